What follows belongs to an exercise in optimizing a design on an open flow for small area; a production flow would make more cautious choices. Where RTL was checked, it was by simulation tests only, not by an equivalence proof against the original. The runs stand in the order in which they began. Some may have run side by side, so a run need not build on the results above it, and the first need not be the original design. The series may have gaps, and a smaller design here may also do less where the tests do not look. Only the layout flow was run in runs 4, 5 and 10 to 12; the RTL was not checked for function there. The clock port is modelled as an ideal driver; clocking choices that lean on that would not hold on a real chip. Power is estimated from default activity; no workload was simulated.

===== flow/config.mk =====
export PLATFORM = sky130hd
export DESIGN_NAME = uart_axis_bridge
export DESIGN_NICKNAME = uart_axis_bridge
export VERILOG_FILES = /design/flow/design.v
export SDC_FILE = /design/flow/constraint.sdc
export NUM_CORES = 4
export LEC_CHECK = 0
export CAP_MARGIN = 20
export CORE_MARGIN = 2
export CORE_UTILIZATION = 40
export SLEW_MARGIN = 20

===== flow/constraint.sdc =====
create_clock -name core_clock -period 10.0 [get_ports {clk}]
set_input_delay 2.0000 -clock core_clock [delete_from_list [all_inputs] [get_ports {clk}]]
set_output_delay 2.0000 -clock core_clock [all_outputs]
set_load 0.01 [all_outputs]

===== flow/design.v =====
module speed_config(
	input clk,
	input rst_n,
	input bps_start,
	output clk_bps
    );
reg [12:0] cnt;	 
reg clk_bps_r;	 
always @(posedge clk or negedge rst_n) begin
	if(!rst_n)begin
		cnt <= 13'd0; 
	end
	else if((cnt == (10_000_000/10/1152)) || !bps_start) begin
		cnt <= 13'd0; 
	end
	else begin
		cnt <= cnt + 1'b1;
	end
end
always @(posedge clk or negedge rst_n) begin
	if(!rst_n) begin
		clk_bps_r <= 1'b0;
	end
	else if(cnt == ((10_000_000/10/1152)/2)) begin
		clk_bps_r <= 1'b1; 
	end
	else begin
		clk_bps_r <= 1'b0;
	end
end
assign clk_bps = clk_bps_r;
endmodule
module uart_rx(
	input clk,
	input rst_n,
	input uart_rx,
	input clk_bps,
	output bps_start, 
	output [7:0] rx_data, 
	output rx_int 
    );
reg uart_rx0,uart_rx1,uart_rx2,uart_rx3; 
wire neg_uart_rx;  
always @(posedge clk or negedge rst_n) begin
	if(!rst_n) begin
		uart_rx0 <= 1'b0;
		uart_rx1 <= 1'b0;
		uart_rx2 <= 1'b0;
		uart_rx3 <= 1'b0;
	end
	else begin
		uart_rx0 <= uart_rx;
		uart_rx1 <= uart_rx0;
		uart_rx2 <= uart_rx1;
		uart_rx3 <= uart_rx2;
	end
end
assign neg_uart_rx = uart_rx3 & uart_rx2 & ~uart_rx1 & ~uart_rx0;
reg bps_start_r;
reg [3:0] num; 
reg rx_int_r; 
assign rx_int = rx_int_r;
always @(posedge clk or negedge rst_n) begin
	if(!rst_n) begin
		bps_start_r <= 1'b0;
		rx_int_r <= 1'b0;
	end
	else if(neg_uart_rx) begin
		bps_start_r <= 1'b1;
		rx_int_r <= 1'b1;
	end
	else if(num == 4'd9) begin
		bps_start_r <= 1'b0;
		rx_int_r <= 1'b0;
	end
end
assign bps_start = bps_start_r;
reg [7:0] rx_data_r;
reg [7:0] rx_temp_data;
always @(posedge clk or negedge rst_n) begin
	if(!rst_n) begin
		rx_temp_data <= 8'd0;
		num <= 4'd0;
		rx_data_r <= 8'd0;
	end
	else if(rx_int) begin 
		if(clk_bps) begin 
			num <= num + 1'b1;
			case(num)
				4'd1: rx_temp_data[0] <= uart_rx;
				4'd2: rx_temp_data[1] <= uart_rx;
				4'd3: rx_temp_data[2] <= uart_rx;
				4'd4: rx_temp_data[3] <= uart_rx;
				4'd5: rx_temp_data[4] <= uart_rx;
				4'd6: rx_temp_data[5] <= uart_rx;
				4'd7: rx_temp_data[6] <= uart_rx;
				4'd8: rx_temp_data[7] <= uart_rx;
				default: ;
			endcase
		end
		else if(num == 4'd9) begin
			num <= 4'd0;
			rx_data_r <= rx_temp_data;
		end
	end
end
assign rx_data = rx_data_r;
endmodule
module uart_tx(
	input clk,
	input rst_n,
	input clk_bps,
	input [7:0] rx_data,
	input [12:0] x_axis,
	input [12:0] y_axis,
	input [12:0] z_axis,
	input rx_int,
	output uart_tx,
	output bps_start
    );
reg rx_int0,rx_int1,rx_int2;
wire neg_rx_int;
always @(posedge clk or negedge rst_n) begin
	if(!rst_n) begin
		rx_int0 <= 1'b0;
		rx_int1 <= 1'b0;
		rx_int2 <= 1'b0;
	end
	else begin
		rx_int0 <= rx_int;
		rx_int1 <= rx_int0;
		rx_int2 <= rx_int1;
	end
end
assign neg_rx_int = ~rx_int1 & rx_int2;
reg [7:0] tx_data;
reg bps_start_r;
reg tx_en;
reg [3:0] num;
always @(posedge clk or negedge rst_n) begin
	if(!rst_n) begin
		bps_start_r <= 1'b0;
		tx_en <= 1'b0;
		tx_data <= 8'd0;
	end
	else if(neg_rx_int) begin
		case(rx_data)
			8'h78:begin 
				tx_data <= x_axis[7:0]; 
			end
			8'h79:begin
				tx_data <= y_axis[7:0]; 
			end
			8'h7a:begin
				tx_data <= z_axis[7:0]; 
			end
			8'h58:begin
				tx_data <= {x_axis[12],x_axis[12],x_axis[12],x_axis[12:8]}; 
			end
			8'h59:begin
				tx_data <= {y_axis[12],y_axis[12],y_axis[12],y_axis[12:8]}; 
			end
			8'h5a:begin
				tx_data <= {z_axis[12],z_axis[12],z_axis[12],z_axis[12:8]}; 
			end
			default:begin
				tx_data <= 8'h00;
			end
		endcase
		bps_start_r <= 1'b1;
		tx_en <= 1'b1;
	end
	else if(num == 4'd10) begin
		bps_start_r <= 1'b0;
		tx_en <= 1'b0;
	end
end
assign bps_start = bps_start_r;
reg uart_tx_r;
always @(posedge clk or negedge rst_n) begin
	if(!rst_n) begin
		num <= 4'd0;
		uart_tx_r <= 1'b1;
	end
	else if(tx_en) begin
		if(clk_bps) begin
			num <= num + 1'b1;
			case(num)
				4'd0:uart_tx_r <= 1'b0; 
				4'd1:uart_tx_r <= tx_data[0];
				4'd2:uart_tx_r <= tx_data[1];
				4'd3:uart_tx_r <= tx_data[2];
				4'd4:uart_tx_r <= tx_data[3];
				4'd5:uart_tx_r <= tx_data[4];
				4'd6:uart_tx_r <= tx_data[5];
				4'd7:uart_tx_r <= tx_data[6];
				4'd8:uart_tx_r <= tx_data[7];
				4'd9:uart_tx_r <= 1'b1; 
				default: uart_tx_r <= 1'b1;
			endcase
		end
		else if(num == 4'd10) begin
			num <= 4'd0;
		end
	end
end
assign uart_tx = uart_tx_r;
endmodule
module uart_axis_bridge(
	input clk,
	input rst_n,
	input uart_rx,
	input [12:0] x_axis,
	input [12:0] y_axis,
	input [12:0] z_axis,
	output uart_tx
    );
wire bps_start1,bps_start2;
wire clk_bps1,clk_bps2;
wire [7:0] rx_data;
wire rx_int;
speed_config speed_rx(
	.clk(clk),
	.rst_n(rst_n),
	.bps_start(bps_start1),
	.clk_bps(clk_bps1)
);
uart_rx rx_i(
	.clk(clk),
	.rst_n(rst_n),
	.uart_rx(uart_rx),
	.rx_data(rx_data),
	.rx_int(rx_int),
	.clk_bps(clk_bps1),
	.bps_start(bps_start1)
);
speed_config speed_tx(
	.clk(clk),
	.rst_n(rst_n),
	.bps_start(bps_start2),
	.clk_bps(clk_bps2)
);
uart_tx tx_i(
	.clk(clk),
	.rst_n(rst_n),
	.rx_data(rx_data),
	.rx_int(rx_int),
	.x_axis(x_axis),
	.y_axis(y_axis),
	.z_axis(z_axis),
	.uart_tx(uart_tx),
	.clk_bps(clk_bps2),
	.bps_start(bps_start2)
);
endmodule

===== flow/run.sh =====
#!/bin/bash
# synth_recipe.tcl (not shown) runs the flow's synth.tcl, then flattens the netlist and writes it again
# the make line also repeats each setting of config.mk as NAME=value (left out here)
make -C /OpenROAD-flow-scripts/flow DESIGN_CONFIG=/design/flow/config.mk WORK_HOME=/design/flow/orfs CLKGATE_MAP_FILE= SYNTH_SCRIPT=/design/flow/synth_recipe.tcl finish

==> results of run 1 <==
## area by class of cell
| class | count | share of cell area, % |
|---|---|---|
| inverter | 16 | 1.404 |
| clock inverter | 6 | 1.491 |
| clock buffer | 9 | 2.895 |
| timing repair buffer | 43 | 9.883 |
| multi-input combinational | 238 | 40.20 |
| tap | 108 | 3.158 |
| sequential | 70 | 40.96 |
## placed cells by master, fill, tap and decap left out, types with 12 or more instances in the layout
| master | synthesis | routed |
|---|---|---|
| nand3_1 | 12 | 12 |
| inv_1 | 16 | 16 |
| dfrtp_1 | 69 | 69 |
| o21ai_0 | 15 | 15 |
| ha_1 | 14 | 14 |
| xnor2_1 | 16 | 16 |
| mux2_2 | 16 | 16 |
| clkdlybuf4s50_1 | 0 | 41 |
| nor2_1 | 33 | 33 |
| nand2_1 | 34 | 34 |
## registers in the layout, indices dropped and copies added, names as in the netlist, 4 cells and up
name,flops
rx_i.num,4
rx_i.rx_data_r,8
rx_i.rx_temp_data,8
speed_rx.cnt,13
speed_tx.cnt,13
tx_i.num,4
tx_i.tx_data,8
## worst min path at each step
stage	start	end	slack [ns]	cells past startpoint
floorplan	tx_i.rx_int0$_DFF_PN0_	tx_i.rx_int1$_DFF_PN0_	0.33	0
global placement	tx_i.rx_int0$_DFF_PN0_	tx_i.rx_int1$_DFF_PN0_	0.33	0
detailed placement	tx_i.rx_int0$_DFF_PN0_	tx_i.rx_int1$_DFF_PN0_	0.34	0
CTS	tx_i.rx_int0$_DFF_PN0_	tx_i.rx_int1$_DFF_PN0_	0.37	0
global route	tx_i.rx_int0$_DFF_PN0_	tx_i.rx_int1$_DFF_PN0_	0.38	0
finish	tx_i.rx_int0$_DFF_PN0_	tx_i.rx_int1$_DFF_PN0_	0.36	0
## power breakdown
part | internal, mW | total [mW] | switching (mW)
Clock | 0.113 | 0.220 | 0.107
Sequential | 0.311 | 0.349 | 0.0380
Combinational | 0.0564 | 0.110 | 0.0535
## stage by stage
step / setup slack, ns / util (%)
finish: 6.595 / 49.07
global route: 6.538 / 49.07
CTS: 6.575 / 49.07
detailed placement: 6.726 / 46.92
global placement: 6.759 / 46.92
floorplan: 7.240 / -
## synth_stat cells (3+ instances only)
cell,count,area (µm²)
mux2_2,16,180.2
xor2_1,8,70.07
nand3b_1,6,45.04
a32oi_1,4,35.03
nor2_1,33,123.9
nand3_1,12,60.06
xnor2_1,16,140.1
nor3_1,6,30.03
nor4_1,7,43.79
inv_1,16,60.06
nor4b_1,3,26.28
ha_1,14,175.2
buf_2,4,20.02
nand4_1,8,50.05
clkbuf_1,7,26.28
a21oi_1,4,20.02
nor2b_1,3,18.77
nand2b_1,3,18.77
mux2i_1,11,110.1
o2bb2ai_1,6,52.55
o21ai_0,15,75.07
nand2_1,34,127.6
dfrtp_1,69,1727
## logic make-up after synthesis
| kind of cell | count (synthesis) | synth area share [%] |
|---|---|---|
| mux | 29 | 9.318 |
| fa+ha+maj | 14 | 4.868 |
| buf+inv | 29 | 3.477 |
| xor+xnor | 24 | 5.841 |
| simple gates | 128 | 18.74 |
| flops | 70 | 48.71 |
| compound gates | 43 | 9.040 |
## routing by layer
layer / wire (µm) / vias up
li1: - / 1273
met2: 3084 / 37
met4: 78 / 0
met1: 3453 / 1232
met5: 0 / -
met3: 265 / 8
==> results.yml, run 1 <==
logic_synthesis:
  async_flop_share_pct: 100.0
  ys_seq_area_share_pct: 48.71
  synth_area_mm2: 0.003598
  ys.flop_type: "dfrtp_1"
  synth_edf_count: 0
  synth_cell_type_count: 49
  syn_nets: 393
  synth_cells: 337
  postSynthAreaPerCell_um2: 10.68
  yosysWarnings: 3
  ys_ff_latch: 70
clocking:
  h-tree-depth: 3
  clk_latency_ns: 0.34
  cts.clk_slew.worst_paths_ns: 0.08
  cts.sinks: 70
  cts_tree: "yes"
  clock-root-buffer: "clkbuf_8"
  cts_buffer_depth: 2
  cts-resized-gates: 0
  numCtsBuffers: 9
  cts_setup_buffers: 0
  cts_hold_buf: 0
timing:
  fmax_ghz: 0.2937
  tightest_slew_ns: 0.9233
  grt_setup_unrepaired: "false"
  relSlewSlack_pct: 38.03
  tns_ns: 0
  slew_violations: 0
  fin_hold_ws_ns: 0.3614
  clock_skew_ns: 0.01089
  setup_viol: 0
  period_share_pct: 34.05
  period_needed_ns: 3.405
  finalHoldViolCount: 0
floorplanning:
  start_util_pct: 41.26
  boundaryPins: 43
  die_area_mm2: 0.009770
  core-area_mm2: 0.008721
  die_x_um: 98.85
  fp-row-count: 34
  die-height_um: 98.85
worst_setup_path:
  crit_cells: 1
  cp.arrival_ns: 1.41
  reg2reg_slack_ns: 8.04
  cp-startpoint: "tx_i.uart_tx_r$_DFFE_PN1P_"
  cpPeakStageDelay_ns: 0.54
  crit_fanout: 2
  cp_slowest_cell: "clkdlybuf4s50_1"
  cp-end-kind: "primary output"
  r2r-start: "speed_rx.cnt[10]$_DFF_PN0_"
  start_kind: "register"
  required_ns: 8.00
  cp_top_family: "buffers and inverters"
  cp-endpoint: "uart_tx"
  crit_chain: "clkdlybuf4s50_1"
  path_class: "register to primary output"
  cp.buffers_inverters: 1
  r2r_cells: 4
  r2r_end: "speed_rx.cnt[4]$_DFF_PN0_"
grt:
  grt.busiest_layer: "met2"
  grt_pass1_vias: 2575
  met2_usage_pct: 22.87
  grt_overflow: 0
  grt_max_degree: 71
  antenna_found_initial: 0
  grt_first_pass_wirelength_um: 11990
  use_met1_pct: 21.27
  track_usage_pct: 15.20
  met3_usage_pct: 4.184
finish:
  nets: 434
  syn2layout_area_growth_pct: 18.92
  final_area_mm2: 0.004279
  n_antenna_cell: 0
  fin_cells: 490
  regArea_mm2: 0.001753
  drive_above_1_share_pct: 11.26
  nFillCells: 799
  multi_input_area_mm2: 0.001720
pwr:
  p_total_uw: 679.1
  power_density_mw_per_mm2: 158.7
  p_leak_nw: 1.784
  peakVddDrop_mv: 0.1246
detailed_routing:
  routed_via_density: 5.204
  first_pass_iters: 7
  dr_total_vias: 2550
  drc: 0
  drt_first_iter_violations: 104
  avgRoutedWirePerCell_um: 14.04
  drtAntennaViolNets: 0
  drt-total-wl_um: 6881
job:
  drv_cap: 0
placed_design:
  dp_hpwl_um: 4751
  routabilityCongestion: 0.7771
  placed_area_mm2: 0.004091
  placed_cells: 475
  port_buffers: 42
status:
  status: "complete, no violations"
hold_path:
  worstHoldPathType: "register to register"
==> inputs of run 2 (changes only) <==
==> flow/design.v (replaced) <==
module speed_config(
	input clk,
	input bps_start,
	output clk_bps
    );
reg [9:0] s;
assign clk_bps = &s[7:0];
always @(posedge clk) begin
	if (!bps_start)
		s <= 10'b0100111001;	 
	else
		s <= {s[8:1], s[0] & ~clk_bps, ~(s[9] ^ s[6])};
end
endmodule
module uart_rx(
	input clk,
	input rst_n,
	input uart_rx,
	input clk_bps,
	output bps_start,
	output [7:0] rx_data,
	output rx_done
    );
reg [3:0] f;
wire neg_uart_rx = f[3] & f[2] & ~f[1] & ~f[0];
always @(posedge clk or negedge rst_n) begin
	if (!rst_n)
		f <= 4'd0;
	else
		f <= {f[2:0], uart_rx};
end
reg rx_int;
reg last;	 
reg sr0;
reg [8:1] sr;
always @(posedge clk or negedge rst_n) begin
	if (!rst_n) begin
		rx_int <= 1'b0;
		last <= 1'b0;
	end else begin
		if (neg_uart_rx)
			rx_int <= 1'b1;
		else if (last)
			rx_int <= 1'b0;
		last <= clk_bps & sr[1] & ~sr0;
	end
end
always @(posedge clk or negedge rst_n) begin
	if (!rst_n)
		sr0 <= 1'b1;
	else if (clk_bps)
		sr0 <= sr[1] & ~sr0;
end
always @(posedge clk) begin
	if (clk_bps)
		sr <= sr0 ? 8'b1000_0000 : {uart_rx, sr[8:2]};
end
assign bps_start = rx_int;
assign rx_data = sr[8:1];
assign rx_done = last & ~neg_uart_rx;
endmodule
module uart_tx(
	input clk,
	input rst_n,
	input clk_bps,
	input [7:0] rx_data,
	input [12:0] x_axis,
	input [12:0] y_axis,
	input [12:0] z_axis,
	input rx_done,
	output uart_tx,
	output bps_start
    );
reg [1:0] d;
wire go = d[1] & ~d[0];
always @(posedge clk or negedge rst_n) begin
	if (!rst_n)
		d <= 2'b00;
	else
		d <= {d[0], rx_done | (d[0] & ~d[1])};
end
reg [7:0] tx_data;
always @(posedge clk) begin
	if (go) begin
		case (rx_data)
			8'h78: tx_data <= x_axis[7:0];
			8'h79: tx_data <= y_axis[7:0];
			8'h7a: tx_data <= z_axis[7:0];
			8'h58: tx_data <= {{3{x_axis[12]}}, x_axis[12:8]};
			8'h59: tx_data <= {{3{y_axis[12]}}, y_axis[12:8]};
			8'h5a: tx_data <= {{3{z_axis[12]}}, z_axis[12:8]};
			default: tx_data <= 8'h00;
		endcase
	end
end
reg tx_en;
reg [3:0] m;
reg uart_tx_r;
wire done = (m == 4'd9);
always @(posedge clk or negedge rst_n) begin
	if (!rst_n) begin
		tx_en <= 1'b0;
		m <= 4'hf;
		uart_tx_r <= 1'b1;
	end else begin
		if (go)
			tx_en <= 1'b1;
		else if (done)
			tx_en <= 1'b0;
		if (clk_bps) begin
			m <= m + 1'b1;
			uart_tx_r <= m[3] ? ~m[0] : tx_data[m[2:0]];
		end else if (done)
			m <= 4'hf;
	end
end
assign uart_tx = uart_tx_r;
assign bps_start = tx_en;
endmodule
module uart_axis_bridge(
	input clk,
	input rst_n,
	input uart_rx,
	input [12:0] x_axis,
	input [12:0] y_axis,
	input [12:0] z_axis,
	output uart_tx
    );
wire bps_start1,bps_start2;
wire clk_bps1,clk_bps2;
wire [7:0] rx_data;
wire rx_done;
speed_config speed_rx(
	.clk(clk),
	.bps_start(bps_start1),
	.clk_bps(clk_bps1)
);
uart_rx rx_i(
	.clk(clk),
	.rst_n(rst_n),
	.uart_rx(uart_rx),
	.clk_bps(clk_bps1),
	.bps_start(bps_start1),
	.rx_data(rx_data),
	.rx_done(rx_done)
);
speed_config speed_tx(
	.clk(clk),
	.bps_start(bps_start2),
	.clk_bps(clk_bps2)
);
uart_tx tx_i(
	.clk(clk),
	.rst_n(rst_n),
	.clk_bps(clk_bps2),
	.rx_data(rx_data),
	.x_axis(x_axis),
	.y_axis(y_axis),
	.z_axis(z_axis),
	.rx_done(rx_done),
	.uart_tx(uart_tx),
	.bps_start(bps_start2)
);
endmodule
==> run 2 against run 1 <==
Clock skew shrank 0.0042 ns. Total power is 24% lower. Combinational power shrank 23%. Clock-buffer cell count decreased by 4. Sequential share of layout area rose by 5.8 points.
==> results.yml, run 2 <==
detailed_routing:
  first_pass_iters: 4
  drt-total-wl_um: 4039
  routed_via_density: 4.908
  drt_first_iter_violations: 54
  drtAntennaViolNets: 0
  drc: 0
  dr_total_vias: 1389
  avgRoutedWirePerCell_um: 14.27
logic_synthesis:
  synth_top_area_share_pct: 22.65
  yosys.area.top_type: "edfxtp_1"
  syn_nets: 212
  synth_area_mm2: 0.002121
  synth_cells: 168
  postSynthAreaPerCell_um2: 12.62
  synth_top_family_by_area: "simple AND/OR/NAND/NOR gates"
  synthMuxAreaShare_pct: 11.39
  netlist_top_cells_area: "edfxtp_1, dfxtp_1, dfrtp_1"
  ys_seq_area_share_pct: 59.59
  synth_xor_area_share_pct: 1.239
  synth_compound_area_share_pct: 7.611
  synth_fa_ha_area_share_pct: 1.180
  async_flop_share_pct: 29.41
  synth_commonest_cells: "dfxtp_1, edfxtp_1, nand2b_1"
  yosys.cell_count.top_type: "dfxtp_1"
  synth_edf_count: 16
  synth-simple-area-share_pct: 17.11
  yosysWarnings: 3
  ys_ff_latch: 51
  ys.flop_type: "dfxtp_1"
  synth_cell_type_count: 38
worst_setup_path:
  cp_slowest_cell: "dfstp_2"
  path_class: "register to primary output"
  crit_fanout: 2
  crit_cells: 1
  start_kind: "register"
  r2r_cells: 3
  crit_chain: "clkdlybuf4s50_1"
  reg2reg_slack_ns: 8.19
  cp.arrival_ns: 1.36
  cp-end-kind: "primary output"
  cp.buffers_inverters: 1
  cp_top_family: "flip-flops"
  required_ns: 8.00
  cpPeakStageDelay_ns: 0.54
pwr:
  swShare_pct: 26.86
  power_switching_uw: 138.5
  share_clk_of_total_power_pct: 23.7
  p_int_uw: 377.2
  peakVddDrop_mv: 0.1077
  combPwrFrac_pct: 16.5
  pwr-share-seq_pct: 59.8
  power_density_mw_per_mm2: 191.0
  p_leak_nw: 0.9940
hold_path:
  worstHoldPathType: "register to register"
  hold_depth: 0
placed_design:
  dp_hpwl_um: 3137
  port_buffers: 42
  routabilityCongestion: 0.7757
clocking:
  clock-root-buffer: "clkbuf_8"
  cts.clk_slew.worst_paths_ns: 0.10
  h-tree-depth: 2
  cts_buffer_depth: 2
  cts_hold_buf: 0
  numCtsBuffers: 5
  clk_latency_ns: 0.30
  cts_tree: "yes"
  cts-resized-gates: 0
  cts.sinks: 51
  cts_setup_buffers: 0
grt:
  grt_max_degree: 19
  grt_overflow: 0
  grt_first_pass_wirelength_um: 6920
  grt_pass1_vias: 1403
  track_usage_pct: 14.61
  antenna_found_initial: 0
finish:
  final_cell_mix: "clkdlybuf4s50_1, dfxtp_1, edfxtp_1"
  final_common_cell: "clkdlybuf4s50_1"
  nets: 256
  syn2layout_area_growth_pct: 27.32
  n_antenna_cell: 0
  reg_top3: "speed_rx.s: 10 flops, speed_tx.s: 10 flops"
  regArea_mm2: 0.001264
  nFillCells: 452
  multi_input_area_um2: 817.0
  drive_above_1_share_pct: 15.02
floorplanning:
  start_util_pct: 41.52
  die_area_mm2: 0.005901
  fp-row-count: 26
  die-height_um: 76.82
  boundaryPins: 43
  core-area_mm2: 0.005107
  die_x_um: 76.82
timing:
  finalHoldViolCount: 0
  relSlewSlack_pct: 52.72
  grt_setup_unrepaired: "false"
  tns_ns: 0
  period_needed_ns: 3.356
  clock_skew_ns: 0.006707
  tightest_slew_ns: 0.7077
  fin_hold_ws_ns: 0.3812
  slew_violations: 0
  setup_viol: 0
  period_share_pct: 33.56
  fmax_ghz: 0.2980
job:
  drv_cap: 0
status:
  status: "complete, no violations"
## run 2: cell types whose count changed after synthesis, moves of 12 or more
cell      change
ha_1         -12
nor2_1       -25
nand2_1      -26
dfrtp_1      -60
edfxtp_1     +16
dfxtp_1      +20
xnor2_1      -15
inv_1        -12
## run 2: power by group through the flow
| stage | registers (mW) | logic [mW] | clock network (mW) |
|---|---|---|---|
| 3_5_place_dp | 0.313 | 0.0863 | 0 |
| 2_1_floorplan | 0.296 | 0.0659 | 0 |
| 3_3_place_gp | 0.310 | 0.0827 | 0 |
| 5_1_grt | 0.317 | 0.0991 | 0.135 |
| 4_1_cts | 0.309 | 0.0873 | 0.126 |
| 6_report | 0.309 | 0.0850 | 0.122 |
## run 2: cell type report
| type | instances | area share, % |
|---|---|---|
| Tap cell | 70 | 3.244 |
| Timing Repair Buffer | 42 | 15.57 |
| Inverter | 4 | 0.5561 |
| Sequential cell | 51 | 46.80 |
| Clock buffer | 5 | 2.549 |
| Multi-Input combinational cell | 108 | 30.26 |
| Clock inverter | 3 | 1.019 |
## run 2: metrics by stage
step | instance area (µm²) | utilization [%] | worst slack [ns] | power (mW) | instances
2_1_floorplan | 2121 | - | 7.079 | 0.3621 | 168
3_3_place_gp | 2604 | 50.98 | 6.631 | 0.3923 | 275
3_5_place_dp | 2604 | 50.98 | 6.605 | 0.3994 | 275
4_1_cts | 2700 | 52.87 | 6.628 | 0.5225 | 283
5_1_grt | 2700 | 52.87 | 6.601 | 0.5509 | 283
6_report | 2700 | 52.87 | 6.644 | 0.5157 | 283
## run 2: worst paths after layout
path,start,endpoint
worst max-delay path,tx_i.uart_tx_r$_DFFE_PN1P_,uart_tx
worst min-delay path,rx_i.f[2]$_DFF_PN0_,rx_i.f[3]$_DFF_PN0_
worst max register to register,rx_i.sr[2]$_SDFFCE_PP0P_,tx_i.tx_data[1]$_DFFE_PP_
worst min register to register,rx_i.f[2]$_DFF_PN0_,rx_i.f[3]$_DFF_PN0_
max in group asynchronous,rst_n,rx_i.f[1]$_DFF_PN0_
min in group asynchronous,rst_n,rx_i.rx_int$_DFFE_PN0P_
## run 2: routing by layer
layer	vias to the layer above	wire, µm	track usage [%]
li1	692	-	-
met1	679	1948	20.79
met2	16	1983	23.07
met3	2	90	2.941
met4	0	17	3.273
met5	-	0	0
## run 2: cells by family after synthesis
| logic type | Yosys count |
|---|---|
| xor gates and xnor gates | 3 |
| buffers and inverters | 9 |
| muxes | 17 |
| AOI/OAI and AO/OA | 25 |
| DFF | 51 |
| and+or+nand+nor | 61 |
| adders and majority gates | 2 |
==> inputs of run 3 (changes only) <==
==> flow/flow/run.sh (new file) <==
#!/bin/bash
# The standard layout, with the port buffers made of the smallest buffer cell.
set -euo pipefail
export BUFFER_PORTS_ARGS="-buffer_cell sky130_fd_sc_hd__buf_1"
bash standard.sh finish > make_finish.log 2>&1
==> flow/standard.sh (new file) <==
#!/bin/bash
# synth_recipe.tcl (not shown) runs the flow's synth.tcl, then flattens the netlist and writes it again
# the make line also repeats each setting of config.mk as NAME=value (left out here)
make -C /OpenROAD-flow-scripts/flow DESIGN_CONFIG=/design/flow/config.mk WORK_HOME=/design/flow/orfs CLKGATE_MAP_FILE= SYNTH_SCRIPT=/design/flow/synth_recipe.tcl "${@:-finish}"
removed: flow/run.sh
==> run 3 against run 2 <==
Clock power down 9%. Global-route usage is 1.3 points lower. Routed wire length shrank 10%. Non-clock buffer count stayed put. Clock skew decreased by 0.0031 ns. Clock-buffer cell count increased by 1. Fmax up 13%. Register-to-register slack about the same. Cell count did not move. Sequential power about the same. Worst hold slack worse by 0.0012 ns. Largest power group unchanged.
==> results.yml, run 3 <==
floorplanning:
  die_x_um: 76.82
  core-area_mm2: 0.005107
  fp-row-count: 26
  die_area_mm2: 0.005901
  die-height_um: 76.82
  boundaryPins: 43
  start_util_pct: 41.52
job:
  drv_cap: 0
pwr:
  share_clk_of_total_power_pct: 22.6
  p_leak_nw: 0.8787
  combPwrFrac_pct: 14.8
  swShare_pct: 25.94
  power_density_mw_per_mm2: 202.5
  power_switching_uw: 127.4
  peakVddDrop_mv: 0.1124
  pwr-share-seq_pct: 62.6
  p_int_uw: 363.7
timing:
  slew_violations: 0
  clock_skew_ns: 0.003609
  tightest_slew_ns: 0.7666
  relSlewSlack_pct: 48.79
  period_share_pct: 29.77
  grt_setup_unrepaired: "false"
  period_needed_ns: 2.977
  tns_ns: 0
  setup_viol: 0
  fmax_ghz: 0.3359
  finalHoldViolCount: 0
clocking:
  h-tree-depth: 2
  numCtsBuffers: 5
  cts_tree: "yes"
  cts-resized-gates: 0
  cts_buffer_depth: 2
  cts_setup_buffers: 0
  clock-root-buffer: "clkbuf_8"
  cts.clk_slew.worst_paths_ns: 0.08
  cts.sinks: 51
  cts_hold_buf: 0
  clk_latency_ns: 0.29
worst_setup_path:
  cpPeakStageDelay_ns: 0.54
  required_ns: 8.00
  cp_slowest_cell: "dfstp_2"
  crit_fanout: 2
  cp-end-kind: "primary output"
  crit_chain: "buf_1"
  cp.arrival_ns: 0.98
  path_class: "register to primary output"
  cp_top_family: "flip-flops"
  cp.buffers_inverters: 1
  start_kind: "register"
logic_synthesis:
  yosys.area.top_type: "edfxtp_1"
  synth_edf_count: 16
  ys_ff_latch: 51
  synth_cell_type_count: 38
  ys_seq_area_share_pct: 59.59
  async_flop_share_pct: 29.41
  yosysWarnings: 3
  synth_commonest_cells: "dfxtp_1, edfxtp_1, nand2b_1"
  syn_nets: 212
  synth_cells: 168
  yosys.cell_count.top_type: "dfxtp_1"
  synth_top_area_share_pct: 22.65
  synth_area_mm2: 0.002121
  postSynthAreaPerCell_um2: 12.62
  netlist_top_cells_area: "edfxtp_1, dfxtp_1, dfrtp_1"
  ys.flop_type: "dfxtp_1"
grt:
  antenna_found_initial: 0
  grt_overflow: 0
  grt_max_degree: 16
  grt_pass1_vias: 1355
  grt_first_pass_wirelength_um: 6258
  track_usage_pct: 13.32
finish:
  reg_top3: "speed_rx.s: 10 flops, speed_tx.s: 10 flops"
  final_util_pct: 47.48
  nFillCells: 485
  final_common_cell: "buf_1"
  final_cell_mix: "buf_1, dfxtp_1, edfxtp_1"
  n_antenna_cell: 0
  multi_input_area_um2: 817.0
  syn2layout_area_growth_pct: 14.34
  drive_above_1_share_pct: 14.55
  nets: 256
  regArea_mm2: 0.001264
detailed_routing:
  dr_total_vias: 1377
  first_pass_iters: 4
  avgRoutedWirePerCell_um: 12.83
  drt-total-wl_um: 3630
  drt_first_iter_violations: 109
  drc: 0
  drtAntennaViolNets: 0
  routed_via_density: 4.866
placed_design:
  port_buffers: 42
  dp_hpwl_um: 2725
  routabilityCongestion: 0.7976
status:
  status: "complete, no violations"
hold_path:
  worstHoldPathType: "register to register"
run 3: cell counts after synthesis:
Identical to the previous run, type by type.
run 3: final timing paths:
kind / cells past startpoint / slack, ns / to / from
hold reg to reg: 0 / 0.38 / rx_i.f[2]$_DFF_PN0_ / rx_i.f[1]$_DFF_PN0_
max in group asynchronous: 1 / 7.79 / rx_i.f[1]$_DFF_PN0_ / rst_n
min in group asynchronous: 1 / 1.74 / tx_i.d[1]$_DFF_PN0_ / rst_n
setup / recovery: 1 / 7.02 / uart_tx / tx_i.uart_tx_r$_DFFE_PN1P_
hold / removal: 0 / 0.38 / rx_i.f[2]$_DFF_PN0_ / rx_i.f[1]$_DFF_PN0_
setup reg to reg: 3 / 8.20 / tx_i.tx_data[0]$_DFFE_PP_ / rx_i.sr[2]$_SDFFCE_PP0P_
run 3: power by group through the flow:
stage | clock, mW | sequential [mW] | combinational [mW]
floorplan | 0 | 0.296 | 0.0659
finish | 0.111 | 0.307 | 0.0728
global route | 0.123 | 0.316 | 0.0847
global placement | 0 | 0.313 | 0.0720
CTS | 0.117 | 0.309 | 0.0746
detailed placement | 0 | 0.312 | 0.0736
run 3: cells by family after synthesis:
family,share of synthesized area [%]
DFF,59.59
muxes,11.39
buffers and inverters,1.888
xor gates and xnor gates,1.239
adders and majority gates,1.180
AOI/OAI and AO/OA,7.610
and+or+nand+nor,17.11
run 3: through the flow:
step | hold WS (ns) | cell area, µm² | instances | power (mW) | setup slack (ns)
final | 0.3800 | 2425 | 283 | 0.4911 | 7.023
after global routing | 0.3980 | 2425 | 283 | 0.5241 | 6.980
after CTS | 0.3837 | 2425 | 283 | 0.4999 | 7.008
after detailed placement | 0.3660 | 2341 | 275 | 0.3861 | 6.957
after global placement | 0.3582 | 2341 | 275 | 0.3849 | 6.972
after floorplan | 0.3533 | 2121 | 168 | 0.3621 | 7.079
run 3: metal layers:
| layer | vias to the layer above | wire [µm] | track usage (%) |
|---|---|---|---|
| met4 | 0 | 65 | 4.727 |
| met3 | 9 | 145 | 3.647 |
| met5 | - | 0 | 0 |
| met2 | 25 | 1599 | 19.21 |
| li1 | 696 | - | - |
| met1 | 647 | 1819 | 19.22 |
run 3: layout make-up:
type | count | area share [%]
sequential | 51 | 52.12
tap | 70 | 3.612
inverter | 4 | 0.6192
clock buffer | 6 | 2.993
multi-input combinational | 108 | 33.69
timing repair buffer | 42 | 6.502
clock inverter | 2 | 0.4644
==> inputs of run 4 (changes only) <==
--- a/flow/design.v
+++ b/flow/design.v
@@ -1,49 +1,49 @@
 module speed_config(
 	input clk,
 	input bps_start,
-	output clk_bps
+	output clk_bps,
+	output at_436
     );
-reg [9:0] s;
-assign clk_bps = &s[7:0];
-always @(posedge clk) begin
-	if (!bps_start)
-		s <= 10'b0100111001;	 
-	else
-		s <= {s[8:1], s[0] & ~clk_bps, ~(s[9] ^ s[6])};
-end
+localparam [9:0] INV = 10'b1010101010;
+localparam [9:0] LOAD = 10'b0100111001;	 
+reg [9:0] t;
+wire [9:0] s = t ^ INV;
+wire c = s[0] & s[2] & s[3] & s[5] & s[6] & s[7];
+assign clk_bps = c & s[1] & s[4];
+assign at_436 = c & ~s[1] & s[8];
+wire [9:0] s_next = bps_start ? {s[8:1], s[0] & ~clk_bps, ~(s[9] ^ s[6])} : LOAD;
+always @(posedge clk)
+	t <= s_next ^ INV;
 endmodule
 module uart_rx(
 	input clk,
 	input rst_n,
 	input uart_rx,
 	input clk_bps,
+	input at_436,
 	output bps_start,
 	output [7:0] rx_data,
 	output rx_done
     );
-reg [3:0] f;
-wire neg_uart_rx = f[3] & f[2] & ~f[1] & ~f[0];
+reg [2:0] q;
+wire neg_uart_rx = q[2];
 always @(posedge clk or negedge rst_n) begin
 	if (!rst_n)
-		f <= 4'd0;
+		q <= 3'b000;
 	else
-		f <= {f[2:0], uart_rx};
+		q <= {~uart_rx & q[1] & ~q[0], q[0] & (uart_rx | q[1]), uart_rx};
 end
 reg rx_int;
-reg last;	 
 reg sr0;
 reg [8:1] sr;
+wire last = sr0 & at_436;
 always @(posedge clk or negedge rst_n) begin
-	if (!rst_n) begin
+	if (!rst_n)
 		rx_int <= 1'b0;
-		last <= 1'b0;
-	end else begin
-		if (neg_uart_rx)
-			rx_int <= 1'b1;
-		else if (last)
-			rx_int <= 1'b0;
-		last <= clk_bps & sr[1] & ~sr0;
-	end
+	else if (neg_uart_rx)
+		rx_int <= 1'b1;
+	else if (last)
+		rx_int <= 1'b0;
 end
 always @(posedge clk or negedge rst_n) begin
 	if (!rst_n)
@@ -93,29 +93,25 @@
 		endcase
 	end
 end
-reg tx_en;
 reg [3:0] m;
 reg uart_tx_r;
-wire done = (m == 4'd9);
+wire idle = m[3] & m[1] & ~m[0];	 
+wire done = m[3] & ~m[1] & m[0];	 
 always @(posedge clk or negedge rst_n) begin
 	if (!rst_n) begin
-		tx_en <= 1'b0;
-		m <= 4'hf;
+		m <= 4'd10;
 		uart_tx_r <= 1'b1;
 	end else begin
-		if (go)
-			tx_en <= 1'b1;
-		else if (done)
-			tx_en <= 1'b0;
-		if (clk_bps) begin
+		if (go & (idle | done))
+			m <= 4'd15;
+		else if (clk_bps | done)
 			m <= m + 1'b1;
+		if (clk_bps)
 			uart_tx_r <= m[3] ? ~m[0] : tx_data[m[2:0]];
-		end else if (done)
-			m <= 4'hf;
 	end
 end
 assign uart_tx = uart_tx_r;
-assign bps_start = tx_en;
+assign bps_start = ~idle;
 endmodule
 module uart_axis_bridge(
 	input clk,
@@ -128,18 +124,21 @@
     );
 wire bps_start1,bps_start2;
 wire clk_bps1,clk_bps2;
+wire at_436_1,at_436_2;
 wire [7:0] rx_data;
 wire rx_done;
 speed_config speed_rx(
 	.clk(clk),
 	.bps_start(bps_start1),
-	.clk_bps(clk_bps1)
+	.clk_bps(clk_bps1),
+	.at_436(at_436_1)
 );
 uart_rx rx_i(
 	.clk(clk),
 	.rst_n(rst_n),
 	.uart_rx(uart_rx),
 	.clk_bps(clk_bps1),
+	.at_436(at_436_1),
 	.bps_start(bps_start1),
 	.rx_data(rx_data),
 	.rx_done(rx_done)
@@ -147,7 +146,8 @@
 speed_config speed_tx(
 	.clk(clk),
 	.bps_start(bps_start2),
-	.clk_bps(clk_bps2)
+	.clk_bps(clk_bps2),
+	.at_436(at_436_2)
 );
 uart_tx tx_i(
 	.clk(clk),
==> run 4 against run 3 <==
Critical endpoint unchanged. Core utilization is 0.43 points higher. Die area shrank 1.5%. Clock power is 44% higher. Critical path depth did not move. Routed wire length fell by 0.74%. Non-clock buffer count unchanged. Synthesized cell count is 6.0% higher. Clock-buffer cell count is 2 higher. Sequential share of layout area decreased by 3.3 points. Worst hold slack worse by 0.0098 ns. Largest power group unchanged. Fmax shrank 0.19%.
==> results.yml, run 4 <==
worst_setup_path:
  crit_fanout: 2
  cp.arrival_ns: 0.98
  cp_top_family: "flip-flops"
  crit_cells: 1
  cp-startpoint: "tx_i.uart_tx_r$_DFFE_PN1P_"
  r2r-start: "speed_rx.t[7]$_DFF_P_"
  r2r_cells: 4
  start_kind: "register"
  cp_slowest_cell: "dfstp_2"
  path_class: "register to primary output"
  r2r_end: "rx_i.sr0$_DFFE_PN1P_"
  cp.buffers_inverters: 1
  cp-end-kind: "primary output"
  crit_chain: "buf_1"
  cpPeakStageDelay_ns: 0.54
  required_ns: 8.00
  reg2reg_slack_ns: 8.06
  cp-endpoint: "uart_tx"
finish:
  nFillCells: 500
  final_common_cell: "buf_1"
  syn2layout_area_growth_pct: 16.49
  nets: 260
  drive_above_1_share_pct: 14.22
  fin_cells: 288
  n_antenna_cell: 0
  final_area_mm2: 0.002431
  final_cell_mix: "buf_1, dfxtp_1, nand2_1"
  reg_top3: "speed_rx.t: 10 flops, speed_tx.t: 10 flops"
placed_design:
  routabilityCongestion: 0.7211
  placed_cells: 280
  port_buffers: 42
  dp_hpwl_um: 2666
  placed_area_mm2: 0.002287
detailed_routing:
  drt_first_iter_violations: 73
  routed_via_density: 4.833
  avgRoutedWirePerCell_um: 12.51
  first_pass_iters: 4
  drt-total-wl_um: 3603
  dr_total_vias: 1392
  drtAntennaViolNets: 0
  drc: 0
status:
  status: "complete, no violations"
logic_synthesis:
  yosysWarnings: 3
  ys.flop_type: "dfxtp_1"
  synth_cell_type_count: 43
  yosys.cell_count.top_type: "dfxtp_1"
  synth_commonest_cells: "dfxtp_1, nand2_1, edfxtp_1"
  postSynthAreaPerCell_um2: 11.72
  ys_ff_latch: 48
  synth_edf_count: 16
  syn_nets: 221
  netlist_top_cells_area: "edfxtp_1, dfxtp_1, dfrtp_1"
  async_flop_share_pct: 25.00
  synth_cells: 178
  ys_seq_area_share_pct: 56.83
  synth_area_mm2: 0.002087
  synth_top_area_share_pct: 23.02
  yosys.area.top_type: "edfxtp_1"
grt:
  grt_pass1_vias: 1451
  grt_max_degree: 16
  grt_first_pass_wirelength_um: 6375
  grt.busiest_layer: "met2"
  grt_overflow: 0
  met3_usage_pct: 3.555
  track_usage_pct: 13.55
  antenna_found_initial: 0
  use_met1_pct: 18.15
  met2_usage_pct: 20.97
timing:
  finalHoldViolCount: 0
  period_share_pct: 29.83
  setup_viol: 0
  clock_skew_ns: 0.006662
  relSlewSlack_pct: 43.87
  slew_violations: 0
  fmax_ghz: 0.3352
  period_needed_ns: 2.983
  tightest_slew_ns: 0.8402
  grt_setup_unrepaired: "false"
  tns_ns: 0
pwr:
  peakVddDrop_mv: 0.08990
  power_density_mw_per_mm2: 185.1
  combPwrFrac_pct: 8.5
  p_int_uw: 350.3
  swShare_pct: 22.14
  share_clk_of_total_power_pct: 35.5
  pwr-share-seq_pct: 55.9
  power_switching_uw: 99.61
  p_leak_nw: 0.8805
floorplanning:
  start_util_pct: 41.12
  die_x_um: 76.23
  boundaryPins: 43
  die-height_um: 76.23
  core-area_mm2: 0.005075
  die_area_mm2: 0.005811
  fp-row-count: 26
job:
  drv_cap: 0
clocking:
  cts.clk_slew.worst_paths_ns: 0.09
  cts.sinks: 48
  numCtsBuffers: 5
  cts_buffer_depth: 2
  clk_latency_ns: 0.30
  cts-resized-gates: 0
  cts_hold_buf: 0
  h-tree-depth: 2
  cts_tree: "yes"
  clock-root-buffer: "clkbuf_8"
  cts_setup_buffers: 0
hold_path:
  worstHoldPathType: "register to register"
run 4: cell count changes in the layout (fill, tap and decap cells not counted), sizes merged, moves of 4 or more:
cell	change
nand2	+9
nand2b	-10
nor2b	+6
nand3	+6
and2	-8
nand4	-4
nor2	+4
run 4: how the worst min path moves through the flow:
stage / cells after the start / end / from
final: 1 / speed_tx.t[9]$_DFF_P_ / speed_tx.t[8]$_SDFF_PP1_
after global routing: 1 / speed_tx.t[9]$_DFF_P_ / speed_tx.t[8]$_SDFF_PP1_
after CTS: 1 / speed_tx.t[9]$_DFF_P_ / speed_tx.t[8]$_SDFF_PP1_
after detailed placement: 1 / speed_tx.t[9]$_DFF_P_ / speed_tx.t[8]$_SDFF_PP1_
after global placement: 1 / speed_tx.t[9]$_DFF_P_ / speed_tx.t[8]$_SDFF_PP1_
after floorplan: 1 / speed_tx.t[9]$_DFF_P_ / speed_tx.t[8]$_SDFF_PP1_
run 4: routing by layer:
layer	vias to the layer above	part of all wire, %
li1	719	-
met1	656	49
met2	9	47
met3	8	2.2
met4	0	1.8
met5	-	0
run 4: cell families (layout without fill, tap and decap cells):
group                      count (synthesis)  in the layout  synth area share [%]
and+or+nand+nor                           69             69                 17.87
DFF                                       48             48                 56.83
AOI/OAI and AO/OA                         25             25                 8.873
muxes                                     19             19                 11.63
buffers and inverters                     12             52                 2.518
xor gates and xnor gates                   4              4                 1.679
adders and majority gates                  1              1                0.5994
run 4: final cells by class:
class	count	area [µm²]	area share (%)
well taps	70	87.58	3.603
repair buffers	42	157.7	6.485
inverters	2	7.507	0.3088
flip-flops and latches	48	1186	48.79
clock buffers	8	143.9	5.919
multi-input cells	118	848.3	34.89
run 4: power groups by stage:
stage	Combinational, mW	Sequential, mW	Clock [mW]
2_1_floorplan	0.0321	0.247	0
3_3_place_gp	0.0375	0.257	0
3_5_place_dp	0.0390	0.256	0
4_1_cts	0.0395	0.252	0.164
5_1_grt	0.0443	0.256	0.171
6_report	0.0383	0.252	0.160
run 4: metrics by stage:
| stage | total power [mW] | setup slack (ns) | hold slack (ns) | util, % |
|---|---|---|---|---|
| finish | 0.4499 | 7.017 | 0.3702 | 47.90 |
| global route | 0.4718 | 6.973 | 0.3944 | 47.90 |
| CTS | 0.4551 | 6.995 | 0.3708 | 47.90 |
| detailed placement | 0.2947 | 6.957 | 0.3500 | 45.07 |
| global placement | 0.2943 | 6.965 | 0.3497 | 45.07 |
| floorplan | 0.2796 | 7.079 | 0.3434 | - |
==> inputs of run 5 (changes only) <==
==> flow/flow/run.sh (replaced) <==
#!/bin/bash
set -euo pipefail
export BUFFER_PORTS_ARGS="-buffer_cell sky130_fd_sc_hd__buf_1"
export CTS_ARGS="-sink_clustering_enable -repair_clock_nets -dont_use_dummy_load"
bash standard.sh finish > make_finish.log 2>&1
==> run 5 against run 4 <==
Core utilization shrank 1.5 points. Critical endpoint unchanged. Flip-flop and latch count did not move. Cell count decreased by 1.0%. Combinational power about the same. Synthesized cell count unchanged. Total power shrank 13%. Largest cell class unchanged.
==> results.yml, run 5 <==
logic_synthesis:
  synth_edf_count: 16
  ys_ff_latch: 48
  netlist_top_cells_area: "edfxtp_1, dfxtp_1, dfrtp_1"
  ys.flop_type: "dfxtp_1"
  synth_cells: 178
  yosys.cell_count.top_type: "dfxtp_1"
  yosysWarnings: 3
  syn_nets: 221
  synth_area_mm2: 0.002087
  synth_commonest_cells: "dfxtp_1, nand2_1, edfxtp_1"
  synth_top_area_share_pct: 23.02
  async_flop_share_pct: 25.00
  ys_seq_area_share_pct: 56.83
  yosys.area.top_type: "edfxtp_1"
  postSynthAreaPerCell_um2: 11.72
  synth_cell_type_count: 43
clocking:
  numCtsBuffers: 5
  cts_buffer_depth: 2
  cts_tree: "yes"
  clk_latency_ns: 0.31
  cts-resized-gates: 0
  cts.sinks: 48
  cts_setup_buffers: 0
  cts_hold_buf: 0
  h-tree-depth: 2
  clock-root-buffer: "clkbuf_8"
  cts.clk_slew.worst_paths_ns: 0.09
grt:
  grt_first_pass_wirelength_um: 6361
  grt_max_degree: 16
  track_usage_pct: 13.65
  grt_overflow: 0
  antenna_found_initial: 0
  grt_pass1_vias: 1457
hold_path:
  min_to: "speed_tx.t[9]$_DFF_P_"
  hold_depth: 1
  worstHoldPathType: "register to register"
  hp-start: "speed_tx.t[8]$_SDFF_PP1_"
detailed_routing:
  drtAntennaViolNets: 0
  drc: 0
  avgRoutedWirePerCell_um: 12.56
  drt_first_iter_violations: 42
  drt-total-wl_um: 3581
  routed_via_density: 4.881
  dr_total_vias: 1391
  first_pass_iters: 3
worst_setup_path:
  cp.buffers_inverters: 1
  cp-end-kind: "primary output"
  cp.arrival_ns: 0.98
  r2r-start: "speed_rx.t[7]$_DFF_P_"
  cp_top_family: "flip-flops"
  start_kind: "register"
  path_class: "register to primary output"
  required_ns: 8.00
  cpPeakStageDelay_ns: 0.54
  cp_slowest_cell: "dfstp_2"
  crit_fanout: 2
  crit_chain: "buf_1"
  reg2reg_slack_ns: 8.05
  r2r_end: "rx_i.sr0$_DFFE_PN1P_"
  r2r_cells: 4
finish:
  drive_above_1_share_pct: 13.02
  multi_input_area_um2: 848.3
  final_common_cell: "buf_1"
  nets: 260
  reg_top3: "speed_rx.t: 10 flops, speed_tx.t: 10 flops"
  final_cell_mix: "buf_1, dfxtp_1, nand2_1"
  syn2layout_area_growth_pct: 12.89
  nFillCells: 512
  regArea_mm2: 0.001186
  n_antenna_cell: 0
floorplanning:
  core-area_mm2: 0.005075
  die_area_mm2: 0.005811
  start_util_pct: 41.12
  fp-row-count: 26
  die_x_um: 76.23
  die-height_um: 76.23
  boundaryPins: 43
timing:
  clock_skew_ns: 0.01585
  tightest_slew_ns: 0.8536
  fmax_ghz: 0.3360
  slew_violations: 0
  period_share_pct: 29.76
  period_needed_ns: 2.976
  layout_setup_ws_ns: 7.024
  grt_setup_unrepaired: "false"
  setup_viol: 0
  tns_ns: 0
  relSlewSlack_pct: 42.97
  finalHoldViolCount: 0
pwr:
  power_density_mw_per_mm2: 166.5
  peakVddDrop_mv: 0.06440
  p_leak_nw: 0.8435
placed_design:
  port_buffers: 42
  dp_hpwl_um: 2666
  pre_cts_ws_ns: 6.957
  routabilityCongestion: 0.7211
job:
  drv_cap: 0
status:
  status: "complete, no violations"
[run 5: cell count changes in the layout (fill, tap and decap cells not counted), sizes merged]
cell    change
clkbuf      -3
[run 5: final cells by class]
class / instances / area share (%)
timing repair buffer: 42 / 6.691
tap: 70 / 3.717
multi-input combinational: 118 / 36.01
sequential: 48 / 50.35
inverter: 2 / 0.3186
clock buffer: 5 / 2.921
[run 5: worst max path at each step]
stage,depth (start not counted),from,to
6_report,1,tx_i.uart_tx_r$_DFFE_PN1P_,uart_tx
5_1_grt,1,tx_i.uart_tx_r$_DFFE_PN1P_,uart_tx
3_5_place_dp,4,z_axis[3],tx_i.tx_data[3]$_DFFE_PP_
2_1_floorplan,3,z_axis[1],tx_i.tx_data[1]$_DFFE_PP_
3_3_place_gp,4,z_axis[1],tx_i.tx_data[1]$_DFFE_PP_
4_1_cts,1,tx_i.uart_tx_r$_DFFE_PN1P_,uart_tx
[run 5: cells by family (layout without fill, tap and decap cells)]
group | Yosys count | count (layout) | share of synthesized area [%]
multiplexers | 19 | 19 | 11.63
AND/OR/NAND/NOR | 69 | 69 | 17.87
adder cells (fa/ha/maj) | 1 | 1 | 0.5994
buffers and inverters | 12 | 49 | 2.518
flip-flops | 48 | 48 | 56.83
AO/OA/AOI/OAI | 25 | 25 | 8.873
XOR/XNOR | 4 | 4 | 1.679
[run 5: where the power goes]
group | internal (mW) | switching [mW]
clock | 0.0451 | 0.0576
sequential | 0.233 | 0.0186
combinational | 0.0229 | 0.0154
total | 0.301 | 0.0916
[run 5: per-layer routing]
| layer | up-vias | wire length [µm] | GRT usage [%] |
|---|---|---|---|
| met5 | - | 0 | 0 |
| met4 | 0 | 84 | 7.091 |
| met3 | 7 | 87 | 3.555 |
| met2 | 9 | 1672 | 20.88 |
| met1 | 658 | 1737 | 17.85 |
| li1 | 717 | - | - |
[run 5: per-stage QoR]
stage	instance area, µm²	cells	power [mW]	util (%)	hold WS, ns
final	2356	285	0.3923	46.43	0.3703
after floorplan	2087	178	0.2796	-	0.3434
after global placement	2287	280	0.2943	45.07	0.3497
after global routing	2356	285	0.4135	46.43	0.3944
after CTS	2356	285	0.3975	46.43	0.3708
after detailed placement	2287	280	0.2947	45.07	0.3500
==> inputs of run 6 (changes only) <==
--- a/flow/design.v
+++ b/flow/design.v
@@ -79,19 +79,19 @@
 	else
 		d <= {d[0], rx_done | (d[0] & ~d[1])};
 end
+wire cmd = ~rx_data[7] & rx_data[6] & rx_data[4] & rx_data[3] & ~rx_data[2];
+wire sx = cmd & ~rx_data[1] & ~rx_data[0];
+wire sy = cmd & ~rx_data[1] & rx_data[0];
+wire sz = cmd & rx_data[1] & ~rx_data[0];
+wire sxl = sx & rx_data[5], syl = sy & rx_data[5], szl = sz & rx_data[5];
+wire sxh = sx & ~rx_data[5], syh = sy & ~rx_data[5], szh = sz & ~rx_data[5];
+wire [7:0] lo = (x_axis[7:0] & {8{sxl}}) | (y_axis[7:0] & {8{syl}}) | (z_axis[7:0] & {8{szl}});
+wire [4:0] hi = (x_axis[12:8] & {5{sxh}}) | (y_axis[12:8] & {5{syh}}) | (z_axis[12:8] & {5{szh}});
+wire [7:0] reply = lo | {{3{hi[4]}}, hi};
 reg [7:0] tx_data;
 always @(posedge clk) begin
-	if (go) begin
-		case (rx_data)
-			8'h78: tx_data <= x_axis[7:0];
-			8'h79: tx_data <= y_axis[7:0];
-			8'h7a: tx_data <= z_axis[7:0];
-			8'h58: tx_data <= {{3{x_axis[12]}}, x_axis[12:8]};
-			8'h59: tx_data <= {{3{y_axis[12]}}, y_axis[12:8]};
-			8'h5a: tx_data <= {{3{z_axis[12]}}, z_axis[12:8]};
-			default: tx_data <= 8'h00;
-		endcase
-	end
+	if (go)
+		tx_data <= reply;
 end
 reg [3:0] m;
 reg uart_tx_r;
==> flow/flow/run.sh (replaced) <==
#!/bin/bash
# The standard layout, with three changes: ABC maps the logic for area, the
# port buffers are the smallest buffer cell, and CTS adds no dummy loads.
set -euo pipefail
here=$(pwd)
export AREA_ABC_SCRIPT=$here/flow/abc.script
export BUFFER_PORTS_ARGS="-buffer_cell sky130_fd_sc_hd__buf_1"
export CTS_ARGS="-sink_clustering_enable -repair_clock_nets -dont_use_dummy_load"
bash standard.sh SYNTH_SCRIPT=$here/flow/synth.tcl finish > make_finish.log 2>&1
==> flow/flow/abc.script (new file) <==
strash
dch -f
amap -F 20 -A 40
topo
==> flow/flow/synth.tcl (new file) <==
# The standard flow's synthesis script (synth_recipe.tcl), with ABC mapping the logic for
# area instead of speed. Everything but the ABC script is unchanged, so the
# registers are the standard synthesis's.
proc synth {args} { yosys synth -nofsm -noshare {*}$args }
proc abc {args} {
  set i [lsearch -exact $args -script]
  lset args [expr {$i + 1}] $::env(AREA_ABC_SCRIPT)
  yosys abc {*}$args
}
source $::env(SCRIPTS_DIR)/synth.tcl
# left out here: clear keep_hierarchy, flatten, clean up, hide names made inside functions, write 1_2_yosys.v
==> run 6 against run 5 <==
Still clean on timing, DRC and antenna. Total power down 3.1%. Combinational power down 15%. Routed wire length up 0.14%. Clock power down 5%. First-iteration DRC count up 110%. Non-clock buffer count up 1. Fmax up 0.61%. Sequential power about the same. Global-route usage up 1.1 points. Core utilization up 2.2 points. Critical endpoint unchanged. Largest power group unchanged.
==> results.yml, run 6 <==
logic_synthesis:
  syn_nets: 211
  yosysWarnings: 3
  synth_cell_type_count: 29
  async_flop_share_pct: 25.00
  yosys.cell_count.top_type: "nand2_1"
  synth_area_mm2: 0.001832
  ys_seq_area_share_pct: 64.75
  ys.flop_type: "dfxtp_1"
  netlist_top_cells_area: "edfxtp_1, dfxtp_1, dfrtp_1"
  ys_ff_latch: 48
  synth_edf_count: 16
  synth_top_area_share_pct: 26.23
  yosys.area.top_type: "edfxtp_1"
  synth_commonest_cells: "nand2_1, nor2_1, dfxtp_1"
  postSynthAreaPerCell_um2: 10.90
  synth_cells: 168
clocking:
  cts_buffer_depth: 2
  cts_hold_buf: 0
  clock-root-buffer: "clkbuf_8"
  cts_tree: "yes"
  clk_latency_ns: 0.29
  cts.sinks: 48
  cts-resized-gates: 0
  h-tree-depth: 2
  cts.clk_slew.worst_paths_ns: 0.07
  numCtsBuffers: 5
  cts_setup_buffers: 0
finish:
  n_antenna_cell: 0
  syn2layout_area_growth_pct: 16.32
  reg_top3: "speed_rx.t: 10 flops, speed_tx.t: 10 flops"
  multi_input_area_um2: 589.3
  final_cell_mix: "buf_1, nand2_1, nor2_1"
  nets: 261
  final_util_pct: 48.60
  drive_above_1_share_pct: 4.630
  regArea_mm2: 0.001186
  nFillCells: 418
  final_common_cell: "buf_1"
  final_area_mm2: 0.002131
worst_setup_path:
  cp_slowest_cell: "dfstp_2"
  crit_fanout: 2
  cp_top_family: "flip-flops"
  cpPeakStageDelay_ns: 0.53
  required_ns: 8.00
  crit_chain: "buf_1"
  cp.buffers_inverters: 1
  cp.arrival_ns: 0.96
  crit_cells: 1
  start_kind: "register"
  path_class: "register to primary output"
  r2r_cells: 8
  cp-end-kind: "primary output"
timing:
  finalHoldViolCount: 0
  clock_skew_ns: 0.01789
  period_share_pct: 29.58
  period_needed_ns: 2.958
  grt_setup_unrepaired: "false"
  setup_viol: 0
  slew_violations: 0
  fmax_ghz: 0.3380
  relSlewSlack_pct: 51.24
  tns_ns: 0
  tightest_slew_ns: 0.7300
detailed_routing:
  drtAntennaViolNets: 0
  drc: 0
  dr_total_vias: 1425
  first_pass_iters: 4
  drt-total-wl_um: 3586
  drt_first_iter_violations: 90
  routed_via_density: 5.317
  avgRoutedWirePerCell_um: 13.38
placed_design:
  placed_area_mm2: 0.002062
  dp_hpwl_um: 2841
  routabilityCongestion: 0.8574
  port_buffers: 42
floorplanning:
  start_util_pct: 41.78
  core-area_mm2: 0.004384
  die_x_um: 71.67
  boundaryPins: 43
  die-height_um: 71.67
  fp-row-count: 24
  die_area_mm2: 0.005137
hold_path:
  hold_depth: 1
  worstHoldPathType: "register to register"
grt:
  grt.busiest_layer: "met2"
  grt_pass1_vias: 1293
  met2_usage_pct: 21.81
  met3_usage_pct: 4.782
  antenna_found_initial: 0
  grt_first_pass_wirelength_um: 5920
  grt_max_degree: 15
  use_met1_pct: 20.81
  track_usage_pct: 14.77
  grt_overflow: 0
job:
  drv_cap: 0
pwr:
  power_density_mw_per_mm2: 178.4
  pwr-share-seq_pct: 65.8
  share_clk_of_total_power_pct: 25.7
  p_leak_nw: 0.8342
  p_int_uw: 293.4
  power_switching_uw: 86.73
  swShare_pct: 22.81
  combPwrFrac_pct: 8.5
  peakVddDrop_mv: 0.09676
status:
  status: "complete, no violations"
==> run 6: cell count changes after synthesis, moves of 8 or more <==
cell,delta
clkinv_1,+15
mux2_2,-11
nand2_1,+9
nor2b_1,-11
nor2_1,+12
a222oi_1,+13
clkbuf_1,-8
==> run 6: final timing paths <==
path	start	slack, ns	endpoint
setup reg to reg	tx_i.m[1]$_DFFE_PN1P_	7.60	tx_i.m[3]$_DFFE_PN1P_
hold / removal	speed_tx.t[8]$_SDFF_PP1_	0.37	speed_tx.t[9]$_DFF_P_
max in group asynchronous	rst_n	7.83	rx_i.q[2]$_DFF_PN0_
setup / recovery	tx_i.uart_tx_r$_DFFE_PN1P_	7.04	uart_tx
hold reg to reg	speed_tx.t[8]$_SDFF_PP1_	0.37	speed_tx.t[9]$_DFF_P_
min in group asynchronous	rst_n	1.71	tx_i.m[2]$_DFFE_PN0P_
==> run 6: logic make-up after synthesis <==
kind of cell	synth area share, %
AOI/OAI and AO/OA	13.80
adders and majority gates	0.6830
buffers and inverters	3.074
DFF	64.75
and+or+nand+nor	17.69
==> run 6: worst reg2reg max path, cell delays in order, from the launching register on <==
cell	delay, ns
dfstp_2	0.60
clkinv_1	0.20
nor3_1	0.54
o21ai_0	0.28
nand2_1	0.17
nor2_1	0.11
nor4_1	0.27
nand2_1	0.08
o21ai_0	0.08
==> run 6: power by group through the flow <==
stage / Combinational [mW] / Clock [mW] / Sequential, mW
6_report: 0.0324 / 0.0976 / 0.250
3_3_place_gp: 0.0314 / 0 / 0.255
5_1_grt: 0.0387 / 0.108 / 0.256
2_1_floorplan: 0.0215 / 0 / 0.249
4_1_cts: 0.0335 / 0.102 / 0.251
3_5_place_dp: 0.0335 / 0 / 0.255
==> run 6: area by class of cell <==
cell class	instances	area share, %
clock buffers	5	3.230
well taps	52	3.053
flip-flops and latches	48	55.67
multi-input cells	105	27.66
repair buffers	43	7.751
inverters	15	2.642
==> run 6: routing by layer <==
layer  part of all wire (%)  vias up
met1                     46      672
met3                    5.5        6
met2                     47       35
met4                    1.1        0
li1                       -      712
met5                      0        -
==> run 6: through the flow <==
step | instances | hold WS, ns | total power [mW] | setup slack, ns
floorplan | 168 | 0.3434 | 0.2704 | 7.220
global placement | 263 | 0.3470 | 0.2861 | 7.002
detailed placement | 263 | 0.3584 | 0.2881 | 6.984
CTS | 268 | 0.3769 | 0.3862 | 7.022
global route | 268 | 0.3893 | 0.4026 | 7.000
finish | 268 | 0.3699 | 0.3802 | 7.042
==> inputs of run 7 (changes only) <==
--- a/flow/flow/run.sh
+++ b/flow/flow/run.sh
@@ -5,5 +5,5 @@
 here=$(pwd)
 export AREA_ABC_SCRIPT=$here/flow/abc.script
 export BUFFER_PORTS_ARGS="-buffer_cell sky130_fd_sc_hd__buf_1"
-export CTS_ARGS="-sink_clustering_enable -repair_clock_nets -dont_use_dummy_load"
+export CTS_ARGS="-sink_clustering_enable -repair_clock_nets -dont_use_dummy_load -buf_list sky130_fd_sc_hd__clkbuf_8 -sink_clustering_size 25 -sink_clustering_max_diameter 200"
 bash standard.sh SYNTH_SCRIPT=$here/flow/synth.tcl finish > make_finish.log 2>&1
==> run 7 against run 6 <==
Still clean. Via count stayed put. Global-route usage did not move. Clock-buffer cell count stayed put. Register-to-register slack about the same. First-iteration DRC count stayed put. Sequential share of layout area unchanged. Cell count did not move. Routed wire length did not move. Critical path type unchanged. Largest cell class unchanged. Highest routed layer unchanged.
==> results.yml, run 7 <==
floorplanning:
  fp-row-count: 24
  core-area_mm2: 0.004384
  die_x_um: 71.67
  die-height_um: 71.67
  start_util_pct: 41.78
  die_area_mm2: 0.005137
  boundaryPins: 43
hold_path:
  worstHoldPathType: "register to register"
  hold_depth: 1
  hp-start: "speed_tx.t[8]$_SDFF_PP1_"
  min_to: "speed_tx.t[9]$_DFF_P_"
clocking:
  clk_latency_ns: 0.29
  cts.clk_slew.worst_paths_ns: 0.07
  h-tree-depth: 2
  cts-resized-gates: 0
  cts_hold_buf: 0
  cts_buffer_depth: 2
  cts_setup_buffers: 0
  numCtsBuffers: 5
  clock-root-buffer: "clkbuf_8"
  cts.sinks: 48
  cts_tree: "yes"
worst_setup_path:
  crit_fanout: 2
  cp.buffers_inverters: 1
  r2r-start: "tx_i.m[1]$_DFFE_PN1P_"
  path_class: "register to primary output"
  cp-end-kind: "primary output"
  cpPeakStageDelay_ns: 0.53
  crit_chain: "buf_1"
  required_ns: 8.00
  cp_slowest_cell: "dfstp_2"
  cp.arrival_ns: 0.96
  start_kind: "register"
  r2r_end: "tx_i.m[3]$_DFFE_PN1P_"
  r2r_cells: 8
  reg2reg_slack_ns: 7.60
  cp_top_family: "flip-flops"
logic_synthesis:
  synth_commonest_cells: "nand2_1, nor2_1, dfxtp_1"
  synth_top_area_share_pct: 26.23
  synth_edf_count: 16
  async_flop_share_pct: 25.00
  yosys.cell_count.top_type: "nand2_1"
  ys.flop_type: "dfxtp_1"
  syn_nets: 211
  ys_ff_latch: 48
  yosys.area.top_type: "edfxtp_1"
  synth_cell_type_count: 29
  ys_seq_area_share_pct: 64.75
  postSynthAreaPerCell_um2: 10.90
  yosysWarnings: 3
  synth_area_mm2: 0.001832
  synth_cells: 168
  netlist_top_cells_area: "edfxtp_1, dfxtp_1, dfrtp_1"
finish:
  final_area_mm2: 0.002131
  nets: 261
  final_common_cell: "buf_1"
  syn2layout_area_growth_pct: 16.32
  final_cell_mix: "buf_1, nand2_1, nor2_1"
  n_antenna_cell: 0
  drive_above_1_share_pct: 4.630
  final_util_pct: 48.60
  reg_top3: "speed_rx.t: 10 flops, speed_tx.t: 10 flops"
  fin_cells: 268
detailed_routing:
  drtAntennaViolNets: 0
  drc: 0
  dr_total_vias: 1425
  first_pass_iters: 4
  avgRoutedWirePerCell_um: 13.38
  drt-total-wl_um: 3586
  drt_first_iter_violations: 90
  routed_via_density: 5.317
timing:
  period_needed_ns: 2.958
  finalHoldViolCount: 0
  slew_violations: 0
  fin_hold_ws_ns: 0.3699
  tightest_slew_ns: 0.7300
  relSlewSlack_pct: 51.24
  tns_ns: 0
  layout_setup_ws_ns: 7.042
  clock_skew_ns: 0.01789
  period_share_pct: 29.58
  setup_viol: 0
  grt_setup_unrepaired: "false"
  fmax_ghz: 0.3380
grt:
  grt_max_degree: 15
  grt_pass1_vias: 1293
  track_usage_pct: 14.77
  antenna_found_initial: 0
  grt_overflow: 0
  grt_first_pass_wirelength_um: 5920
pwr:
  power_density_mw_per_mm2: 178.4
  p_total_uw: 380.2
  p_leak_nw: 0.8342
  peakVddDrop_mv: 0.09676
placed_design:
  port_buffers: 42
  pre_cts_ws_ns: 6.984
  dp_hpwl_um: 2841
  placed_area_mm2: 0.002062
  routabilityCongestion: 0.8574
  placed_cells: 263
job:
  drv_cap: 0
status:
  status: "complete, no violations"
==> run 7: cell counts in the layout (fill, tap and decap cells not counted) <==
No cell type changed its count.
==> run 7: worst max-delay path by stage <==
stage                          startpoint                         to  slack (ns)  cells past startpoint
2_1_floorplan                  y_axis[12]  tx_i.tx_data[4]$_DFFE_PP_        7.22                      2
3_3_place_gp                   y_axis[12]  tx_i.tx_data[5]$_DFFE_PP_        7.00                      3
3_5_place_dp                   y_axis[12]  tx_i.tx_data[7]$_DFFE_PP_        6.98                      3
4_1_cts        tx_i.uart_tx_r$_DFFE_PN1P_                    uart_tx        7.02                      1
5_1_grt        tx_i.uart_tx_r$_DFFE_PN1P_                    uart_tx        7.00                      1
6_report       tx_i.uart_tx_r$_DFFE_PN1P_                    uart_tx        7.04                      1
==> run 7: cell families after synthesis <==
family	Yosys count	share of synthesized area, %
AND/OR/NAND/NOR	72	17.69
AO/OA/AOI/OAI	32	13.80
adder cells (fa/ha/maj)	1	0.6830
buffers and inverters	15	3.074
flip-flops	48	64.75
==> run 7: routing by layer <==
metal  vias to the layer above  track usage, %  part of all wire [%]
li1                        712               -                     -
met1                       672           20.81                    46
met2                        35           21.81                    47
met3                         6           4.782                   5.5
met4                         0           4.403                   1.1
met5                         -               0                     0
==> run 7: layout make-up <==
type | instances | area (µm²)
Inverter | 15 | 56.30
Timing Repair Buffer | 43 | 165.2
Clock buffer | 5 | 68.82
Sequential cell | 48 | 1186
Fill cell | 418 | 2253
Tap cell | 52 | 65.06
Multi-Input combinational cell | 105 | 589.3
==> run 7: where the power goes <==
group,leakage [nW],internal (mW),switching (mW),total (mW)
clock network,0.0359,0.0451,0.0526,0.0976
registers,0.446,0.232,0.0181,0.250
logic,0.352,0.0163,0.0161,0.0324
total,0.834,0.293,0.0867,0.380
==> inputs of run 8 (changes only) <==
==> flow/flow/run.sh (replaced) <==
#!/bin/bash
# The standard layout, with three changes: ABC maps the logic for area, the
# port buffers are the smallest buffer cell, and CTS adds no dummy loads.
set -euo pipefail
here=$(pwd)
export AREA_ABC_SCRIPT=$here/flow/abc.script
export BUFFER_PORTS_ARGS="-buffer_cell sky130_fd_sc_hd__buf_1"
export CTS_ARGS="-sink_clustering_enable -repair_clock_nets -dont_use_dummy_load -buf_list sky130_fd_sc_hd__clkbuf_8 -sink_clustering_size 17"
bash standard.sh SYNTH_SCRIPT=$here/flow/synth.tcl finish > make_finish.log 2>&1
==> run 8 against run 7 <==
Total power unchanged. Worst hold slack unchanged. Largest power group unchanged. Cell count unchanged. Still clean.
==> results.yml, run 8 <==
status:
  status: "complete, no violations"
worst_setup_path:
  cp_slowest_cell: "dfstp_2"
  cp.buffers_inverters: 1
  cp.arrival_ns: 0.96
  crit_fanout: 2
  crit_chain: "buf_1"
  cpPeakStageDelay_ns: 0.53
  required_ns: 8.00
  path_class: "register to primary output"
  cp-end-kind: "primary output"
  cp_top_family: "flip-flops"
  start_kind: "register"
clocking:
  cts_buffer_depth: 2
  cts_tree: "yes"
  clock-root-buffer: "clkbuf_8"
  cts_setup_buffers: 0
  cts_hold_buf: 0
  clk_latency_ns: 0.29
  cts.clk_slew.worst_paths_ns: 0.07
  cts-resized-gates: 0
  h-tree-depth: 2
  cts.sinks: 48
  numCtsBuffers: 5
timing:
  tightest_slew_ns: 0.7300
  setup_viol: 0
  slew_violations: 0
  period_needed_ns: 2.958
  tns_ns: 0
  finalHoldViolCount: 0
  grt_setup_unrepaired: "false"
  fmax_ghz: 0.3380
  clock_skew_ns: 0.01789
  period_share_pct: 29.58
  relSlewSlack_pct: 51.24
logic_synthesis:
  async_flop_share_pct: 25.00
  yosys.cell_count.top_type: "nand2_1"
  ys_ff_latch: 48
  synth_edf_count: 16
  yosys.area.top_type: "edfxtp_1"
  synth_top_area_share_pct: 26.23
  ys.flop_type: "dfxtp_1"
  yosysWarnings: 3
  synth_commonest_cells: "nand2_1, nor2_1, dfxtp_1"
  synth_cell_type_count: 29
  netlist_top_cells_area: "edfxtp_1, dfxtp_1, dfrtp_1"
  syn_nets: 211
  synth_area_mm2: 0.001832
  ys_seq_area_share_pct: 64.75
  postSynthAreaPerCell_um2: 10.90
  synth_cells: 168
detailed_routing:
  drt_first_iter_violations: 90
  avgRoutedWirePerCell_um: 13.38
  routed_via_density: 5.317
  drt-total-wl_um: 3586
  dr_total_vias: 1425
  drtAntennaViolNets: 0
  first_pass_iters: 4
  drc: 0
placed_design:
  placed_area_mm2: 0.002062
  routabilityCongestion: 0.8574
  placed_cells: 263
  dp_hpwl_um: 2841
  port_buffers: 42
pwr:
  peakVddDrop_mv: 0.09676
  power_density_mw_per_mm2: 178.4
  p_leak_nw: 0.8342
grt:
  grt_max_degree: 15
  antenna_found_initial: 0
  track_usage_pct: 14.77
  grt_first_pass_wirelength_um: 5920
  grt_pass1_vias: 1293
  grt_overflow: 0
finish:
  nets: 261
  drive_above_1_share_pct: 4.630
  final_common_cell: "buf_1"
  fin_cells: 268
  final_cell_mix: "buf_1, nand2_1, nor2_1"
  syn2layout_area_growth_pct: 16.32
  n_antenna_cell: 0
  reg_top3: "speed_rx.t: 10 flops, speed_tx.t: 10 flops"
  nFillCells: 418
  final_area_mm2: 0.002131
floorplanning:
  fp-row-count: 24
  die_area_mm2: 0.005137
  core-area_mm2: 0.004384
  boundaryPins: 43
  die-height_um: 71.67
  die_x_um: 71.67
  start_util_pct: 41.78
hold_path:
  worstHoldPathType: "register to register"
job:
  drv_cap: 0
==> run 8: cell counts after synthesis <==
No cell type changed its count.
==> run 8: cell type report <==
| type | instances | area [µm²] | share of cell area (%) |
|---|---|---|---|
| inverter | 15 | 56.30 | 2.642 |
| clock buffer | 5 | 68.82 | 3.230 |
| multi-input combinational | 105 | 589.3 | 27.66 |
| sequential | 48 | 1186 | 55.67 |
| timing repair buffer | 43 | 165.2 | 7.751 |
| tap | 52 | 65.06 | 3.053 |
==> run 8: kinds of logic after synthesis <==
| logic type | Yosys count | synth area share (%) |
|---|---|---|
| buffers and inverters | 15 | 3.074 |
| and+or+nand+nor | 72 | 17.69 |
| adders and majority gates | 1 | 0.6830 |
| AOI/OAI and AO/OA | 32 | 13.80 |
| DFF | 48 | 64.75 |
==> run 8: layer usage <==
metal,global-route usage (%),wire [µm],part of all wire (%),vias up
li1,-,-,-,712
met1,20.81,1666,46,672
met2,21.81,1682,47,35
met3,4.782,197,5.5,6
met4,4.403,40,1.1,0
met5,0,0,0,-
==> run 8: path summary, 6_finish.rpt <==
check | from | endpoint | slack (ns) | depth (start not counted)
worst max-delay path | tx_i.uart_tx_r$_DFFE_PN1P_ | uart_tx | 7.04 | 1
worst min-delay path | speed_tx.t[8]$_SDFF_PP1_ | speed_tx.t[9]$_DFF_P_ | 0.37 | 1
worst max register to register | tx_i.m[1]$_DFFE_PN1P_ | tx_i.m[3]$_DFFE_PN1P_ | 7.60 | 8
worst min register to register | speed_tx.t[8]$_SDFF_PP1_ | speed_tx.t[9]$_DFF_P_ | 0.37 | 1
max in group asynchronous | rst_n | rx_i.q[2]$_DFF_PN0_ | 7.83 | 1
min in group asynchronous | rst_n | tx_i.m[2]$_DFFE_PN0P_ | 1.71 | 1
==> run 8: power by group <==
part	internal, mW	switching, mW
Sequential	0.232	0.0181
Combinational	0.0163	0.0161
Clock	0.0451	0.0526
==> run 8: per-stage QoR <==
| stage | total power [mW] | hold WS [ns] | setup WS [ns] | utilization, % |
|---|---|---|---|---|
| 2_1_floorplan | 0.2704 | 0.3434 | 7.220 | - |
| 3_3_place_gp | 0.2861 | 0.3470 | 7.002 | 47.03 |
| 3_5_place_dp | 0.2881 | 0.3584 | 6.984 | 47.03 |
| 4_1_cts | 0.3862 | 0.3769 | 7.022 | 48.60 |
| 5_1_grt | 0.4026 | 0.3893 | 7.000 | 48.60 |
| 6_report | 0.3802 | 0.3699 | 7.042 | 48.60 |
==> inputs of run 9 (changes only) <==
--- a/flow/design.v
+++ b/flow/design.v
@@ -1,17 +1,40 @@
-module speed_config(
+module speed_rx(
 	input clk,
 	input bps_start,
 	output clk_bps,
 	output at_436
     );
-localparam [9:0] INV = 10'b1010101010;
-localparam [9:0] LOAD = 10'b0100111001;	 
+localparam [9:0] INV = 10'b1110100010;
+localparam [9:0] LOAD = 10'b0001100011;	 
+localparam [9:0] G = 10'b0011100110;	 
+localparam [9:0] J = 10'b0000100000;	 
+localparam [9:0] JUMP = 10'b0000101000;	 
 reg [9:0] t;
 wire [9:0] s = t ^ INV;
-wire c = s[0] & s[2] & s[3] & s[5] & s[6] & s[7];
-assign clk_bps = c & s[1] & s[4];
-assign at_436 = c & ~s[1] & s[8];
-wire [9:0] s_next = bps_start ? {s[8:1], s[0] & ~clk_bps, ~(s[9] ^ s[6])} : LOAD;
+assign clk_bps = ~s[0] & ~s[1] & s[2] & ~s[4] & ~s[5] & ~s[6] & ~s[7] & ~s[8];
+assign at_436 = ~s[0] & ~s[1] & ~s[2] & s[3] & ~s[4] & ~s[6] & ~s[8] & ~s[9];
+wire [9:0] shifted = {s[8:0], s[6] ^ s[9]};
+wire [9:0] counted = clk_bps ? (shifted & ~J) | (JUMP & J) : shifted;
+wire [9:0] s_next = bps_start ? counted : (counted & ~G) | (LOAD & G);
+always @(posedge clk)
+	t <= s_next ^ INV;
+endmodule
+module speed_tx(
+	input clk,
+	input bps_start,
+	output clk_bps
+    );
+localparam [9:0] INV = 10'b0011000100;
+localparam [9:0] LOAD = 10'b0011000000;	 
+localparam [9:0] G = 10'b0101000100;	 
+localparam [9:0] J = 10'b0100001000;	 
+localparam [9:0] JUMP = 10'b0000100001;	 
+reg [9:0] t;
+wire [9:0] s = t ^ INV;
+assign clk_bps = ~s[0] & ~s[1] & s[2] & ~s[3] & s[4] & ~s[5] & ~s[6] & s[7] & ~s[8];
+wire [9:0] shifted = {s[8:0], s[2] ^ s[9]};
+wire [9:0] counted = clk_bps ? (shifted & ~J) | (JUMP & J) : shifted;
+wire [9:0] s_next = bps_start ? counted : (counted & ~G) | (LOAD & G);
 always @(posedge clk)
 	t <= s_next ^ INV;
 endmodule
@@ -124,10 +147,10 @@
     );
 wire bps_start1,bps_start2;
 wire clk_bps1,clk_bps2;
-wire at_436_1,at_436_2;
+wire at_436_1;
 wire [7:0] rx_data;
 wire rx_done;
-speed_config speed_rx(
+speed_rx speed_rx(
 	.clk(clk),
 	.bps_start(bps_start1),
 	.clk_bps(clk_bps1),
@@ -143,11 +166,10 @@
 	.rx_data(rx_data),
 	.rx_done(rx_done)
 );
-speed_config speed_tx(
+speed_tx speed_tx(
 	.clk(clk),
 	.bps_start(bps_start2),
-	.clk_bps(clk_bps2),
-	.at_436(at_436_2)
+	.clk_bps(clk_bps2)
 );
 uart_tx tx_i(
 	.clk(clk),
==> flow/flow/run.sh (replaced) <==
#!/bin/bash
# The standard layout, with three changes: ABC maps the logic for area, the
# port buffers are the smallest buffer cell, and CTS adds no dummy loads.
set -euo pipefail
here=$(pwd)
export AREA_ABC_SCRIPT=$here/flow/abc.script
export BUFFER_PORTS_ARGS="-buffer_cell sky130_fd_sc_hd__buf_1"
export CTS_ARGS="-sink_clustering_enable -repair_clock_nets -dont_use_dummy_load"
bash standard.sh SYNTH_SCRIPT=$here/flow/synth.tcl finish > make_finish.log 2>&1
==> run 9 against run 8 <==
Sequential share of layout area rose by 1.0 points. Critical path depth is the same. Flip-flop and latch count stayed put. Total power shrank 3.0%. Routed wire length grew 0.17%. Cell count fell by 5.2%. Cell area shrank 1.8%. Critical path type unchanged. Critical endpoint unchanged. Highest routed layer unchanged.
==> results.yml, run 9 <==
status:
  status: "complete, no violations"
logic_synthesis:
  syn_nets: 198
  synth_cell_type_count: 26
  async_flop_share_pct: 25.00
  synth_commonest_cells: "dfxtp_1, nor2_1, edfxtp_1, nand2_1"
  postSynthAreaPerCell_um2: 11.52
  yosys.cell_count.top_type: "dfxtp_1"
  synth_top_area_share_pct: 26.91
  synth_edf_count: 16
  ys_seq_area_share_pct: 66.43
  yosys.area.top_type: "edfxtp_1"
  netlist_top_cells_area: "edfxtp_1, dfxtp_1, dfrtp_1"
  ys_ff_latch: 48
  synth_cells: 155
  yosysWarnings: 4
  synth_area_mm2: 0.001785
  ys.flop_type: "dfxtp_1"
floorplanning:
  die_area_mm2: 0.005014
  die_x_um: 70.81
  start_util_pct: 41.29
  fp-row-count: 24
  die-height_um: 70.81
  boundaryPins: 43
  core-area_mm2: 0.004324
clocking:
  cts-resized-gates: 0
  cts_buffer_depth: 2
  cts_setup_buffers: 0
  numCtsBuffers: 5
  clock-root-buffer: "clkbuf_8"
  cts_tree: "yes"
  cts_hold_buf: 0
  cts.sinks: 48
  cts.clk_slew.worst_paths_ns: 0.08
  h-tree-depth: 2
  clk_latency_ns: 0.30
finish:
  reg_top3: "speed_rx.t: 10 flops, speed_tx.t: 10 flops"
  nets: 247
  final_area_mm2: 0.002092
  drive_above_1_share_pct: 4.950
  n_antenna_cell: 0
  fin_cells: 254
  syn2layout_area_growth_pct: 17.17
  final_cell_mix: "buf_1, dfxtp_1, nor2_1"
  final_common_cell: "buf_1"
detailed_routing:
  drc: 0
  drt_first_iter_violations: 94
  first_pass_iters: 6
  routed_via_density: 5.335
  dr_total_vias: 1355
  avgRoutedWirePerCell_um: 14.14
  drt-total-wl_um: 3592
  drtAntennaViolNets: 0
timing:
  slew_violations: 0
  setup_viol: 0
  finalHoldViolCount: 0
  relSlewSlack_pct: 51.85
  tightest_slew_ns: 0.7207
  period_share_pct: 29.70
  tns_ns: 0
  fin_hold_ws_ns: 0.3428
  period_needed_ns: 2.970
  layout_setup_ws_ns: 7.030
  fmax_ghz: 0.3367
  grt_setup_unrepaired: "false"
  clock_skew_ns: 0.01717
worst_setup_path:
  cp-end-kind: "primary output"
  cp.arrival_ns: 0.97
  cp_slowest_cell: "dfstp_2"
  cp_top_family: "flip-flops"
  start_kind: "register"
  crit_chain: "buf_1"
  path_class: "register to primary output"
  crit_fanout: 2
  cp.buffers_inverters: 1
  required_ns: 8.00
  cpPeakStageDelay_ns: 0.53
placed_design:
  placed_cells: 249
  placed_area_mm2: 0.002014
  port_buffers: 42
  dp_hpwl_um: 2725
  pre_cts_ws_ns: 6.954
  routabilityCongestion: 0.9172
pwr:
  peakVddDrop_mv: 0.08715
  p_leak_nw: 0.7745
  power_density_mw_per_mm2: 176.3
grt:
  grt_first_pass_wirelength_um: 6099
  grt_max_degree: 15
  antenna_found_initial: 0
  track_usage_pct: 15.29
  grt_pass1_vias: 1356
  grt_overflow: 0
hold_path:
  worstHoldPathType: "register to register"
job:
  drv_cap: 0
run 9: changes by cell type in the layout (fill, tap and decap cells not counted), sizes merged, moves of 2 or more:
cell / change
o211ai: -2
nor3: +2
nand2: -10
nor2: -7
clkinv: -2
o221ai: +2
o22ai: +3
run 9: cell families (layout without fill, tap and decap cells):
logic type	Yosys count	in the layout	synth area share, %
buffers and inverters	13	60	2.733
and+or+nand+nor	58	58	15.28
AOI/OAI and AO/OA	35	35	14.86
adders and majority gates	1	1	0.7007
DFF	48	48	66.43
run 9: area by class of cell:
type / instances / area (µm²)
fillers: 401 / 2232
flip-flops and latches: 48 / 1186
multi-input cells: 94 / 565.5
repair buffers: 42 / 157.7
clock buffers: 5 / 68.82
well taps: 52 / 65.06
inverters: 13 / 48.80
run 9: report_power, final:
| part | internal (mW) | leakage [nW] | total, mW | switching (mW) |
|---|---|---|---|---|
| registers | 0.227 | 0.453 | 0.243 | 0.0168 |
| logic | 0.0124 | 0.286 | 0.0268 | 0.0144 |
| clock network | 0.0451 | 0.0359 | 0.0987 | 0.0537 |
| total | 0.284 | 0.774 | 0.369 | 0.0849 |
run 9: through the flow:
stage	utilization, %	power [mW]
global route	48.38	0.3883
floorplan	-	0.2557
detailed placement	46.59	0.2720
finish	48.38	0.3689
CTS	48.18	0.3706
global placement	46.59	0.2698
run 9: layer usage:
metal | vias up | routed length (µm) | track usage, %
met3 | 2 | 174 | 3.419
met5 | - | 0 | 0
met4 | 0 | 26 | 7.757
met1 | 637 | 1682 | 20.79
met2 | 33 | 1708 | 23.05
li1 | 683 | - | -
run 9: path summary, 6_finish.rpt:
| kind | startpoint | to | slack, ns | cells past startpoint |
|---|---|---|---|---|
| max | tx_i.uart_tx_r$_DFFE_PN1P_ | uart_tx | 7.03 | 1 |
| min | speed_rx.t[3]$_DFF_P_ | speed_rx.t[4]$_DFF_P_ | 0.34 | 0 |
| max reg2reg | tx_i.m[1]$_DFFE_PN1P_ | tx_i.m[2]$_DFFE_PN0P_ | 7.96 | 7 |
| min reg2reg | speed_rx.t[3]$_DFF_P_ | speed_rx.t[4]$_DFF_P_ | 0.34 | 0 |
| max in group asynchronous | rst_n | rx_i.q[2]$_DFF_PN0_ | 7.88 | 1 |
| min in group asynchronous | rst_n | tx_i.m[2]$_DFFE_PN0P_ | 1.69 | 1 |
==> inputs of run 10 (changes only) <==
--- a/flow/design.v
+++ b/flow/design.v
@@ -118,16 +118,15 @@
 end
 reg [3:0] m;
 reg uart_tx_r;
-wire idle = m[3] & m[1] & ~m[0];	 
-wire done = m[3] & ~m[1] & m[0];	 
+wire idle = m[3] & ~m[1] & m[0];	 
 always @(posedge clk or negedge rst_n) begin
 	if (!rst_n) begin
-		m <= 4'd10;
+		m <= 4'd9;
 		uart_tx_r <= 1'b1;
 	end else begin
-		if (go & (idle | done))
+		if (go & idle)
 			m <= 4'd15;
-		else if (clk_bps | done)
+		else if (clk_bps)
 			m <= m + 1'b1;
 		if (clk_bps)
 			uart_tx_r <= m[3] ? ~m[0] : tx_data[m[2:0]];
==> run 10 against run 9 <==
Synthesized area shrank 0.14%. Critical path depth is the same. Fmax grew 0.66%. Sequential power is essentially flat. Critical endpoint unchanged. Largest power group unchanged.
==> results.yml, run 10 <==
status:
  status: "complete, no violations"
worst_setup_path:
  cp-end-kind: "primary output"
  crit_chain: "buf_1"
  cp.buffers_inverters: 1
  path_class: "register to primary output"
  cp_top_family: "flip-flops"
  start_kind: "register"
  crit_cells: 1
  cpPeakStageDelay_ns: 0.53
  r2r_cells: 7
  cp.arrival_ns: 0.95
  crit_fanout: 2
  required_ns: 8.00
  cp_slowest_cell: "dfstp_2"
  reg2reg_slack_ns: 7.91
finish:
  nets: 246
  final_cell_mix: "buf_1, dfxtp_1, nor2_1"
  final_common_cell: "buf_1"
  fin_cells: 253
  syn2layout_area_growth_pct: 17.19
  nFillCells: 402
  regArea_mm2: 0.001186
  n_antenna_cell: 0
  reg_top3: "speed_rx.t: 10 flops, speed_tx.t: 10 flops"
  drive_above_1_share_pct: 4.975
  final_util_pct: 48.32
  multi_input_area_um2: 555.5
logic_synthesis:
  ys_ff_latch: 48
  synth_commonest_cells: "dfxtp_1, nor2_1, edfxtp_1"
  synth_cell_type_count: 30
  async_flop_share_pct: 25.00
  yosys.area.top_type: "edfxtp_1"
  postSynthAreaPerCell_um2: 11.58
  synth_edf_count: 16
  ys.flop_type: "dfxtp_1"
  syn_nets: 197
  yosysWarnings: 4
  synth_cells: 154
  yosys.cell_count.top_type: "dfxtp_1"
  netlist_top_cells_area: "edfxtp_1, dfxtp_1, dfrtp_1"
  synth_top_area_share_pct: 26.95
  synth_area_mm2: 0.001783
  ys_seq_area_share_pct: 66.53
detailed_routing:
  drc: 0
  drtAntennaViolNets: 0
  drt_first_iter_violations: 120
  drt-total-wl_um: 3522
  dr_total_vias: 1406
  routed_via_density: 5.557
  avgRoutedWirePerCell_um: 13.92
  first_pass_iters: 4
grt:
  track_usage_pct: 15.06
  grt_first_pass_wirelength_um: 5885
  antenna_found_initial: 0
  grt_max_degree: 16
  grt_pass1_vias: 1327
  grt_overflow: 0
clocking:
  cts_tree: "yes"
  clk_latency_ns: 0.30
  cts.clk_slew.worst_paths_ns: 0.08
  cts.sinks: 48
  h-tree-depth: 2
  cts_setup_buffers: 0
  numCtsBuffers: 5
  cts_hold_buf: 0
  cts-resized-gates: 0
  clock-root-buffer: "clkbuf_8"
  cts_buffer_depth: 2
floorplanning:
  core-area_mm2: 0.004324
  start_util_pct: 41.23
  die_x_um: 70.77
  die_area_mm2: 0.005008
  fp-row-count: 24
  die-height_um: 70.77
  boundaryPins: 43
timing:
  relSlewSlack_pct: 52.87
  clock_skew_ns: 0.01869
  tns_ns: 0
  period_share_pct: 29.51
  finalHoldViolCount: 0
  period_needed_ns: 2.951
  tightest_slew_ns: 0.7055
  slew_violations: 0
  setup_viol: 0
  fmax_ghz: 0.3389
  grt_setup_unrepaired: "false"
pwr:
  share_clk_of_total_power_pct: 26.7
  pwr-share-seq_pct: 66.0
  power_switching_uw: 83.71
  combPwrFrac_pct: 7.4
  swShare_pct: 22.77
  p_leak_nw: 0.7639
  p_int_uw: 284.0
  peakVddDrop_mv: 0.08819
  power_density_mw_per_mm2: 176.0
  p_total_uw: 367.7
hold_path:
  worstHoldPathType: "register to register"
  hold_depth: 0
placed_design:
  dp_hpwl_um: 2763
  routabilityCongestion: 1.010
  placed_cells: 248
  port_buffers: 42
job:
  drv_cap: 0
==> run 10: metrics by stage <==
stage / setup WS, ns / hold slack, ns / area (µm²)
after floorplan: 7.220 / 0.3304 / 1783
after global placement: 7.010 / 0.3356 / 2012
after detailed placement: 6.965 / 0.3380 / 2012
after CTS: 7.032 / 0.3411 / 2081
after global routing: 6.994 / 0.3484 / 2090
final: 7.049 / 0.3341 / 2090
==> run 10: routing by layer <==
metal  track usage, %  share of wire [%]  vias to the layer above
li1                 -                  -                      674
met1            20.07                 44                      677
met2            22.85                 48                       44
met3            4.416                5.9                       11
met4            6.709                2.5                        0
met5                0                  0                        -
==> run 10: power groups by stage <==
stage	clock, mW	sequential, mW	combinational [mW]
after CTS	0.103	0.242	0.0254
after floorplan	0	0.241	0.0147
final	0.0980	0.243	0.0272
after global placement	0	0.245	0.0248
after detailed placement	0	0.246	0.0254
after global routing	0.112	0.246	0.0305
==> run 10: logic make-up (layout without fill, tap and decap cells) <==
| group | after synthesis | in the layout | share of synthesized area, % |
|---|---|---|---|
| AND/OR/NAND/NOR | 57 | 57 | 15.09 |
| flip-flops | 48 | 48 | 66.53 |
| buffers and inverters | 15 | 62 | 3.158 |
| adder cells (fa/ha/maj) | 1 | 1 | 0.7016 |
| AO/OA/AOI/OAI | 33 | 33 | 14.53 |
==> run 10: layout make-up <==
| class | count | area share (%) |
|---|---|---|
| clock buffers | 5 | 3.293 |
| inverters | 15 | 2.695 |
| multi-input cells | 91 | 26.59 |
| flip-flops and latches | 48 | 56.77 |
| well taps | 52 | 3.114 |
| repair buffers | 42 | 7.545 |
==> run 10: worst paths after layout <==
kind | start | end
worst max-delay path | tx_i.uart_tx_r$_DFFE_PN1P_ | uart_tx
worst min-delay path | speed_tx.t[4]$_DFF_P_ | speed_tx.t[5]$_DFF_P_
worst max register to register | speed_tx.t[1]$_DFF_P_ | tx_i.m[3]$_DFFE_PN1P_
worst min register to register | speed_tx.t[4]$_DFF_P_ | speed_tx.t[5]$_DFF_P_
max in group asynchronous | rst_n | rx_i.q[2]$_DFF_PN0_
min in group asynchronous | rst_n | tx_i.d[0]$_DFF_PN0_
==> inputs of run 11 (changes only) <==
==> flow/flow/run.sh (replaced) <==
#!/bin/bash
# The standard layout, with four changes: ABC maps the logic for area, the
# port buffers are the smallest buffer cell, CTS adds no dummy loads and
# builds the tree of small buffers, and after CTS fix_clk.tcl makes the
# leaf buffers stronger only where a flip-flop clock pin would see a slow
# edge (and the root buffer, which drives only buffers, smaller).
set -euo pipefail
here=$(pwd)
export AREA_ABC_SCRIPT=$here/flow/abc.script
export BUFFER_PORTS_ARGS="-buffer_cell sky130_fd_sc_hd__buf_1"
export CTS_ARGS="-sink_clustering_enable -repair_clock_nets -dont_use_dummy_load -root_buf sky130_fd_sc_hd__clkbuf_4 -buf_list sky130_fd_sc_hd__clkbuf_4"
export POST_CTS_TCL=$here/flow/fix_clk.tcl
export CLK_SLEW_TARGET=0.115
export CLK_BUF_BIG=sky130_fd_sc_hd__clkbuf_8
export CLK_ROOT_BUF=sky130_fd_sc_hd__clkbuf_2
bash standard.sh SYNTH_SCRIPT=$here/flow/synth.tcl finish > make_finish.log 2>&1
==> flow/flow/fix_clk.tcl (new file) <==
# Clock tree buffers whose flip-flop clock pins would see a slow edge are
# made stronger; the others stay small.
estimate_parasitics -placement
set block [ord::get_db_block]
foreach inst [$block getInsts] {
  set master [[$inst getMaster] getName]
  if {![string match "sky130_fd_sc_hd__clkbuf_*" $master]} { continue }
  set net [[$inst findITerm X] getNet]
  if {$net == "NULL"} { continue }
  set worst 0.0
  foreach pin [get_pins -of_objects [get_nets [$net getName]]] {
    if {![string match "*/CLK" [get_full_name $pin]]} { continue }
    set s [get_property $pin slew_max]
    if {$s > $worst} { set worst $s }
  }
  if {$worst == 0.0} {
    # drives only other clock buffers
    if {$master != $::env(CLK_ROOT_BUF)} {
      puts "fix_clk: [$inst getName] drives no flip-flop, $master -> $::env(CLK_ROOT_BUF)"
      replace_cell [$inst getName] $::env(CLK_ROOT_BUF)
    }
  } elseif {$worst > $::env(CLK_SLEW_TARGET)} {
    puts "fix_clk: [$inst getName] clock pin slew $worst, $master -> $::env(CLK_BUF_BIG)"
    replace_cell [$inst getName] $::env(CLK_BUF_BIG)
  }
}
detailed_placement
check_placement -verbose
estimate_parasitics -placement
==> run 11 against run 10 <==
Still clean. Via count is 0.43% higher. Critical path depth is the same. Cell count unchanged. Synthesized cell count unchanged. Register-to-register slack improved by 0.03 ns. Total power shrank 4.5%. Sequential share of layout area increased by 0.58 points. Sequential power hardly changed. Core utilization fell by 0.49 points. Critical endpoint unchanged. Largest cell class unchanged. Highest routed layer unchanged.
==> results.yml, run 11 <==
worst_setup_path:
  cp_top_family: "flip-flops"
  crit_fanout: 2
  cp_slowest_cell: "dfstp_2"
  cp-end-kind: "primary output"
  path_class: "register to primary output"
  cp.arrival_ns: 1.04
  cp.buffers_inverters: 1
  cpPeakStageDelay_ns: 0.54
  start_kind: "register"
  crit_chain: "buf_1"
  required_ns: 8.00
timing:
  period_share_pct: 30.42
  setup_viol: 0
  fmax_ghz: 0.3287
  tightest_slew_ns: 0.7062
  layout_setup_ws_ns: 6.958
  slew_violations: 0
  grt_setup_unrepaired: "false"
  period_needed_ns: 3.042
  finalHoldViolCount: 0
  relSlewSlack_pct: 52.82
  fin_hold_ws_ns: 0.3566
  tns_ns: 0
  clock_skew_ns: 0.02153
grt:
  antenna_found_initial: 0
  grt_max_degree: 16
  grt_pass1_vias: 1326
  grt_overflow: 0
  track_usage_pct: 15.00
  grt_first_pass_wirelength_um: 5878
placed_design:
  dp_hpwl_um: 2763
  routabilityCongestion: 1.010
  port_buffers: 42
  pre_cts_ws_ns: 6.965
pwr:
  power_density_mw_per_mm2: 169.7
  peakVddDrop_mv: 0.09186
  p_leak_nw: 0.7557
logic_synthesis:
  yosys.cell_count.top_type: "dfxtp_1"
  synth_cells: 154
  ys_ff_latch: 48
  synth_top_area_share_pct: 26.95
  yosys.area.top_type: "edfxtp_1"
  synth_area_mm2: 0.001783
  synth_edf_count: 16
  ys_seq_area_share_pct: 66.53
  synth_commonest_cells: "dfxtp_1, nor2_1, edfxtp_1"
  async_flop_share_pct: 25.00
  synth_cell_type_count: 30
  yosysWarnings: 4
  netlist_top_cells_area: "edfxtp_1, dfxtp_1, dfrtp_1"
  postSynthAreaPerCell_um2: 11.58
  syn_nets: 197
  ys.flop_type: "dfxtp_1"
detailed_routing:
  drt-total-wl_um: 3544
  avgRoutedWirePerCell_um: 14.01
  first_pass_iters: 5
  dr_total_vias: 1412
  drc: 0
  drtAntennaViolNets: 0
  drt_first_iter_violations: 117
  routed_via_density: 5.581
clocking:
  cts_tree: "yes"
  cts.sinks: 48
  clk_latency_ns: 0.36
  cts.clk_slew.worst_paths_ns: 0.09
finish:
  nets: 246
  n_antenna_cell: 0
  reg_top3: "speed_rx.t: 10 flops, speed_tx.t: 10 flops"
  syn2layout_area_growth_pct: 16.00
  final_common_cell: "buf_1"
  drive_above_1_share_pct: 4.975
  final_cell_mix: "buf_1, dfxtp_1, nor2_1"
floorplanning:
  boundaryPins: 43
  die_area_mm2: 0.005008
  fp-row-count: 24
  core-area_mm2: 0.004324
  start_util_pct: 41.23
  die_x_um: 70.77
  die-height_um: 70.77
status:
  status: "complete, no violations"
job:
  drv_cap: 0
hold_path:
  worstHoldPathType: "register to register"
-- run 11: cell types whose count changed in the layout (fill, tap and decap cells not counted) --
cell,previous run,this run
clkbuf_2,0,1
clkbuf_8,5,2
clkbuf_4,0,2
-- run 11: final timing paths --
path / from / to / slack [ns] / cells past startpoint
setup / recovery: tx_i.uart_tx_r$_DFFE_PN1P_ / uart_tx / 6.96 / 1
hold / removal: speed_rx.t[3]$_DFF_P_ / speed_rx.t[4]$_DFF_P_ / 0.36 / 0
setup reg to reg: speed_tx.t[1]$_DFF_P_ / tx_i.m[3]$_DFFE_PN1P_ / 7.94 / 7
hold reg to reg: speed_rx.t[3]$_DFF_P_ / speed_rx.t[4]$_DFF_P_ / 0.36 / 0
max in group asynchronous: rst_n / rx_i.q[1]$_DFF_PN0_ / 7.93 / 1
min in group asynchronous: rst_n / tx_i.m[2]$_DFFE_PN0P_ / 1.63 / 1
-- run 11: per-layer routing --
| layer | wire (µm) | up-vias | GRT usage [%] |
|---|---|---|---|
| li1 | - | 674 | - |
| met2 | 1684 | 48 | 22.64 |
| met4 | 65 | 0 | 6.709 |
| met1 | 1621 | 682 | 20.07 |
| met5 | 0 | - | 0 |
| met3 | 172 | 8 | 4.416 |
-- run 11: cell families (layout without fill, tap and decap cells) --
family | Yosys count | count (layout) | share of synthesized area [%]
flops | 48 | 48 | 66.53
fa+ha+maj | 1 | 1 | 0.7016
simple gates | 57 | 57 | 15.09
compound gates | 33 | 33 | 14.53
buf+inv | 15 | 62 | 3.158
-- run 11: power breakdown --
group          switching (mW)  internal, mW  leakage, nW  total, mW
Combinational          0.0147        0.0125        0.275     0.0272
Clock                  0.0515        0.0299       0.0277     0.0814
Sequential             0.0161         0.226        0.453      0.242
Total                  0.0823         0.269        0.756      0.351
-- run 11: metrics by stage --
stage / area [µm²] / instances / power, mW / util, %
after floorplan: 1783 / 154 / 0.2557 / -
after global placement: 2012 / 248 / 0.2698 / 46.53
after detailed placement: 2012 / 248 / 0.2714 / 46.53
after global routing: 2068 / 253 / 0.3707 / 47.83
final: 2068 / 253 / 0.3510 / 47.83
-- run 11: final cells by class --
| cell class | count | area [µm²] |
|---|---|---|
| multi-input cells | 91 | 555.5 |
| inverters | 15 | 56.30 |
| fillers | 400 | 2256 |
| flip-flops and latches | 48 | 1186 |
| clock buffers | 5 | 47.55 |
| repair buffers | 42 | 157.7 |
| well taps | 52 | 65.06 |
==> inputs of run 12 (changes only) <==
--- a/flow/flow/run.sh
+++ b/flow/flow/run.sh
@@ -12,5 +12,5 @@
 export POST_CTS_TCL=$here/flow/fix_clk.tcl
 export CLK_SLEW_TARGET=0.115
 export CLK_BUF_BIG=sky130_fd_sc_hd__clkbuf_8
-export CLK_ROOT_BUF=sky130_fd_sc_hd__clkbuf_2
+export CLK_ROOT_BUF=sky130_fd_sc_hd__clkbuf_1
 bash standard.sh SYNTH_SCRIPT=$here/flow/synth.tcl finish > make_finish.log 2>&1
==> run 12 against run 11 <==
Total power down 0.38%. Global-route usage unchanged. Cell count unchanged. Sequential power about the same. Fmax down 4.4%. Critical endpoint unchanged. Highest routed layer unchanged.
==> results.yml, run 12 <==
status:
  status: "complete, no violations"
finish:
  n_antenna_cell: 0
  final_cell_mix: "buf_1, dfxtp_1, nor2_1"
  nets: 246
  syn2layout_area_growth_pct: 15.93
  final_common_cell: "buf_1"
  nFillCells: 401
  reg_top3: "speed_rx.t: 10 flops, speed_tx.t: 10 flops"
  fin_cells: 253
  final_util_pct: 47.80
  drive_above_1_share_pct: 4.478
logic_synthesis:
  async_flop_share_pct: 25.00
  synth_area_mm2: 0.001783
  synth_top_area_share_pct: 26.95
  yosys.area.top_type: "edfxtp_1"
  ys.flop_type: "dfxtp_1"
  synth_fa_ha_area_share_pct: 0.7018
  synth_xor_area_share_pct: 0
  syn_nets: 197
  yosys.cell_count.top_type: "dfxtp_1"
  netlist_top_cells_area: "edfxtp_1, dfxtp_1, dfrtp_1"
  ys_seq_area_share_pct: 66.53
  ys_ff_latch: 48
  synth_cells: 154
  synth_edf_count: 16
  synth-simple-area-share_pct: 15.09
  yosysWarnings: 4
  synth_cell_type_count: 30
  synthMuxAreaShare_pct: 0
  postSynthAreaPerCell_um2: 11.58
  synth_commonest_cells: "dfxtp_1, nor2_1, edfxtp_1"
  synth_top_family_by_area: "simple AND/OR/NAND/NOR gates"
  synth_compound_area_share_pct: 14.53
floorplanning:
  start_util_pct: 41.23
  die_area_mm2: 0.005008
  die-height_um: 70.77
  core-area_mm2: 0.004324
  boundaryPins: 43
  die_x_um: 70.77
  fp-row-count: 24
clocking:
  cts.sinks: 48
  clk_latency_ns: 0.50
  cts.clk_slew.worst_paths_ns: 0.10
  cts_tree: "yes"
placed_design:
  routabilityCongestion: 1.010
  pre_cts_ws_ns: 6.965
  dp_hpwl_um: 2763
  port_buffers: 42
  placed_cells: 248
worst_setup_path:
  cp_top_family: "flip-flops"
  crit_fanout: 2
  cp.buffers_inverters: 1
  start_kind: "register"
  cpPeakStageDelay_ns: 0.54
  crit_chain: "buf_1"
  required_ns: 8.00
  cp-end-kind: "primary output"
  cp.arrival_ns: 1.18
  cp_slowest_cell: "dfstp_2"
  path_class: "register to primary output"
timing:
  clock_skew_ns: 0.02451
  tightest_slew_ns: 0.7120
  grt_setup_unrepaired: "false"
  slew_violations: 0
  tns_ns: 0
  period_share_pct: 31.82
  setup_viol: 0
  finalHoldViolCount: 0
  fmax_ghz: 0.3143
  period_needed_ns: 3.182
  layout_setup_ws_ns: 6.818
  relSlewSlack_pct: 52.43
detailed_routing:
  routed_via_density: 5.530
  first_pass_iters: 4
  drt-total-wl_um: 3536
  avgRoutedWirePerCell_um: 13.98
  dr_total_vias: 1399
  drt_first_iter_violations: 116
  drc: 0
  drtAntennaViolNets: 0
grt:
  track_usage_pct: 15.00
  grt_pass1_vias: 1326
  antenna_found_initial: 0
  grt_first_pass_wirelength_um: 5878
  grt_max_degree: 16
  grt_overflow: 0
pwr:
  power_density_mw_per_mm2: 169.2
  peakVddDrop_mv: 0.09165
  p_leak_nw: 0.7528
job:
  drv_cap: 0
hold_path:
  worstHoldPathType: "register to register"
run 12: metal layers:
| metal | up-vias | share of wire, % | track usage (%) | wire length, µm |
|---|---|---|---|---|
| li1 | 674 | - | - | - |
| met1 | 675 | 46 | 20.07 | 1610 |
| met2 | 41 | 47 | 22.64 | 1663 |
| met3 | 9 | 5.1 | 4.416 | 181 |
| met4 | 0 | 2.3 | 6.709 | 80 |
| met5 | - | 0 | 0 | 0 |
run 12: metrics by stage:
step | instance area, µm² | hold WS (ns) | total power [mW]
2_1_floorplan | 1783 | 0.3304 | 0.2557
6_report | 2067 | 0.3540 | 0.3497
5_1_grt | 2067 | 0.3633 | 0.3691
3_5_place_dp | 2012 | 0.3380 | 0.2714
3_3_place_gp | 2012 | 0.3356 | 0.2698
run 12: report_power, final:
group / internal, mW / switching [mW] / leakage, nW
combinational: 0.0124 / 0.0146 / 0.275
clock: 0.0284 / 0.0518 / 0.0248
sequential: 0.226 / 0.0161 / 0.453
run 12: final timing paths:
path,startpoint,end,depth (start not counted),slack (ns)
setup / recovery,tx_i.uart_tx_r$_DFFE_PN1P_,uart_tx,1,6.82
hold / removal,speed_tx.t[3]$_SDFF_PP0_,speed_tx.t[4]$_DFF_P_,0,0.35
setup reg to reg,speed_tx.t[1]$_DFF_P_,tx_i.m[3]$_DFFE_PN1P_,7,7.95
hold reg to reg,speed_tx.t[3]$_SDFF_PP0_,speed_tx.t[4]$_DFF_P_,0,0.35
max in group asynchronous,rst_n,rx_i.q[1]$_DFF_PN0_,1,8.06
min in group asynchronous,rst_n,tx_i.m[2]$_DFFE_PN0P_,1,1.49
run 12: cell type report:
class                           instances  area [µm²]  share of cell area [%]
Timing Repair Buffer                   42       157.7                   7.627
Multi-Input combinational cell         91       555.5                   26.88
Inverter                               15       56.30                   2.724
Sequential cell                        48        1186                   57.39
Clock buffer                            5       46.29                   2.240
Tap cell                               52       65.06                   3.148
run 12: cells by family (layout without fill, tap and decap cells):
kind of cell	after synthesis	in the layout
buffers and inverters	15	62
AO/OA/AOI/OAI	33	33
adder cells (fa/ha/maj)	1	1
flip-flops	48	48
AND/OR/NAND/NOR	57	57
run 12: worst reg2reg max path, stage by stage, from the launching register on:
cell and delay [ns]:
dfxtp_1 0.32, nor4_1 0.30, nand4b_1 0.12, nor3_1 0.39, clkinv_1 0.31, nor4_1 0.32, nand2_1 0.10, o21ai_0 0.11
==> inputs of run 13 (changes only) <==
--- a/flow/design.v
+++ b/flow/design.v
@@ -58,7 +58,9 @@
 end
 reg rx_int;
 reg sr0;
-reg [8:1] sr;
+reg [8:1] srs;
+localparam [8:1] SRINV = 8'b10110100;
+wire [8:1] sr = srs ^ SRINV;
 wire last = sr0 & at_436;
 always @(posedge clk or negedge rst_n) begin
 	if (!rst_n)
@@ -76,7 +78,7 @@
 end
 always @(posedge clk) begin
 	if (clk_bps)
-		sr <= sr0 ? 8'b1000_0000 : {uart_rx, sr[8:2]};
+		srs <= (sr0 ? 8'b1000_0000 : {uart_rx, sr[8:2]}) ^ SRINV;
 end
 assign bps_start = rx_int;
 assign rx_data = sr[8:1];
==> run 13 against run 12 <==
Highest routed layer unchanged. Global-route usage increased by 0.47 points. Core utilization decreased by 0.43 points. First-iteration DRC count increased by 23%. Cell count decreased by 1.6%. Flip-flop and latch count unchanged. Fmax about the same. Worst setup slack got worse by 0.0030 ns. Still clean.
==> results.yml, run 13 <==
grt:
  antenna_found_initial: 0
  track_usage_pct: 15.47
  grt_pass1_vias: 1305
  grt_first_pass_wirelength_um: 5927
  grt_overflow: 0
  grt_max_degree: 15
floorplanning:
  die_x_um: 70.58
  die-height_um: 70.58
  core-area_mm2: 0.004324
  fp-row-count: 24
  die_area_mm2: 0.004981
  start_util_pct: 41.00
  boundaryPins: 43
finish:
  regArea_mm2: 0.001186
  nets: 242
  n_antenna_cell: 0
  syn2layout_area_growth_pct: 15.53
  nFillCells: 423
  multi_input_area_um2: 534.3
  final_common_cell: "buf_1"
  drive_above_1_share_pct: 4.061
  final_cell_mix: "buf_1, dfxtp_1, nand2_1, nor2_1, edfxtp_1"
  reg_top3: "speed_rx.t: 10 flops, speed_tx.t: 10 flops"
hold_path:
  hp-start: "speed_rx.t[7]$_DFF_P_"
  min_to: "speed_rx.t[8]$_DFF_P_"
  worstHoldPathType: "register to register"
  hold_depth: 0
worst_setup_path:
  reg2reg_slack_ns: 7.77
  cp.buffers_inverters: 1
  path_class: "register to primary output"
  crit_fanout: 2
  cp-end-kind: "primary output"
  cp.arrival_ns: 1.18
  start_kind: "register"
  cpPeakStageDelay_ns: 0.54
  crit_chain: "buf_1"
  r2r-start: "speed_tx.t[1]$_DFF_P_"
  cp_top_family: "flip-flops"
  r2r_cells: 7
  required_ns: 8.00
  cp_slowest_cell: "dfstp_2"
  r2r_end: "tx_i.m[3]$_DFFE_PN1P_"
timing:
  tns_ns: 0
  fmax_ghz: 0.3140
  slew_violations: 0
  relSlewSlack_pct: 50.30
  clock_skew_ns: 0.03228
  finalHoldViolCount: 0
  setup_viol: 0
  period_share_pct: 31.85
  tightest_slew_ns: 0.7440
  period_needed_ns: 3.185
  grt_setup_unrepaired: "false"
pwr:
  p_leak_nw: 0.7505
  share_clk_of_total_power_pct: 22.8
  combPwrFrac_pct: 9.2
  swShare_pct: 24.92
  power_density_mw_per_mm2: 185.4
  power_switching_uw: 94.62
  pwr-share-seq_pct: 68.1
  p_int_uw: 285.1
  p_total_uw: 379.7
  peakVddDrop_mv: 0.1001
detailed_routing:
  first_pass_iters: 6
  routed_via_density: 5.594
  drt_first_iter_violations: 143
  drc: 0
  dr_total_vias: 1393
  drt-total-wl_um: 3707
  drtAntennaViolNets: 0
  avgRoutedWirePerCell_um: 14.89
placed_design:
  routabilityCongestion: 0.9421
  dp_hpwl_um: 2844
  port_buffers: 42
job:
  drv_cap: 0
logic_synthesis:
  async_flop_share_pct: 25.00
  yosysWarnings: 4
  synth_area_mm2: 0.001773
  ys_seq_area_share_pct: 66.90
  yosys.cell_count.top_type: "dfxtp_1"
  syn_nets: 193
  synth_cell_type_count: 30
  ys_ff_latch: 48
  synth_edf_count: 16
  postSynthAreaPerCell_um2: 11.82
  synth_top_area_share_pct: 27.10
  yosys.area.top_type: "edfxtp_1"
  synth_cells: 150
  synth_commonest_cells: "dfxtp_1, nand2_1, nor2_1"
  ys.flop_type: "dfxtp_1"
  netlist_top_cells_area: "edfxtp_1, dfxtp_1, dfrtp_1"
clocking:
  cts.sinks: 48
  clk_latency_ns: 0.53
  cts.clk_slew.worst_paths_ns: 0.08
  cts_tree: "yes"
status:
  status: "complete, no violations"
[run 13: cell type report]
type | count | share of cell area (%)
Sequential cell | 48 | 57.91
Multi-Input combinational cell | 88 | 26.08
Timing Repair Buffer | 42 | 7.697
Tap cell | 52 | 3.177
Clock buffer | 5 | 2.566
Inverter | 14 | 2.566
[run 13: worst max-delay path by stage]
| stage | start | to | slack, ns | cells past startpoint |
|---|---|---|---|---|
| floorplan | y_axis[12] | tx_i.tx_data[4]$_DFFE_PP_ | 7.22 | 2 |
| global placement | y_axis[12] | tx_i.tx_data[7]$_DFFE_PP_ | 7.03 | 3 |
| detailed placement | y_axis[12] | tx_i.tx_data[6]$_DFFE_PP_ | 6.96 | 3 |
| global route | tx_i.uart_tx_r$_DFFE_PN1P_ | uart_tx | 6.73 | 1 |
| finish | tx_i.uart_tx_r$_DFFE_PN1P_ | uart_tx | 6.82 | 1 |
[run 13: cell families (layout without fill, tap and decap cells)]
group | count (synthesis) | count (layout) | share of synthesized area, %
buf+inv | 14 | 61 | 2.964
compound gates | 32 | 32 | 15.10
fa+ha+maj | 1 | 1 | 0.7056
flops | 48 | 48 | 66.90
simple gates | 55 | 55 | 14.33
[run 13: routing by layer]
layer / vias up / GRT usage [%] / routed length (µm) / part of all wire [%]
met1: 667 / 20.35 / 1602 / 43
met5: - / 0 / 0 / 0
li1: 668 / - / - / -
met4: 0 / 7.338 / 63 / 1.7
met2: 49 / 23.90 / 1799 / 49
met3: 9 / 4.274 / 241 / 6.5
[run 13: power groups by stage]
stage / logic [mW] / clock network [mW] / registers [mW]
floorplan: 0.0228 / 0 / 0.256
global placement: 0.0341 / 0 / 0.262
detailed placement: 0.0351 / 0 / 0.263
global route: 0.0404 / 0.0965 / 0.263
finish: 0.0348 / 0.0865 / 0.258
[run 13: stage by stage]
step / util [%] / setup WS, ns / instances / hold WS (ns) / cell area, µm²
2_1_floorplan: - / 7.220 / 150 / 0.3304 / 1773
3_3_place_gp: 46.15 / 7.030 / 244 / 0.3345 / 1996
3_5_place_dp: 46.15 / 6.958 / 244 / 0.3427 / 1996
5_1_grt: 47.37 / 6.731 / 249 / 0.3582 / 2048
6_report: 47.37 / 6.815 / 249 / 0.3567 / 2048
==> inputs of run 14 (changes only) <==
--- a/flow/config.mk
+++ b/flow/config.mk
@@ -5,7 +5,7 @@
 export SDC_FILE = /design/flow/constraint.sdc
 export NUM_CORES = 4
 export LEC_CHECK = 0
-export CAP_MARGIN = 20
+export CAP_MARGIN = 0
 export CORE_MARGIN = 2
 export CORE_UTILIZATION = 40
-export SLEW_MARGIN = 20
+export SLEW_MARGIN = 0
==> run 14 against run 13 <==
Total power did not move. Register-to-register slack is essentially flat. Worst hold slack unchanged. Via count unchanged. Combinational power is essentially flat. Cell area unchanged. Non-clock buffer count stayed put. Clock skew stayed put. Critical path depth stayed put. Worst setup slack unchanged. Fmax is the same. Sequential share of layout area unchanged. Critical path type unchanged. Critical endpoint unchanged. Largest cell class unchanged.
==> results.yml, run 14 <==
worst_setup_path:
  cp-startpoint: "tx_i.uart_tx_r$_DFFE_PN1P_"
  required_ns: 8.00
  cp_slowest_cell: "dfstp_2"
  r2r-start: "speed_tx.t[1]$_DFF_P_"
  cpPeakStageDelay_ns: 0.54
  start_kind: "register"
  r2r_cells: 7
  cp_top_family: "flip-flops"
  reg2reg_slack_ns: 7.77
  crit_fanout: 2
  crit_chain: "buf_1"
  cp.arrival_ns: 1.18
  cp-end-kind: "primary output"
  path_class: "register to primary output"
  cp.buffers_inverters: 1
  r2r_end: "tx_i.m[3]$_DFFE_PN1P_"
logic_synthesis:
  ys.flop_type: "dfxtp_1"
  synth_commonest_cells: "dfxtp_1, nand2_1, nor2_1"
  synth_top_area_share_pct: 27.10
  synth_cells: 150
  postSynthAreaPerCell_um2: 11.82
  yosys.cell_count.top_type: "dfxtp_1"
  ys_seq_area_share_pct: 66.90
  synth_cell_type_count: 30
  yosys.area.top_type: "edfxtp_1"
  synth_area_mm2: 0.001773
  netlist_top_cells_area: "edfxtp_1, dfxtp_1, dfrtp_1"
  async_flop_share_pct: 25.00
  ys_ff_latch: 48
  syn_nets: 193
  synth_edf_count: 16
  yosysWarnings: 4
timing:
  period_share_pct: 31.85
  slew_violations: 0
  relSlewSlack_pct: 50.30
  clock_skew_ns: 0.03228
  tightest_slew_ns: 0.7440
  grt_setup_unrepaired: "false"
  finalHoldViolCount: 0
  period_needed_ns: 3.185
  setup_viol: 0
  fin_hold_ws_ns: 0.3567
  layout_setup_ws_ns: 6.815
  fmax_ghz: 0.3140
  tns_ns: 0
pwr:
  peakVddDrop_mv: 0.1001
  power_density_mw_per_mm2: 185.4
  p_total_uw: 379.7
  p_leak_nw: 0.7505
placed_design:
  port_buffers: 42
  routabilityCongestion: 0.9421
  placed_cells: 244
  placed_area_mm2: 0.001996
  pre_cts_ws_ns: 6.958
  dp_hpwl_um: 2844
finish:
  final_cell_mix: "buf_1, dfxtp_1, nand2_1, nor2_1, edfxtp_1"
  syn2layout_area_growth_pct: 15.53
  drive_above_1_share_pct: 4.061
  final_common_cell: "buf_1"
  nets: 242
  reg_top3: "speed_rx.t: 10 flops, speed_tx.t: 10 flops"
  final_util_pct: 47.37
  final_area_mm2: 0.002048
  n_antenna_cell: 0
  fin_cells: 249
grt:
  antenna_found_initial: 0
  grt_pass1_vias: 1305
  track_usage_pct: 15.47
  grt_first_pass_wirelength_um: 5927
  grt_overflow: 0
  grt_max_degree: 15
clocking:
  cts.clk_slew.worst_paths_ns: 0.08
  clk_latency_ns: 0.53
  cts.sinks: 48
  cts_tree: "yes"
floorplanning:
  die_x_um: 70.58
  die-height_um: 70.58
  boundaryPins: 43
  start_util_pct: 41.00
  die_area_mm2: 0.004981
  fp-row-count: 24
  core-area_mm2: 0.004324
job:
  drv_cap: 0
detailed_routing:
  drt_first_iter_violations: 143
  first_pass_iters: 6
  avgRoutedWirePerCell_um: 14.89
  drtAntennaViolNets: 0
  drt-total-wl_um: 3707
  routed_via_density: 5.594
  drc: 0
  dr_total_vias: 1393
hold_path:
  min_to: "speed_rx.t[8]$_DFF_P_"
  hp-start: "speed_rx.t[7]$_DFF_P_"
  hold_depth: 0
  worstHoldPathType: "register to register"
status:
  status: "complete, no violations"
[run 14: cell counts in the layout (fill, tap and decap cells not counted)]
No cell type changed its count.
[run 14: final cells by class]
| type | count | area (µm²) |
|---|---|---|
| repair buffers | 42 | 157.7 |
| well taps | 52 | 65.06 |
| flip-flops and latches | 48 | 1186 |
| clock buffers | 5 | 52.55 |
| inverters | 14 | 52.55 |
| fillers | 423 | 2276 |
| multi-input cells | 88 | 534.3 |
[run 14: worst max-delay path by stage]
stage	endpoint	cells past startpoint	slack, ns
finish	uart_tx	1	6.82
global placement	tx_i.tx_data[7]$_DFFE_PP_	3	7.03
detailed placement	tx_i.tx_data[6]$_DFFE_PP_	3	6.96
floorplan	tx_i.tx_data[4]$_DFFE_PP_	2	7.22
global route	uart_tx	1	6.73
[run 14: layer usage]
| layer | GRT usage (%) | routed length [µm] |
|---|---|---|
| met5 | 0 | 0 |
| met4 | 7.338 | 63 |
| met3 | 4.274 | 241 |
| met2 | 23.90 | 1799 |
| met1 | 20.35 | 1602 |
[run 14: where the power goes]
group          internal (mW)  leakage [nW]  switching, mW
clock                 0.0325        0.0274         0.0539
combinational         0.0153         0.256         0.0195
sequential             0.237         0.467         0.0212
total                  0.285         0.751         0.0946
[run 14: cells by family (layout without fill, tap and decap cells)]
group           after synthesis  after routing  synth area share, %
simple gates                 55             55                14.33
flops                        48             48                66.90
buf+inv                      14             61                2.964
compound gates               32             32                15.10
fa+ha+maj                     1              1               0.7056
==> inputs of run 15 (changes only) <==
--- a/flow/config.mk
+++ b/flow/config.mk
@@ -5,7 +5,8 @@
 export SDC_FILE = /design/flow/constraint.sdc
 export NUM_CORES = 4
 export LEC_CHECK = 0
-export CAP_MARGIN = 0
+export CAP_MARGIN = 20
 export CORE_MARGIN = 2
-export CORE_UTILIZATION = 40
-export SLEW_MARGIN = 0
+export CORE_UTILIZATION = 70
+export PLACE_DENSITY = 0.85
+export SLEW_MARGIN = 20
==> run 15 against run 14 <==
First-iteration DRC count fell by 20%. Critical path type unchanged. Fmax grew 1.3%. Flip-flop and latch count unchanged. Register-to-register slack better by 0.12 ns. Non-clock buffer count unchanged. Core utilization rose by 35 points. Clock power shrank 12%.
==> results.yml, run 15 <==
detailed_routing:
  drt_first_iter_violations: 115
  wl_met1_um: 1567
  drc: 0
  first_pass_iters: 7
  avgRoutedWirePerCell_um: 17.03
  highest_layer: "met4"
  dr_wl_met2_um: 2027
  drt-total-wl_um: 3866
  drtAntennaViolNets: 0
  wl_met3_um: 223
  routed_via_density: 6.383
  dr_total_vias: 1449
clocking:
  cts.sinks: 48
  cts_tree: "yes"
  cts.clk_slew.worst_paths_ns: 0.09
  clk_latency_ns: 0.49
worst_setup_path:
  cp_top_family: "flip-flops"
  crit_chain: "buf_1"
  cp.buffers_inverters: 1
  cp_slowest_cell: "dfstp_2"
  start_kind: "register"
  crit_fanout: 2
  required_ns: 8.00
  cp.arrival_ns: 1.14
  cp-end-kind: "primary output"
  cpPeakStageDelay_ns: 0.54
  path_class: "register to primary output"
timing:
  fmax_ghz: 0.3181
  finalHoldViolCount: 0
  relSlewSlack_pct: 47.75
  tightest_slew_ns: 0.7821
  tns_ns: 0
  layout_setup_ws_ns: 6.856
  grt_setup_unrepaired: "false"
  fin_hold_ws_ns: 0.3618
  slew_violations: 0
  setup_viol: 0
  period_needed_ns: 3.144
  clock_skew_ns: 0.02388
  period_share_pct: 31.44
grt:
  grt_max_degree: 17
  grt_overflow: 0
  antenna_found_initial: 0
  track_usage_pct: 27.84
  grt_first_pass_wirelength_um: 5582
  grt_pass1_vias: 1286
finish:
  syn2layout_area_growth_pct: 13.27
  reg_top3: "speed_rx.t: 10 flops, speed_tx.t: 10 flops"
  n_antenna_cell: 0
  final_area_mm2: 0.002008
  nets: 242
  fin_cells: 227
  final_common_cell: "buf_1"
  drive_above_1_share_pct: 4.061
  nFillCells: 138
  final_cell_mix: "buf_1, dfxtp_1, nand2_1, nor2_1, edfxtp_1"
logic_synthesis:
  ys.flop_type: "dfxtp_1"
  synth_cell_type_count: 30
  postSynthAreaPerCell_um2: 11.82
  synth_commonest_cells: "dfxtp_1, nand2_1, nor2_1"
  async_flop_share_pct: 25.00
  synth_top_area_share_pct: 27.10
  netlist_top_cells_area: "edfxtp_1, dfxtp_1, dfrtp_1"
  synth_edf_count: 16
  yosys.area.top_type: "edfxtp_1"
  yosysWarnings: 4
  synth_cells: 150
  yosys.cell_count.top_type: "dfxtp_1"
  ys_seq_area_share_pct: 66.90
  ys_ff_latch: 48
  synth_area_mm2: 0.001773
  syn_nets: 193
pwr:
  peakVddDrop_mv: 0.1912
  power_density_mw_per_mm2: 185.6
  p_leak_nw: 0.7453
placed_design:
  routabilityCongestion: 0.7616
  dp_hpwl_um: 2922
  port_buffers: 42
  pre_cts_ws_ns: 6.921
  placed_cells: 222
  placed_area_mm2: 0.001968
hold_path:
  worstHoldPathType: "register to register"
floorplanning:
  fp-row-count: 18
  die_x_um: 54.33
  die_area_mm2: 0.002951
  boundaryPins: 43
  start_util_pct: 72.89
  die-height_um: 54.33
  core-area_mm2: 0.002432
job:
  drv_cap: 0
status:
  status: "complete, no violations"
-- run 15: cell types whose count changed in the layout (fill, tap and decap cells not counted) --
cell / change
clkbuf_4: +2
clkbuf_8: -2
-- run 15: report_power, final --
part | total, mW | internal (mW) | switching [mW] | leakage (nW)
combinational | 0.0360 | 0.0153 | 0.0207 | 0.256
clock | 0.0758 | 0.0242 | 0.0516 | 0.0222
sequential | 0.261 | 0.237 | 0.0237 | 0.467
total | 0.373 | 0.277 | 0.0960 | 0.745
-- run 15: final timing paths --
path | start | end | slack [ns] | depth (start not counted)
worst max-delay path | tx_i.uart_tx_r$_DFFE_PN1P_ | uart_tx | 6.86 | 1
worst min-delay path | speed_tx.t[6]$_DFF_P_ | speed_tx.t[7]$_DFF_P_ | 0.36 | 0
worst max register to register | speed_tx.t[1]$_DFF_P_ | tx_i.m[3]$_DFFE_PN1P_ | 7.89 | 7
worst min register to register | speed_tx.t[6]$_DFF_P_ | speed_tx.t[7]$_DFF_P_ | 0.36 | 0
max in group asynchronous | rst_n | tx_i.d[1]$_DFF_PN0_ | 8.08 | 1
min in group asynchronous | rst_n | rx_i.q[2]$_DFF_PN0_ | 1.49 | 1
-- run 15: cells by family after synthesis --
kind of cell	synth area share, %
AO/OA/AOI/OAI	15.10
buffers and inverters	2.964
adder cells (fa/ha/maj)	0.7056
flip-flops	66.90
AND/OR/NAND/NOR	14.33
-- run 15: routing by layer --
metal	GRT usage, %	up-vias
li1	-	669
met1	34.14	711
met2	47.39	59
met3	6.557	10
met4	11.25	0
met5	0	-
-- run 15: cell type report --
class	count	area [µm²]	share of cell area, %
sequential	48	1186	59.07
timing repair buffer	42	157.7	7.850
multi-input combinational	88	534.3	26.60
clock buffer	5	40.04	1.994
inverter	14	52.55	2.617
tap	30	37.54	1.869
-- run 15: through the flow --
step	utilization, %	power (mW)
global route	82.56	0.3941
floorplan	-	0.2789
global placement	80.92	0.2930
finish	82.56	0.3727
detailed placement	80.92	0.3003
==> inputs of run 16 (changes only) <==
--- a/flow/config.mk
+++ b/flow/config.mk
@@ -7,6 +7,6 @@
 export LEC_CHECK = 0
 export CAP_MARGIN = 20
 export CORE_MARGIN = 2
-export CORE_UTILIZATION = 70
-export PLACE_DENSITY = 0.85
+export CORE_UTILIZATION = 55
+export PLACE_DENSITY = 0.7
 export SLEW_MARGIN = 20
==> run 16 against run 15 <==
Sequential power about the same. Flip-flop and latch count unchanged. Worst setup slack better by 0.062 ns. Fmax up 2.0%. Total power down 1.6%. Clock skew down 0.0033 ns. Register-to-register slack better by 0.05 ns. Synthesized area unchanged. Global-route usage down 8.0 points. Routed wire length down 16%. Clock-buffer cell count unchanged. Critical path depth unchanged. Critical path type unchanged. Critical endpoint unchanged.
==> results.yml, run 16 <==
finish:
  final_common_cell: "buf_1"
  syn2layout_area_growth_pct: 14.26
  drive_above_1_share_pct: 4.061
  nets: 242
  n_antenna_cell: 0
  final_cell_mix: "buf_1, dfxtp_1, nand2_1, nor2_1, edfxtp_1"
  reg_top3: "speed_rx.t: 10 flops, speed_tx.t: 10 flops"
  fin_cells: 241
worst_setup_path:
  crit_chain: "buf_1"
  r2r-start: "speed_tx.t[1]$_DFF_P_"
  cp-end-kind: "primary output"
  cpPeakStageDelay_ns: 0.54
  cp_top_family: "flip-flops"
  start_kind: "register"
  cp.buffers_inverters: 1
  required_ns: 8.00
  crit_fanout: 2
  reg2reg_slack_ns: 7.94
  cp_slowest_cell: "dfstp_2"
  cp.arrival_ns: 1.08
  cp-startpoint: "tx_i.uart_tx_r$_DFFE_PN1P_"
  path_class: "register to primary output"
hold_path:
  hp-start: "speed_tx.t[8]$_SDFF_PP0_"
  worstHoldPathType: "register to register"
detailed_routing:
  first_pass_iters: 4
  avgRoutedWirePerCell_um: 13.52
  drc: 0
  drt-total-wl_um: 3259
  drtAntennaViolNets: 0
  routed_via_density: 5.685
  dr_total_vias: 1370
  drt_first_iter_violations: 107
floorplanning:
  die_area_mm2: 0.003694
  fp-row-count: 20
  core-area_mm2: 0.003053
  boundaryPins: 43
  start_util_pct: 58.07
  die-height_um: 60.78
  die_x_um: 60.78
logic_synthesis:
  netlist_top_cells_area: "edfxtp_1, dfxtp_1, dfrtp_1"
  yosys.cell_count.top_type: "dfxtp_1"
  syn_nets: 193
  synth_edf_count: 16
  ys_seq_area_share_pct: 66.90
  yosys.area.top_type: "edfxtp_1"
  async_flop_share_pct: 25.00
  synth_area_mm2: 0.001773
  synth_cells: 150
  ys.flop_type: "dfxtp_1"
  ys_ff_latch: 48
  synth_cell_type_count: 30
  postSynthAreaPerCell_um2: 11.82
  synth_commonest_cells: "dfxtp_1, nand2_1, nor2_1"
  synth_top_area_share_pct: 27.10
  yosysWarnings: 4
timing:
  finalHoldViolCount: 0
  period_needed_ns: 3.082
  tns_ns: 0
  grt_setup_unrepaired: "false"
  period_share_pct: 30.82
  relSlewSlack_pct: 51.91
  fmax_ghz: 0.3245
  clock_skew_ns: 0.02056
  slew_violations: 0
  setup_viol: 0
  tightest_slew_ns: 0.7198
grt:
  use_met1_pct: 27.83
  track_usage_pct: 19.80
  grt_max_degree: 17
  met2_usage_pct: 29.65
  met3_usage_pct: 5.757
  grt_overflow: 0
  grt.busiest_layer: "met2"
  antenna_found_initial: 0
  grt_first_pass_wirelength_um: 5313
  grt_pass1_vias: 1224
placed_design:
  placed_cells: 236
  routabilityCongestion: 0.8045
  dp_hpwl_um: 2507
  port_buffers: 42
job:
  drv_cap: 0
pwr:
  power_density_mw_per_mm2: 181.1
  peakVddDrop_mv: 0.1373
  p_leak_nw: 0.7453
clocking:
  cts.sinks: 48
  cts_tree: "yes"
  clk_latency_ns: 0.42
  cts.clk_slew.worst_paths_ns: 0.09
status:
  status: "complete, no violations"
run 16: worst paths after layout:
path,to,depth (start not counted)
worst max-delay path,uart_tx,1
max in group asynchronous,tx_i.d[1]$_DFF_PN0_,1
worst max register to register,tx_i.m[3]$_DFFE_PN1P_,7
worst min register to register,speed_tx.t[9]$_DFF_P_,0
min in group asynchronous,tx_i.d[0]$_DFF_PN0_,1
worst min-delay path,speed_tx.t[9]$_DFF_P_,0
run 16: area by class of cell:
| type | instances | area [µm²] |
|---|---|---|
| multi-input cells | 88 | 534.3 |
| flip-flops and latches | 48 | 1186 |
| fillers | 250 | 1027 |
| well taps | 44 | 55.05 |
| inverters | 14 | 52.55 |
| clock buffers | 5 | 40.04 |
| repair buffers | 42 | 157.7 |
run 16: power by group:
group          internal, mW  leakage [nW]  switching, mW
registers             0.237         0.467         0.0216
logic                0.0153         0.256         0.0193
clock network        0.0244        0.0222         0.0492
total                 0.277         0.745         0.0900
run 16: through the flow:
stage	power, mW	util [%]	cell area (µm²)	hold slack, ns	setup WS [ns]
global route	0.3869	66.35	2026	0.3655	6.812
global placement	0.2942	65.04	1986	0.3383	7.037
floorplan	0.2789	-	1773	0.3304	7.220
finish	0.3669	66.35	2026	0.3577	6.918
detailed placement	0.2979	65.04	1986	0.3399	6.987
run 16: cell families (layout without fill, tap and decap cells):
kind of cell,Yosys count,count (layout),share of synthesized area (%)
buf+inv,14,61,2.964
simple gates,55,55,14.33
flops,48,48,66.90
fa+ha+maj,1,1,0.7056
compound gates,32,32,15.10
run 16: layer usage:
metal | part of all wire [%] | up-vias
met2 | 51 | 36
met1 | 44 | 664
met5 | 0 | -
met3 | 4.1 | 6
li1 | - | 664
met4 | 1.4 | 0
run 16: worst reg2reg max path: stages, from the launching register on:
cell and delay [ns]:
dfxtp_1 0.32, nor4_1 0.28, nand4b_1 0.13, nor3_1 0.47
clkinv_1 0.32, nor4_1 0.32, nand2_1 0.10, o21ai_0 0.08
==> inputs of run 17 (changes only) <==
--- a/flow/flow/run.sh
+++ b/flow/flow/run.sh
@@ -10,7 +10,7 @@
 export BUFFER_PORTS_ARGS="-buffer_cell sky130_fd_sc_hd__buf_1"
 export CTS_ARGS="-sink_clustering_enable -repair_clock_nets -dont_use_dummy_load -root_buf sky130_fd_sc_hd__clkbuf_4 -buf_list sky130_fd_sc_hd__clkbuf_4"
 export POST_CTS_TCL=$here/flow/fix_clk.tcl
-export CLK_SLEW_TARGET=0.115
+export CLK_SLEW_TARGET=0.122
 export CLK_BUF_BIG=sky130_fd_sc_hd__clkbuf_8
 export CLK_ROOT_BUF=sky130_fd_sc_hd__clkbuf_1
 bash standard.sh SYNTH_SCRIPT=$here/flow/synth.tcl finish > make_finish.log 2>&1
==> run 17 against run 16 <==
Synthesized cell count unchanged. Global-route usage did not move. Core utilization did not move. Highest routed layer unchanged. First-iteration DRC count did not move. Clock power about the same. Sequential share of layout area stayed put. Clock skew stayed put. Cell count unchanged. Still clean. Routed wire length unchanged. Fmax is the same. Total power unchanged.
==> results.yml, run 17 <==
pwr:
  power_switching_uw: 90.00
  peakVddDrop_mv: 0.1373
  share_clk_of_total_power_pct: 20.1
  power_density_mw_per_mm2: 181.1
  pwr-share-seq_pct: 70.5
  swShare_pct: 24.53
  p_int_uw: 276.9
  p_total_uw: 366.9
  p_leak_nw: 0.7453
  combPwrFrac_pct: 9.4
worst_setup_path:
  crit_chain: "buf_1"
  cp.arrival_ns: 1.08
  r2r-start: "speed_tx.t[1]$_DFF_P_"
  cp-end-kind: "primary output"
  cp_top_family: "flip-flops"
  cp_slowest_cell: "dfstp_2"
  reg2reg_slack_ns: 7.94
  crit_fanout: 2
  r2r_cells: 7
  r2r_end: "tx_i.m[3]$_DFFE_PN1P_"
  cp.buffers_inverters: 1
  path_class: "register to primary output"
  required_ns: 8.00
  cpPeakStageDelay_ns: 0.54
  start_kind: "register"
grt:
  grt_first_pass_wirelength_um: 5313
  grt_max_degree: 17
  grt_pass1_vias: 1224
  track_usage_pct: 19.80
  antenna_found_initial: 0
  grt_overflow: 0
timing:
  finalHoldViolCount: 0
  tns_ns: 0
  slew_violations: 0
  relSlewSlack_pct: 51.91
  layout_setup_ws_ns: 6.918
  period_share_pct: 30.82
  setup_viol: 0
  tightest_slew_ns: 0.7198
  clock_skew_ns: 0.02056
  fmax_ghz: 0.3245
  period_needed_ns: 3.082
  grt_setup_unrepaired: "false"
hold_path:
  worstHoldPathType: "register to register"
  min_to: "speed_tx.t[9]$_DFF_P_"
  hold_depth: 0
  hp-start: "speed_tx.t[8]$_SDFF_PP0_"
logic_synthesis:
  yosys.cell_count.top_type: "dfxtp_1"
  synth_commonest_cells: "dfxtp_1, nand2_1, nor2_1"
  synth_top_area_share_pct: 27.10
  synth_cells: 150
  ys_ff_latch: 48
  yosys.area.top_type: "edfxtp_1"
  synth_area_mm2: 0.001773
  synth_edf_count: 16
  async_flop_share_pct: 25.00
  syn_nets: 193
  postSynthAreaPerCell_um2: 11.82
  ys.flop_type: "dfxtp_1"
  synth_cell_type_count: 30
  yosysWarnings: 4
  ys_seq_area_share_pct: 66.90
  netlist_top_cells_area: "edfxtp_1, dfxtp_1, dfrtp_1"
clocking:
  cts.sinks: 48
  cts.clk_slew.worst_paths_ns: 0.09
  cts_tree: "yes"
  clk_latency_ns: 0.42
detailed_routing:
  avgRoutedWirePerCell_um: 13.52
  first_pass_iters: 4
  drt_first_iter_violations: 107
  drtAntennaViolNets: 0
  drt-total-wl_um: 3259
  routed_via_density: 5.685
  dr_total_vias: 1370
  drc: 0
placed_design:
  dp_hpwl_um: 2507
  pre_cts_ws_ns: 6.987
  port_buffers: 42
  routabilityCongestion: 0.8045
finish:
  n_antenna_cell: 0
  reg_top3: "speed_rx.t: 10 flops, speed_tx.t: 10 flops"
  nets: 242
  syn2layout_area_growth_pct: 14.26
  final_common_cell: "buf_1"
  drive_above_1_share_pct: 4.061
  final_cell_mix: "buf_1, dfxtp_1, nand2_1, nor2_1, edfxtp_1"
floorplanning:
  core-area_mm2: 0.003053
  die_area_mm2: 0.003694
  start_util_pct: 58.07
  boundaryPins: 43
  die_x_um: 60.78
  die-height_um: 60.78
  fp-row-count: 20
status:
  status: "complete, no violations"
job:
  drv_cap: 0
## run 17: cell counts after synthesis
Identical to the previous run, type by type.
## run 17: area by class of cell
| cell class | instances | area, µm² |
|---|---|---|
| timing repair buffer | 42 | 157.7 |
| clock buffer | 5 | 40.04 |
| tap | 44 | 55.05 |
| fill | 250 | 1027 |
| inverter | 14 | 52.55 |
| multi-input combinational | 88 | 534.3 |
| sequential | 48 | 1186 |
## run 17: kinds of logic (layout without fill, tap and decap cells)
logic type | after synthesis | after routing | share of synthesized area [%]
AO/OA/AOI/OAI | 32 | 32 | 15.10
adder cells (fa/ha/maj) | 1 | 1 | 0.7056
buffers and inverters | 14 | 61 | 2.964
flip-flops | 48 | 48 | 66.90
AND/OR/NAND/NOR | 55 | 55 | 14.33
## run 17: worst max-delay path by stage
stage          depth (start not counted)                        end  slack [ns]                  startpoint
6_report                               1                    uart_tx        6.92  tx_i.uart_tx_r$_DFFE_PN1P_
5_1_grt                                1                    uart_tx        6.81  tx_i.uart_tx_r$_DFFE_PN1P_
3_5_place_dp                           3  tx_i.tx_data[4]$_DFFE_PP_        6.99                  y_axis[12]
3_3_place_gp                           3  tx_i.tx_data[7]$_DFFE_PP_        7.04                  y_axis[12]
2_1_floorplan                          2  tx_i.tx_data[4]$_DFFE_PP_        7.22                  y_axis[12]
## run 17: metrics by stage
step / cell area, µm² / util [%] / std cells / hold WS, ns
3_5_place_dp: 1986 / 65.04 / 236 / 0.3399
2_1_floorplan: 1773 / - / 150 / 0.3304
6_report: 2026 / 66.35 / 241 / 0.3577
5_1_grt: 2026 / 66.35 / 241 / 0.3655
3_3_place_gp: 1986 / 65.04 / 236 / 0.3383
## run 17: routing by layer
metal | vias to the layer above | part of all wire [%] | global-route usage [%]
met1 | 664 | 44 | 27.83
met2 | 36 | 51 | 29.65
met4 | 0 | 1.4 | 6.832
li1 | 664 | - | -
met5 | - | 0 | 0
met3 | 6 | 4.1 | 5.757
## run 17: power by group through the flow
stage	registers [mW]	logic [mW]	clock network (mW)
finish	0.259	0.0346	0.0736
global route	0.264	0.0399	0.0834
detailed placement	0.263	0.0351	0
global placement	0.261	0.0328	0
floorplan	0.256	0.0228	0
==> inputs of run 18 (changes only) <==
--- a/flow/design.v
+++ b/flow/design.v
@@ -61,7 +61,7 @@
 reg [8:1] srs;
 localparam [8:1] SRINV = 8'b10110100;
 wire [8:1] sr = srs ^ SRINV;
-wire last = sr0 & at_436;
+wire last = sr0 & at_436 & rx_int;
 always @(posedge clk or negedge rst_n) begin
 	if (!rst_n)
 		rx_int <= 1'b0;
@@ -73,7 +73,7 @@
 always @(posedge clk or negedge rst_n) begin
 	if (!rst_n)
 		sr0 <= 1'b1;
-	else if (clk_bps)
+	else if (clk_bps & rx_int)
 		sr0 <= sr[1] & ~sr0;
 end
 always @(posedge clk) begin
@@ -121,6 +121,7 @@
 reg [3:0] m;
 reg uart_tx_r;
 wire idle = m[3] & ~m[1] & m[0];	 
+wire p = clk_bps & ~idle;
 always @(posedge clk or negedge rst_n) begin
 	if (!rst_n) begin
 		m <= 4'd9;
@@ -128,9 +129,9 @@
 	end else begin
 		if (go & idle)
 			m <= 4'd15;
-		else if (clk_bps)
+		else if (p)
 			m <= m + 1'b1;
-		if (clk_bps)
+		if (p)
 			uart_tx_r <= m[3] ? ~m[0] : tx_data[m[2:0]];
 	end
 end
==> run 18 against run 17 <==
Worst hold slack barely moved. Synthesized cell count up 2.7%. Fmax is 1.5% lower. Critical path depth did not move. Cell area rose by 0.37%. Critical path type unchanged. Total power fell by 6.0%. Register-to-register slack is essentially flat. Worst setup slack got worse by 0.048 ns. Non-clock buffer count up 1. Flip-flop and latch count did not move. Critical endpoint unchanged. Clock-buffer cell count unchanged.
==> results.yml, run 18 <==
worst_setup_path:
  cp-end-kind: "primary output"
  cp_top_family: "flip-flops"
  path_class: "register to primary output"
  cpPeakStageDelay_ns: 0.54
  cp-startpoint: "tx_i.uart_tx_r$_DFFE_PN1P_"
  reg2reg_slack_ns: 7.95
  cp.arrival_ns: 1.13
  r2r-start: "tx_i.m[0]$_DFFE_PN1P_"
  start_kind: "register"
  cp_slowest_cell: "dfstp_2"
  cp.buffers_inverters: 1
  crit_chain: "buf_1"
  required_ns: 8.00
  crit_fanout: 2
finish:
  n_antenna_cell: 0
  final_area_mm2: 0.002033
  reg_top3: "speed_rx.t: 10 flops, speed_tx.t: 10 flops"
  drive_above_1_share_pct: 4.455
  nets: 247
  fin_cells: 246
  final_cell_mix: "buf_1, nand2_1, dfxtp_1"
  final_common_cell: "buf_1"
  syn2layout_area_growth_pct: 14.28
placed_design:
  port_buffers: 42
  placed_area_mm2: 0.001999
  dp_hpwl_um: 2653
  placed_cells: 241
  routabilityCongestion: 0.8064
  pre_cts_ws_ns: 6.988
logic_synthesis:
  async_flop_share_pct: 25.00
  yosys.cell_count.top_type: "nand2_1"
  synth_cells: 154
  synth_top_area_share_pct: 27.00
  synth_area_mm2: 0.001779
  syn_nets: 197
  ys_seq_area_share_pct: 66.67
  postSynthAreaPerCell_um2: 11.55
  ys_ff_latch: 48
  synth_cell_type_count: 26
  ys.flop_type: "dfxtp_1"
  yosysWarnings: 4
  synth_edf_count: 16
  synth_commonest_cells: "nand2_1, dfxtp_1, nor2_1"
  yosys.area.top_type: "edfxtp_1"
  netlist_top_cells_area: "edfxtp_1, dfxtp_1, dfrtp_1"
timing:
  tightest_slew_ns: 0.6764
  tns_ns: 0
  slew_violations: 0
  clock_skew_ns: 0.01160
  grt_setup_unrepaired: "false"
  layout_setup_ws_ns: 6.870
  setup_viol: 0
  period_share_pct: 31.30
  finalHoldViolCount: 0
  relSlewSlack_pct: 54.74
  period_needed_ns: 3.130
  fmax_ghz: 0.3195
detailed_routing:
  drt-total-wl_um: 3402
  dr_total_vias: 1385
  drt_first_iter_violations: 195
  drc: 0
  drtAntennaViolNets: 0
  routed_via_density: 5.630
  avgRoutedWirePerCell_um: 13.83
  first_pass_iters: 7
floorplanning:
  core-area_mm2: 0.003053
  die_x_um: 60.88
  boundaryPins: 43
  fp-row-count: 20
  start_util_pct: 58.28
  die-height_um: 60.88
  die_area_mm2: 0.003706
grt:
  track_usage_pct: 19.59
  grt_overflow: 0
  grt_pass1_vias: 1241
  grt_max_degree: 14
  grt_first_pass_wirelength_um: 5264
  antenna_found_initial: 0
hold_path:
  worstHoldPathType: "register to register"
  hp-start: "speed_tx.t[8]$_SDFF_PP0_"
pwr:
  p_leak_nw: 0.7554
  power_density_mw_per_mm2: 169.6
  peakVddDrop_mv: 0.1588
  p_total_uw: 344.9
clocking:
  cts.sinks: 48
  clk_latency_ns: 0.46
  cts_tree: "yes"
  cts.clk_slew.worst_paths_ns: 0.11
status:
  status: "complete, no violations"
job:
  drv_cap: 0
[run 18: final cells by class]
type,instances,area (µm²)
multi-input cells,91,536.8
flip-flops and latches,48,1186
clock buffers,5,33.78
inverters,15,56.30
fillers,255,1020
well taps,44,55.05
repair buffers,43,165.2
[run 18: worst paths after layout]
check	endpoint	depth (start not counted)
setup reg to reg	tx_i.m[1]$_DFFE_PN0P_	7
hold / removal	speed_tx.t[9]$_DFF_P_	0
hold reg to reg	speed_tx.t[9]$_DFF_P_	0
min in group asynchronous	tx_i.d[0]$_DFF_PN0_	1
max in group asynchronous	rx_i.q[2]$_DFF_PN0_	1
setup / recovery	uart_tx	1
[run 18: cell families (layout without fill, tap and decap cells)]
kind of cell    after synthesis  after routing  share of synthesized area, %
compound gates               33             33                         15.05
fa+ha+maj                     1              1                        0.7031
buf+inv                      15             63                         3.164
flops                        48             48                         66.67
simple gates                 57             57                         14.42
[run 18: layer usage]
metal / track usage, % / vias up / wire (µm)
li1: - / 682 / -
met1: 25.87 / 654 / 1459
met2: 30.26 / 39 / 1712
met3: 6.610 / 10 / 184
met4: 7.143 / 0 / 46
met5: 0 / - / 0
[run 18: metrics by stage]
stage          util [%]  hold slack [ns]
2_1_floorplan         -           0.3236
3_3_place_gp      65.49           0.3351
3_5_place_dp      65.49           0.3380
5_1_grt           66.60           0.3691
6_report          66.60           0.3579
[run 18: where the power goes]
part           internal, mW  switching, mW
logic                0.0134         0.0148
clock network        0.0201         0.0482
registers             0.230         0.0180
total                 0.264         0.0810

## re-timing with driven ports
The results above use ideal ports. As a check the final layouts listed here were re-extracted and re-timed, cells and wires unchanged. Step 1, drivers: a clkbuf_16 drives clk and a buf_2 each remaining input, both assumed. Step 2 times the ports against the registers' clock, not the clock port: input delays grow and output delays shrink by t, the midpoint of the rising clock arrivals with the driver on. Three values: ideal, step 1, step 2; two values: the first two.
run	shift t [ns]	slack for setup (ns)	worst slew at a driven data input, ns
run 1	0.362	6.595 / 6.567 / 6.718	0.05
run 2	0.319	6.644 / 6.619 / 6.607	0.05
run 3	0.319	7.023 / 6.996 / 6.938	0.05
run 4	0.323	7.017 / 6.992 / 6.959	0.04
run 5	0.324	7.024 / 6.998 / 6.950	0.04
run 6	0.305	7.042 / 7.017 / 6.984	0.05
run 7	0.305	7.042 / 7.017 / 6.984	0.05
run 8	0.305	7.042 / 7.017 / 6.984	0.05
run 9	0.313	7.030 / 7.003 / 6.972	0.05
run 10	0.311	7.049 / 7.024 / 6.882	0.05
run 11	0.373	6.958 / 6.935 / 6.917	0.05
run 12	0.510	6.818 / 6.796 / 6.925	0.05
run 13	0.534	6.815 / 6.791 / 6.977	0.05
run 14	0.534	6.815 / 6.791 / 6.977	0.05
run 15	0.495	6.856 / 6.836 / 6.886	0.04
run 16	0.436	6.918 / 6.894 / 6.971	0.04
run 17	0.436	6.918 / 6.894 / 6.971	0.04
run 18	0.475	6.870 / 6.848 / 6.953	0.04
After both steps every run listed still meets setup and hold. For run 10, which loses most, drivers alone change the setup slack by -0.025 ns; drivers and shift together by -0.167 ns.
